This is an optimization exercise on Yosys and OpenROAD, whose aim is small area, not a production implementation. At most, simulation tests tie the RTL to the original design; equivalence was not proved. Order is by start time. A run may have started before the one above it ended, and the first run may already hold edits. Some runs may be left out. An edit can pass the tests and still lose a function that they never use. Function not checked in runs 3 to 9, 12 to 14 and 17: the RTL went through the layout flow alone. The clock input has no modelled driver; a real chip could not lean on it and would need a root buffer or a full tree.

### flow/config.mk
export PLATFORM = sky130hd
export DESIGN_NAME = HostInterface
export DESIGN_NICKNAME = HostInterface
export VERILOG_FILES = /design/flow/design.v
export SDC_FILE = /design/flow/constraint.sdc
export NUM_CORES = 4
export LEC_CHECK = 0
export CAP_MARGIN = 20
export CORE_MARGIN = 2
export CORE_UTILIZATION = 40
export SLEW_MARGIN = 20
### flow/constraint.sdc
create_clock -name core_clock -period 10.0 [get_ports {ifclk}]
set_input_delay 2.0000 -clock core_clock [delete_from_list [all_inputs] [get_ports {ifclk}]]
set_output_delay 2.0000 -clock core_clock [all_outputs]
set_load 0.01 [all_outputs]
### flow/run.sh
#!/bin/bash
# synth_recipe.tcl (not shown) runs the flow's synth.tcl, then flattens the netlist and writes it again
# the make line also repeats each setting of config.mk as NAME=value (left out here)
make -C /OpenROAD-flow-scripts/flow DESIGN_CONFIG=/design/flow/config.mk WORK_HOME=/design/flow/orfs CLKGATE_MAP_FILE= SYNTH_SCRIPT=/design/flow/synth_recipe.tcl finish
### flow/design.v
module HostInterface
  (
   input wire ifclk,
   input wire resetb,
   input wire fx2_hics_b,
   input [2:0] fx2_flags,
   output reg fx2_sloe_b,
   output reg fx2_slrd_b,
   output reg fx2_slwr_b,
   output reg fx2_slcs_b,
   output reg fx2_pktend_b,
   output reg [1:0] fx2_fifo_addr,
   input [15:0] fx2_fd_in,
   output [15:0] fx2_fd_out,
   output fx2_fd_oe,
   output     [15:0] di_term_addr,
   output reg [31:0] di_reg_addr,
   output reg [31:0] di_len,
   output reg        di_read_mode,
   output reg        di_read_req,
   output reg        di_read,
   input wire        di_read_rdy,
   input      [15:0] di_reg_datao,
   output reg        di_write,
   input wire        di_write_rdy,
   output reg        di_write_mode,
   output reg [15:0] di_reg_datai,
   input [15:0]      di_transfer_status
   );
   wire [31:0] transfer_len;
   reg [2:0] flags;
   wire  empty_b     = flags[0];
   wire  full_b      = flags[1];
   reg  cmd_start;
   reg [15:0] fd_in, fd_out;
   reg [15:0] cmd_buf[0:7];
   assign fx2_fd_out = fd_out;
   assign fx2_fd_oe = fx2_sloe_b;
   always @(posedge ifclk or negedge resetb) begin
      if(!resetb) begin
         flags <= 0;
         fd_in <= 0;
         cmd_start <= 1;
	 fx2_slcs_b <= 0;
      end else begin
         flags <= fx2_flags;
         fd_in <= fx2_fd_in;
         cmd_start <= fx2_hics_b;
      end
   end
   parameter [1:0] WRITE_EP = 0;
   parameter [1:0] READ_EP  = 2;
   parameter 
     IDLE          = 0,
     RCV_CMD       = 1,
     PROCESS_CMD   = 2,
     SEND_ACK      = 3;
   reg [1:0] state;
   reg [31:0] tcount;
   wire [31:0] next_tcount = tcount + 1;
   parameter [15:0] READ_CMD = 16'hC301;
   parameter [15:0] WRITE_CMD= 16'hC302;
   wire [15:0] cmd     = cmd_buf[0];
   assign di_term_addr     = cmd_buf[1];
   reg [15:0] checksum, status;
   reg [1:0]  wait_count;
   wire       read_ok_from_fx2_fifo = !fx2_slrd_b && empty_b;
   always @(posedge ifclk or negedge resetb) begin
      if(!resetb) begin
         state            <= IDLE;
         di_read_mode     <= 0;
         di_write_mode    <= 0;
         di_write         <= 0;
         di_read          <= 0;
         di_read_req      <= 0;
         tcount           <= 0;
         di_reg_datai     <= 0;
	 di_len           <= 0;
	 di_reg_addr      <= 0;
         fx2_sloe_b       <= 0;  
         fx2_slrd_b       <= 1;  
         fx2_slwr_b       <= 1;  
         fx2_pktend_b     <= 1;  
         fx2_fifo_addr    <= 2'b11;
         fd_out           <= 0;
         checksum         <= 0;
         status           <= 0;
	 cmd_buf[0] <= 0;
	 cmd_buf[1] <= 0;
	 cmd_buf[2] <= 0;
	 cmd_buf[3] <= 0;
	 cmd_buf[4] <= 0;
	 cmd_buf[5] <= 0;
	 wait_count <= 0;
      end else begin
         di_read_mode     <= ((state == PROCESS_CMD) || (state == SEND_ACK)) && (cmd == READ_CMD);
         di_write_mode    <= ((state == PROCESS_CMD) || (state == SEND_ACK)) && (cmd == WRITE_CMD);
         status           <= di_transfer_status;
         if(cmd_start) begin
            state         <= RCV_CMD;
            tcount        <= 0;
            fx2_sloe_b    <= 0; 
            fx2_slrd_b    <= !(empty_b && fx2_slrd_b);  
            fx2_slwr_b    <= 1;  
            fx2_pktend_b  <= 1;  
            fx2_fifo_addr <= WRITE_EP;
            tcount        <= 0;
            checksum      <= 0;
            di_read_mode  <= 0;
            di_write_mode <= 0;
            di_write      <= 0;
            di_read       <= 0;
            di_read_req   <= 0;
            di_reg_datai  <= 0;
	    di_len        <= 0;
	    di_reg_addr   <= 0;
            fd_out        <= 0;
            status        <= 0;
	    cmd_buf[0]    <= 0;
	    cmd_buf[1]    <= 0;
	    cmd_buf[2]    <= 0;
	    cmd_buf[3]    <= 0;
	    cmd_buf[4]    <= 0;
	    cmd_buf[5]    <= 0;
         end else begin
            case(state)
              IDLE: begin
                 fx2_sloe_b    <= 0;  
                 fx2_slrd_b    <= 1;  
		 wait_count    <= 0;
                 fx2_slwr_b    <= 1;  
                 fx2_pktend_b  <= 1;  
                 fx2_fifo_addr <= WRITE_EP;
                 tcount        <= 0;
                 checksum      <= 0;
              end
              RCV_CMD: begin
		 wait_count <= 0;
                 if(fx2_slrd_b) begin
                    if(empty_b) begin
                       fx2_slrd_b <= 0;          
                    end
                 end else begin
                    fx2_slrd_b <= 1;  
                 end
                 if(read_ok_from_fx2_fifo) begin
		    if(tcount[2:0] < 6)  
                      cmd_buf[tcount[2:0]] <= fd_in;  
                    tcount <= next_tcount;       
                 end else begin
                    if(tcount[3:0] >= 8) begin
                       state  <= PROCESS_CMD;
                       tcount <= 0;
                       di_reg_addr  <= { cmd_buf[3], cmd_buf[2] };
                       di_len       <= { cmd_buf[5], cmd_buf[4] } >> 1;
                    end
                 end
              end
              SEND_ACK: begin  
                 fx2_fifo_addr <= READ_EP;
                 if(fx2_sloe_b==0) begin
                    fx2_sloe_b      <= 1;  
                 end else if(fx2_slwr_b) begin
                    if (full_b) begin
                        fx2_slwr_b      <= 0;  
                        tcount          <= tcount + 1;
                        case(tcount)
                          0: fd_out          <= 16'hA50F;
                          1: fd_out          <= checksum;
                          2: fd_out          <= status;
                          default:fd_out     <= di_reg_datao;
                        endcase
                    end
                 end else begin
                    fx2_slwr_b      <= 1;
                    if(tcount >= 4) begin
                       state           <= IDLE;
                       fx2_pktend_b <= 0;  
                    end
                 end
              end
              PROCESS_CMD: begin
                 case(cmd)
                    READ_CMD: begin
                       fx2_sloe_b     <= 1;      
                       fx2_fifo_addr  <= READ_EP;
                       fx2_slwr_b     <= !di_read;                       
                       if(di_read) begin
                          fd_out      <= di_reg_datao;
                          checksum    <= checksum + di_reg_datao; 
                       end
                       if(!di_read_mode) begin  
                          di_read_req <= 1;
                       end else if(tcount >= di_len) begin  
                          di_read              <= 0;
                          di_read_req          <= 0;
                          if (!fx2_slwr_b && full_b) begin  
                             if (|tcount[7:0]) begin  
				fx2_pktend_b <= 0;  
			     end else begin
				tcount <= 0;
				state  <= SEND_ACK;  
			     end
                          end else if(!fx2_pktend_b) begin
			     fx2_pktend_b <= 1;
                             tcount <= 0;
			     state  <= SEND_ACK;
			  end
                       end else begin
                          if(full_b && di_read_rdy && !di_read) begin
                             di_read           <= 1;
                             tcount            <= next_tcount;
                             di_reg_addr       <= di_reg_addr + 1;
                             di_read_req       <= (next_tcount < di_len);
                          end else begin
                             di_read_req       <= 0;
                             di_read           <= 0;
                          end
                       end
                    end
                   WRITE_CMD: begin
                      if(!di_write_mode) begin
                         fx2_fifo_addr          <= WRITE_EP;
                         fx2_sloe_b          <= 0;  
                      end else if(tcount >= di_len) begin  
                         fx2_slrd_b         <= 1;
                         di_write           <= 0;
                         if(di_write_rdy) begin 
                            tcount <= 0;
                            state <= SEND_ACK;
                         end
                      end else begin
                         fx2_fifo_addr <= WRITE_EP;
			 if(wait_count >= 2) begin
                            if(empty_b && di_write_rdy) begin
                               fx2_slrd_b <= 0;        
			       wait_count <= 0;
                            end
                         end else begin
                            fx2_slrd_b <= 1;  
			    wait_count <= wait_count + 1;
                         end
			 if(read_ok_from_fx2_fifo) begin 
                            di_write     <= 1;
                            di_reg_datai <= fd_in;    
                            checksum     <= checksum + fd_in;  
                            tcount       <= next_tcount;  
			    if(tcount != 0) begin
			       di_reg_addr <= di_reg_addr + 1;
			    end
			 end else begin
			    di_write     <= 0;
			 end
                      end
                   end
                   default: begin
                      state <= IDLE;
                   end
                 endcase
              end
            endcase
         end
      end
   end
endmodule
==> results of run 1 <==
worst max-delay path, stage by stage (launching register included):
cell,delay (ns)
dfrtp_1,0.38
nor4bb_1,0.48
nand4_1,0.38
nor2_1,0.61
buf_4,0.34
nand2_1,0.08
nand2_1,0.07
ha_1,0.16
inv_1,0.06
fa_1,0.38
nor2b_1,0.15
o21ai_0,0.11
a21boi_0,0.38
o211ai_1,0.16
a21oi_1,0.27
nor2_1,0.12
o311ai_0,0.35
a22o_1,0.17
cell usage in the layout (no fill, tap or decap), drive strengths merged, types with 14 or more instances in the layout:
cell / n
o21ai: 259
a22o: 18
clkdlybuf4s50: 176
clkbuf: 50
nor2b: 30
nor3: 27
buf: 22
dfrtp: 282
nand3: 47
o211ai: 18
nand2b: 61
ha: 87
a22oi: 17
inv: 55
a21o: 14
nand4: 31
nor2: 82
a21oi: 59
xnor2: 25
nand2: 306
xor2: 15
and3: 29
registers in the layout (all words and copies together) (netlist names), 31 cells and up:
register     flops
cmd_buf         95
di_len          31
di_reg_addr     32
tcount          32
layer usage:
| metal | up-vias | share of wire | global-route usage | wire, um |
|---|---|---|---|---|
| li1 | 6408 | - | - | - |
| met1 | 6505 | 0.45 | 0.327 | 21500 |
| met2 | 407 | 0.47 | 0.384 | 22500 |
| met3 | 59 | 0.059 | 0.0364 | 2840 |
| met4 | 2 | 0.017 | 0.0523 | 833 |
| met5 | - | 0.00027 | 0 | 13 |
how the worst max path moves through the flow:
stage | startpoint | to
6_report | cmd_buf[0][6]$_DFFE_PN0P_ | checksum[14]$_DFFE_PN0P_
4_1_cts | cmd_buf[0][6]$_DFFE_PN0P_ | checksum[14]$_DFFE_PN0P_
2_1_floorplan | di_reg_datao[0] | checksum[14]$_DFFE_PN0P_
3_3_place_gp | di_reg_datao[0] | checksum[14]$_DFFE_PN0P_
3_5_place_dp | di_reg_datao[0] | checksum[14]$_DFFE_PN0P_
5_1_grt | cmd_buf[0][6]$_DFFE_PN0P_ | checksum[14]$_DFFE_PN0P_
cell usage after synthesis, types with 25 or more instances:
cell type / instances / area [um2]
dfrtp_1: 282 / 7060
o21ai_0: 257 / 1290
xnor2_1: 25 / 219
nand3_1: 47 / 235
nor2_1: 81 / 304
a21oi_1: 59 / 295
clkbuf_1: 84 / 315
nand4_1: 31 / 194
nand2b_1: 61 / 382
nor3_1: 26 / 130
nand2_1: 306 / 1150
and3_1: 29 / 181
nor2b_1: 30 / 188
ha_1: 87 / 1090
inv_1: 53 / 199
cell families (layout without fill, tap and decap cells):
logic type	after synthesis	after routing	share of synthesized area
compound gates	494	494	0.195
other cells	1	2	0.000241
simple gates	667	667	0.204
buf+inv	154	314	0.0399
fa+ha+maj	88	88	0.0713
xor+xnor	40	40	0.0225
mux	6	6	0.00402
flops	288	288	0.464
final cells by class:
type,instances,area share
tap,518,0.0342
timing repair buffer,198,0.103
clock inverter,13,0.00851
clock buffer,50,0.0528
sequential,288,0.381
multi-input combinational,1297,0.411
inverter,53,0.0105
metrics by stage:
stage          instance area, um2  std cells  hold WS, ns  utilization  setup WS, ns
5_1_grt                     19000       2417        0.501        0.492          4.85
2_1_floorplan               15600       1739        0.441            -          5.97
4_1_cts                     19000       2417        0.476        0.492          5.34
3_3_place_gp                17800       2354        0.457        0.461          4.96
6_report                    19000       2417        0.473        0.492          5.28
3_5_place_dp                17800       2354        0.463        0.461          4.95
==> flow_summary.toml, run 1 <==
[hold_path]
hold_path.class = "flip-flop to flip-flop"
hold_path_depth = 2
min-delay-start = "cmd_buf[2][15]$_DFFE_PN0P_"
hold_end = "cmd_buf[2][15]$_DFFE_PN0P_"

[place]
dp_hpwl_mm = 32.9
place.port_buffers = 177
gp_congestion = 0.904

[worst_setup_path]
worst_r2r_startpoint = "cmd_buf[0][6]$_DFFE_PN0P_"
cp.arrival_ns = 5.19
path_class = "flip-flop to flip-flop"
cp_max_fo = 15
end_kind = "flip-flop"
r2r_cells = 17
r2r_setup_slack_ns = 5.28
cp.required_ns = 10.46
startpoint_type = "flip-flop"
r2r-end = "checksum[14]$_DFFE_PN0P_"

[drt]
vias_per_cell = 5.54
dr.pass1.iters = 5
wire_per_inst_um = 19.7
drtIter0Drc = 1045
totalWireLength_mm = 47.7
num_vias = 13400
detail-route-antenna-nets = 0
drc = 0

[synth]
ys_ff_latch = 288
synth.yosys.seq_area_share = 0.464
yosysWarnings = 2
async_flop_share = 1.00
synth_cell_types = 76
avgSynthCellArea_um2 = 8.95
synth_edf_count = 0
syn_area_mm2 = 0.0156
syn_inst = 1738
ys.flop_type = "dfrtp_1"

[timing]
hold_viol = 0
finalSetupViolCount = 0
rsz0062_at_grt = "no"
slew_headroom = 0.237
tns_ns = 0
min_period_ns = 4.72
tightest_slew_ns = 1.14
maxSlewViolCount = 0
post-route-period-util = 0.472
skew_ns = 0.0218
fmax_mhz = 212

[cells_and_area]
multi_input_area_mm2 = 0.00779
fillers = 3695
area_delta_synth_final_pct = 22.0
nets = 2017
antenna_cells = 0
seq_area_mm2 = 0.00722
layout-drive-gt1-share = 0.0569

[floorplan]
rows = 72
die_x_um = 201
die_h_um = 201
ios = 181
core-area_mm2 = 0.0386
die_area_mm2 = 0.0405
initial_core_util = 0.403

[clocking]
post_cts_buffers = 0
clk_latency_ns = 0.53
cts.reportedPaths.clkPinSlew_ns = 0.06
cts-resized-gates = 0
cts_hold_buf = 0
cts.path.max_buffers = 3
h-tree-depth = 2
root_buffer = "clkbuf_16"
cts_made_buffers = 35
cts_sinks = 288
cts_tree = "built"

[global_routing]
grt_pass1_wl_mm = 74.7
antenna_found_initial = 3
grt_overflow = 0
grt_pass1_vias = 12900
grt_max_degree = 172
grtUsageTotal = 0.234

[job]
max_cap_viol_count = 0

[status]
status = "complete, no violations"
Power of run 1 is not shown: the default activity estimate is doubtful for this run.
==> inputs of run 2 (changes only) <==
==> flow/design.v (replaced) <==
module HostInterface
  (
   input wire ifclk,
   input wire resetb,
   input wire fx2_hics_b,
   input [2:0] fx2_flags,
   output reg fx2_sloe_b,
   output reg fx2_slrd_b,
   output reg fx2_slwr_b,
   output fx2_slcs_b,
   output reg fx2_pktend_b,
   output [1:0] fx2_fifo_addr,
   input [15:0] fx2_fd_in,
   output [15:0] fx2_fd_out,
   output fx2_fd_oe,
   output reg [15:0] di_term_addr,
   output [31:0] di_reg_addr,
   output [31:0] di_len,
   output di_read_mode,
   output reg        di_read_req,
   output reg        di_read,
   input wire        di_read_rdy,
   input      [15:0] di_reg_datao,
   output reg        di_write,
   input wire        di_write_rdy,
   output di_write_mode,
   output [15:0] di_reg_datai,
   input [15:0]      di_transfer_status
   );
   localparam [1:0] RCV_CMD = 2'd0, IDLE = 2'd1, PROCESS_CMD = 2'd2, SEND_ACK = 2'd3;
   reg        empty_b, full_b, cmd_start;
   reg [15:0] fd_in;           
   reg [15:0] fd_out;
   reg [1:0]  state;
   reg        is_rd, is_wr;    
   reg        mode;            
   reg        fa1, fa0;        
   reg [31:0] addr;            
   reg [30:0] len;             
   reg [30:0] rem;             
   reg [3:0]  cnt;             
   reg [15:0] checksum;        
   wire hide = (state == RCV_CMD);
   assign di_reg_addr   = hide ? 32'd0 : addr;
   assign di_len        = hide ? 32'd0 : {1'b0, len};
   assign fx2_slcs_b    = 1'b0;
   assign fx2_fifo_addr = {fa1, fa0};
   assign fx2_fd_out    = fd_out;
   assign fx2_fd_oe     = fx2_sloe_b;
   assign di_reg_datai  = fd_in;
   assign di_read_mode  = mode & is_rd;
   assign di_write_mode = mode & is_wr;
   wire read_ok  = !fx2_slrd_b && empty_b;
   wire rem_zero = (rem == 31'd0);
   wire rem_one  = (rem == 31'd1);
   reg        n_sloe_b, n_slrd_b, n_slwr_b, n_pktend_b, n_fa1;
   reg [1:0]  n_state;
   reg        n_mode, n_read_req, n_read, n_write;
   reg [15:0] n_fd_out, n_checksum, n_term;
   reg [31:0] n_addr;
   reg [30:0] n_len, n_rem;
   reg [3:0]  n_cnt;
   reg        n_is_rd, n_is_wr;
   reg [15:0] sum_in;
   always @* begin
      n_sloe_b   = fx2_sloe_b;
      n_slrd_b   = fx2_slrd_b;
      n_slwr_b   = fx2_slwr_b;
      n_pktend_b = fx2_pktend_b;
      n_fa1      = fa1;
      n_state    = state;
      n_mode     = (state == PROCESS_CMD) || (state == SEND_ACK);
      n_read_req = di_read_req;
      n_read     = di_read;
      n_write    = di_write;
      n_fd_out   = fd_out;
      n_checksum = checksum;
      n_term     = di_term_addr;
      n_addr     = addr;
      n_len      = len;
      n_rem      = rem;
      n_cnt      = cnt;
      n_is_rd    = is_rd;
      n_is_wr    = is_wr;
      sum_in     = is_rd ? di_reg_datao : fd_in;
      if (cmd_start) begin
         n_state    = RCV_CMD;
         n_cnt      = 0;
         n_sloe_b   = 0;
         n_slrd_b   = !(empty_b && fx2_slrd_b);
         n_slwr_b   = 1;
         n_pktend_b = 1;
         n_fa1      = 0;
         n_checksum = 0;
         n_mode     = 0;
         n_write    = 0;
         n_read     = 0;
         n_read_req = 0;
         n_fd_out   = 0;
         n_term     = 0;
      end else begin
         case (state)
           IDLE: begin
              n_sloe_b   = 0;
              n_slrd_b   = 1;
              n_slwr_b   = 1;
              n_pktend_b = 1;
              n_fa1      = 0;
              n_cnt      = 0;
              n_checksum = 0;
           end
           RCV_CMD: begin
              n_slrd_b = !(fx2_slrd_b && empty_b);
              if (read_ok) begin
                 case (cnt[2:0])
                   3'd0: begin
                      n_is_rd = (fd_in == 16'hC301);
                      n_is_wr = (fd_in == 16'hC302);
                   end
                   3'd1: n_term = fd_in;
                   3'd2: n_addr[15:0] = fd_in;
                   3'd3: n_addr[31:16] = fd_in;
                   3'd4: begin
                      n_len[14:0] = fd_in[15:1];
                      n_rem[14:0] = fd_in[15:1];
                   end
                   3'd5: begin
                      n_len[30:15] = fd_in;
                      n_rem[30:15] = fd_in;
                   end
                   default: ;
                 endcase
                 n_cnt = cnt + 1;
              end else if (cnt[3]) begin
                 n_state = PROCESS_CMD;
                 n_cnt   = 0;
              end
           end
           SEND_ACK: begin
              n_fa1 = 1;
              if (cnt[2] | cnt[1])
                n_checksum = di_transfer_status;
              if (!fx2_sloe_b) begin
                 n_sloe_b = 1;
              end else if (fx2_slwr_b) begin
                 if (full_b) begin
                    n_slwr_b = 0;
                    n_cnt    = cnt + 1;
                    case (cnt[1:0])
                      2'd0: n_fd_out = 16'hA50F;
                      2'd3: n_fd_out = di_reg_datao;
                      default: n_fd_out = checksum;
                    endcase
                 end
              end else begin
                 n_slwr_b = 1;
                 if (cnt[2]) begin
                    n_state    = IDLE;
                    n_pktend_b = 0;
                 end
              end
           end
           PROCESS_CMD: begin
              if (is_rd) begin
                 n_sloe_b = 1;
                 n_fa1    = 1;
                 n_slwr_b = !di_read;
                 if (di_read) begin
                    n_fd_out   = di_reg_datao;
                    n_checksum = checksum + sum_in;
                 end
                 if (!mode) begin
                    n_read_req = 1;
                 end else if (rem_zero) begin
                    n_read     = 0;
                    n_read_req = 0;
                    if (!fx2_slwr_b && full_b) begin
                       if (|len[7:0])
                         n_pktend_b = 0;
                       else
                         n_state = SEND_ACK;
                    end else if (!fx2_pktend_b) begin
                       n_pktend_b = 1;
                       n_state    = SEND_ACK;
                    end
                 end else begin
                    if (full_b && di_read_rdy && !di_read) begin
                       n_read     = 1;
                       n_rem      = rem - 1;
                       n_addr     = addr + 1;
                       n_read_req = !rem_one;
                    end else begin
                       n_read_req = 0;
                       n_read     = 0;
                    end
                 end
              end else if (is_wr) begin
                 if (!mode) begin
                    n_fa1    = 0;
                    n_sloe_b = 0;
                 end else if (rem_zero) begin
                    n_slrd_b = 1;
                    n_write  = 0;
                    if (di_write_rdy) begin
                       n_cnt   = 0;
                       n_state = SEND_ACK;
                    end
                 end else begin
                    n_fa1 = 0;
                    if (cnt[1]) begin
                       if (empty_b && di_write_rdy) begin
                          n_slrd_b   = 0;
                          n_cnt[1:0] = 0;
                       end
                    end else begin
                       n_slrd_b   = 1;
                       n_cnt[1:0] = cnt[1:0] + 1;
                    end
                    if (read_ok) begin
                       n_write    = 1;
                       n_checksum = checksum + sum_in;
                       n_rem      = rem - 1;
                       n_cnt[2]   = 1;
                       if (cnt[2])
                         n_addr = addr + 1;
                    end else begin
                       n_write = 0;
                    end
                 end
              end else begin
                 n_state = IDLE;
              end
           end
         endcase
      end
   end
   always @(posedge ifclk or negedge resetb) begin
      if (!resetb) begin
         empty_b      <= 0;
         cmd_start    <= 1;
         state        <= RCV_CMD;
         fx2_sloe_b   <= 0;
         fx2_slrd_b   <= 1;
         fx2_slwr_b   <= 1;
         fx2_pktend_b <= 1;
         fa1          <= 1;
         fa0          <= 1;
         mode         <= 0;
         di_read_req  <= 0;
         di_read      <= 0;
         di_write     <= 0;
         di_term_addr <= 0;
      end else begin
         empty_b      <= fx2_flags[0];
         cmd_start    <= fx2_hics_b;
         state        <= n_state;
         fx2_sloe_b   <= n_sloe_b;
         fx2_slrd_b   <= n_slrd_b;
         fx2_slwr_b   <= n_slwr_b;
         fx2_pktend_b <= n_pktend_b;
         fa1          <= n_fa1;
         fa0          <= 0;
         mode         <= n_mode;
         di_read_req  <= n_read_req;
         di_read      <= n_read;
         di_write     <= n_write;
         di_term_addr <= n_term;
      end
   end
   always @(posedge ifclk) begin
      full_b   <= fx2_flags[1];
      if (!n_slrd_b)
        fd_in  <= fx2_fd_in;
      fd_out   <= n_fd_out;
      checksum <= n_checksum;
      addr     <= n_addr;
      len      <= n_len;
      rem      <= n_rem;
      cnt      <= n_cnt;
      is_rd    <= n_is_rd;
      is_wr    <= n_is_wr;
   end
endmodule
==> run 2 against run 1 <==
Fmax is 1.8% higher. Worst setup slack better by 0.085 ns. Synthesized cell count is 42% lower.
==> flow_summary.toml, run 2 <==
[status]
status = "complete, no violations"

[cells_and_area]
nets = 1240
seq_area_mm2 = 0.00486
reg.largest.list = "addr (32), len (31), rem (31)"
multi_input_area_mm2 = 0.00470
regMostFlops = "addr"
layout_commonest_cell = "clkdlybuf4s50_1"
layout-drive-gt1-share = 0.0818
fillers = 2256
antenna_cells = 0
layout_common_cells = "clkdlybuf4s50_1 (177), a21oi_1 (133), edfxtp_1 (112)"
largest_register_ffs = 32
area_delta_synth_final_pct = 27.7

[clocking]
cts_sinks = 179
cts_hold_buf = 0
post_cts_buffers = 0
cts_tree = "built"
cts_made_buffers = 17
cts.reportedPaths.clkPinSlew_ns = 0.08
cts.path.max_buffers = 2
cts-resized-gates = 0
root_buffer = "clkbuf_16"
clk_latency_ns = 0.44
h-tree-depth = 4

[floorplan]
die_h_um = 161
rows = 57
die_area_mm2 = 0.0258
core-area_mm2 = 0.0242
die_x_um = 161
ios = 181
initial_core_util = 0.405

[timing]
rsz0062_at_grt = "no"
fmax_mhz = 216
maxSlewViolCount = 0
skew_ns = 0.0115
hold_viol = 0
tns_ns = 0
slew_headroom = 0.359
finalSetupViolCount = 0
min_period_ns = 4.64
post-route-period-util = 0.464
tightest_slew_ns = 0.958

[drt]
dr.pass1.iters = 5
totalWireLength_mm = 30.6
num_vias = 8264
wire_per_inst_um = 20.5
drtIter0Drc = 658
vias_per_cell = 5.52
detail-route-antenna-nets = 0
drc = 0

[synth]
ys.flop_type = "edfxtp_1"
yosys.area.top_type_share = 0.342
syn_area_mm2 = 0.00983
yosysTopAreaCell = "edfxtp_1"
synth_cell_types = 70
synth_area_leaders = "edfxtp_1 (34%), dfxtp_1 (7.5%), a21oi_1 (6.8%)"
synth.yosys.seq_area_share = 0.495
avgSynthCellArea_um2 = 9.82
async_flop_share = 0.168
synth_edf_count = 112
synth_commonest_cells = "a21oi_1 (133), edfxtp_1 (112), nand2_1 (100), nor2_1 (76), and2_1 (65)"
synth_most_common_cell = "a21oi_1"
yosysWarnings = 1
syn_inst = 1001
ys_ff_latch = 179

[worst_setup_path]
worst_r2r_startpoint = "is_rd$_DFFE_PP_"
startpoint_type = "primary input"
path_class = "primary input to flip-flop"
cp.required_ns = 10.34
cp_cell_sequence = "clkdlybuf4s50_1 > mux2_2 > ha_1 > fa_1 > a211oi_1 > o211ai_1 > a31oi_1 > o21ai_0 > mux2i_1 > a41o_1"
slowest_delay_ns = 0.47
end_kind = "flip-flop"
cp.arrival_ns = 4.97
cp_max_fo = 3
cpMaxStageDelayCell = "clkdlybuf4s50_1"
critPathLaunch = "di_reg_datao[0]"

[global_routing]
gr-usage-met2 = 0.400
use_met3 = 0.0382
grt_overflow = 0
busiest_layer = "met2"
grt_pass1_vias = 8001
grt_max_degree = 85
grtUsageTotal = 0.238
grtUsageMet1 = 0.307
antenna_found_initial = 0
grt_pass1_wl_mm = 47.1

[place]
dp_hpwl_mm = 21.3
gp_congestion = 0.935
place.port_buffers = 177

[hold_path]
min-delay-start = "checksum[0]$_SDFFE_PP0P_"
hold_path.class = "flip-flop to flip-flop"

[job]
max_cap_viol_count = 0
==> run 2: cell types whose count changed after synthesis, sizes merged, moves of 47 or more <==
cell    previous run  this run
dfrtp            282        24
o21ai            259        29
nand2            306       100
edfxtp             0       112
a21oi             59       133
ha                87        23
and2              10        65
nand2b            61        11
clkbuf            85        38
==> run 2: path summary, 6_finish.rpt <==
| kind | to | slack, ns | depth (start not counted) |
|---|---|---|---|
| max | checksum[10]$_SDFFE_PP0P_ | 5.36 | 10 |
| min | checksum[0]$_SDFFE_PP0P_ | 0.47 | 2 |
| max reg2reg | checksum[10]$_SDFFE_PP0P_ | 6.59 | 10 |
| min reg2reg | checksum[0]$_SDFFE_PP0P_ | 0.47 | 2 |
| max in group asynchronous | fx2_pktend_b$_DFFE_PN1P_ | 7.68 | 2 |
| min in group asynchronous | di_term_addr[6]$_DFFE_PN0P_ | 1.95 | 2 |
==> run 2: layer usage <==
layer	wire, um	share of wire
met4	1040	0.034
met5	0	0
met3	1670	0.054
met2	14900	0.49
met1	13000	0.43
==> run 2: worst max-delay path: cells and delay by family <==
family                   cells  cell delay (ns)
buffers and inverters        1             0.47
adder cells (fa/ha/maj)      2             0.67
multiplexers                 2             0.46
AO/OA/AOI/OAI                5             1.38
==> run 2: layout make-up <==
cell class,count,share of cell area
sequential,179,0.387
timing repair buffer,194,0.151
multi-input combinational,748,0.375
clock buffer,17,0.0339
clock inverter,15,0.0145
inverter,20,0.00598
tap,324,0.0323
==> run 2: metrics by stage <==
step                      utilization  area (um2)  instances  hold slack (ns)  worst slack, ns
after floorplan                     -        9830       1003            0.449             5.40
after global placement          0.493       11900       1465            0.463             5.01
after detailed placement        0.493       11900       1465            0.468             4.97
after CTS                       0.518       12600       1497            0.477             5.41
after global routing            0.518       12600       1497            0.506             5.27
final                           0.518       12600       1497            0.473             5.36
==> run 2: logic make-up (layout without fill, tap and decap cells) <==
logic type / Yosys count / count (layout) / synth area share
xor gates and xnor gates: 66 / 66 / 0.0588
adders and majority gates: 24 / 24 / 0.0313
AOI/OAI and AO/OA: 255 / 255 / 0.159
DFF: 179 / 179 / 0.495
muxes: 25 / 25 / 0.0280
and+or+nand+nor: 375 / 375 / 0.196
other: 1 / 3 / 0.000382
buffers and inverters: 76 / 246 / 0.0312
Power of run 2 is not shown: the default activity estimate is doubtful for this run.
==> inputs of run 3 (changes only) <==
--- a/flow/design.v
+++ b/flow/design.v
@@ -51,6 +51,31 @@
    assign di_read_mode  = mode & is_rd;
    assign di_write_mode = mode & is_wr;
    wire read_ok  = !fx2_slrd_b && empty_b;
+   wire [31:0] addr_inc;
+   wire [32:0] addr_c;
+   wire [30:0] rem_dec;
+   wire [31:0] rem_b;
+   wire [15:0] csum;
+   wire [16:0] csum_c;
+   reg  [15:0] sum_in;
+   assign addr_c[0] = 1'b1;
+   assign rem_b[0]  = 1'b1;
+   assign csum_c[0] = 1'b0;
+   genvar gi;
+   generate
+      for (gi = 0; gi < 32; gi = gi + 1) begin : g_inc
+         assign addr_inc[gi]  = addr[gi] ^ addr_c[gi];
+         assign addr_c[gi+1]  = addr[gi] & addr_c[gi];
+      end
+      for (gi = 0; gi < 31; gi = gi + 1) begin : g_dec
+         assign rem_dec[gi]  = rem[gi] ^ rem_b[gi];
+         assign rem_b[gi+1]  = ~rem[gi] & rem_b[gi];
+      end
+      for (gi = 0; gi < 16; gi = gi + 1) begin : g_add
+         assign csum[gi]     = checksum[gi] ^ sum_in[gi] ^ csum_c[gi];
+         assign csum_c[gi+1] = (checksum[gi] & sum_in[gi]) | (csum_c[gi] & (checksum[gi] ^ sum_in[gi]));
+      end
+   endgenerate
    wire rem_zero = (rem == 31'd0);
    wire rem_one  = (rem == 31'd1);
    reg        n_sloe_b, n_slrd_b, n_slwr_b, n_pktend_b, n_fa1;
@@ -61,7 +86,6 @@
    reg [30:0] n_len, n_rem;
    reg [3:0]  n_cnt;
    reg        n_is_rd, n_is_wr;
-   reg [15:0] sum_in;
    always @* begin
       n_sloe_b   = fx2_sloe_b;
       n_slrd_b   = fx2_slrd_b;
@@ -167,7 +191,7 @@
                  n_slwr_b = !di_read;
                  if (di_read) begin
                     n_fd_out   = di_reg_datao;
-                    n_checksum = checksum + sum_in;
+                    n_checksum = csum;
                  end
                  if (!mode) begin
                     n_read_req = 1;
@@ -186,8 +210,8 @@
                  end else begin
                     if (full_b && di_read_rdy && !di_read) begin
                        n_read     = 1;
-                       n_rem      = rem - 1;
-                       n_addr     = addr + 1;
+                       n_rem      = rem_dec;
+                       n_addr     = addr_inc;
                        n_read_req = !rem_one;
                     end else begin
                        n_read_req = 0;
@@ -218,11 +242,11 @@
                     end
                     if (read_ok) begin
                        n_write    = 1;
-                       n_checksum = checksum + sum_in;
-                       n_rem      = rem - 1;
+                       n_checksum = csum;
+                       n_rem      = rem_dec;
                        n_cnt[2]   = 1;
                        if (cnt[2])
-                         n_addr = addr + 1;
+                         n_addr = addr_inc;
                     end else begin
                        n_write = 0;
                     end
==> flow/flow/run.sh (new file) <==
#!/bin/bash
# Standard synthesis, then the standard layout with small port buffers and
# power (size) recovery on non-critical gates.
set -euo pipefail
bash standard.sh synth > synth.log 2>&1
export BUFFER_PORTS_ARGS="-buffer_cell sky130_fd_sc_hd__buf_1"
export RECOVER_POWER=100
bash standard.sh finish > layout.log 2>&1
==> flow/standard.sh (new file) <==
#!/bin/bash
# synth_recipe.tcl (not shown) runs the flow's synth.tcl, then flattens the netlist and writes it again
# the make line also repeats each setting of config.mk as NAME=value (left out here)
make -C /OpenROAD-flow-scripts/flow DESIGN_CONFIG=/design/flow/config.mk WORK_HOME=/design/flow/orfs CLKGATE_MAP_FILE= SYNTH_SCRIPT=/design/flow/synth_recipe.tcl "${@:-finish}"
--- a/flow/config.mk
+++ b/flow/config.mk
@@ -8,4 +8,5 @@
 export CAP_MARGIN = 20
 export CORE_MARGIN = 2
 export CORE_UTILIZATION = 40
+export CTS_BUF_LIST = sky130_fd_sc_hd__clkbuf_4 sky130_fd_sc_hd__clkbuf_8
 export SLEW_MARGIN = 20
removed: flow/run.sh
==> run 3 against run 2 <==
The layout now fails its checks (capacitance limit, slew limit). Area after synthesis fell by 1.3%. First-iteration DRC count rose by 13%. Non-clock buffer count is the same. Routed wire length fell by 12%. Die area decreased by 1.3%. Count of clock-buffer cells in the layout grew 2. Flip-flop and latch count unchanged. Global-route usage down 2.7 points. Critical path depth grew 10. Sequential share of layout area rose by 5.7 points. Worst setup slack lost 3.6 ns.
==> flow_summary.toml, run 3 <==
[floorplan]
ios = 181
die_x_um = 160
initial_core_util = 0.411
core-area_mm2 = 0.0236
rows = 56
die_area_mm2 = 0.0255
die_h_um = 160

[global_routing]
grtUsageTotal = 0.211
grt_max_degree = 73
antenna_found_initial = 1
grt_pass1_wl_mm = 41.3
grt_overflow = 0
grt_pass1_vias = 7219

[worst_setup_path]
cp.arrival_ns = 8.58
worst_r2r_startpoint = "is_rd$_DFFE_PP_"
cp.required_ns = 10.32
startpoint_type = "flip-flop"
critPathLaunch = "is_rd$_DFFE_PP_"
r2r_setup_slack_ns = 1.74
cp_max_fo = 29
path_class = "flip-flop to flip-flop"
end_kind = "flip-flop"

[drt]
totalWireLength_mm = 27.0
wl_met1_mm = 12.1
top_layer = "met4"
dr.pass1.iters = 6
num_vias = 7438
wl_met3_mm = 2.24
drc = 0
drtIter0Drc = 744
vias_per_cell = 5.25
wl_met2_mm = 12.0
detail-route-antenna-nets = 0
wire_per_inst_um = 19.0

[timing]
finalSetupViolCount = 0
hold_slack_ns = 0.491
tightest_slew_ns = 3.24
hold_viol = 0
skew_ns = 0.0180
tns_ns = 0
min_period_ns = 8.26
fmax_mhz = 121
maxSlewViolCount = 374
rsz0062_at_grt = "no"
post-route-period-util = 0.826
slew_headroom = -1.16

[job]
max_cap_viol_count = 9

[synth]
synth_edf_count = 112
avgSynthCellArea_um2 = 10.5
yosys.area.top_type_share = 0.347
yosysWarnings = 1
ys.flop_type = "edfxtp_1"
ys_ff_latch = 179
synth.yosys.seq_area_share = 0.501
synth_commonest_cells = "nand2_1 (156), edfxtp_1 (112), a21oi_1 (73), nor2b_1 (67), ha_1 (66)"
syn_area_mm2 = 0.00970
yosysTopAreaCell = "edfxtp_1"
syn_inst = 926
synth_area_leaders = "edfxtp_1 (35%), ha_1 (8.5%), dfxtp_1 (7.6%)"
async_flop_share = 0.168
synth_most_common_cell = "nand2_1"
synth_cell_types = 66

[clocking]
clk_latency_ns = 0.48
cts.path.max_buffers = 2
cts_hold_buf = 0
cts.reportedPaths.clkPinSlew_ns = 0.10
cts_tree = "built"
cts_sinks = 179
root_buffer = "clkbuf_8"
cts-resized-gates = 0
cts_made_buffers = 17
post_cts_buffers = 0
h-tree-depth = 4

[cells_and_area]
reg.largest.list = "addr (32), len (31), rem (31)"
multi_input_area_mm2 = 0.00436
layout-drive-gt1-share = 0.0528
nets = 1222
layout_common_cells = "buf_1 (176), nand2_1 (156), edfxtp_1 (112)"
layout_commonest_cell = "buf_1"
regMostFlops = "addr"
antenna_cells = 0
fillers = 2315
area_delta_synth_final_pct = 12.9
seq_area_mm2 = 0.00486
largest_register_ffs = 32

[status]
status = "complete, but fails checks"
so_faults = "capacitance limit, slew limit"

[place]
gp_congestion = 0.898
dp_hpwl_mm = 18.2
place.port_buffers = 177

[hold_path]
hold_path.class = "flip-flop to flip-flop"
min-delay-start = "fa1$_DFFE_PN1P_"
## run 3: changes by cell type after synthesis, moves of 31 or more
cell | previous run | this run
nor2_1 | 76 | 45
nand2_1 | 100 | 156
xnor2_1 | 41 | 5
ha_1 | 23 | 66
and2_1 | 65 | 3
inv_1 | 19 | 57
nor2b_1 | 7 | 67
a21oi_1 | 133 | 73
## run 3: worst paths after layout
check                                                to  depth (start not counted)
hold / removal                          fa1$_DFFE_PN1P_                          2
min in group asynchronous  di_term_addr[10]$_DFFE_PN0P_                          1
max in group asynchronous             empty_b$_DFF_PN0_                          1
setup reg to reg              checksum[14]$_SDFFE_PP0P_                         20
hold reg to reg                         fa1$_DFFE_PN1P_                          2
setup / recovery              checksum[14]$_SDFFE_PP0P_                         20
## run 3: final cells by class
class | instances | share of cell area
clock inverters | 13 | 0.0127
multi-input cells | 637 | 0.398
flip-flops and latches | 179 | 0.444
repair buffers | 194 | 0.0668
well taps | 319 | 0.0364
clock buffers | 19 | 0.0227
inverters | 57 | 0.0195
## run 3: logic make-up after synthesis
family / count (synthesis) / synth area share
AND/OR/NAND/NOR: 347 / 0.186
flip-flops: 179 / 0.501
AO/OA/AOI/OAI: 166 / 0.105
buffers and inverters: 112 / 0.0506
adder cells (fa/ha/maj): 80 / 0.114
multiplexers: 36 / 0.0378
XOR/XNOR: 5 / 0.00452
other: 1 / 0.000387
## run 3: through the flow
stage,setup slack [ns],instances,instance area [um2],utilization
finish,1.74,1418,11000,0.464
global placement,1.48,1386,10700,0.451
detailed placement,1.43,1386,10700,0.451
CTS,1.93,1418,11000,0.468
floorplan,1.87,928,9710,-
global route,1.46,1418,11000,0.464
## run 3: per-layer routing
metal	GRT usage	vias up
met3	0.0644	48
met4	0.0669	0
met2	0.322	309
met1	0.288	3538
met5	0	-
li1	-	3543
## run 3: critical path: stages, from the launching register on
cell      delay, ns
edfxtp_1       0.39
clkbuf_1       1.33
mux2i_1        0.29
fa_1           0.49
fa_1           0.40
fa_1           0.39
fa_1           0.39
fa_1           0.39
fa_1           0.39
fa_1           0.39
fa_1           0.38
fa_1           0.39
fa_1           0.40
fa_1           0.41
fa_1           0.42
fa_1           0.37
inv_1          0.07
fa_1           0.40
mux2_2         0.27
nand2_1        0.07
mux2i_1        0.08
Power of run 3 is not shown: the default activity estimate is doubtful for this run.
==> inputs of run 4 (changes only) <==
--- a/flow/flow/run.sh
+++ b/flow/flow/run.sh
@@ -4,5 +4,4 @@
 set -euo pipefail
 bash standard.sh synth > synth.log 2>&1
 export BUFFER_PORTS_ARGS="-buffer_cell sky130_fd_sc_hd__buf_1"
-export RECOVER_POWER=100
 bash standard.sh finish > layout.log 2>&1
==> run 4 against run 3 <==
Now clean on timing, DRC and antenna. Die area unchanged. First-iteration DRC count decreased by 2.4%. Critical path depth increased by 2. Non-clock buffer count unchanged. Critical endpoint unchanged. Largest cell class unchanged.
==> flow_summary.toml, run 4 <==
[cells_and_area]
nets = 1222
reg.largest.list = "addr (32), len (31), rem (31)"
fillers = 2306
largest_register_ffs = 32
area_delta_synth_final_pct = 13.9
layout_commonest_cell = "buf_1"
layout-drive-gt1-share = 0.0783
layout_common_cells = "buf_1 (176), nand2_1 (156), edfxtp_1 (112)"
antenna_cells = 0
regMostFlops = "addr"

[worst_setup_path]
cp.required_ns = 10.32
path_class = "primary input to flip-flop"
end_kind = "flip-flop"
cp_max_fo = 2
startpoint_type = "primary input"
cp.arrival_ns = 8.40

[timing]
tns_ns = 0
finalSetupViolCount = 0
rsz0062_at_grt = "no"
hold_viol = 0
post-route-period-util = 0.808
slew_headroom = 0.245
skew_ns = 0.0187
tightest_slew_ns = 1.13
maxSlewViolCount = 0
min_period_ns = 8.08
fmax_mhz = 124

[global_routing]
grt_overflow = 0
use_met3 = 0.0644
grt_pass1_wl_mm = 41.3
grt_pass1_vias = 7219
antenna_found_initial = 1
busiest_layer = "met2"
grtUsageTotal = 0.211
grtUsageMet1 = 0.288
grt_max_degree = 73
gr-usage-met2 = 0.322

[floorplan]
core-area_mm2 = 0.0236
die_x_um = 160
rows = 56
initial_core_util = 0.411
die_area_mm2 = 0.0255
die_h_um = 160
ios = 181

[clocking]
cts-resized-gates = 0
cts_sinks = 179
cts_hold_buf = 0
h-tree-depth = 4
cts.path.max_buffers = 2
post_cts_buffers = 0
clk_latency_ns = 0.48
cts.reportedPaths.clkPinSlew_ns = 0.10
cts_tree = "built"
root_buffer = "clkbuf_8"
cts_made_buffers = 17

[synth]
synth_edf_count = 112
synth_area_leaders = "edfxtp_1 (35%), ha_1 (8.5%), dfxtp_1 (7.6%)"
avgSynthCellArea_um2 = 10.5
yosysTopAreaCell = "edfxtp_1"
synth_cell_types = 66
syn_area_mm2 = 0.00970
ys_ff_latch = 179
synth.yosys.seq_area_share = 0.501
syn_inst = 926
synth_commonest_cells = "nand2_1 (156), edfxtp_1 (112), a21oi_1 (73), nor2b_1 (67), ha_1 (66)"
synth_most_common_cell = "nand2_1"
yosysWarnings = 1
async_flop_share = 0.168
yosys.area.top_type_share = 0.347
ys.flop_type = "edfxtp_1"

[drt]
drtIter0Drc = 726
wire_per_inst_um = 19.0
drc = 0
totalWireLength_mm = 27.0
vias_per_cell = 5.26
dr.pass1.iters = 5
num_vias = 7459
detail-route-antenna-nets = 0

[place]
gp_congestion = 0.898
place.port_buffers = 177
dp_hpwl_mm = 18.2

[hold_path]
hold_path.class = "flip-flop to flip-flop"

[job]
max_cap_viol_count = 0

[status]
status = "complete, no violations"
==> run 4: cell types whose count changed in the layout (fill, tap and decap cells not counted), moves of 2 or more <==
cell | previous run | this run
buf_4 | 1 | 17
and2_1 | 1 | 3
a21oi_1 | 73 | 71
a211oi_2 | 0 | 2
dfstp_1 | 4 | 0
and2_0 | 2 | 0
dfstp_2 | 2 | 6
a21oi_2 | 1 | 3
a211oi_1 | 19 | 17
clkbuf_1 | 17 | 0
==> run 4: layout make-up <==
type / instances / area (um2) / area share
clock buffer: 19 / 249 / 0.0225
clock inverter: 13 / 139 / 0.0126
inverter: 57 / 214 / 0.0194
multi-input combinational: 637 / 4390 / 0.397
sequential: 179 / 4860 / 0.440
tap: 319 / 399 / 0.0361
timing repair buffer: 194 / 793 / 0.0718
==> run 4: per-layer routing <==
metal | routed length, um | vias up
met5 | 0 | -
met4 | 562 | 0
met3 | 2320 | 43
met2 | 12100 | 323
met1 | 12000 | 3553
li1 | - | 3540
==> run 4: critical path: stages <==
cell and delay (ns):
buf_1 0.09, mux2_2 0.16, ha_1 0.14, inv_1 0.05
fa_1 0.38, fa_1 0.40, fa_1 0.39, fa_1 0.38
fa_1 0.39, fa_1 0.39, fa_1 0.40, fa_1 0.39
fa_1 0.39, fa_1 0.40, fa_1 0.41, fa_1 0.42
fa_1 0.37, inv_1 0.07, fa_1 0.40, mux2_2 0.26
nand2_1 0.06, mux2i_1 0.08
==> run 4: path summary, 6_finish.rpt <==
path,startpoint,to,slack [ns],cells past startpoint
setup / recovery,di_reg_datao[0],checksum[14]$_SDFFE_PP0P_,1.92,22
hold / removal,fa1$_DFFE_PN1P_,fa1$_DFFE_PN1P_,0.48,2
setup reg to reg,fd_in[0]$_DFFE_PN_,checksum[14]$_SDFFE_PP0P_,2.67,21
hold reg to reg,fa1$_DFFE_PN1P_,fa1$_DFFE_PN1P_,0.48,2
max in group asynchronous,resetb,mode$_DFF_PN0_,7.81,1
min in group asynchronous,resetb,di_term_addr[10]$_DFFE_PN0P_,1.62,1
==> run 4: through the flow <==
| stage | util | instances | hold WS [ns] | setup WS [ns] | cell area [um2] |
|---|---|---|---|---|---|
| 2_1_floorplan | - | 928 | 0.445 | 1.87 | 9710 |
| 3_3_place_gp | 0.451 | 1386 | 0.465 | 1.48 | 10700 |
| 3_5_place_dp | 0.451 | 1386 | 0.468 | 1.43 | 10700 |
| 4_1_cts | 0.468 | 1418 | 0.483 | 1.93 | 11000 |
| 5_1_grt | 0.468 | 1418 | 0.507 | 1.79 | 11000 |
| 6_report | 0.468 | 1418 | 0.480 | 1.92 | 11000 |
==> run 4: cells by family after synthesis <==
logic type | share of synthesized area
simple gates | 0.186
flops | 0.501
compound gates | 0.105
buf+inv | 0.0506
fa+ha+maj | 0.114
mux | 0.0378
xor+xnor | 0.00452
other cells | 0.000387
Power of run 4 is not shown: the default activity estimate is doubtful for this run.
==> inputs of run 5 (changes only) <==
==> flow/run.sh (new file) <==
#!/bin/bash
# synth_recipe.tcl (not shown) runs the flow's synth.tcl, then flattens the netlist and writes it again
# the make line also repeats each setting of config.mk as NAME=value (left out here)
make -C /OpenROAD-flow-scripts/flow DESIGN_CONFIG=/design/flow/config.mk WORK_HOME=/design/flow/orfs CLKGATE_MAP_FILE= SYNTH_SCRIPT=/design/flow/synth_recipe.tcl finish
--- a/flow/config.mk
+++ b/flow/config.mk
@@ -8,5 +8,4 @@
 export CAP_MARGIN = 20
 export CORE_MARGIN = 2
 export CORE_UTILIZATION = 40
-export CTS_BUF_LIST = sky130_fd_sc_hd__clkbuf_4 sky130_fd_sc_hd__clkbuf_8
 export SLEW_MARGIN = 20
removed: flow/flow/run.sh
removed: flow/standard.sh
==> run 5 against run 4 <==
Routed wire length grew 2.1%. Utilization up 5.5 points. Hold slack improved by 0.0023 ns. Die area did not move. Synthesized cell count stayed put.
==> flow_summary.toml, run 5 <==
[synth]
async_flop_share = 0.168
yosys.area.top_type_share = 0.347
synth_area_leaders = "edfxtp_1 (35%), ha_1 (8.5%), dfxtp_1 (7.6%)"
syn_area_mm2 = 0.00970
synth_commonest_cells = "nand2_1 (156), edfxtp_1 (112), a21oi_1 (73), nor2b_1 (67), ha_1 (66)"
avgSynthCellArea_um2 = 10.5
yosysWarnings = 1
ys_ff_latch = 179
synth_cell_types = 66
synth_edf_count = 112
ys.flop_type = "edfxtp_1"
synth_most_common_cell = "nand2_1"
synth.yosys.seq_area_share = 0.501
yosysTopAreaCell = "edfxtp_1"
syn_inst = 926

[clocking]
cts_hold_buf = 0
cts-resized-gates = 0
h-tree-depth = 4
cts.reportedPaths.clkPinSlew_ns = 0.07
cts.path.max_buffers = 2
clk_latency_ns = 0.44
post_cts_buffers = 0
cts_tree = "built"
cts_sinks = 179
cts_made_buffers = 17
root_buffer = "clkbuf_16"

[global_routing]
grt_overflow = 0
grt_pass1_wl_mm = 42.4
grt_max_degree = 87
grt_pass1_vias = 7314
grtUsageTotal = 0.218
antenna_found_initial = 1

[cells_and_area]
multi_input_area_mm2 = 0.00439
largest_register_ffs = 32
fin_area_mm2 = 0.0123
layout-drive-gt1-share = 0.0781
layout_common_cells = "clkdlybuf4s50_1 (177), nand2_1 (156), edfxtp_1 (112)"
nets = 1224
seq_area_mm2 = 0.00486
area_delta_synth_final_pct = 27.3
reg.largest.list = "addr (32), len (31), rem (31)"
final_util = 0.523
layout_commonest_cell = "clkdlybuf4s50_1"
antenna_cells = 0
fillers = 2147
stdcell_count = 1420
regMostFlops = "addr"

[timing]
fmax_mhz = 117
finalSetupViolCount = 0
skew_ns = 0.0155
tightest_slew_ns = 1.08
tns_ns = 0
min_period_ns = 8.53
rsz0062_at_grt = "no"
hold_viol = 0
slew_headroom = 0.279
post-route-period-util = 0.853
maxSlewViolCount = 0

[worst_setup_path]
path_class = "primary input to flip-flop"
setup.worst_path.end = "checksum[14]$_SDFFE_PP0P_"
critPathLaunch = "di_reg_datao[0]"
worst_r2r_startpoint = "is_rd$_DFFE_PP_"
end_kind = "flip-flop"
cp_max_fo = 2
cp.arrival_ns = 8.80
cp.required_ns = 10.28
r2r_cells = 21
r2r_setup_slack_ns = 2.81
startpoint_type = "primary input"
r2r-end = "checksum[14]$_SDFFE_PP0P_"

[drt]
wl_met2_mm = 12.1
wire_per_inst_um = 19.4
detail-route-antenna-nets = 0
dr.pass1.iters = 4
num_vias = 7463
drc = 0
drtIter0Drc = 569
wl_met1_mm = 12.5
wl_met3_mm = 2.21
vias_per_cell = 5.26
top_layer = "met4"
totalWireLength_mm = 27.5

[place]
place_inst = 1388
gp_congestion = 0.864
dp_hpwl_mm = 18.9
placed_area_mm2 = 0.0118
place.port_buffers = 177

[floorplan]
die_area_mm2 = 0.0255
core-area_mm2 = 0.0236
ios = 181
initial_core_util = 0.411
die_x_um = 160
rows = 56
die_h_um = 160

[hold_path]
hold_path.class = "flip-flop to flip-flop"
hold_path_depth = 2

[status]
status = "complete, no violations"

[job]
max_cap_viol_count = 0
==> run 5: through the flow <==
stage	setup WS, ns	hold slack, ns
6_report	1.47	0.482
5_1_grt	1.20	0.509
4_1_cts	1.45	0.490
3_5_place_dp	1.02	0.482
3_3_place_gp	1.09	0.473
2_1_floorplan	1.87	0.445
==> run 5: per-layer routing <==
metal,up-vias,global-route usage
met5,-,0
met3,45,0.0584
met2,303,0.324
met4,0,0.0810
met1,3567,0.305
li1,3548,-
==> run 5: kinds of logic (layout without fill, tap and decap cells) <==
kind of cell    after synthesis  after routing  share of synthesized area
flops                       179            179                      0.501
simple gates                347            347                      0.186
other cells                   1              3                   0.000387
mux                          36             36                     0.0378
fa+ha+maj                    80             80                      0.114
xor+xnor                      5              5                    0.00452
buf+inv                     112            285                     0.0506
compound gates              166            166                      0.105
==> run 5: how the worst min path moves through the flow <==
stage                         start  slack (ns)               to
finish              fa1$_DFFE_PN1P_        0.48  fa1$_DFFE_PN1P_
global route        fa1$_DFFE_PN1P_        0.51  fa1$_DFFE_PN1P_
CTS                 fa1$_DFFE_PN1P_        0.49  fa1$_DFFE_PN1P_
detailed placement  fa1$_DFFE_PN1P_        0.48  fa1$_DFFE_PN1P_
global placement    fa1$_DFFE_PN1P_        0.47  fa1$_DFFE_PN1P_
floorplan           fa1$_DFFE_PN1P_        0.44  fa1$_DFFE_PN1P_
==> run 5: worst max-delay path, cell delays in order <==
cell and delay (ns):
clkdlybuf4s50_1 0.50, mux2_2 0.16, ha_1 0.13, inv_1 0.05, fa_1 0.38, fa_1 0.39, fa_1 0.39, fa_1 0.39
fa_1 0.39, fa_1 0.39, fa_1 0.39, fa_1 0.39, fa_1 0.39, fa_1 0.40, fa_1 0.40, fa_1 0.42
fa_1 0.37, inv_1 0.07, fa_1 0.41, mux2_2 0.28, nand2_1 0.06, mux2i_1 0.07
==> run 5: cell type report <==
| cell class | count | share of cell area |
|---|---|---|
| Clock buffer | 18 | 0.0348 |
| Clock inverter | 14 | 0.0117 |
| Inverter | 57 | 0.0173 |
| Multi-Input combinational cell | 637 | 0.355 |
| Sequential cell | 179 | 0.394 |
| Tap cell | 319 | 0.0323 |
| Timing Repair Buffer | 196 | 0.155 |
Power of run 5 is not shown: the default activity estimate is doubtful for this run.
==> inputs of run 6 (changes only) <==
==> flow/flow/run.sh (new file) <==
#!/bin/bash
# Standard synthesis, then the standard layout with: the smallest buffer on
# each port, synthesis buffers removed and every logic cell downsized at
# floorplan (repair_design restores drive where it is needed).
set -euo pipefail
bash standard.sh synth > synth.log 2>&1
export BUFFER_PORTS_ARGS="-buffer_cell sky130_fd_sc_hd__buf_1"
export REMOVE_ABC_BUFFERS=1
export POST_FLOORPLAN_TCL="$PWD/flow/downsize.tcl"
bash standard.sh finish > layout.log 2>&1
==> flow/flow/downsize.tcl (new file) <==
# Swap every logic cell to the smallest cell of its family (same function and
# pins, lower drive); repair_design later upsizes or buffers where slew or
# capacitance need it.
set db [ord::get_db]
set block [ord::get_db_block]
set smallest [dict create]
foreach lib [$db getLibs] {
  foreach m [$lib getMasters] {
    set n [$m getName]
    if { ![regexp {^(sky130_fd_sc_hd__[a-z0-9]+)_([0-9]+)$} $n -> fam drv] } { continue }
    if { [lsearch -exact $::env(DONT_USE_CELLS) $n] >= 0 } { continue }
    set a [expr {[$m getWidth] * [$m getHeight]}]
    if { ![dict exists $smallest $fam] || $a < [lindex [dict get $smallest $fam] 1] } {
      dict set smallest $fam [list $m $a]
    }
  }
}
set swapped 0
foreach inst [$block getInsts] {
  set m [$inst getMaster]
  set n [$m getName]
  if { ![regexp {^(sky130_fd_sc_hd__[a-z0-9]+)_([0-9]+)$} $n -> fam drv] } { continue }
  if { [regexp {tap|fill|decap|conb|clkbuf|clkinv|dly} $fam] } { continue }
  if { ![dict exists $smallest $fam] } { continue }
  set best [lindex [dict get $smallest $fam] 0]
  if { [$best getName] ne $n } {
    if { [$inst swapMaster $best] } { incr swapped }
  }
}
puts "downsize: swapped $swapped instances"
==> flow/standard.sh (new file) <==
#!/bin/bash
# synth_recipe.tcl (not shown) runs the flow's synth.tcl, then flattens the netlist and writes it again
# the make line also repeats each setting of config.mk as NAME=value (left out here)
make -C /OpenROAD-flow-scripts/flow DESIGN_CONFIG=/design/flow/config.mk WORK_HOME=/design/flow/orfs CLKGATE_MAP_FILE= SYNTH_SCRIPT=/design/flow/synth_recipe.tcl "${@:-finish}"
--- a/flow/config.mk
+++ b/flow/config.mk
@@ -8,4 +8,5 @@
 export CAP_MARGIN = 20
 export CORE_MARGIN = 2
 export CORE_UTILIZATION = 40
+export CTS_BUF_LIST = sky130_fd_sc_hd__clkbuf_4 sky130_fd_sc_hd__clkbuf_8
 export SLEW_MARGIN = 20
removed: flow/run.sh
==> run 6 against run 5 <==
Still clean on timing, DRC and antenna. Routed wire length down 5.9%. Area after synthesis is the same. Register-to-register slack worse by 0.13 ns. Via count fell by 3.6%. Fmax grew 6.4%. Synthesized cell count unchanged. Critical path depth did not move. Cell count shrank 0.35%. Clock skew grew 0.0040 ns. Utilization is 6.3 points lower. Critical path type unchanged.
==> flow_summary.toml, run 6 <==
[status]
status = "complete, no violations"

[timing]
slew_headroom = 0.321
tns_ns = 0
tightest_slew_ns = 1.02
fmax_mhz = 125
hold_viol = 0
maxSlewViolCount = 0
skew_ns = 0.0195
finalSetupViolCount = 0
min_period_ns = 8.02
rsz0062_at_grt = "no"
post-route-period-util = 0.802

[synth]
ys.flop_type = "edfxtp_1"
syn_area_mm2 = 0.00970
synth_commonest_cells = "nand2_1 (156), edfxtp_1 (112), a21oi_1 (73), nor2b_1 (67), ha_1 (66)"
yosys.area.top_type_share = 0.347
syn_inst = 926
avgSynthCellArea_um2 = 10.5
ys_ff_latch = 179
yosysTopAreaCell = "edfxtp_1"
synth_most_common_cell = "nand2_1"
yosysWarnings = 1
async_flop_share = 0.168
synth_cell_types = 66
synth.yosys.seq_area_share = 0.501
synth_edf_count = 112
synth_area_leaders = "edfxtp_1 (35%), ha_1 (8.5%), dfxtp_1 (7.6%)"

[global_routing]
grt_pass1_vias = 6695
grt_max_degree = 83
antenna_found_initial = 0
grtUsageTotal = 0.204
grt_overflow = 0
grt_pass1_wl_mm = 39.7

[place]
place_inst = 1383
dp_hpwl_mm = 17.6
gp_congestion = 0.890
place.port_buffers = 177
placed_area_mm2 = 0.0105

[cells_and_area]
regMostFlops = "addr"
layout_common_cells = "buf_1 (176), nand2_1 (156), edfxtp_1 (112)"
final_util = 0.460
largest_register_ffs = 32
area_delta_synth_final_pct = 12.1
layout-drive-gt1-share = 0.0511
layout_commonest_cell = "buf_1"
stdcell_count = 1415
nets = 1219
reg.largest.list = "addr (32), len (31), rem (31)"
seq_area_mm2 = 0.00486
antenna_cells = 0
fillers = 2310
multi_input_area_mm2 = 0.00427
fin_area_mm2 = 0.0109

[worst_setup_path]
cpMaxStageDelayCell = "fa_1"
cp.arrival_ns = 8.34
slowest_delay_ns = 0.41
cp_cell_sequence = "buf_1 > mux2_1 > ha_1 > inv_1 > fa_1 > fa_1 > fa_1 > fa_1 > fa_1 > fa_1 > fa_1 > fa_1 > fa_1 > fa_1 > fa_1 > fa_1 > fa_1 > inv_1 > fa_1 > mux2_1 > nand2_1 > mux2i_1"
path_class = "primary input to flip-flop"
cp_max_fo = 2
startpoint_type = "primary input"
cp.required_ns = 10.33
path_common_cell = "fa_1"
r2r_cells = 21
end_kind = "flip-flop"

[clocking]
cts_made_buffers = 17
cts_tree = "built"
root_buffer = "clkbuf_8"
cts_sinks = 179
cts.path.max_buffers = 2
cts-resized-gates = 0
cts_hold_buf = 0
clk_latency_ns = 0.46
cts.reportedPaths.clkPinSlew_ns = 0.10
post_cts_buffers = 0
h-tree-depth = 4

[floorplan]
ios = 181
die_h_um = 160
initial_core_util = 0.411
die_area_mm2 = 0.0255
die_x_um = 160
core-area_mm2 = 0.0236
rows = 56

[drt]
dr.pass1.iters = 5
drtIter0Drc = 617
wire_per_inst_um = 18.3
vias_per_cell = 5.08
detail-route-antenna-nets = 0
totalWireLength_mm = 25.9
drc = 0
num_vias = 7192

[hold_path]
hold_path.class = "flip-flop to flip-flop"
hold_path_depth = 2

[job]
max_cap_viol_count = 0
-- run 6: cells by family after synthesis --
logic type,Yosys count,synth area share
mux,36,0.0378
fa+ha+maj,80,0.114
other cells,1,0.000387
xor+xnor,5,0.00452
buf+inv,112,0.0506
compound gates,166,0.105
simple gates,347,0.186
flops,179,0.501
-- run 6: layout make-up --
class                           count  area share
Sequential cell                   179       0.447
Multi-Input combinational cell    637       0.393
Timing Repair Buffer              191      0.0709
Tap cell                          319      0.0367
Clock buffer                       20      0.0236
Inverter                           57      0.0197
Clock inverter                     12     0.00898
-- run 6: worst max-delay path: cells and delay by family --
family | cells | cell delay (ns)
fa+ha+maj | 15 | 5.54
simple gates | 1 | 0.06
mux | 3 | 0.50
buf+inv | 3 | 0.21
-- run 6: final timing paths --
check	startpoint	to	slack (ns)
max reg2reg	is_rd$_DFFE_PP_	checksum[14]$_SDFFE_PP0P_	2.68
min reg2reg	fa1$_DFFE_PN1P_	fa1$_DFFE_PN1P_	0.50
min in group asynchronous	resetb	fx2_sloe_b$_DFFE_PN0P_	1.65
max	di_reg_datao[0]	checksum[14]$_SDFFE_PP0P_	1.98
min	fa1$_DFFE_PN1P_	fa1$_DFFE_PN1P_	0.50
max in group asynchronous	resetb	di_term_addr[0]$_DFFE_PN0P_	7.79
-- run 6: layer usage --
layer	track usage	vias up	routed length (um)
met5	0	-	0
met4	0.0537	0	425
met3	0.0330	25	1460
met2	0.319	234	11900
met1	0.294	3392	12100
li1	-	3541	-
-- run 6: stage by stage --
step                hold WS (ns)  setup slack (ns)
global route               0.514              1.71
finish                     0.497              1.98
detailed placement         0.468              1.46
CTS                        0.490              1.99
global placement           0.470              1.52
floorplan                  0.465              1.83
Power of run 6 is not shown: the default activity estimate is doubtful for this run.
==> inputs of run 7 (changes only) <==
--- a/flow/flow/run.sh
+++ b/flow/flow/run.sh
@@ -7,4 +7,5 @@
 export BUFFER_PORTS_ARGS="-buffer_cell sky130_fd_sc_hd__buf_1"
 export REMOVE_ABC_BUFFERS=1
 export POST_FLOORPLAN_TCL="$PWD/flow/downsize.tcl"
+export CTS_ARGS="-sink_clustering_enable -repair_clock_nets -dont_use_dummy_load -buf_list sky130_fd_sc_hd__clkbuf_8 -sink_clustering_size 30 -sink_clustering_max_diameter 120"
 bash standard.sh finish > layout.log 2>&1
==> run 7 against run 6 <==
Still clean. First-iteration DRC count increased by 9.9%. Cell count shrank 0.99%. Synthesized cell count unchanged. Routed wire length shrank 0.32%. Worst setup slack got worse by 0.010 ns. Hold slack worse by 0.0026 ns. Clock skew rose by 0.015 ns. Via count shrank 0.24%. Design area decreased by 1.1%.
==> flow_summary.toml, run 7 <==
[clocking]
cts.path.max_buffers = 2
cts_made_buffers = 17
clk_latency_ns = 0.46
post_cts_buffers = 0
cts.reportedPaths.clkPinSlew_ns = 0.09
root_buffer = "clkbuf_8"
cts_hold_buf = 0
cts_tree = "built"
cts_sinks = 179
cts-resized-gates = 0
h-tree-depth = 4

[drt]
drtIter0Drc = 678
vias_per_cell = 5.12
drc = 0
totalWireLength_mm = 25.8
wire_per_inst_um = 18.4
dr.pass1.iters = 5
num_vias = 7175
detail-route-antenna-nets = 0

[worst_setup_path]
r2r_setup_slack_ns = 2.69
cp.arrival_ns = 8.34
cp.required_ns = 10.31
path_class = "primary input to flip-flop"
critPathLaunch = "di_reg_datao[0]"
worst_r2r_startpoint = "is_rd$_DFFE_PP_"
cp_max_fo = 2
end_kind = "flip-flop"
startpoint_type = "primary input"

[timing]
post-route-period-util = 0.803
rsz0062_at_grt = "no"
tightest_slew_ns = 1.03
hold_viol = 0
fmax_mhz = 125
tns_ns = 0
slew_headroom = 0.312
skew_ns = 0.0345
min_period_ns = 8.03
maxSlewViolCount = 0
finalSetupViolCount = 0

[floorplan]
initial_core_util = 0.411
core-area_mm2 = 0.0236
die_x_um = 160
die_h_um = 160
ios = 181
die_area_mm2 = 0.0255
rows = 56

[place]
gp_congestion = 0.890
dp_hpwl_mm = 17.6
place.port_buffers = 177

[synth]
synth_commonest_cells = "nand2_1 (156), edfxtp_1 (112), a21oi_1 (73), nor2b_1 (67), ha_1 (66)"
yosysTopAreaCell = "edfxtp_1"
ys_ff_latch = 179
syn_inst = 926
yosysWarnings = 1
synth.yosys.seq_area_share = 0.501
syn_area_mm2 = 0.00970
synth_most_common_cell = "nand2_1"
synth_edf_count = 112
synth_cell_types = 66
yosys.area.top_type_share = 0.347
ys.flop_type = "edfxtp_1"
synth_area_leaders = "edfxtp_1 (35%), ha_1 (8.5%), dfxtp_1 (7.6%)"
avgSynthCellArea_um2 = 10.5
async_flop_share = 0.168

[cells_and_area]
reg.largest.list = "addr (32), len (31), rem (31)"
layout-drive-gt1-share = 0.0379
area_delta_synth_final_pct = 10.9
nets = 1219
largest_register_ffs = 32
layout_common_cells = "buf_1 (176), nand2_1 (156), edfxtp_1 (112)"
layout_commonest_cell = "buf_1"
regMostFlops = "addr"

[global_routing]
grt_overflow = 0
grt_max_degree = 83
grt_pass1_vias = 6683
antenna_found_initial = 0
grt_pass1_wl_mm = 39.6
grtUsageTotal = 0.203

[hold_path]
min-delay-start = "fa1$_DFFE_PN1P_"
hold_path.class = "flip-flop to flip-flop"

[status]
status = "complete, no violations"

[job]
max_cap_viol_count = 0
[run 7: cell counts after synthesis]
Identical to the previous run, type by type.
[run 7: worst max-delay path, cell delays in order]
cell and delay (ns):
buf_1 0.09, mux2_1 0.13, ha_1 0.14, inv_1 0.05, fa_1 0.38, fa_1 0.40
fa_1 0.39, fa_1 0.39, fa_1 0.38, fa_1 0.39, fa_1 0.38, fa_1 0.38
fa_1 0.38, fa_1 0.38, fa_1 0.39, fa_1 0.40, fa_1 0.36, inv_1 0.07
fa_1 0.41, mux2_1 0.29, nand2_1 0.06, mux2i_1 0.07
[run 7: logic make-up after synthesis]
kind of cell | count (synthesis) | share of synthesized area
flip-flops | 179 | 0.501
AND/OR/NAND/NOR | 347 | 0.186
XOR/XNOR | 5 | 0.00452
multiplexers | 36 | 0.0378
other | 1 | 0.000387
adder cells (fa/ha/maj) | 80 | 0.114
buffers and inverters | 112 | 0.0506
AO/OA/AOI/OAI | 166 | 0.105
[run 7: metal layers]
metal	part of all wire	global-route usage
met1	0.48	0.294
met2	0.46	0.315
met3	0.049	0.0353
met4	0.016	0.0537
met5	0	0
[run 7: through the flow]
stage	setup slack [ns]	util	instances	instance area [um2]	hold slack, ns
after floorplan	1.83	-	873	9430	0.465
after global placement	1.52	0.445	1383	10500	0.470
after detailed placement	1.46	0.445	1383	10500	0.468
after CTS	1.98	0.455	1400	10700	0.486
after global routing	1.71	0.455	1400	10700	0.511
final	1.97	0.455	1401	10800	0.494
[run 7: path summary, 6_finish.rpt]
path,end,cells past startpoint
worst max-delay path,checksum[14]$_SDFFE_PP0P_,22
worst min-delay path,fa1$_DFFE_PN1P_,2
worst max register to register,checksum[14]$_SDFFE_PP0P_,21
worst min register to register,fa1$_DFFE_PN1P_,2
max in group asynchronous,di_term_addr[0]$_DFFE_PN0P_,1
min in group asynchronous,di_term_addr[7]$_DFFE_PN0P_,1
[run 7: layout make-up]
class / count / area [um2]
Antenna cell: 1 / 2.50
Clock buffer: 17 / 234
Fill cell: 2307 / 12900
Inverter: 57 / 214
Multi-Input combinational cell: 637 / 4270
Sequential cell: 179 / 4860
Tap cell: 319 / 399
Timing Repair Buffer: 191 / 771
Power of run 7 is not shown: the default activity estimate is doubtful for this run.
==> inputs of run 8 (changes only) <==
--- a/flow/flow/run.sh
+++ b/flow/flow/run.sh
@@ -7,5 +7,5 @@
 export BUFFER_PORTS_ARGS="-buffer_cell sky130_fd_sc_hd__buf_1"
 export REMOVE_ABC_BUFFERS=1
 export POST_FLOORPLAN_TCL="$PWD/flow/downsize.tcl"
-export CTS_ARGS="-sink_clustering_enable -repair_clock_nets -dont_use_dummy_load -buf_list sky130_fd_sc_hd__clkbuf_8 -sink_clustering_size 30 -sink_clustering_max_diameter 120"
+export CTS_ARGS="-sink_clustering_enable -repair_clock_nets -dont_use_dummy_load -buf_list \"sky130_fd_sc_hd__clkbuf_8 sky130_fd_sc_hd__clkbuf_16\" -sink_clustering_size 50 -sink_clustering_max_diameter 200"
 bash standard.sh finish > layout.log 2>&1
==> run 8 against run 7 <==
Still clean on timing, DRC and antenna. Area after synthesis stayed put. Utilization is 0.81 points higher. Count of clock-buffer cells in the layout stayed put. Register-to-register slack hardly changed. Critical path depth stayed put. Flip-flop and latch count stayed put. Design area is 1.8% higher. Clock skew is 0.011 ns lower. Sequential share of layout area is 0.79 points lower. Critical path type unchanged. Critical endpoint unchanged.
==> flow_summary.toml, run 8 <==
[place]
gp_congestion = 0.890
place.port_buffers = 177
place_inst = 1383
dp_hpwl_mm = 17.6

[floorplan]
core-area_mm2 = 0.0236
die_area_mm2 = 0.0255
die_x_um = 160
rows = 56
ios = 181
initial_core_util = 0.411
die_h_um = 160

[job]
max_cap_viol_count = 0

[timing]
rsz0062_at_grt = "no"
min_period_ns = 8.06
tightest_slew_ns = 1.04
skew_ns = 0.0234
slew_headroom = 0.308
tns_ns = 0
finalSetupViolCount = 0
post-route-period-util = 0.806
hold_viol = 0
maxSlewViolCount = 0
fmax_mhz = 124

[clocking]
cts.reportedPaths.clkPinSlew_ns = 0.07
post_cts_buffers = 0
cts_tree = "built"
cts.path.max_buffers = 2
cts_hold_buf = 0
h-tree-depth = 4
cts-resized-gates = 0
root_buffer = "clkbuf_16"
cts_sinks = 179
cts_made_buffers = 17
clk_latency_ns = 0.43

[synth]
ys.flop_type = "edfxtp_1"
synth_cell_types = 66
synth_edf_count = 112
syn_inst = 926
avgSynthCellArea_um2 = 10.5
yosysWarnings = 1
synth_most_common_cell = "nand2_1"
yosys.area.top_type_share = 0.347
synth.yosys.seq_area_share = 0.501
async_flop_share = 0.168
ys_ff_latch = 179
yosysTopAreaCell = "edfxtp_1"
synth_commonest_cells = "nand2_1 (156), edfxtp_1 (112), a21oi_1 (73), nor2b_1 (67), ha_1 (66)"
synth_area_leaders = "edfxtp_1 (35%), ha_1 (8.5%), dfxtp_1 (7.6%)"
syn_area_mm2 = 0.00970

[drt]
vias_per_cell = 5.15
wl_met2_mm = 11.9
drc = 0
top_layer = "met4"
wl_met1_mm = 12.2
drtIter0Drc = 579
num_vias = 7209
detail-route-antenna-nets = 0
totalWireLength_mm = 26.0
wl_met3_mm = 1.45
dr.pass1.iters = 5
wire_per_inst_um = 18.5

[hold_path]
hold_path_depth = 2
hold_path.class = "flip-flop to flip-flop"

[worst_setup_path]
r2r_setup_slack_ns = 2.68
cp.required_ns = 10.28
startpoint_type = "primary input"
r2r_cells = 21
path_class = "primary input to flip-flop"
cp.arrival_ns = 8.35
end_kind = "flip-flop"
cp_max_fo = 2

[cells_and_area]
layout-drive-gt1-share = 0.0379
layout_commonest_cell = "buf_1"
largest_register_ffs = 32
reg.largest.list = "addr (32), len (31), rem (31)"
nets = 1219
area_delta_synth_final_pct = 12.8
regMostFlops = "addr"
layout_common_cells = "buf_1 (176), nand2_1 (156), edfxtp_1 (112)"
stdcell_count = 1401
fillers = 2306

[global_routing]
grt_overflow = 0
antenna_found_initial = 0
grt_pass1_vias = 6747
grtUsageTotal = 0.204
grt_max_degree = 83
grt_pass1_wl_mm = 39.8

[status]
status = "complete, no violations"
## run 8: changes by cell type in the layout (fill, tap and decap cells not counted)
cell       before  now
clkbuf_16       0   17
clkbuf_8       17    0
## run 8: cell type report
cell class | count | area [um2] | area share
diodes | 1 | 2.50 | 0.000229
clock buffers | 17 | 425 | 0.0389
inverters | 57 | 214 | 0.0196
multi-input cells | 637 | 4270 | 0.390
repair buffers | 191 | 771 | 0.0704
flip-flops and latches | 179 | 4860 | 0.444
well taps | 319 | 399 | 0.0365
## run 8: through the flow
stage / utilization / setup WS, ns / hold slack [ns] / area (um2)
2_1_floorplan: - / 1.83 / 0.465 / 9430
3_3_place_gp: 0.445 / 1.52 / 0.470 / 10500
3_5_place_dp: 0.445 / 1.46 / 0.468 / 10500
4_1_cts: 0.463 / 1.92 / 0.483 / 10900
5_1_grt: 0.463 / 1.65 / 0.508 / 10900
6_report: 0.463 / 1.94 / 0.491 / 10900
## run 8: cell families after synthesis
| kind of cell | after synthesis | share of synthesized area |
|---|---|---|
| buf+inv | 112 | 0.0506 |
| simple gates | 347 | 0.186 |
| xor+xnor | 5 | 0.00452 |
| mux | 36 | 0.0378 |
| compound gates | 166 | 0.105 |
| flops | 179 | 0.501 |
| fa+ha+maj | 80 | 0.114 |
| other cells | 1 | 0.000387 |
## run 8: worst paths after layout
kind / endpoint / start
max reg2reg: checksum[14]$_SDFFE_PP0P_ / is_rd$_DFFE_PP_
min: fa1$_DFFE_PN1P_ / fa1$_DFFE_PN1P_
min in group asynchronous: di_term_addr[11]$_DFFE_PN0P_ / resetb
max: checksum[14]$_SDFFE_PP0P_ / di_reg_datao[0]
min reg2reg: fa1$_DFFE_PN1P_ / fa1$_DFFE_PN1P_
max in group asynchronous: di_term_addr[0]$_DFFE_PN0P_ / resetb
## run 8: layer usage
| metal | vias up | GRT usage |
|---|---|---|
| met5 | - | 0 |
| met4 | 0 | 0.0566 |
| met3 | 30 | 0.0340 |
| met2 | 231 | 0.319 |
| met1 | 3424 | 0.293 |
| li1 | 3524 | - |
## run 8: critical path: stages
cell and delay, ns:
buf_1 0.09, mux2_1 0.13, ha_1 0.14, inv_1 0.05, fa_1 0.38, fa_1 0.40
fa_1 0.39, fa_1 0.39, fa_1 0.38, fa_1 0.39, fa_1 0.38, fa_1 0.38
fa_1 0.38, fa_1 0.38, fa_1 0.39, fa_1 0.39, fa_1 0.36, inv_1 0.07
fa_1 0.41, mux2_1 0.29, nand2_1 0.06, mux2i_1 0.07
Power of run 8 is not shown: the default activity estimate is doubtful for this run.
==> inputs of run 9 (changes only) <==
--- a/flow/design.v
+++ b/flow/design.v
@@ -34,7 +34,7 @@
    reg [1:0]  state;
    reg        is_rd, is_wr;    
    reg        mode;            
-   reg        fa1, fa0;        
+   reg        fa1;             
    reg [31:0] addr;            
    reg [30:0] len;             
    reg [30:0] rem;             
@@ -44,7 +44,7 @@
    assign di_reg_addr   = hide ? 32'd0 : addr;
    assign di_len        = hide ? 32'd0 : {1'b0, len};
    assign fx2_slcs_b    = 1'b0;
-   assign fx2_fifo_addr = {fa1, fa0};
+   assign fx2_fifo_addr = {fa1, hide & fa1};
    assign fx2_fd_out    = fd_out;
    assign fx2_fd_oe     = fx2_sloe_b;
    assign di_reg_datai  = fd_in;
@@ -57,7 +57,6 @@
    wire [31:0] rem_b;
    wire [15:0] csum;
    wire [16:0] csum_c;
-   reg  [15:0] sum_in;
    assign addr_c[0] = 1'b1;
    assign rem_b[0]  = 1'b1;
    assign csum_c[0] = 1'b0;
@@ -72,8 +71,8 @@
          assign rem_b[gi+1]  = ~rem[gi] & rem_b[gi];
       end
       for (gi = 0; gi < 16; gi = gi + 1) begin : g_add
-         assign csum[gi]     = checksum[gi] ^ sum_in[gi] ^ csum_c[gi];
-         assign csum_c[gi+1] = (checksum[gi] & sum_in[gi]) | (csum_c[gi] & (checksum[gi] ^ sum_in[gi]));
+         assign csum[gi]     = checksum[gi] ^ fd_out[gi] ^ csum_c[gi];
+         assign csum_c[gi+1] = (checksum[gi] & fd_out[gi]) | (csum_c[gi] & (checksum[gi] ^ fd_out[gi]));
       end
    endgenerate
    wire rem_zero = (rem == 31'd0);
@@ -106,7 +105,6 @@
       n_cnt      = cnt;
       n_is_rd    = is_rd;
       n_is_wr    = is_wr;
-      sum_in     = is_rd ? di_reg_datao : fd_in;
       if (cmd_start) begin
          n_state    = RCV_CMD;
          n_cnt      = 0;
@@ -130,8 +128,6 @@
               n_slwr_b   = 1;
               n_pktend_b = 1;
               n_fa1      = 0;
-              n_cnt      = 0;
-              n_checksum = 0;
            end
            RCV_CMD: begin
               n_slrd_b = !(fx2_slrd_b && empty_b);
@@ -166,6 +162,7 @@
                 n_checksum = di_transfer_status;
               if (!fx2_sloe_b) begin
                  n_sloe_b = 1;
+                 n_fd_out = 0;
               end else if (fx2_slwr_b) begin
                  if (full_b) begin
                     n_slwr_b = 0;
@@ -185,14 +182,14 @@
               end
            end
            PROCESS_CMD: begin
+              if ((is_rd && !fx2_slwr_b) || (is_wr && di_write))
+                n_checksum = csum;
               if (is_rd) begin
                  n_sloe_b = 1;
                  n_fa1    = 1;
                  n_slwr_b = !di_read;
-                 if (di_read) begin
-                    n_fd_out   = di_reg_datao;
-                    n_checksum = csum;
-                 end
+                 if (di_read)
+                   n_fd_out = di_reg_datao;
                  if (!mode) begin
                     n_read_req = 1;
                  end else if (rem_zero) begin
@@ -242,7 +239,7 @@
                     end
                     if (read_ok) begin
                        n_write    = 1;
-                       n_checksum = csum;
+                       n_fd_out   = fd_in;
                        n_rem      = rem_dec;
                        n_cnt[2]   = 1;
                        if (cnt[2])
@@ -268,7 +265,6 @@
          fx2_slwr_b   <= 1;
          fx2_pktend_b <= 1;
          fa1          <= 1;
-         fa0          <= 1;
          mode         <= 0;
          di_read_req  <= 0;
          di_read      <= 0;
@@ -283,7 +279,6 @@
          fx2_slwr_b   <= n_slwr_b;
          fx2_pktend_b <= n_pktend_b;
          fa1          <= n_fa1;
-         fa0          <= 0;
          mode         <= n_mode;
          di_read_req  <= n_read_req;
          di_read      <= n_read;
--- a/flow/flow/run.sh
+++ b/flow/flow/run.sh
@@ -7,5 +7,5 @@
 export BUFFER_PORTS_ARGS="-buffer_cell sky130_fd_sc_hd__buf_1"
 export REMOVE_ABC_BUFFERS=1
 export POST_FLOORPLAN_TCL="$PWD/flow/downsize.tcl"
-export CTS_ARGS="-sink_clustering_enable -repair_clock_nets -dont_use_dummy_load -buf_list \"sky130_fd_sc_hd__clkbuf_8 sky130_fd_sc_hd__clkbuf_16\" -sink_clustering_size 50 -sink_clustering_max_diameter 200"
+export CTS_ARGS="-sink_clustering_enable -repair_clock_nets -dont_use_dummy_load -buf_list sky130_fd_sc_hd__clkbuf_8 -sink_clustering_size 30 -sink_clustering_max_diameter 120"
 bash standard.sh finish > layout.log 2>&1
==> run 9 against run 8 <==
Die area fell by 2.1%. Via count up 1.3%. Critical path depth increased by 10. Sequential share of layout area grew 1.6 points. Still clean on timing, DRC and antenna. Global-route usage increased by 1.5 points. Critical path type is now flip-flop to flip-flop. Register-to-register slack improved by 0.77 ns. Routed wire length grew 2.5%. Flip-flop and latch count shrank 1.
==> flow_summary.toml, run 9 <==
[cells_and_area]
regMostFlops = "addr"
layout-drive-gt1-share = 0.0340
nets = 1197
stdcell_count = 1378
final_util = 0.449
layout_common_cells = "buf_1 (176), nand2_1 (162), edfxtp_1 (112)"
multi_input_area_mm2 = 0.00410
largest_register_ffs = 32
layout_commonest_cell = "buf_1"
fillers = 2302
reg.largest.list = "addr (32), len (31), rem (31)"
seq_area_mm2 = 0.00484
area_delta_synth_final_pct = 10.8
antenna_cells = 0

[synth]
synth_cell_types = 65
syn_area_mm2 = 0.00949
yosysWarnings = 1
avgSynthCellArea_um2 = 10.5
yosys.area.top_type_share = 0.354
syn_inst = 908
yosysTopAreaCell = "edfxtp_1"
synth_area_leaders = "edfxtp_1 (35%), ha_1 (8.7%), dfxtp_1 (7.8%)"
async_flop_share = 0.163
synth_commonest_cells = "nand2_1 (162), edfxtp_1 (112), a21oi_1 (76), and2_1 (68), ha_1 (66)"
ys.flop_type = "edfxtp_1"
synth_edf_count = 112
synth_most_common_cell = "nand2_1"
synth.yosys.seq_area_share = 0.510
ys_ff_latch = 178

[clocking]
cts-resized-gates = 0
cts_made_buffers = 17
cts.path.max_buffers = 2
root_buffer = "clkbuf_8"
cts_hold_buf = 0
h-tree-depth = 4
clk_latency_ns = 0.47
post_cts_buffers = 0
cts.reportedPaths.clkPinSlew_ns = 0.08
cts_sinks = 178
cts_tree = "built"

[worst_setup_path]
crit_cells = 32
r2r_cells = 32
cpMaxStageDelayCell = "edfxtp_1"
end_kind = "flip-flop"
cp.arrival_ns = 6.69
cp_max_fo = 3
worst_r2r_startpoint = "addr[0]$_DFFE_PP_"
cp.required_ns = 10.14
slowest_delay_ns = 0.43
worst-path-buf-inv = 0
crit_family = "adder cells"
startpoint_type = "flip-flop"
path_class = "flip-flop to flip-flop"
critPathLaunch = "addr[0]$_DFFE_PP_"
path_common_cell = "ha_1"

[floorplan]
die_area_mm2 = 0.0250
rows = 56
ios = 181
die_h_um = 158
core-area_mm2 = 0.0234
die_x_um = 158
initial_core_util = 0.405

[timing]
tightest_slew_ns = 1.08
rsz0062_at_grt = "no"
fmax_mhz = 153
maxSlewViolCount = 0
hold_viol = 0
slew_headroom = 0.281
tns_ns = 0
skew_ns = 0.0418
post-route-period-util = 0.655
finalSetupViolCount = 0
min_period_ns = 6.55

[global_routing]
grt_overflow = 0
grt_max_degree = 68
antenna_found_initial = 0
grt_pass1_vias = 7255
grtUsageTotal = 0.219
grt_pass1_wl_mm = 41.4

[hold_path]
hold_path_depth = 2
min-delay-start = "fa1$_DFFE_PN1P_"
hold_path.class = "flip-flop to flip-flop"

[place]
gp_congestion = 0.870
place.port_buffers = 177
dp_hpwl_mm = 18.5
place_inst = 1361

[drt]
wire_per_inst_um = 19.3
drtIter0Drc = 545
dr.pass1.iters = 5
vias_per_cell = 5.30
detail-route-antenna-nets = 0
num_vias = 7303
drc = 0
totalWireLength_mm = 26.6

[job]
max_cap_viol_count = 0

[status]
status = "complete, no violations"
[run 9: changes by cell type after synthesis, sizes merged, moves of 6 or more]
cell | previous run | this run
a221oi | 4 | 13
a222oi | 0 | 8
a22oi | 9 | 0
a311oi | 0 | 12
and2 | 3 | 68
buf | 31 | 24
clkbuf | 24 | 31
mux2i | 31 | 7
nand2 | 156 | 162
nand2b | 21 | 8
nor2 | 46 | 40
nor2b | 67 | 5
o21ai | 25 | 33
[run 9: per-layer routing]
layer / vias up / part of all wire / global-route usage
met4: 0 / 0.015 / 0.0532
met5: - / 0 / 0
met3: 31 / 0.083 / 0.0616
li1: 3500 / - / -
met1: 3487 / 0.44 / 0.297
met2: 285 / 0.47 / 0.347
[run 9: cell families (layout without fill, tap and decap cells)]
logic type,Yosys count,after routing,synth area share
and+or+nand+nor,342,342,0.181
muxes,8,8,0.00857
buffers and inverters,107,257,0.0481
AOI/OAI and AO/OA,189,189,0.133
xor gates and xnor gates,3,3,0.00277
adders and majority gates,80,80,0.117
other,1,2,0.000395
DFF,178,178,0.510
[run 9: worst paths after layout]
kind                                           endpoint  slack [ns]
setup / recovery                     addr[31]$_DFFE_PP_        3.45
hold / removal                          fa1$_DFFE_PN1P_        0.51
setup reg to reg                     addr[31]$_DFFE_PP_        3.45
hold reg to reg                         fa1$_DFFE_PN1P_        0.51
max in group asynchronous   di_term_addr[1]$_DFFE_PN0P_        7.87
min in group asynchronous  di_term_addr[11]$_DFFE_PN0P_        1.61
[run 9: metrics by stage]
step / hold slack (ns) / area (um2) / worst slack, ns
detailed placement: 0.509 / 10300 / 3.39
floorplan: 0.477 / 9230 / 3.90
finish: 0.511 / 10500 / 3.45
CTS: 0.523 / 10500 / 3.35
global placement: 0.506 / 10300 / 3.44
global route: 0.535 / 10500 / 3.04
[run 9: cell type report]
type,instances,area share
multi-input combinational,624,0.390
inverter,52,0.0186
sequential,178,0.460
tap,319,0.0380
timing repair buffer,188,0.0712
clock buffer,17,0.0223
[run 9: worst min-delay path, stage by stage, from the launching register on]
cell and delay (ns):
dfstp_1 0.37, inv_1 0.07, o22ai_1 0.07
Power of run 9 is not shown: the default activity estimate is doubtful for this run.
==> inputs of run 10 (changes only) <==
--- a/flow/design.v
+++ b/flow/design.v
@@ -34,7 +34,7 @@
    reg [1:0]  state;
    reg        is_rd, is_wr;    
    reg        mode;            
-   reg        fa1;             
+   reg        fa1, fa0;        
    reg [31:0] addr;            
    reg [30:0] len;             
    reg [30:0] rem;             
@@ -44,7 +44,7 @@
    assign di_reg_addr   = hide ? 32'd0 : addr;
    assign di_len        = hide ? 32'd0 : {1'b0, len};
    assign fx2_slcs_b    = 1'b0;
-   assign fx2_fifo_addr = {fa1, hide & fa1};
+   assign fx2_fifo_addr = {fa1, fa0};
    assign fx2_fd_out    = fd_out;
    assign fx2_fd_oe     = fx2_sloe_b;
    assign di_reg_datai  = fd_in;
@@ -265,6 +265,7 @@
          fx2_slwr_b   <= 1;
          fx2_pktend_b <= 1;
          fa1          <= 1;
+         fa0          <= 1;
          mode         <= 0;
          di_read_req  <= 0;
          di_read      <= 0;
@@ -279,6 +280,7 @@
          fx2_slwr_b   <= n_slwr_b;
          fx2_pktend_b <= n_pktend_b;
          fa1          <= n_fa1;
+         fa0          <= 0;
          mode         <= n_mode;
          di_read_req  <= n_read_req;
          di_read      <= n_read;
==> run 10 against run 9 <==
First-iteration DRC count grew 4.8%. Synthesized cell count shrank 5.6%. Area after synthesis shrank 2.9%. Count of clock-buffer cells in the layout is the same. Die area shrank 2.9%. Fmax shrank 0.12%. Non-clock buffer count is the same. Global-route usage shrank 1.5 points. Largest cell class unchanged. Register-to-register slack is essentially flat. Highest routed layer unchanged. Clock skew shrank 0.0029 ns.
==> flow_summary.toml, run 10 <==
[status]
status = "complete, no violations"

[worst_setup_path]
cpMaxStageDelayCell = "edfxtp_1"
cp.arrival_ns = 6.71
startpoint_type = "flip-flop"
slowest_delay_ns = 0.44
path_common_cell = "ha_1"
cp_max_fo = 3
cp.required_ns = 10.15
path_class = "flip-flop to flip-flop"
end_kind = "flip-flop"

[timing]
slew_headroom = 0.331
finalSetupViolCount = 0
skew_ns = 0.0390
tightest_slew_ns = 1.00
maxSlewViolCount = 0
tns_ns = 0
post-route-period-util = 0.656
hold_slack_ns = 0.506
fmax_mhz = 152
rsz0062_at_grt = "no"
min_period_ns = 6.56
hold_viol = 0

[cells_and_area]
area_delta_synth_final_pct = 12.1
layout_common_cells = "buf_1 (176), nand2_1 (117), edfxtp_1 (112)"
antenna_cells = 0
nets = 1149
layout_commonest_cell = "buf_1"
reg.largest.list = "addr (32), len (31), rem (31)"
regMostFlops = "addr"
layout-drive-gt1-share = 0.0376
largest_register_ffs = 32
final_util = 0.456

[clocking]
cts.path.max_buffers = 2
root_buffer = "clkbuf_8"
cts-resized-gates = 0
cts_hold_buf = 0
cts_made_buffers = 17
cts.reportedPaths.clkPinSlew_ns = 0.07
clk_latency_ns = 0.47
cts_sinks = 179
cts_tree = "built"
post_cts_buffers = 0
h-tree-depth = 4

[drt]
drc = 0
vias_per_cell = 5.36
wire_per_inst_um = 18.6
detail-route-antenna-nets = 0
num_vias = 6948
totalWireLength_mm = 24.1
drtIter0Drc = 571
dr.pass1.iters = 5

[synth]
async_flop_share = 0.168
synth_area_leaders = "edfxtp_1 (37%), ha_1 (9.0%), dfxtp_1 (8.0%)"
synth_edf_count = 112
ys.flop_type = "edfxtp_1"
syn_area_mm2 = 0.00921
synth.yosys.seq_area_share = 0.528
synth_commonest_cells = "nand2_1 (118), edfxtp_1 (112), nor2_1 (71), and2_1 (66), ha_1 (66)"
syn_inst = 857
yosysTopAreaCell = "edfxtp_1"
avgSynthCellArea_um2 = 10.7
yosys.area.top_type_share = 0.365
ys_ff_latch = 179
synth_most_common_cell = "nand2_1"
yosysWarnings = 1
synth_cell_types = 63

[floorplan]
die_h_um = 156
initial_core_util = 0.407
core-area_mm2 = 0.0226
die_area_mm2 = 0.0243
die_x_um = 156
rows = 55
ios = 181

[place]
gp_congestion = 0.850
place.port_buffers = 177
dp_hpwl_mm = 16.9

[hold_path]
hold_path.class = "flip-flop to flip-flop"

[global_routing]
grt_overflow = 0
grt_pass1_wl_mm = 38.1
antenna_found_initial = 0
grt_pass1_vias = 6813
grtUsageTotal = 0.204
grt_max_degree = 75

[job]
max_cap_viol_count = 0
[run 10: cell count changes in the layout (fill, tap and decap cells not counted), moves of 6 or more]
cell	delta
a21oi_1	-40
a222oi_1	-6
a22o_1	+15
nand2_1	-45
nor2_1	+32
[run 10: cell families after synthesis]
logic type,Yosys count,synth area share
AO/OA/AOI/OAI,168,0.129
XOR/XNOR,3,0.00285
adder cells (fa/ha/maj),80,0.120
buffers and inverters,102,0.0450
flip-flops,179,0.528
multiplexers,7,0.00774
other,1,0.000407
AND/OR/NAND/NOR,317,0.167
[run 10: layer usage]
layer / vias up / global-route usage / wire (um)
met1: 3294 / 0.287 / 11000
met2: 279 / 0.321 / 11000
met4: 0 / 0.0581 / 325
li1: 3348 / - / -
met5: - / 0 / 0
met3: 27 / 0.0417 / 1770
[run 10: layout make-up]
type	count	area, um2
sequential	179	4860
fill	2210	12300
multi-input combinational	578	3940
inverter	49	184
clock buffer	17	234
tap	285	357
timing repair buffer	188	748
[run 10: worst max-delay path: cells and delay by family (launching register included)]
family / cells / cell delay [ns]
xor+xnor: 1 / 0.16
fa+ha+maj: 30 / 5.57
compound gates: 1 / 0.08
flops: 1 / 0.44
[run 10: stage by stage]
| step | setup slack, ns | instances | area [um2] |
|---|---|---|---|
| 4_1_cts | 3.33 | 1296 | 10300 |
| 3_3_place_gp | 3.42 | 1279 | 10100 |
| 6_report | 3.44 | 1296 | 10300 |
| 3_5_place_dp | 3.37 | 1279 | 10100 |
| 5_1_grt | 3.06 | 1296 | 10300 |
| 2_1_floorplan | 3.86 | 806 | 8990 |
[run 10: final timing paths]
path	cells past startpoint	startpoint	slack, ns	endpoint
worst max-delay path	32	addr[0]$_DFFE_PP_	3.44	addr[31]$_DFFE_PP_
worst min-delay path	1	fa1$_DFFE_PN1P_	0.51	fa1$_DFFE_PN1P_
worst max register to register	32	addr[0]$_DFFE_PP_	3.44	addr[31]$_DFFE_PP_
worst min register to register	1	fa1$_DFFE_PN1P_	0.51	fa1$_DFFE_PN1P_
max in group asynchronous	1	resetb	7.86	di_term_addr[13]$_DFFE_PN0P_
min in group asynchronous	1	resetb	1.61	di_term_addr[2]$_DFFE_PN0P_
Power of run 10 is not shown: the default activity estimate is doubtful for this run.
==> inputs of run 11 (changes only) <==
--- a/flow/flow/run.sh
+++ b/flow/flow/run.sh
@@ -7,5 +7,5 @@
 export BUFFER_PORTS_ARGS="-buffer_cell sky130_fd_sc_hd__buf_1"
 export REMOVE_ABC_BUFFERS=1
 export POST_FLOORPLAN_TCL="$PWD/flow/downsize.tcl"
-export CTS_ARGS="-sink_clustering_enable -repair_clock_nets -dont_use_dummy_load -buf_list sky130_fd_sc_hd__clkbuf_8 -sink_clustering_size 30 -sink_clustering_max_diameter 120"
+export CTS_ARGS="-sink_clustering_enable -repair_clock_nets -dont_use_dummy_load -buf_list sky130_fd_sc_hd__clkbuf_8 -sink_buffer_max_cap_derate 1.0"
 bash standard.sh finish > layout.log 2>&1
--- a/flow/config.mk
+++ b/flow/config.mk
@@ -7,6 +7,6 @@
 export LEC_CHECK = 0
 export CAP_MARGIN = 20
 export CORE_MARGIN = 2
-export CORE_UTILIZATION = 40
-export CTS_BUF_LIST = sky130_fd_sc_hd__clkbuf_4 sky130_fd_sc_hd__clkbuf_8
+export CORE_UTILIZATION = 60
+export GPL_TIMING_DRIVEN = 0
 export SLEW_MARGIN = 20
==> run 11 against run 10 <==
Synthesized cell count is the same. First-iteration DRC count grew 9.1%. Via count grew 2.2%. Hold slack gained 0.0096 ns. Utilization grew 23 points. Sequential share of layout area is essentially flat. Critical endpoint unchanged. Worst setup slack gained 0.068 ns. Routed wire length shrank 1.3%. Still clean on timing, DRC and antenna.
==> flow_summary.toml, run 11 <==
[timing]
tns_ns = 0
hold_viol = 0
skew_ns = 0.0228
rsz0062_at_grt = "no"
min_period_ns = 6.49
slew_headroom = 0.362
maxSlewViolCount = 0
post-route-period-util = 0.649
hold_slack_ns = 0.516
finalSetupViolCount = 0
fmax_mhz = 154
tightest_slew_ns = 0.956

[synth]
ys_ff_latch = 179
synth_commonest_cells = "nand2_1 (118), edfxtp_1 (112), nor2_1 (71), and2_1 (66), ha_1 (66)"
yosys.area.top_type_share = 0.365
syn_inst = 857
yosysWarnings = 1
synth_area_leaders = "edfxtp_1 (37%), ha_1 (9.0%), dfxtp_1 (8.0%)"
syn_area_mm2 = 0.00921
synth_edf_count = 112
async_flop_share = 0.168
synth_most_common_cell = "nand2_1"
synth.yosys.seq_area_share = 0.528
synth_cell_types = 63
yosysTopAreaCell = "edfxtp_1"
avgSynthCellArea_um2 = 10.7
ys.flop_type = "edfxtp_1"

[drt]
drtIter0Drc = 623
num_vias = 7098
wire_per_inst_um = 19.8
vias_per_cell = 5.92
dr.pass1.iters = 7
totalWireLength_mm = 23.8
detail-route-antenna-nets = 0
drc = 0

[worst_setup_path]
cpMaxStageDelayCell = "edfxtp_1"
startpoint_type = "flip-flop"
slowest_delay_ns = 0.42
cp_max_fo = 3
cp.required_ns = 10.22
r2r_cells = 32
path_class = "flip-flop to flip-flop"
crit_family = "adder cells"
worst-path-buf-inv = 0
end_kind = "flip-flop"
r2r_setup_slack_ns = 3.51
path_common_cell = "ha_1"
r2r-end = "addr[31]$_DFFE_PP_"
cp.arrival_ns = 6.71
worst_r2r_startpoint = "addr[0]$_DFFE_PP_"

[hold_path]
hold_end = "di_term_addr[7]$_DFFE_PN0P_"
hold_path_depth = 1
hold_path.class = "flip-flop to flip-flop"
min-delay-start = "di_term_addr[7]$_DFFE_PN0P_"

[global_routing]
grt_max_degree = 49
use_met3 = 0.0526
grtUsageMet1 = 0.372
grt_pass1_wl_mm = 36.8
gr-usage-met2 = 0.500
grt_pass1_vias = 7025
antenna_found_initial = 0
busiest_layer = "met2"
grtUsageTotal = 0.296
grt_overflow = 0

[clocking]
clk_latency_ns = 0.46
root_buffer = "clkbuf_8"
h-tree-depth = 4
cts_sinks = 179
cts.reportedPaths.clkPinSlew_ns = 0.09
cts.path.max_buffers = 2
post_cts_buffers = 0
cts_made_buffers = 17
cts-resized-gates = 0
cts_hold_buf = 0
cts_tree = "built"

[floorplan]
ios = 181
core-area_mm2 = 0.0151
die_h_um = 128
die_area_mm2 = 0.0164
die_x_um = 128
rows = 45
initial_core_util = 0.610

[cells_and_area]
nets = 1149
antenna_cells = 0
fillers = 1198
area_delta_synth_final_pct = 12.1
layout_common_cells = "buf_1 (176), nand2_1 (117), edfxtp_1 (112)"
reg.largest.list = "addr (32), len (31), rem (31)"
largest_register_ffs = 32
layout_commonest_cell = "buf_1"
layout-drive-gt1-share = 0.0415
regMostFlops = "addr"

[place]
place.port_buffers = 177
gp_congestion = 0.904
dp_hpwl_mm = 16.7

[job]
max_cap_viol_count = 0

[status]
status = "complete, no violations"
==> run 11: cell counts after synthesis <==
No cell type changed its count.
==> run 11: how the worst max path moves through the flow <==
stage                       from                 end  depth (start not counted)
5_1_grt        addr[0]$_DFFE_PP_  addr[31]$_DFFE_PP_                         32
6_report       addr[0]$_DFFE_PP_  addr[31]$_DFFE_PP_                         32
4_1_cts        addr[0]$_DFFE_PP_  addr[31]$_DFFE_PP_                         32
2_1_floorplan  addr[0]$_DFFE_PP_  addr[31]$_DFFE_PP_                         32
3_3_place_gp   addr[0]$_DFFE_PP_  addr[31]$_DFFE_PP_                         32
3_5_place_dp   addr[0]$_DFFE_PP_  addr[31]$_DFFE_PP_                         32
==> run 11: layer usage <==
layer,part of all wire,routed length [um]
met5,0,0
met4,0.034,805
met2,0.50,11800
met1,0.41,9760
met3,0.058,1370
==> run 11: area by class of cell <==
cell class | count | area, um2 | area share
clock buffers | 17 | 234 | 0.0227
repair buffers | 188 | 851 | 0.0824
inverters | 49 | 184 | 0.0178
well taps | 188 | 235 | 0.0228
flip-flops and latches | 179 | 4860 | 0.471
multi-input cells | 578 | 3960 | 0.383
==> run 11: cells by family after synthesis <==
kind of cell / after synthesis / share of synthesized area
buffers and inverters: 102 / 0.0450
XOR/XNOR: 3 / 0.00285
other: 1 / 0.000407
multiplexers: 7 / 0.00774
flip-flops: 179 / 0.528
AND/OR/NAND/NOR: 317 / 0.167
AO/OA/AOI/OAI: 168 / 0.129
adder cells (fa/ha/maj): 80 / 0.120
==> run 11: per-stage QoR <==
step | instance area, um2 | utilization | setup WS [ns] | cells
floorplan | 8990 | - | 3.86 | 806
global placement | 9840 | 0.652 | 3.28 | 1171
detailed placement | 10100 | 0.668 | 3.39 | 1182
CTS | 10300 | 0.684 | 3.40 | 1199
global route | 10300 | 0.684 | 3.11 | 1199
finish | 10300 | 0.684 | 3.51 | 1199
Power of run 11 is not shown: the default activity estimate is doubtful for this run.
==> inputs of run 12 (changes only) <==
--- a/flow/design.v
+++ b/flow/design.v
@@ -17,7 +17,7 @@
    output [31:0] di_reg_addr,
    output [31:0] di_len,
    output di_read_mode,
-   output reg        di_read_req,
+   output            di_read_req,
    output reg        di_read,
    input wire        di_read_rdy,
    input      [15:0] di_reg_datao,
@@ -34,26 +34,29 @@
    reg [1:0]  state;
    reg        is_rd, is_wr;    
    reg        mode;            
-   reg        fa1, fa0;        
+   reg        rq0;             
+   reg        fa1;             
    reg [31:0] addr;            
    reg [30:0] len;             
-   reg [30:0] rem;             
+   reg [30:0] remn;            
    reg [3:0]  cnt;             
    reg [15:0] checksum;        
    wire hide = (state == RCV_CMD);
    assign di_reg_addr   = hide ? 32'd0 : addr;
    assign di_len        = hide ? 32'd0 : {1'b0, len};
    assign fx2_slcs_b    = 1'b0;
-   assign fx2_fifo_addr = {fa1, fa0};
+   assign fx2_fifo_addr = {fa1, hide & fa1};
    assign fx2_fd_out    = fd_out;
    assign fx2_fd_oe     = fx2_sloe_b;
    assign di_reg_datai  = fd_in;
    assign di_read_mode  = mode & is_rd;
    assign di_write_mode = mode & is_wr;
+   assign di_read_req   = rq0 | (di_read & !rem_zero);
    wire read_ok  = !fx2_slrd_b && empty_b;
+   wire [3:0] cnt_inc = cnt + 4'd1;
    wire [31:0] addr_inc;
    wire [32:0] addr_c;
-   wire [30:0] rem_dec;
+   wire [30:0] rem_dec;        
    wire [31:0] rem_b;
    wire [15:0] csum;
    wire [16:0] csum_c;
@@ -67,19 +70,18 @@
          assign addr_c[gi+1]  = addr[gi] & addr_c[gi];
       end
       for (gi = 0; gi < 31; gi = gi + 1) begin : g_dec
-         assign rem_dec[gi]  = rem[gi] ^ rem_b[gi];
-         assign rem_b[gi+1]  = ~rem[gi] & rem_b[gi];
+         assign rem_dec[gi]  = remn[gi] ^ rem_b[gi];
+         assign rem_b[gi+1]  = remn[gi] & rem_b[gi];
       end
       for (gi = 0; gi < 16; gi = gi + 1) begin : g_add
          assign csum[gi]     = checksum[gi] ^ fd_out[gi] ^ csum_c[gi];
          assign csum_c[gi+1] = (checksum[gi] & fd_out[gi]) | (csum_c[gi] & (checksum[gi] ^ fd_out[gi]));
       end
    endgenerate
-   wire rem_zero = (rem == 31'd0);
-   wire rem_one  = (rem == 31'd1);
+   wire rem_zero = &remn;
    reg        n_sloe_b, n_slrd_b, n_slwr_b, n_pktend_b, n_fa1;
    reg [1:0]  n_state;
-   reg        n_mode, n_read_req, n_read, n_write;
+   reg        n_mode, n_read, n_write;
    reg [15:0] n_fd_out, n_checksum, n_term;
    reg [31:0] n_addr;
    reg [30:0] n_len, n_rem;
@@ -93,7 +95,6 @@
       n_fa1      = fa1;
       n_state    = state;
       n_mode     = (state == PROCESS_CMD) || (state == SEND_ACK);
-      n_read_req = di_read_req;
       n_read     = di_read;
       n_write    = di_write;
       n_fd_out   = fd_out;
@@ -101,7 +102,7 @@
       n_term     = di_term_addr;
       n_addr     = addr;
       n_len      = len;
-      n_rem      = rem;
+      n_rem      = remn;
       n_cnt      = cnt;
       n_is_rd    = is_rd;
       n_is_wr    = is_wr;
@@ -117,7 +118,6 @@
          n_mode     = 0;
          n_write    = 0;
          n_read     = 0;
-         n_read_req = 0;
          n_fd_out   = 0;
          n_term     = 0;
       end else begin
@@ -125,7 +125,6 @@
            IDLE: begin
               n_sloe_b   = 0;
               n_slrd_b   = 1;
-              n_slwr_b   = 1;
               n_pktend_b = 1;
               n_fa1      = 0;
            end
@@ -142,15 +141,15 @@
                    3'd3: n_addr[31:16] = fd_in;
                    3'd4: begin
                       n_len[14:0] = fd_in[15:1];
-                      n_rem[14:0] = fd_in[15:1];
+                      n_rem[14:0] = ~fd_in[15:1];
                    end
                    3'd5: begin
                       n_len[30:15] = fd_in;
-                      n_rem[30:15] = fd_in;
+                      n_rem[30:15] = ~fd_in;
                    end
                    default: ;
                  endcase
-                 n_cnt = cnt + 1;
+                 n_cnt = cnt_inc;
               end else if (cnt[3]) begin
                  n_state = PROCESS_CMD;
                  n_cnt   = 0;
@@ -166,7 +165,7 @@
               end else if (fx2_slwr_b) begin
                  if (full_b) begin
                     n_slwr_b = 0;
-                    n_cnt    = cnt + 1;
+                    n_cnt    = cnt_inc;
                     case (cnt[1:0])
                       2'd0: n_fd_out = 16'hA50F;
                       2'd3: n_fd_out = di_reg_datao;
@@ -191,10 +190,8 @@
                  if (di_read)
                    n_fd_out = di_reg_datao;
                  if (!mode) begin
-                    n_read_req = 1;
                  end else if (rem_zero) begin
                     n_read     = 0;
-                    n_read_req = 0;
                     if (!fx2_slwr_b && full_b) begin
                        if (|len[7:0])
                          n_pktend_b = 0;
@@ -209,16 +206,13 @@
                        n_read     = 1;
                        n_rem      = rem_dec;
                        n_addr     = addr_inc;
-                       n_read_req = !rem_one;
                     end else begin
-                       n_read_req = 0;
                        n_read     = 0;
                     end
                  end
               end else if (is_wr) begin
+                 n_fd_out = fd_in;    
                  if (!mode) begin
-                    n_fa1    = 0;
-                    n_sloe_b = 0;
                  end else if (rem_zero) begin
                     n_slrd_b = 1;
                     n_write  = 0;
@@ -227,7 +221,6 @@
                        n_state = SEND_ACK;
                     end
                  end else begin
-                    n_fa1 = 0;
                     if (cnt[1]) begin
                        if (empty_b && di_write_rdy) begin
                           n_slrd_b   = 0;
@@ -235,11 +228,10 @@
                        end
                     end else begin
                        n_slrd_b   = 1;
-                       n_cnt[1:0] = cnt[1:0] + 1;
+                       n_cnt[1:0] = cnt_inc[1:0];
                     end
                     if (read_ok) begin
                        n_write    = 1;
-                       n_fd_out   = fd_in;
                        n_rem      = rem_dec;
                        n_cnt[2]   = 1;
                        if (cnt[2])
@@ -265,9 +257,8 @@
          fx2_slwr_b   <= 1;
          fx2_pktend_b <= 1;
          fa1          <= 1;
-         fa0          <= 1;
          mode         <= 0;
-         di_read_req  <= 0;
+         rq0          <= 0;
          di_read      <= 0;
          di_write     <= 0;
          di_term_addr <= 0;
@@ -280,9 +271,8 @@
          fx2_slwr_b   <= n_slwr_b;
          fx2_pktend_b <= n_pktend_b;
          fa1          <= n_fa1;
-         fa0          <= 0;
          mode         <= n_mode;
-         di_read_req  <= n_read_req;
+         rq0          <= !cmd_start && state == PROCESS_CMD && is_rd && !mode;
          di_read      <= n_read;
          di_write     <= n_write;
          di_term_addr <= n_term;
@@ -296,7 +286,7 @@
       checksum <= n_checksum;
       addr     <= n_addr;
       len      <= n_len;
-      rem      <= n_rem;
+      remn     <= n_rem;
       cnt      <= n_cnt;
       is_rd    <= n_is_rd;
       is_wr    <= n_is_wr;
--- a/flow/flow/run.sh
+++ b/flow/flow/run.sh
@@ -7,5 +7,5 @@
 export BUFFER_PORTS_ARGS="-buffer_cell sky130_fd_sc_hd__buf_1"
 export REMOVE_ABC_BUFFERS=1
 export POST_FLOORPLAN_TCL="$PWD/flow/downsize.tcl"
-export CTS_ARGS="-sink_clustering_enable -repair_clock_nets -dont_use_dummy_load -buf_list sky130_fd_sc_hd__clkbuf_8 -sink_buffer_max_cap_derate 1.0"
+export CTS_ARGS="-sink_clustering_enable -repair_clock_nets -dont_use_dummy_load -buf_list sky130_fd_sc_hd__clkbuf_8 -sink_clustering_size 30 -sink_clustering_max_diameter 120"
 bash standard.sh finish > layout.log 2>&1
--- a/flow/config.mk
+++ b/flow/config.mk
@@ -7,6 +7,6 @@
 export LEC_CHECK = 0
 export CAP_MARGIN = 20
 export CORE_MARGIN = 2
-export CORE_UTILIZATION = 60
-export GPL_TIMING_DRIVEN = 0
+export CORE_UTILIZATION = 40
+export CTS_BUF_LIST = sky130_fd_sc_hd__clkbuf_4 sky130_fd_sc_hd__clkbuf_8
 export SLEW_MARGIN = 20
==> run 12 against run 11 <==
Still clean. Die area is 47% higher. Hold slack worse by 0.028 ns. Routed wire length is 1.4% higher. Register-to-register slack worse by 0.17 ns. Non-clock buffer count is 4 higher. Clock skew is 0.0011 ns higher. Worst setup slack worse by 0.17 ns. Critical path depth is 11 lower. Area after synthesis is 1.0% lower. Sequential share of layout area is 0.41 points higher. Design area is 1.4% lower. Largest cell class unchanged.
==> flow_summary.toml, run 12 <==
[synth]
synth_cell_types = 67
yosysWarnings = 1
async_flop_share = 0.163
synth_commonest_cells = "nand2_1 (174), edfxtp_1 (112), nor2b_1 (69), ha_1 (65), nor2_1 (45)"
yosysTopAreaCell = "edfxtp_1"
ys.flop_type = "edfxtp_1"
synth.yosys.seq_area_share = 0.531
syn_inst = 827
syn_area_mm2 = 0.00911
avgSynthCellArea_um2 = 11.0
ys_ff_latch = 178
yosys.area.top_type_share = 0.369
synth_most_common_cell = "nand2_1"
synth_edf_count = 112
synth_area_leaders = "edfxtp_1 (37%), ha_1 (8.9%), dfxtp_1 (8.1%)"

[hold_path]
hold_path_depth = 2
min-delay-start = "checksum[15]$_SDFFE_PP0P_"
hold_path.class = "flip-flop to flip-flop"

[clocking]
cts_hold_buf = 0
cts_tree = "built"
h-tree-depth = 4
clk_latency_ns = 0.45
cts-resized-gates = 0
cts.reportedPaths.clkPinSlew_ns = 0.06
post_cts_buffers = 0
cts_sinks = 178
cts_made_buffers = 17
cts.path.max_buffers = 2
root_buffer = "clkbuf_8"

[worst_setup_path]
cp.required_ns = 10.36
worst-path-buf-inv = 2
critPathLaunch = "fd_out[0]$_SDFFE_PP0P_"
cp_cell_sequence = "ha_1 > fa_1 > fa_1 > fa_1 > fa_1 > fa_1 > fa_1 > fa_1 > fa_1 > fa_1 > fa_1 > fa_1 > fa_1 > inv_1 > fa_1 > inv_1 > fa_1 > xnor2_1 > o31ai_1 > nand2_1 > a21oi_1"
r2r_cells = 21
worst_r2r_startpoint = "fd_out[0]$_SDFFE_PP0P_"
crit_cells = 21
crit_family = "adder cells"
path_class = "flip-flop to flip-flop"
cp_max_fo = 3
startpoint_type = "flip-flop"
cp.arrival_ns = 7.02
slowest_delay_ns = 0.41
path_common_cell = "fa_1"
cpMaxStageDelayCell = "fa_1"
end_kind = "flip-flop"

[global_routing]
grt_pass1_vias = 6738
grt_pass1_wl_mm = 38.3
antenna_found_initial = 0
grt_overflow = 0
grt_max_degree = 108
grtUsageTotal = 0.206

[drt]
drc = 0
wire_per_inst_um = 19.0
num_vias = 6788
vias_per_cell = 5.35
totalWireLength_mm = 24.1
detail-route-antenna-nets = 0
drtIter0Drc = 607
dr.pass1.iters = 6

[floorplan]
initial_core_util = 0.405
core-area_mm2 = 0.0225
ios = 181
die_x_um = 155
rows = 55
die_h_um = 155
die_area_mm2 = 0.0240

[cells_and_area]
multi_input_area_mm2 = 0.00392
layout_commonest_cell = "buf_1"
largest_register_ffs = 32
nets = 1120
layout_common_cells = "buf_1 (176), nand2_1 (175), edfxtp_1 (112)"
area_delta_synth_final_pct = 11.7
seq_area_mm2 = 0.00484
fillers = 2184
reg.largest.list = "addr (32), len (31), remn (31)"
regMostFlops = "addr"
antenna_cells = 0
fin_area_mm2 = 0.0102
layout-drive-gt1-share = 0.0417
final_util = 0.452

[timing]
hold_viol = 0
fmax_mhz = 150
post-route-period-util = 0.666
skew_ns = 0.0240
tns_ns = 0
maxSlewViolCount = 0
hold_slack_ns = 0.487
slew_headroom = 0.292
finalSetupViolCount = 0
rsz0062_at_grt = "no"
tightest_slew_ns = 1.06
min_period_ns = 6.66

[status]
status = "complete, no violations"

[place]
gp_congestion = 0.844
place.port_buffers = 177
dp_hpwl_mm = 16.2
placed_area_mm2 = 0.00994

[job]
max_cap_viol_count = 0
[run 12: changes by cell type after synthesis, sizes merged, moves of 19 or more]
cell   before  now
nor2b       8   70
inv        49   14
a21oi      37   18
nand2     118  175
and2       66    5
nor2       71   46
[run 12: cell families after synthesis]
kind of cell	synth area share
AND/OR/NAND/NOR	0.179
flip-flops	0.531
AO/OA/AOI/OAI	0.129
adder cells (fa/ha/maj)	0.120
buffers and inverters	0.0362
XOR/XNOR	0.00288
multiplexers	0.00233
other	0.000411
[run 12: layer usage]
layer	track usage	routed length (um)	part of all wire
met5	0	0	0
met4	0.0639	450	0.019
met3	0.0471	1860	0.077
met2	0.317	10700	0.45
met1	0.290	11000	0.46
[run 12: final timing paths]
| check | end | slack [ns] |
|---|---|---|
| setup / recovery | checksum[15]$_SDFFE_PP0P_ | 3.34 |
| hold / removal | checksum[15]$_SDFFE_PP0P_ | 0.49 |
| setup reg to reg | checksum[15]$_SDFFE_PP0P_ | 3.34 |
| hold reg to reg | checksum[15]$_SDFFE_PP0P_ | 0.49 |
| max in group asynchronous | di_term_addr[14]$_DFFE_PN0P_ | 7.84 |
| min in group asynchronous | empty_b$_DFF_PN0_ | 1.64 |
[run 12: per-stage QoR]
step / setup WS [ns] / cells
finish: 3.34 / 1268
floorplan: 3.65 / 774
CTS: 3.34 / 1268
global route: 3.07 / 1268
global placement: 3.40 / 1251
detailed placement: 3.41 / 1251
[run 12: cell type report]
| class | count | share of cell area |
|---|---|---|
| clock buffers | 17 | 0.0230 |
| inverters | 14 | 0.00516 |
| multi-input cells | 582 | 0.385 |
| flip-flops and latches | 178 | 0.475 |
| well taps | 285 | 0.0350 |
| repair buffers | 192 | 0.0765 |
[run 12: worst min-delay path: cells and delay by family, from the launching register on]
| kind | cells | cell delay, ns |
|---|---|---|
| AOI/OAI and AO/OA | 1 | 0.06 |
| DFF | 1 | 0.33 |
| and+or+nand+nor | 1 | 0.06 |
Power of run 12 is not shown: the default activity estimate is doubtful for this run.
==> inputs of run 13 (changes only) <==
==> flow/config.mk (replaced) <==
export PLATFORM = sky130hd
export DESIGN_NAME = HostInterface
export DESIGN_NICKNAME = HostInterface
export VERILOG_FILES = /design/flow/design.v
export SDC_FILE = /design/flow/constraint.sdc
export NUM_CORES = 4
export LEC_CHECK = 0
export CAP_MARGIN = 0
export CORE_MARGIN = 2
export CORE_UTILIZATION = 40
export SLEW_MARGIN = 0
==> run 13 against run 12 <==
Still clean. Flip-flop and latch count stayed put. Routed wire length unchanged. Sequential share of layout area unchanged. Cell count unchanged. Area after synthesis unchanged. Register-to-register slack is essentially flat. Count of clock-buffer cells in the layout is the same. Non-clock buffer count did not move. Die area unchanged. Global-route usage stayed put. Via count unchanged.
==> flow_summary.toml, run 13 <==
[status]
status = "complete, no violations"

[timing]
post-route-period-util = 0.666
slew_headroom = 0.292
finalSetupViolCount = 0
min_period_ns = 6.66
rsz0062_at_grt = "no"
hold_viol = 0
tightest_slew_ns = 1.06
maxSlewViolCount = 0
skew_ns = 0.0240
fmax_mhz = 150
tns_ns = 0

[floorplan]
initial_core_util = 0.405
die_h_um = 155
rows = 55
die_area_mm2 = 0.0240
core-area_mm2 = 0.0225
ios = 181
die_x_um = 155

[cells_and_area]
area_delta_synth_final_pct = 11.7
seq_area_mm2 = 0.00484
layout_common_cells = "buf_1 (176), nand2_1 (175), edfxtp_1 (112)"
layout-drive-gt1-share = 0.0417
largest_register_ffs = 32
layout_commonest_cell = "buf_1"
stdcell_count = 1268
multi_input_area_mm2 = 0.00392
fillers = 2184
nets = 1120
antenna_cells = 0
reg.largest.list = "addr (32), len (31), remn (31)"
fin_area_mm2 = 0.0102
regMostFlops = "addr"

[synth]
async_flop_share = 0.163
ys.flop_type = "edfxtp_1"
synth.yosys.seq_area_share = 0.531
synth_fa_ha_area_frac = 0.120
synth_most_common_cell = "nand2_1"
synth_top_family_by_area = "simple AND/OR/NAND/NOR gates"
synth_compound_gate_area_share = 0.129
synthXorXnorAreaFrac = 0.00288
syn_area_mm2 = 0.00911
ys_ff_latch = 178
synth_cell_types = 67
synth_edf_count = 112
yosys-mux-area-fraction = 0.00233
yosysTopAreaCell = "edfxtp_1"
avgSynthCellArea_um2 = 11.0
synth_area_leaders = "edfxtp_1 (37%), ha_1 (8.9%), dfxtp_1 (8.1%)"
syn_inst = 827
yosys.area.top_type_share = 0.369
synth_commonest_cells = "nand2_1 (174), edfxtp_1 (112), nor2b_1 (69), ha_1 (65), nor2_1 (45)"
synthSimpleGateAreaFrac = 0.179
yosysWarnings = 1

[worst_setup_path]
r2r-end = "checksum[15]$_SDFFE_PP0P_"
r2r_setup_slack_ns = 3.34
path_class = "flip-flop to flip-flop"
critPathLaunch = "fd_out[0]$_SDFFE_PP0P_"
startpoint_type = "flip-flop"
cp_max_fo = 3
setup.worst_path.end = "checksum[15]$_SDFFE_PP0P_"
r2r_cells = 21
end_kind = "flip-flop"
cp.required_ns = 10.36
cp.arrival_ns = 7.02
worst_r2r_startpoint = "fd_out[0]$_SDFFE_PP0P_"

[hold_path]
hold_path_depth = 2
hold_path.class = "flip-flop to flip-flop"

[drt]
dr.pass1.iters = 6
detail-route-antenna-nets = 0
totalWireLength_mm = 24.1
wl_met1_mm = 11.0
wl_met3_mm = 1.86
num_vias = 6788
vias_per_cell = 5.35
wire_per_inst_um = 19.0
drc = 0
drtIter0Drc = 607
top_layer = "met4"
wl_met2_mm = 10.7

[global_routing]
grtUsageTotal = 0.206
grt_pass1_vias = 6738
antenna_found_initial = 0
grt_max_degree = 108
grt_pass1_wl_mm = 38.3
grt_overflow = 0

[place]
place_inst = 1251
place.port_buffers = 177
placed_area_mm2 = 0.00994
gp_congestion = 0.844
dp_hpwl_mm = 16.2

[clocking]
cts_made_buffers = 17
cts.path.max_buffers = 2
cts_hold_buf = 0
cts-resized-gates = 0
root_buffer = "clkbuf_8"
cts_tree = "built"
cts_sinks = 178
cts.reportedPaths.clkPinSlew_ns = 0.06
clk_latency_ns = 0.45
h-tree-depth = 4
post_cts_buffers = 0

[job]
max_cap_viol_count = 0
## run 13: cell counts after synthesis
No cell type changed its count.
## run 13: cells by family (layout without fill, tap and decap cells)
group,count (synthesis),after routing
simple gates,340,340
mux,2,2
compound gates,156,156
buf+inv,68,223
flops,178,178
fa+ha+maj,79,79
xor+xnor,3,3
other cells,1,2
## run 13: metal layers
| metal | track usage | vias up |
|---|---|---|
| li1 | - | 3277 |
| met4 | 0.0639 | 0 |
| met3 | 0.0471 | 24 |
| met1 | 0.290 | 3189 |
| met5 | 0 | - |
| met2 | 0.317 | 298 |
## run 13: critical path, cell delays in order, from the launching register on
cell and delay (ns):
dfxtp_1 0.33, ha_1 0.22, fa_1 0.40, fa_1 0.40, fa_1 0.39, fa_1 0.40, fa_1 0.40, fa_1 0.40
fa_1 0.41, fa_1 0.40, fa_1 0.41, fa_1 0.40, fa_1 0.41, fa_1 0.38, inv_1 0.09, fa_1 0.16
inv_1 0.05, fa_1 0.38, xnor2_1 0.15, o31ai_1 0.20, nand2_1 0.08, a21oi_1 0.13
## run 13: worst min-delay path by stage
stage	startpoint	endpoint	slack, ns
3_3_place_gp	checksum[15]$_SDFFE_PP0P_	checksum[15]$_SDFFE_PP0P_	0.47
3_5_place_dp	checksum[15]$_SDFFE_PP0P_	checksum[15]$_SDFFE_PP0P_	0.47
5_1_grt	di_term_addr[12]$_DFFE_PN0P_	di_term_addr[12]$_DFFE_PN0P_	0.53
2_1_floorplan	checksum[15]$_SDFFE_PP0P_	checksum[15]$_SDFFE_PP0P_	0.45
4_1_cts	checksum[15]$_SDFFE_PP0P_	checksum[15]$_SDFFE_PP0P_	0.48
6_report	checksum[15]$_SDFFE_PP0P_	checksum[15]$_SDFFE_PP0P_	0.49
## run 13: stage by stage
step	hold slack [ns]	util	setup WS (ns)
floorplan	0.449	-	3.65
global placement	0.473	0.442	3.40
detailed placement	0.472	0.442	3.41
CTS	0.483	0.452	3.34
global route	0.528	0.452	3.07
finish	0.487	0.452	3.34
## run 13: cell type report
class                      instances  share of cell area
multi-input combinational        582               0.385
inverter                          14             0.00516
tap                              285              0.0350
clock buffer                      17              0.0230
sequential                       178               0.475
timing repair buffer             192              0.0765
Power of run 13 is not shown: the default activity estimate is doubtful for this run.
==> inputs of run 14 (changes only) <==
--- a/flow/config.mk
+++ b/flow/config.mk
@@ -7,5 +7,5 @@
 export LEC_CHECK = 0
 export CAP_MARGIN = 0
 export CORE_MARGIN = 2
-export CORE_UTILIZATION = 40
+export CORE_UTILIZATION = 65
 export SLEW_MARGIN = 0
==> run 14 against run 13 <==
First-iteration DRC count is 24% higher. Hold slack improved by 0.0053 ns. Fmax increased by 0.66%. Critical endpoint unchanged. Design area fell by 1.0%. Still clean. Synthesized cell count did not move. Flip-flop and latch count did not move. Sequential share of layout area is 0.50 points higher. Worst setup slack better by 0.044 ns. Cell count fell by 8.0%. Area after synthesis unchanged.
==> flow_summary.toml, run 14 <==
[global_routing]
antenna_found_initial = 0
grt_max_degree = 103
grtUsageTotal = 0.316
grt_pass1_vias = 6817
grt_pass1_wl_mm = 35.3
grt_overflow = 0

[timing]
tightest_slew_ns = 1.30
slew_headroom = 0.132
rsz0062_at_grt = "no"
finalSetupViolCount = 0
min_period_ns = 6.62
post-route-period-util = 0.662
hold_viol = 0
tns_ns = 0
skew_ns = 0.0242
fmax_mhz = 151
maxSlewViolCount = 0

[synth]
ys_ff_latch = 178
async_flop_share = 0.163
synth_most_common_cell = "nand2_1"
syn_area_mm2 = 0.00911
synth.yosys.seq_area_share = 0.531
synth_cell_types = 67
synth_commonest_cells = "nand2_1 (174), edfxtp_1 (112), nor2b_1 (69), ha_1 (65), nor2_1 (45)"
synth_area_leaders = "edfxtp_1 (37%), ha_1 (8.9%), dfxtp_1 (8.1%)"
yosysTopAreaCell = "edfxtp_1"
yosysWarnings = 1
yosys.area.top_type_share = 0.369
avgSynthCellArea_um2 = 11.0
syn_inst = 827
ys.flop_type = "edfxtp_1"
synth_edf_count = 112

[clocking]
cts_tree = "built"
cts.reportedPaths.clkPinSlew_ns = 0.08
cts-resized-gates = 0
cts_hold_buf = 0
clk_latency_ns = 0.46
cts.path.max_buffers = 2
cts_sinks = 178
post_cts_buffers = 0
root_buffer = "clkbuf_8"
cts_made_buffers = 17
h-tree-depth = 4

[floorplan]
die_area_mm2 = 0.0150
die_x_um = 122
core-area_mm2 = 0.0138
rows = 43
initial_core_util = 0.662
die_h_um = 122
ios = 181

[hold_path]
min-delay-start = "checksum[15]$_SDFFE_PP0P_"
hold_path.class = "flip-flop to flip-flop"
hold_end = "checksum[15]$_SDFFE_PP0P_"
hold_path_depth = 2

[worst_setup_path]
cp_cell_sequence = "ha_1 > fa_1 > fa_1 > fa_1 > fa_1 > fa_1 > fa_1 > fa_1 > fa_1 > fa_1 > fa_1 > fa_1 > fa_1 > inv_1 > fa_1 > inv_1 > fa_1 > xnor2_1 > o31ai_1 > nand2_1 > a21oi_1"
worst-path-buf-inv = 2
crit_family = "adder cells"
startpoint_type = "flip-flop"
path_class = "flip-flop to flip-flop"
r2r_cells = 21
cp.required_ns = 10.38
end_kind = "flip-flop"
path_common_cell = "fa_1"
cp_max_fo = 3
cpMaxStageDelayCell = "fa_1"
r2r-end = "checksum[15]$_SDFFE_PP0P_"
cp.arrival_ns = 7.00
slowest_delay_ns = 0.41
worst_r2r_startpoint = "fd_out[0]$_SDFFE_PP0P_"
r2r_setup_slack_ns = 3.38

[cells_and_area]
layout_common_cells = "buf_1 (177), nand2_1 (175), edfxtp_1 (112)"
reg.largest.list = "addr (32), len (31), remn (31)"
area_delta_synth_final_pct = 10.5
layout-drive-gt1-share = 0.0436
layout_commonest_cell = "buf_1"
largest_register_ffs = 32
nets = 1123
regMostFlops = "addr"
fillers = 1064
antenna_cells = 0

[drt]
wire_per_inst_um = 19.5
drc = 0
dr.pass1.iters = 8
drtIter0Drc = 755
detail-route-antenna-nets = 0
vias_per_cell = 6.04
totalWireLength_mm = 22.7
num_vias = 7044

[place]
gp_congestion = 0.891
dp_hpwl_mm = 15.3
place.port_buffers = 177

[job]
max_cap_viol_count = 0

[status]
status = "complete, no violations"
-- run 14: cell counts after synthesis --
No cell type changed its count.
-- run 14: cells by family after synthesis --
family          after synthesis  synth area share
compound gates              156             0.129
xor+xnor                      3           0.00288
fa+ha+maj                    79             0.120
buf+inv                      68            0.0362
flops                       178             0.531
mux                           2           0.00233
other cells                   1          0.000411
simple gates                340             0.179
-- run 14: layout make-up --
type	count	area, um2	area share
clock buffer	17	234	0.0232
timing repair buffer	195	800	0.0794
multi-input combinational	582	3920	0.390
inverter	14	52.6	0.00522
tap	180	225	0.0224
sequential	178	4840	0.480
-- run 14: worst min-delay path, cell delays in order, from the launching register on --
cell and delay (ns):
dfxtp_1 0.33, nand2_1 0.06, a21oi_1 0.06
-- run 14: stage by stage --
stage	std cells	utilization	cell area (um2)	worst slack [ns]	hold slack (ns)
after floorplan	774	-	8840	3.65	0.449
after global placement	1149	0.714	9830	3.47	0.469
after CTS	1166	0.731	10100	3.38	0.496
final	1166	0.731	10100	3.38	0.493
after global routing	1166	0.731	10100	3.06	0.513
after detailed placement	1149	0.714	9830	3.39	0.482
-- run 14: how the worst max path moves through the flow --
stage	from	endpoint	slack [ns]	cells after the start
after detailed placement	addr[0]$_DFFE_PP_	addr[31]$_DFFE_PP_	3.39	32
after global routing	addr[0]$_DFFE_PP_	addr[31]$_DFFE_PP_	3.06	32
after CTS	fd_out[0]$_SDFFE_PP0P_	checksum[15]$_SDFFE_PP0P_	3.38	21
final	fd_out[0]$_SDFFE_PP0P_	checksum[15]$_SDFFE_PP0P_	3.38	21
after floorplan	fd_out[0]$_SDFFE_PP0P_	checksum[15]$_SDFFE_PP0P_	3.65	22
after global placement	fd_out[0]$_SDFFE_PP0P_	checksum[15]$_SDFFE_PP0P_	3.47	21
-- run 14: per-layer routing --
| metal | wire length, um | up-vias | global-route usage |
|---|---|---|---|
| li1 | - | 3278 | - |
| met2 | 10900 | 281 | 0.497 |
| met4 | 620 | 0 | 0.126 |
| met1 | 9220 | 3442 | 0.415 |
| met5 | 0 | - | 0 |
| met3 | 1920 | 43 | 0.0906 |
Power of run 14 is not shown: the default activity estimate is doubtful for this run.
==> inputs of run 15 (changes only) <==
--- a/flow/design.v
+++ b/flow/design.v
@@ -82,7 +82,22 @@
    reg        n_sloe_b, n_slrd_b, n_slwr_b, n_pktend_b, n_fa1;
    reg [1:0]  n_state;
    reg        n_mode, n_read, n_write;
-   reg [15:0] n_fd_out, n_checksum, n_term;
+   reg [15:0] n_term;
+   wire in_proc = !cmd_start && state == PROCESS_CMD;
+   wire in_ack  = !cmd_start && state == SEND_ACK;
+   wire ack_ld  = in_ack && fx2_sloe_b && fx2_slwr_b && full_b;    
+   wire c_add   = in_proc && ((is_rd && !fx2_slwr_b) || (is_wr && di_write));
+   wire c_sts   = in_ack && (cnt[2] || cnt[1]);
+   wire c_hold  = !cmd_start && !c_add && !c_sts;
+   wire [15:0] n_checksum = ({16{c_add}} & csum) | ({16{c_sts}} & di_transfer_status) |
+                            ({16{c_hold}} & checksum);
+   wire f_k     = ack_ld && cnt[1:0] == 2'd0;
+   wire f_c     = ack_ld && (cnt[1:0] == 2'd1 || cnt[1:0] == 2'd2);
+   wire f_d     = (ack_ld && cnt[1:0] == 2'd3) || (in_proc && is_rd && di_read);
+   wire f_f     = in_proc && is_wr;
+   wire f_h     = !cmd_start && !(in_ack && !fx2_sloe_b) && !ack_ld && !(in_proc && (is_wr || di_read));
+   wire [15:0] n_fd_out = ({16{f_k}} & 16'hA50F) | ({16{f_c}} & checksum) | ({16{f_d}} & di_reg_datao) |
+                          ({16{f_f}} & fd_in) | ({16{f_h}} & fd_out);
    reg [31:0] n_addr;
    reg [30:0] n_len, n_rem;
    reg [3:0]  n_cnt;
@@ -97,8 +112,6 @@
       n_mode     = (state == PROCESS_CMD) || (state == SEND_ACK);
       n_read     = di_read;
       n_write    = di_write;
-      n_fd_out   = fd_out;
-      n_checksum = checksum;
       n_term     = di_term_addr;
       n_addr     = addr;
       n_len      = len;
@@ -114,11 +127,9 @@
          n_slwr_b   = 1;
          n_pktend_b = 1;
          n_fa1      = 0;
-         n_checksum = 0;
          n_mode     = 0;
          n_write    = 0;
          n_read     = 0;
-         n_fd_out   = 0;
          n_term     = 0;
       end else begin
          case (state)
@@ -157,20 +168,12 @@
            end
            SEND_ACK: begin
               n_fa1 = 1;
-              if (cnt[2] | cnt[1])
-                n_checksum = di_transfer_status;
               if (!fx2_sloe_b) begin
                  n_sloe_b = 1;
-                 n_fd_out = 0;
               end else if (fx2_slwr_b) begin
                  if (full_b) begin
                     n_slwr_b = 0;
                     n_cnt    = cnt_inc;
-                    case (cnt[1:0])
-                      2'd0: n_fd_out = 16'hA50F;
-                      2'd3: n_fd_out = di_reg_datao;
-                      default: n_fd_out = checksum;
-                    endcase
                  end
               end else begin
                  n_slwr_b = 1;
@@ -181,14 +184,10 @@
               end
            end
            PROCESS_CMD: begin
-              if ((is_rd && !fx2_slwr_b) || (is_wr && di_write))
-                n_checksum = csum;
               if (is_rd) begin
                  n_sloe_b = 1;
                  n_fa1    = 1;
                  n_slwr_b = !di_read;
-                 if (di_read)
-                   n_fd_out = di_reg_datao;
                  if (!mode) begin
                  end else if (rem_zero) begin
                     n_read     = 0;
@@ -211,7 +210,6 @@
                     end
                  end
               end else if (is_wr) begin
-                 n_fd_out = fd_in;    
                  if (!mode) begin
                  end else if (rem_zero) begin
                     n_slrd_b = 1;
--- a/flow/config.mk
+++ b/flow/config.mk
@@ -5,7 +5,8 @@
 export SDC_FILE = /design/flow/constraint.sdc
 export NUM_CORES = 4
 export LEC_CHECK = 0
-export CAP_MARGIN = 0
+export CAP_MARGIN = 20
 export CORE_MARGIN = 2
-export CORE_UTILIZATION = 65
-export SLEW_MARGIN = 0
+export CORE_UTILIZATION = 40
+export CTS_BUF_LIST = sky130_fd_sc_hd__clkbuf_4 sky130_fd_sc_hd__clkbuf_8
+export SLEW_MARGIN = 20
==> run 15 against run 14 <==
Cell count up 6.9%. Worst setup slack lost 0.16 ns. Area after synthesis fell by 1.5%. Count of clock-buffer cells in the layout unchanged. Register-to-register slack worse by 0.16 ns. Hold slack better by 0.015 ns.
==> flow_summary.toml, run 15 <==
[place]
place.port_buffers = 177
place_inst = 1230
place_ws_ns = 3.29
dp_hpwl_mm = 16.4
gp_congestion = 0.877

[synth]
synth.yosys.seq_area_share = 0.539
yosysTopAreaCell = "edfxtp_1"
synth_cell_types = 65
synth_area_leaders = "edfxtp_1 (37%), ha_1 (9.1%), dfxtp_1 (8.2%)"
yosysWarnings = 1
synth_edf_count = 112
avgSynthCellArea_um2 = 11.2
synth_commonest_cells = "nand2_1 (136), edfxtp_1 (112), nor2b_1 (69), ha_1 (65), nor2_1 (49)"
syn_area_mm2 = 0.00898
yosys.area.top_type_share = 0.375
ys.flop_type = "edfxtp_1"
ys_ff_latch = 178
async_flop_share = 0.163
syn_inst = 799
synth_most_common_cell = "nand2_1"

[floorplan]
die_h_um = 154
core-area_mm2 = 0.0220
die_x_um = 154
initial_core_util = 0.409
die_area_mm2 = 0.0237
ios = 181
rows = 54

[cells_and_area]
antenna_cells = 0
layout-drive-gt1-share = 0.0455
nets = 1104
largest_register_ffs = 32
stdcell_count = 1247
fillers = 2118
layout_commonest_cell = "buf_1"
final_util = 0.462
regMostFlops = "addr"
reg.largest.list = "addr (32), len (31), remn (31)"
area_delta_synth_final_pct = 13.0
layout_common_cells = "buf_1 (176), nand2_1 (136), edfxtp_1 (112)"

[timing]
min_period_ns = 6.78
fmax_mhz = 148
tightest_slew_ns = 0.941
skew_ns = 0.0362
finalSetupViolCount = 0
setup_ws_ns = 3.22
slew_headroom = 0.372
rsz0062_at_grt = "no"
post-route-period-util = 0.678
hold_viol = 0
tns_ns = 0
maxSlewViolCount = 0

[worst_setup_path]
end_kind = "flip-flop"
path_class = "flip-flop to flip-flop"
path_common_cell = "fa_1"
cp_cell_sequence = "ha_1 > inv_1 > fa_1 > fa_1 > fa_1 > fa_1 > fa_1 > fa_1 > fa_1 > fa_1 > fa_1 > fa_1 > fa_1 > fa_1 > inv_1 > fa_1 > inv_1 > fa_1 > xnor2_1 > xnor2_1 > nor2_1 > a221o_1"
cpMaxStageDelayCell = "fa_1"
cp.required_ns = 10.34
cp_max_fo = 3
startpoint_type = "flip-flop"
slowest_delay_ns = 0.42
cp.arrival_ns = 7.11

[clocking]
clk_latency_ns = 0.46
cts-resized-gates = 0
cts.reportedPaths.clkPinSlew_ns = 0.10
cts_sinks = 178
root_buffer = "clkbuf_8"
cts_made_buffers = 17
cts_hold_buf = 0
cts.path.max_buffers = 2
cts_tree = "built"
h-tree-depth = 4
post_cts_buffers = 0

[status]
status = "complete, no violations"

[global_routing]
grt_pass1_vias = 6308
grtUsageTotal = 0.200
grt_overflow = 0
grt_pass1_wl_mm = 36.2
grt_max_degree = 92
antenna_found_initial = 0

[drt]
vias_per_cell = 5.31
dr.pass1.iters = 5
wire_per_inst_um = 18.8
num_vias = 6618
detail-route-antenna-nets = 0
drtIter0Drc = 467
drc = 0
totalWireLength_mm = 23.5

[job]
max_cap_viol_count = 0

[hold_path]
hold_path.class = "flip-flop to flip-flop"
run 15: changes by cell type in the layout (fill, tap and decap cells not counted), sizes merged, moves of 5 or more:
cell,change
a211oi,-16
mux2i,+18
a311oi,-12
a221o,+32
a21oi,+5
a222oi,-8
a22o,-15
nand2,-39
inv,+23
run 15: area by class of cell:
cell class,instances,area (um2),share of cell area
flip-flops and latches,178,4840,0.476
multi-input cells,541,3800,0.374
repair buffers,194,793,0.0782
well taps,280,350,0.0345
clock buffers,17,234,0.0231
inverters,37,139,0.0137
run 15: layer usage:
metal  GRT usage  up-vias  share of wire
met3      0.0524       20          0.089
met1       0.277     3122           0.44
met5           0        -              0
li1            -     3180              -
met2       0.312      296           0.45
met4      0.0579        0          0.013
run 15: cells by family (layout without fill, tap and decap cells):
kind of cell | after synthesis | after routing | share of synthesized area
other | 1 | 2 | 0.000418
AO/OA/AOI/OAI | 128 | 128 | 0.107
multiplexers | 20 | 20 | 0.0224
adder cells (fa/ha/maj) | 79 | 79 | 0.122
XOR/XNOR | 4 | 4 | 0.00390
AND/OR/NAND/NOR | 308 | 308 | 0.169
buffers and inverters | 81 | 248 | 0.0366
flip-flops | 178 | 178 | 0.539
run 15: through the flow:
step	instance area (um2)	hold WS (ns)
after CTS	10100	0.512
after global routing	10100	0.536
after floorplan	8790	0.464
final	10100	0.507
after global placement	9920	0.485
after detailed placement	9920	0.486
run 15: path summary, 6_finish.rpt:
kind | to | from | slack, ns | cells past startpoint
worst max register to register | checksum[15]$_DFF_P_ | fd_out[0]$_DFF_P_ | 3.22 | 22
worst max-delay path | checksum[15]$_DFF_P_ | fd_out[0]$_DFF_P_ | 3.22 | 22
worst min register to register | fd_out[11]$_DFF_P_ | fd_out[11]$_DFF_P_ | 0.51 | 2
worst min-delay path | fd_out[11]$_DFF_P_ | fd_out[11]$_DFF_P_ | 0.51 | 2
max in group asynchronous | di_term_addr[1]$_DFFE_PN0P_ | resetb | 7.83 | 1
min in group asynchronous | di_term_addr[12]$_DFFE_PN0P_ | resetb | 1.63 | 1
run 15: worst max-delay path: cells and delay by family, from the launching register on:
kind,cells,cell delay [ns]
AOI/OAI and AO/OA,1,0.27
xor gates and xnor gates,2,0.31
adders and majority gates,15,5.47
buffers and inverters,3,0.17
DFF,1,0.38
and+or+nand+nor,1,0.06
Power of run 15 is not shown: the default activity estimate is doubtful for this run.
==> inputs of run 16 (changes only) <==
--- a/flow/flow/run.sh
+++ b/flow/flow/run.sh
@@ -8,4 +8,5 @@
 export REMOVE_ABC_BUFFERS=1
 export POST_FLOORPLAN_TCL="$PWD/flow/downsize.tcl"
 export CTS_ARGS="-sink_clustering_enable -repair_clock_nets -dont_use_dummy_load -buf_list sky130_fd_sc_hd__clkbuf_8 -sink_clustering_size 30 -sink_clustering_max_diameter 120"
+export POST_CTS_TCL="$PWD/flow/clock_leaves.tcl"
 bash standard.sh finish > layout.log 2>&1
==> flow/flow/clock_leaves.tcl (new file) <==
# After clock tree synthesis: a leaf clock buffer that drives only a few
# flip-flops is swapped for the smaller clkbuf_4 (run as POST_CTS_TCL).
set maxsinks [expr {[info exists ::env(CLK_LEAF_MAX)] ? $::env(CLK_LEAF_MAX) : 9}]
set block [ord::get_db_block]
set small [[ord::get_db] findMaster sky130_fd_sc_hd__clkbuf_4]
foreach inst [$block getInsts] {
  if { ![regexp {^clkbuf_} [$inst getName]] } { continue }
  set out ""
  foreach it [$inst getITerms] {
    if { [[$it getMTerm] getName] eq "X" } { set out [$it getNet] }
  }
  if { $out eq "" || $out eq "NULL" } { continue }
  set n 0; set leaf 1
  foreach it [$out getITerms] {
    if { [$it getInst] eq $inst } { continue }
    if { [[$it getMTerm] getName] ne "CLK" } { set leaf 0 }
    incr n
  }
  if { $leaf && $n <= $maxsinks && [[$inst getMaster] getName] ne "sky130_fd_sc_hd__clkbuf_4" } {
    $inst swapMaster $small
    puts "clock_leaves: [$inst getName] drives $n flip-flops, now clkbuf_4"
  }
}
estimate_parasitics -placement
==> run 16 against run 15 <==
Still clean. Cell count did not move. Fmax hardly changed. Via count grew 0.12%. Count of clock-buffer cells in the layout did not move. Hold slack got worse by 0.00071 ns. Design area decreased by 0.25%. Clock skew fell by 0.0062 ns. Critical path type unchanged.
==> flow_summary.toml, run 16 <==
[status]
status = "complete, no violations"

[timing]
rsz0062_at_grt = "no"
tightest_slew_ns = 0.931
skew_ns = 0.0300
hold_slack_ns = 0.507
post-route-period-util = 0.678
tns_ns = 0
slew_headroom = 0.374
min_period_ns = 6.78
maxSlewViolCount = 0
finalSetupViolCount = 0
hold_viol = 0
setup_ws_ns = 3.22
fmax_mhz = 148

[drt]
vias_per_cell = 5.31
dr.pass1.iters = 5
detail-route-antenna-nets = 0
drtIter0Drc = 453
drc = 0
wire_per_inst_um = 18.8
totalWireLength_mm = 23.4
num_vias = 6626

[floorplan]
ios = 181
die_x_um = 154
die_h_um = 154
die_area_mm2 = 0.0237
rows = 54
initial_core_util = 0.409
core-area_mm2 = 0.0220

[clocking]
clk_latency_ns = 0.45
cts_sinks = 178
cts.reportedPaths.clkPinSlew_ns = 0.10
cts_tree = "built"

[cells_and_area]
layout-drive-gt1-share = 0.0455
fin_area_mm2 = 0.0101
largest_register_ffs = 32
layout_commonest_cell = "buf_1"
antenna_cells = 0
layout_common_cells = "buf_1 (176), nand2_1 (136), edfxtp_1 (112)"
area_delta_synth_final_pct = 12.8
nets = 1104
reg.largest.list = "addr (32), len (31), remn (31)"
regMostFlops = "addr"

[worst_setup_path]
path_common_cell = "fa_1"
end_kind = "flip-flop"
cpMaxStageDelayCell = "fa_1"
cp.required_ns = 10.32
startpoint_type = "flip-flop"
path_class = "flip-flop to flip-flop"
slowest_delay_ns = 0.41
cp.arrival_ns = 7.10
cp_max_fo = 3
cp_cell_sequence = "ha_1 > inv_1 > fa_1 > fa_1 > fa_1 > fa_1 > fa_1 > fa_1 > fa_1 > fa_1 > fa_1 > fa_1 > fa_1 > fa_1 > inv_1 > fa_1 > inv_1 > fa_1 > xnor2_1 > xnor2_1 > nor2_1 > a221o_1"

[place]
dp_hpwl_mm = 16.4
placed_area_mm2 = 0.00992
place_ws_ns = 3.29
gp_congestion = 0.877
place.port_buffers = 177

[synth]
syn_inst = 799
yosysTopAreaCell = "edfxtp_1"
ys.flop_type = "edfxtp_1"
synth.yosys.seq_area_share = 0.539
syn_area_mm2 = 0.00898
yosysWarnings = 1
yosys.area.top_type_share = 0.375
avgSynthCellArea_um2 = 11.2
synth_commonest_cells = "nand2_1 (136), edfxtp_1 (112), nor2b_1 (69), ha_1 (65), nor2_1 (49)"
synth_most_common_cell = "nand2_1"
ys_ff_latch = 178
synth_edf_count = 112
async_flop_share = 0.163
synth_area_leaders = "edfxtp_1 (37%), ha_1 (9.1%), dfxtp_1 (8.2%)"
synth_cell_types = 65

[global_routing]
antenna_found_initial = 0
grt_pass1_wl_mm = 36.3
grt_overflow = 0
grt_pass1_vias = 6305
grtUsageTotal = 0.200
grt_max_degree = 92

[job]
max_cap_viol_count = 0

[hold_path]
hold_path.class = "flip-flop to flip-flop"
==> run 16: cell counts after synthesis <==
No cell type changed its count.
==> run 16: path summary, 6_finish.rpt <==
| kind | end | startpoint | slack (ns) | depth (start not counted) |
|---|---|---|---|---|
| setup / recovery | checksum[15]$_DFF_P_ | fd_out[0]$_DFF_P_ | 3.22 | 22 |
| hold / removal | fd_out[11]$_DFF_P_ | fd_out[11]$_DFF_P_ | 0.51 | 2 |
| setup reg to reg | checksum[15]$_DFF_P_ | fd_out[0]$_DFF_P_ | 3.22 | 22 |
| hold reg to reg | fd_out[11]$_DFF_P_ | fd_out[11]$_DFF_P_ | 0.51 | 2 |
| max in group asynchronous | di_term_addr[7]$_DFFE_PN0P_ | resetb | 7.83 | 1 |
| min in group asynchronous | state[0]$_DFFE_PN0P_ | resetb | 1.62 | 1 |
==> run 16: worst max-delay path: cells and delay by family, from the launching register on <==
kind	cells	cell delay (ns)
and+or+nand+nor	1	0.06
AOI/OAI and AO/OA	1	0.27
buffers and inverters	3	0.17
xor gates and xnor gates	2	0.31
DFF	1	0.38
adders and majority gates	15	5.46
==> run 16: per-layer routing <==
metal,share of wire,GRT usage
met1,0.45,0.277
met2,0.46,0.312
met3,0.083,0.0524
met4,0.013,0.0579
met5,0,0
==> run 16: per-stage QoR <==
step | util | cells
floorplan | - | 756
global placement | 0.452 | 1230
detailed placement | 0.452 | 1230
global route | 0.461 | 1247
finish | 0.461 | 1247
==> run 16: cell families after synthesis <==
| group | count (synthesis) | share of synthesized area |
|---|---|---|
| AOI/OAI and AO/OA | 128 | 0.107 |
| other | 1 | 0.000418 |
| and+or+nand+nor | 308 | 0.169 |
| xor gates and xnor gates | 4 | 0.00390 |
| buffers and inverters | 81 | 0.0366 |
| adders and majority gates | 79 | 0.122 |
| muxes | 20 | 0.0224 |
| DFF | 178 | 0.539 |
==> run 16: final cells by class <==
cell class	instances	area, um2
clock buffer	17	209
tap	280	350
inverter	37	139
timing repair buffer	194	793
multi-input combinational	541	3800
fill	2124	11800
sequential	178	4840
Power of run 16 is not shown: the default activity estimate is doubtful for this run.
==> inputs of run 17 (changes only) <==
--- a/flow/design.v
+++ b/flow/design.v
@@ -37,13 +37,13 @@
    reg        rq0;             
    reg        fa1;             
    reg [31:0] addr;            
-   reg [30:0] len;             
+   reg [30:0] lenn;            
    reg [30:0] remn;            
    reg [3:0]  cnt;             
    reg [15:0] checksum;        
    wire hide = (state == RCV_CMD);
    assign di_reg_addr   = hide ? 32'd0 : addr;
-   assign di_len        = hide ? 32'd0 : {1'b0, len};
+   assign di_len        = {1'b0, ~(lenn | {31{hide}})};
    assign fx2_slcs_b    = 1'b0;
    assign fx2_fifo_addr = {fa1, hide & fa1};
    assign fx2_fd_out    = fd_out;
@@ -114,7 +114,7 @@
       n_write    = di_write;
       n_term     = di_term_addr;
       n_addr     = addr;
-      n_len      = len;
+      n_len      = lenn;
       n_rem      = remn;
       n_cnt      = cnt;
       n_is_rd    = is_rd;
@@ -151,11 +151,11 @@
                    3'd2: n_addr[15:0] = fd_in;
                    3'd3: n_addr[31:16] = fd_in;
                    3'd4: begin
-                      n_len[14:0] = fd_in[15:1];
+                      n_len[14:0] = ~fd_in[15:1];
                       n_rem[14:0] = ~fd_in[15:1];
                    end
                    3'd5: begin
-                      n_len[30:15] = fd_in;
+                      n_len[30:15] = ~fd_in;
                       n_rem[30:15] = ~fd_in;
                    end
                    default: ;
@@ -192,7 +192,7 @@
                  end else if (rem_zero) begin
                     n_read     = 0;
                     if (!fx2_slwr_b && full_b) begin
-                       if (|len[7:0])
+                       if (!(&lenn[7:0]))
                          n_pktend_b = 0;
                        else
                          n_state = SEND_ACK;
@@ -283,7 +283,7 @@
       fd_out   <= n_fd_out;
       checksum <= n_checksum;
       addr     <= n_addr;
-      len      <= n_len;
+      lenn     <= n_len;
       remn     <= n_rem;
       cnt      <= n_cnt;
       is_rd    <= n_is_rd;
--- a/flow/flow/run.sh
+++ b/flow/flow/run.sh
@@ -8,5 +8,4 @@
 export REMOVE_ABC_BUFFERS=1
 export POST_FLOORPLAN_TCL="$PWD/flow/downsize.tcl"
 export CTS_ARGS="-sink_clustering_enable -repair_clock_nets -dont_use_dummy_load -buf_list sky130_fd_sc_hd__clkbuf_8 -sink_clustering_size 30 -sink_clustering_max_diameter 120"
-export POST_CTS_TCL="$PWD/flow/clock_leaves.tcl"
 bash standard.sh finish > layout.log 2>&1
removed: flow/flow/clock_leaves.tcl
==> run 17 against run 16 <==
Clock skew is 0.0024 ns higher. Routed wire length is 2.6% higher. Non-clock buffer count stayed put. First-iteration DRC count is 27% higher. Global-route usage is 0.68 points higher. Critical path depth stayed put. Design area is 0.33% higher. Die area is 0.18% higher. Utilization is 0.15 points higher. Still clean on timing, DRC and antenna. Worst setup slack better by 0.070 ns. Register-to-register slack better by 0.07 ns. Hold slack better by 0.00079 ns.
==> flow_summary.toml, run 17 <==
[synth]
synth_edf_count = 112
avgSynthCellArea_um2 = 11.0
synth_compound_gate_area_share = 0.109
synth_area_leaders = "edfxtp_1 (37%), ha_1 (9.0%), dfxtp_1 (8.2%)"
syn_inst = 820
yosys.area.top_type_share = 0.374
synthSimpleGateAreaFrac = 0.160
synth_fa_ha_area_frac = 0.122
async_flop_share = 0.163
synthXorXnorAreaFrac = 0.00389
synth_most_common_cell = "nand2_1"
yosysWarnings = 1
yosysTopAreaCell = "edfxtp_1"
synth_top_family_by_area = "simple AND/OR/NAND/NOR gates"
synth.yosys.seq_area_share = 0.538
synth_commonest_cells = "nand2_1 (137), edfxtp_1 (112), nor2_1 (78), ha_1 (65), inv_1 (54)"
synth_cell_types = 61
ys.flop_type = "edfxtp_1"
syn_area_mm2 = 0.00899
ys_ff_latch = 178
yosys-mux-area-fraction = 0.0191

[cells_and_area]
area_delta_synth_final_pct = 12.9
seq_area_mm2 = 0.00484
fillers = 2101
nets = 1123
layout-drive-gt1-share = 0.0436
layout_commonest_cell = "buf_1"
multi_input_area_mm2 = 0.00372
regMostFlops = "addr"
largest_register_ffs = 32
reg.largest.list = "addr (32), lenn (31), remn (31)"
antenna_cells = 0
layout_common_cells = "buf_1 (177), nand2_1 (137), edfxtp_1 (112)"

[floorplan]
core-area_mm2 = 0.0220
die_h_um = 154
initial_core_util = 0.410
die_x_um = 154
rows = 54
ios = 181
die_area_mm2 = 0.0237

[worst_setup_path]
r2r_cells = 22
cp.required_ns = 10.35
cpMaxStageDelayCell = "fa_1"
r2r-end = "checksum[15]$_DFF_P_"
path_class = "flip-flop to flip-flop"
cp.arrival_ns = 7.06
cp_cell_sequence = "ha_1 > inv_1 > fa_1 > fa_1 > fa_1 > fa_1 > fa_1 > fa_1 > fa_1 > fa_1 > fa_1 > fa_1 > fa_1 > fa_1 > inv_1 > fa_1 > inv_1 > fa_1 > xnor2_1 > xnor2_1 > nor2_1 > a221o_1"
cp_max_fo = 3
r2r_setup_slack_ns = 3.29
end_kind = "flip-flop"
worst-path-buf-inv = 3
slowest_delay_ns = 0.42
worst_r2r_startpoint = "fd_out[0]$_DFF_P_"
crit_family = "adder cells"
path_common_cell = "fa_1"
startpoint_type = "flip-flop"

[hold_path]
min-delay-start = "fa1$_DFFE_PN1P_"
hold_end = "fa1$_DFFE_PN1P_"
hold_path_depth = 2
hold_path.class = "flip-flop to flip-flop"

[timing]
finalSetupViolCount = 0
post-route-period-util = 0.671
rsz0062_at_grt = "no"
fmax_mhz = 149
hold_viol = 0
maxSlewViolCount = 0
skew_ns = 0.0324
tightest_slew_ns = 1.08
slew_headroom = 0.274
tns_ns = 0
min_period_ns = 6.71

[global_routing]
antenna_found_initial = 0
grtUsageTotal = 0.207
grt_max_degree = 94
grt_pass1_wl_mm = 37.6
grt_pass1_vias = 6677
grt_overflow = 0

[place]
place.port_buffers = 177
dp_hpwl_mm = 16.9
gp_congestion = 0.887

[clocking]
cts.reportedPaths.clkPinSlew_ns = 0.09
h-tree-depth = 4
cts.path.max_buffers = 2
cts-resized-gates = 0
cts_hold_buf = 0
clk_latency_ns = 0.47
cts_tree = "built"
root_buffer = "clkbuf_8"
cts_sinks = 178
post_cts_buffers = 0
cts_made_buffers = 17

[drt]
drtIter0Drc = 575
totalWireLength_mm = 24.0
dr.pass1.iters = 7
drc = 0
vias_per_cell = 5.32
wire_per_inst_um = 19.0
detail-route-antenna-nets = 0
num_vias = 6740

[status]
status = "complete, no violations"

[job]
max_cap_viol_count = 0
==> run 17: cell families after synthesis <==
family	Yosys count
simple gates	308
flops	178
compound gates	130
buf+inv	103
fa+ha+maj	79
mux	17
xor+xnor	4
other cells	1
==> run 17: through the flow <==
stage / area [um2] / std cells / utilization / worst slack, ns / hold WS [ns]
floorplan: 8780 / 775 / - / 3.57 / 0.462
global placement: 9900 / 1248 / 0.451 / 3.32 / 0.484
detailed placement: 9900 / 1248 / 0.451 / 3.30 / 0.498
CTS: 10100 / 1265 / 0.462 / 3.29 / 0.510
global route: 10200 / 1266 / 0.463 / 3.00 / 0.542
finish: 10200 / 1266 / 0.463 / 3.29 / 0.507
==> run 17: how the worst max path moves through the flow <==
| stage | to | start | cells past startpoint | slack [ns] |
|---|---|---|---|---|
| final | checksum[15]$_DFF_P_ | fd_out[0]$_DFF_P_ | 22 | 3.29 |
| after global routing | checksum[15]$_DFF_P_ | fd_out[0]$_DFF_P_ | 22 | 3.00 |
| after CTS | checksum[15]$_DFF_P_ | fd_out[0]$_DFF_P_ | 22 | 3.29 |
| after detailed placement | checksum[15]$_DFF_P_ | fd_out[0]$_DFF_P_ | 22 | 3.30 |
| after global placement | checksum[15]$_DFF_P_ | fd_out[0]$_DFF_P_ | 22 | 3.32 |
| after floorplan | checksum[15]$_DFF_P_ | fd_out[0]$_DFF_P_ | 22 | 3.57 |
==> run 17: final cells by class <==
class	count	share of cell area
inverters	57	0.0211
flip-flops and latches	178	0.476
clock buffers	17	0.0230
repair buffers	194	0.0787
well taps	280	0.0345
multi-input cells	540	0.367
==> run 17: worst reg2reg max path, cell delays in order (launching register included) <==
cell and delay (ns):
dfxtp_1 0.38, ha_1 0.16, inv_1 0.04, fa_1 0.38, fa_1 0.39, fa_1 0.39
fa_1 0.40, fa_1 0.40, fa_1 0.39, fa_1 0.41, fa_1 0.40, fa_1 0.41
fa_1 0.42, fa_1 0.39, fa_1 0.37, inv_1 0.08, fa_1 0.16, inv_1 0.05
fa_1 0.37, xnor2_1 0.17, xnor2_1 0.13, nor2_1 0.05, a221o_1 0.27
==> run 17: metal layers <==
layer	wire, um	vias to the layer above	GRT usage
met4	504	0	0.0672
met2	10800	306	0.322
met3	2180	34	0.0671
met1	10600	3182	0.275
met5	0	-	0
li1	-	3218	-
Power of run 17 is not shown: the default activity estimate is doubtful for this run.
==> inputs of run 18 (changes only) <==
--- a/flow/design.v
+++ b/flow/design.v
@@ -37,13 +37,13 @@
    reg        rq0;             
    reg        fa1;             
    reg [31:0] addr;            
-   reg [30:0] lenn;            
+   reg [30:0] len;             
    reg [30:0] remn;            
    reg [3:0]  cnt;             
    reg [15:0] checksum;        
    wire hide = (state == RCV_CMD);
    assign di_reg_addr   = hide ? 32'd0 : addr;
-   assign di_len        = {1'b0, ~(lenn | {31{hide}})};
+   assign di_len        = hide ? 32'd0 : {1'b0, len};
    assign fx2_slcs_b    = 1'b0;
    assign fx2_fifo_addr = {fa1, hide & fa1};
    assign fx2_fd_out    = fd_out;
@@ -114,7 +114,7 @@
       n_write    = di_write;
       n_term     = di_term_addr;
       n_addr     = addr;
-      n_len      = lenn;
+      n_len      = len;
       n_rem      = remn;
       n_cnt      = cnt;
       n_is_rd    = is_rd;
@@ -151,11 +151,11 @@
                    3'd2: n_addr[15:0] = fd_in;
                    3'd3: n_addr[31:16] = fd_in;
                    3'd4: begin
-                      n_len[14:0] = ~fd_in[15:1];
+                      n_len[14:0] = fd_in[15:1];
                       n_rem[14:0] = ~fd_in[15:1];
                    end
                    3'd5: begin
-                      n_len[30:15] = ~fd_in;
+                      n_len[30:15] = fd_in;
                       n_rem[30:15] = ~fd_in;
                    end
                    default: ;
@@ -192,7 +192,7 @@
                  end else if (rem_zero) begin
                     n_read     = 0;
                     if (!fx2_slwr_b && full_b) begin
-                       if (!(&lenn[7:0]))
+                       if (|len[7:0])
                          n_pktend_b = 0;
                        else
                          n_state = SEND_ACK;
@@ -283,7 +283,7 @@
       fd_out   <= n_fd_out;
       checksum <= n_checksum;
       addr     <= n_addr;
-      lenn     <= n_len;
+      len      <= n_len;
       remn     <= n_rem;
       cnt      <= n_cnt;
       is_rd    <= n_is_rd;
--- a/flow/flow/run.sh
+++ b/flow/flow/run.sh
@@ -8,4 +8,5 @@
 export REMOVE_ABC_BUFFERS=1
 export POST_FLOORPLAN_TCL="$PWD/flow/downsize.tcl"
 export CTS_ARGS="-sink_clustering_enable -repair_clock_nets -dont_use_dummy_load -buf_list sky130_fd_sc_hd__clkbuf_8 -sink_clustering_size 30 -sink_clustering_max_diameter 120"
+export POST_CTS_TCL="$PWD/flow/clock_leaves.tcl"
 bash standard.sh finish > layout.log 2>&1
==> flow/flow/clock_leaves.tcl (new file) <==
# After clock tree synthesis: a leaf clock buffer that drives only a few
# flip-flops is swapped for the smaller clkbuf_4 (run as POST_CTS_TCL).
set maxsinks [expr {[info exists ::env(CLK_LEAF_MAX)] ? $::env(CLK_LEAF_MAX) : 9}]
set block [ord::get_db_block]
set small [[ord::get_db] findMaster sky130_fd_sc_hd__clkbuf_4]
foreach inst [$block getInsts] {
  if { ![regexp {^clkbuf_} [$inst getName]] } { continue }
  set out ""
  foreach it [$inst getITerms] {
    if { [[$it getMTerm] getName] eq "X" } { set out [$it getNet] }
  }
  if { $out eq "" || $out eq "NULL" } { continue }
  set n 0; set leaf 1
  foreach it [$out getITerms] {
    if { [$it getInst] eq $inst } { continue }
    if { [[$it getMTerm] getName] ne "CLK" } { set leaf 0 }
    incr n
  }
  if { $leaf && $n <= $maxsinks && [[$inst getMaster] getName] ne "sky130_fd_sc_hd__clkbuf_4" } {
    $inst swapMaster $small
    puts "clock_leaves: [$inst getName] drives $n flip-flops, now clkbuf_4"
  }
}
estimate_parasitics -placement
--- a/flow/config.mk
+++ b/flow/config.mk
@@ -8,5 +8,5 @@
 export CAP_MARGIN = 20
 export CORE_MARGIN = 2
 export CORE_UTILIZATION = 40
-export CTS_BUF_LIST = sky130_fd_sc_hd__clkbuf_4 sky130_fd_sc_hd__clkbuf_8
+export PLACE_DENSITY = 0.7
 export SLEW_MARGIN = 20
==> run 18 against run 17 <==
Still clean on timing, DRC and antenna. Critical path depth is the same. Synthesized cell count fell by 2.6%. Design area fell by 0.64%. Clock skew up 0.0057 ns. Die area fell by 0.18%. Cell count shrank 1.8%. Critical path type unchanged. Critical endpoint unchanged. Highest routed layer unchanged.
==> flow_summary.toml, run 18 <==
[job]
max_cap_viol_count = 0

[worst_setup_path]
worst_r2r_startpoint = "fd_out[0]$_DFF_P_"
cp_max_fo = 3
path_class = "flip-flop to flip-flop"
cp.required_ns = 10.32
r2r_cells = 22
startpoint_type = "flip-flop"
r2r-end = "checksum[15]$_DFF_P_"
cp.arrival_ns = 7.17
r2r_setup_slack_ns = 3.16
end_kind = "flip-flop"

[floorplan]
ios = 181
die_h_um = 154
core-area_mm2 = 0.0220
die_area_mm2 = 0.0237
die_x_um = 154
rows = 54
initial_core_util = 0.409

[timing]
slew_headroom = 0.320
hold_slack_ns = 0.506
min_period_ns = 6.84
finalSetupViolCount = 0
post-route-period-util = 0.684
hold_viol = 0
rsz0062_at_grt = "no"
skew_ns = 0.0381
maxSlewViolCount = 0
tightest_slew_ns = 1.01
tns_ns = 0
setup_ws_ns = 3.16
fmax_mhz = 146

[synth]
synth_edf_count = 112
ys.flop_type = "edfxtp_1"
yosysTopAreaCell = "edfxtp_1"
async_flop_share = 0.163
synth_area_leaders = "edfxtp_1 (37%), ha_1 (9.1%), dfxtp_1 (8.2%)"
synth.yosys.seq_area_share = 0.539
synth_commonest_cells = "nand2_1 (136), edfxtp_1 (112), nor2b_1 (69), ha_1 (65), nor2_1 (49)"
yosysWarnings = 1
syn_area_mm2 = 0.00898
yosys.area.top_type_share = 0.375
syn_inst = 799
synth_most_common_cell = "nand2_1"
ys_ff_latch = 178
avgSynthCellArea_um2 = 11.2
synth_cell_types = 65

[global_routing]
grt_overflow = 0
grt_max_degree = 66
grtUsageTotal = 0.197
grt_pass1_vias = 6442
grt_pass1_wl_mm = 35.9
antenna_found_initial = 0

[cells_and_area]
multi_input_area_mm2 = 0.00381
area_delta_synth_final_pct = 12.4
stdcell_count = 1243
layout_commonest_cell = "buf_1"
seq_area_mm2 = 0.00484
reg.largest.list = "addr (32), len (31), remn (31)"
largest_register_ffs = 32
regMostFlops = "addr"
layout-drive-gt1-share = 0.0426
antenna_cells = 0
fillers = 2034
layout_common_cells = "buf_1 (176), nand2_1 (136), edfxtp_1 (112)"
nets = 1100

[status]
status = "complete, no violations"

[place]
place_inst = 1226
place.port_buffers = 177
gp_congestion = 0.886
place_ws_ns = 3.23
dp_hpwl_mm = 16.4

[hold_path]
hold_path.class = "flip-flop to flip-flop"
hold_end = "fd_out[6]$_DFF_P_"
min-delay-start = "fd_out[6]$_DFF_P_"
hold_path_depth = 2

[clocking]
clk_latency_ns = 0.45
cts.reportedPaths.clkPinSlew_ns = 0.09
cts_tree = "built"
cts_sinks = 178

[drt]
drc = 0
vias_per_cell = 5.40
num_vias = 6708
drtIter0Drc = 569
detail-route-antenna-nets = 0
wire_per_inst_um = 18.6
totalWireLength_mm = 23.1
dr.pass1.iters = 5
==> run 18: changes by cell type in the layout (fill, tap and decap cells not counted), moves of 5 or more <==
cell,previous run,this run
nor3_1,6,1
clkbuf_8,17,11
inv_1,57,37
nor2b_1,36,69
clkbuf_4,0,6
nor2_1,76,46
==> run 18: worst max-delay path by stage <==
stage	cells past startpoint	slack (ns)	endpoint	startpoint
after floorplan	22	3.57	checksum[15]$_DFF_P_	fd_out[0]$_DFF_P_
final	22	3.16	checksum[15]$_DFF_P_	fd_out[0]$_DFF_P_
after detailed placement	22	3.23	checksum[15]$_DFF_P_	fd_out[0]$_DFF_P_
after global placement	22	3.32	checksum[15]$_DFF_P_	fd_out[0]$_DFF_P_
after global routing	22	2.86	checksum[15]$_DFF_P_	fd_out[0]$_DFF_P_
==> run 18: per-stage QoR <==
step / instance area [um2] / util
after global routing: 10100 / 0.460
after detailed placement: 9890 / 0.450
final: 10100 / 0.460
after floorplan: 8790 / -
after global placement: 9890 / 0.450
==> run 18: layout make-up <==
cell class,instances,area share
timing repair buffer,190,0.0756
clock buffer,17,0.0195
tap,280,0.0347
sequential,178,0.479
inverter,37,0.0138
multi-input combinational,541,0.377
==> run 18: cells by family after synthesis <==
logic type      Yosys count  share of synthesized area
compound gates          128                      0.107
xor+xnor                  4                    0.00390
fa+ha+maj                79                      0.122
buf+inv                  81                     0.0366
flops                   178                      0.539
mux                      20                     0.0224
other cells               1                   0.000418
simple gates            308                      0.169
==> run 18: layer usage <==
layer / vias to the layer above / GRT usage / share of wire
li1: 3175 / - / -
met1: 3162 / 0.264 / 0.44
met2: 326 / 0.310 / 0.44
met3: 45 / 0.0493 / 0.087
met4: 0 / 0.0788 / 0.030
met5: - / 0 / 0
==> run 18: critical path: stages, from the launching register on <==
cell     delay (ns)
dfxtp_1        0.38
ha_1           0.17
inv_1          0.05
fa_1           0.38
fa_1           0.40
fa_1           0.40
fa_1           0.39
fa_1           0.40
fa_1           0.40
fa_1           0.41
fa_1           0.41
fa_1           0.40
fa_1           0.40
fa_1           0.41
fa_1           0.38
inv_1          0.09
fa_1           0.19
inv_1          0.06
fa_1           0.37
xnor2_1        0.19
xnor2_1        0.14
nor2_1         0.05
a221o_1        0.25
Power of run 18 is not shown: the default activity estimate is doubtful for this run.
==> inputs of run 19 (changes only) <==
--- a/flow/config.mk
+++ b/flow/config.mk
@@ -8,5 +8,5 @@
 export CAP_MARGIN = 20
 export CORE_MARGIN = 2
 export CORE_UTILIZATION = 40
-export PLACE_DENSITY = 0.7
+export PLACE_DENSITY = 0.9
 export SLEW_MARGIN = 20
==> run 19 against run 18 <==
Synthesized cell count stayed put. Critical endpoint unchanged. Hold slack improved by 0.015 ns. Design area is 0.31% higher.
==> flow_summary.toml, run 19 <==
[worst_setup_path]
cpMaxStageDelayCell = "fa_1"
worst-path-buf-inv = 3
crit_family = "adder cells"
path_common_cell = "fa_1"
cp.required_ns = 10.33
startpoint_type = "flip-flop"
path_class = "flip-flop to flip-flop"
slowest_delay_ns = 0.42
cp_cell_sequence = "ha_1 > inv_1 > fa_1 > fa_1 > fa_1 > fa_1 > fa_1 > fa_1 > fa_1 > fa_1 > fa_1 > fa_1 > fa_1 > fa_1 > inv_1 > fa_1 > inv_1 > fa_1 > xnor2_1 > xnor2_1 > nor2_1 > a221o_1"
end_kind = "flip-flop"
cp.arrival_ns = 7.15
cp_max_fo = 3

[cells_and_area]
fillers = 2003
layout-drive-gt1-share = 0.0434
largest_register_ffs = 32
nets = 1104
layout_common_cells = "buf_1 (176), nand2_1 (136), edfxtp_1 (112)"
stdcell_count = 1247
reg.largest.list = "addr (32), len (31), remn (31)"
layout_commonest_cell = "buf_1"
antenna_cells = 0
regMostFlops = "addr"
area_delta_synth_final_pct = 12.8

[timing]
finalSetupViolCount = 0
setup_ws_ns = 3.18
tns_ns = 0
maxSlewViolCount = 0
tightest_slew_ns = 1.00
post-route-period-util = 0.682
rsz0062_at_grt = "no"
slew_headroom = 0.334
skew_ns = 0.0391
fmax_mhz = 147
hold_viol = 0
min_period_ns = 6.82

[drt]
wl_met1_mm = 9.82
wl_met2_mm = 11.4
top_layer = "met4"
detail-route-antenna-nets = 0
wire_per_inst_um = 19.6
totalWireLength_mm = 24.4
num_vias = 6893
drtIter0Drc = 683
vias_per_cell = 5.53
dr.pass1.iters = 5
wl_met3_mm = 2.60
drc = 0

[synth]
syn_inst = 799
synth_area_leaders = "edfxtp_1 (37%), ha_1 (9.1%), dfxtp_1 (8.2%)"
ys_ff_latch = 178
synth.yosys.seq_area_share = 0.539
yosysWarnings = 1
avgSynthCellArea_um2 = 11.2
synth_edf_count = 112
yosysTopAreaCell = "edfxtp_1"
async_flop_share = 0.163
synth_cell_types = 65
synth_commonest_cells = "nand2_1 (136), edfxtp_1 (112), nor2b_1 (69), ha_1 (65), nor2_1 (49)"
syn_area_mm2 = 0.00898
yosys.area.top_type_share = 0.375
synth_most_common_cell = "nand2_1"
ys.flop_type = "edfxtp_1"

[floorplan]
die_h_um = 154
rows = 54
core-area_mm2 = 0.0220
ios = 181
initial_core_util = 0.409
die_area_mm2 = 0.0237
die_x_um = 154

[global_routing]
grtUsageTotal = 0.210
grt_pass1_wl_mm = 38.1
grt_overflow = 0
antenna_found_initial = 0
grt_pass1_vias = 6884
grt_max_degree = 71

[clocking]
cts_tree = "built"
cts_sinks = 178
cts.reportedPaths.clkPinSlew_ns = 0.08
clk_latency_ns = 0.47

[job]
max_cap_viol_count = 0

[place]
place_ws_ns = 3.25
place_inst = 1230
gp_congestion = 0.900
dp_hpwl_mm = 17.4
place.port_buffers = 177

[hold_path]
hold_path.class = "flip-flop to flip-flop"

[status]
status = "complete, no violations"
## run 19: worst paths after layout
check	start	endpoint	slack (ns)	depth (start not counted)
min in group asynchronous	resetb	state[1]$_DFFE_PN0P_	1.59	1
min	fd_out[11]$_DFF_P_	fd_out[11]$_DFF_P_	0.52	2
min reg2reg	fd_out[11]$_DFF_P_	fd_out[11]$_DFF_P_	0.52	2
max	checksum[0]$_DFF_P_	checksum[15]$_DFF_P_	3.18	22
max reg2reg	checksum[0]$_DFF_P_	checksum[15]$_DFF_P_	3.18	22
max in group asynchronous	resetb	di_term_addr[2]$_DFFE_PN0P_	7.83	1
## run 19: kinds of logic (layout without fill, tap and decap cells)
group,after synthesis,count (layout),share of synthesized area
mux,20,20,0.0224
xor+xnor,4,4,0.00390
buf+inv,81,248,0.0366
simple gates,308,308,0.169
other cells,1,2,0.000418
fa+ha+maj,79,79,0.122
flops,178,178,0.539
compound gates,128,128,0.107
## run 19: final cells by class
class                      instances  area (um2)  area share
sequential                       178        4840       0.478
multi-input combinational        541        3790       0.374
tap                              280         350      0.0346
inverter                          37         139      0.0137
clock buffer                      17         215      0.0213
timing repair buffer             194         793      0.0783
## run 19: tightest hold or removal path: stages, from the launching register on
cell and delay [ns]:
dfxtp_1 0.36, a222oi_1 0.08, nand2_1 0.06
## run 19: through the flow
| step | util | hold slack (ns) | cell area (um2) |
|---|---|---|---|
| global route | 0.461 | 0.542 | 10100 |
| global placement | 0.451 | 0.481 | 9910 |
| floorplan | - | 0.464 | 8790 |
| finish | 0.461 | 0.520 | 10100 |
| detailed placement | 0.451 | 0.498 | 9910 |
## run 19: per-layer routing
layer  global-route usage  vias to the layer above
li1                     -                     3184
met1                0.270                     3269
met2                0.344                      399
met3               0.0569                       41
met4               0.0730                        0
met5                    0                        -
Power of run 19 is not shown: the default activity estimate is doubtful for this run.
==> inputs of run 20 (changes only) <==
--- a/flow/config.mk
+++ b/flow/config.mk
@@ -8,5 +8,6 @@
 export CAP_MARGIN = 20
 export CORE_MARGIN = 2
 export CORE_UTILIZATION = 40
-export PLACE_DENSITY = 0.9
+export GPL_TIMING_DRIVEN = 0
+export PLACE_DENSITY = 0.8
 export SLEW_MARGIN = 20
==> run 20 against run 19 <==
Still clean. Worst setup slack improved by 0.058 ns. Sequential share of layout area decreased by 0.37 points. Design area increased by 0.78%. Via count decreased by 1.0%. Global-route usage decreased by 1.1 points. First-iteration DRC count decreased by 7.6%. Register-to-register slack improved by 0.06 ns. Flip-flop and latch count unchanged. Fmax increased by 0.86%. Routed wire length decreased by 3.5%. Area after synthesis unchanged. Critical path depth unchanged. Highest routed layer unchanged.
==> flow_summary.toml, run 20 <==
[worst_setup_path]
crit_family = "adder cells"
cp.required_ns = 10.33
worst_r2r_startpoint = "fd_out[0]$_DFF_P_"
cpMaxStageDelayCell = "fa_1"
r2r_cells = 22
r2r-end = "checksum[15]$_DFF_P_"
crit_cells = 22
startpoint_type = "flip-flop"
setup.worst_path.end = "checksum[15]$_DFF_P_"
critPathLaunch = "fd_out[0]$_DFF_P_"
cp_cell_sequence = "ha_1 > inv_1 > fa_1 > fa_1 > fa_1 > fa_1 > fa_1 > fa_1 > fa_1 > fa_1 > fa_1 > fa_1 > fa_1 > fa_1 > inv_1 > fa_1 > inv_1 > fa_1 > xnor2_1 > xnor2_1 > nor2_1 > a221o_1"
path_common_cell = "fa_1"
cp.arrival_ns = 7.09
slowest_delay_ns = 0.42
path_class = "flip-flop to flip-flop"
r2r_setup_slack_ns = 3.23
worst-path-buf-inv = 3
cp_max_fo = 3
end_kind = "flip-flop"

[clocking]
clk_latency_ns = 0.46
cts_sinks = 178
cts_tree = "built"
cts.reportedPaths.clkPinSlew_ns = 0.09

[timing]
setup_ws_ns = 3.23
slew_headroom = 0.315
min_period_ns = 6.77
tns_ns = 0
post-route-period-util = 0.677
hold_viol = 0
fmax_mhz = 148
finalSetupViolCount = 0
tightest_slew_ns = 1.02
rsz0062_at_grt = "no"
skew_ns = 0.0259
maxSlewViolCount = 0

[drt]
drtIter0Drc = 631
num_vias = 6824
dr.pass1.iters = 6
vias_per_cell = 5.49
drc = 0
wire_per_inst_um = 18.9
totalWireLength_mm = 23.6
detail-route-antenna-nets = 0

[floorplan]
initial_core_util = 0.409
die_h_um = 154
rows = 54
die_area_mm2 = 0.0237
ios = 181
die_x_um = 154
core-area_mm2 = 0.0220

[cells_and_area]
stdcell_count = 1244
area_delta_synth_final_pct = 13.6
layout_common_cells = "buf_1 (176), nand2_1 (136), edfxtp_1 (112)"
antenna_cells = 0
multi_input_area_mm2 = 0.00382
reg.largest.list = "addr (32), len (31), remn (31)"
nets = 1101
seq_area_mm2 = 0.00484
fin_area_mm2 = 0.0102
regMostFlops = "addr"
layout-drive-gt1-share = 0.0477
fillers = 2031
largest_register_ffs = 32
layout_commonest_cell = "buf_1"

[global_routing]
busiest_layer = "met2"
antenna_found_initial = 0
gr-usage-met2 = 0.320
grtUsageTotal = 0.199
grt_max_degree = 44
grtUsageMet1 = 0.262
grt_pass1_vias = 6566
grt_pass1_wl_mm = 36.4
grt_overflow = 0
use_met3 = 0.0493

[place]
place_inst = 1227
dp_hpwl_mm = 17.0
place.port_buffers = 177
place_ws_ns = 3.33
placed_area_mm2 = 0.00998
gp_congestion = 0.917

[synth]
async_flop_share = 0.163
synth_cell_types = 65
avgSynthCellArea_um2 = 11.2
yosysTopAreaCell = "edfxtp_1"
synth_commonest_cells = "nand2_1 (136), edfxtp_1 (112), nor2b_1 (69), ha_1 (65), nor2_1 (49)"
synth.yosys.seq_area_share = 0.539
synth_edf_count = 112
synth_area_leaders = "edfxtp_1 (37%), ha_1 (9.1%), dfxtp_1 (8.2%)"
ys_ff_latch = 178
syn_area_mm2 = 0.00898
syn_inst = 799
yosysWarnings = 1
yosys.area.top_type_share = 0.375
ys.flop_type = "edfxtp_1"
synth_most_common_cell = "nand2_1"

[hold_path]
hold_path.class = "flip-flop to flip-flop"

[status]
status = "complete, no violations"

[job]
max_cap_viol_count = 0
[run 20: cell counts after synthesis]
No cell type changed its count.
[run 20: logic make-up (layout without fill, tap and decap cells)]
kind of cell / count (synthesis) / after routing / share of synthesized area
AND/OR/NAND/NOR: 308 / 308 / 0.169
AO/OA/AOI/OAI: 128 / 128 / 0.107
flip-flops: 178 / 178 / 0.539
other: 1 / 2 / 0.000418
XOR/XNOR: 4 / 4 / 0.00390
buffers and inverters: 81 / 245 / 0.0366
adder cells (fa/ha/maj): 79 / 79 / 0.122
multiplexers: 20 / 20 / 0.0224
[run 20: how the worst min path moves through the flow]
stage                                     from                   end  slack (ns)  cells after the start
after floorplan           checksum[14]$_DFF_P_    fd_out[14]$_DFF_P_        0.46                      2
after global placement       fd_out[6]$_DFF_P_     fd_out[6]$_DFF_P_        0.48                      2
after detailed placement     fd_out[7]$_DFF_P_     fd_out[7]$_DFF_P_        0.49                      2
after global routing      checksum[10]$_DFF_P_  checksum[10]$_DFF_P_        0.53                      1
final                        fd_out[7]$_DFF_P_     fd_out[7]$_DFF_P_        0.51                      2
[run 20: worst register-to-register path: stages (launching register included)]
cell     delay (ns)
dfxtp_1        0.38
ha_1           0.16
inv_1          0.05
fa_1           0.39
fa_1           0.41
fa_1           0.39
fa_1           0.39
fa_1           0.39
fa_1           0.40
fa_1           0.42
fa_1           0.40
fa_1           0.39
fa_1           0.39
fa_1           0.40
fa_1           0.38
inv_1          0.09
fa_1           0.18
inv_1          0.05
fa_1           0.37
xnor2_1        0.18
xnor2_1        0.14
nor2_1         0.05
a221o_1        0.25
[run 20: metrics by stage]
step           hold WS (ns)   util
6_report              0.512  0.465
5_1_grt               0.534  0.465
3_5_place_dp          0.486  0.455
3_3_place_gp          0.482  0.443
2_1_floorplan         0.464      -
[run 20: area by class of cell]
type	instances	share of cell area
inverters	37	0.0136
repair buffers	191	0.0819
well taps	280	0.0343
flip-flops and latches	178	0.474
clock buffers	17	0.0217
multi-input cells	541	0.374
[run 20: per-layer routing]
| metal | vias up | routed length [um] | part of all wire |
|---|---|---|---|
| met5 | - | 0 | 0 |
| met4 | 0 | 631 | 0.027 |
| met3 | 40 | 2270 | 0.096 |
| met2 | 388 | 10800 | 0.46 |
| met1 | 3217 | 9840 | 0.42 |
| li1 | 3179 | - | - |
Power of run 20 is not shown: the default activity estimate is doubtful for this run.
==> inputs of run 21 (changes only) <==
--- a/flow/config.mk
+++ b/flow/config.mk
@@ -8,6 +8,5 @@
 export CAP_MARGIN = 20
 export CORE_MARGIN = 2
 export CORE_UTILIZATION = 40
-export GPL_TIMING_DRIVEN = 0
 export PLACE_DENSITY = 0.8
 export SLEW_MARGIN = 20
==> run 21 against run 20 <==
Routed wire length shrank 1.0%. Via count rose by 0.21%. Hold slack got worse by 0.0038 ns. Area after synthesis stayed put. Critical path depth did not move. Design area shrank 1.1%. Worst setup slack worse by 0.074 ns. Clock skew up 0.0070 ns. Synthesized cell count did not move. Utilization fell by 0.50 points. Cell count about the same. Non-clock buffer count fell by 1.
==> flow_summary.toml, run 21 <==
[drt]
wire_per_inst_um = 18.8
drc = 0
detail-route-antenna-nets = 0
totalWireLength_mm = 23.3
num_vias = 6838
drtIter0Drc = 652
vias_per_cell = 5.50
dr.pass1.iters = 8

[timing]
finalSetupViolCount = 0
slew_headroom = 0.298
tightest_slew_ns = 1.04
tns_ns = 0
hold_slack_ns = 0.508
fmax_mhz = 146
min_period_ns = 6.84
post-route-period-util = 0.684
hold_viol = 0
skew_ns = 0.0329
rsz0062_at_grt = "no"
maxSlewViolCount = 0

[worst_setup_path]
cp.arrival_ns = 7.17
cp.required_ns = 10.33
worst-path-buf-inv = 3
path_class = "flip-flop to flip-flop"
path_common_cell = "fa_1"
worst_r2r_startpoint = "fd_out[0]$_DFF_P_"
r2r-end = "checksum[15]$_DFF_P_"
end_kind = "flip-flop"
crit_family = "adder cells"
cpMaxStageDelayCell = "fa_1"
r2r_setup_slack_ns = 3.16
startpoint_type = "flip-flop"
cp_max_fo = 3
r2r_cells = 22
slowest_delay_ns = 0.43
cp_cell_sequence = "ha_1 > inv_1 > fa_1 > fa_1 > fa_1 > fa_1 > fa_1 > fa_1 > fa_1 > fa_1 > fa_1 > fa_1 > fa_1 > fa_1 > inv_1 > fa_1 > inv_1 > fa_1 > xnor2_1 > xnor2_1 > nor2_1 > a221o_1"

[place]
gp_congestion = 0.914
placed_area_mm2 = 0.00989
place.port_buffers = 177
dp_hpwl_mm = 16.3

[floorplan]
die_h_um = 154
initial_core_util = 0.409
die_area_mm2 = 0.0237
core-area_mm2 = 0.0220
ios = 181
die_x_um = 154
rows = 54

[cells_and_area]
antenna_cells = 0
regMostFlops = "addr"
layout_commonest_cell = "buf_1"
fin_area_mm2 = 0.0101
largest_register_ffs = 32
layout_common_cells = "buf_1 (176), nand2_1 (136), edfxtp_1 (112)"
reg.largest.list = "addr (32), len (31), remn (31)"
area_delta_synth_final_pct = 12.4
nets = 1100
layout-drive-gt1-share = 0.0415

[synth]
synth_commonest_cells = "nand2_1 (136), edfxtp_1 (112), nor2b_1 (69), ha_1 (65), nor2_1 (49)"
ys_ff_latch = 178
synth_most_common_cell = "nand2_1"
ys.flop_type = "edfxtp_1"
syn_inst = 799
yosys.area.top_type_share = 0.375
synth_edf_count = 112
async_flop_share = 0.163
synth_area_leaders = "edfxtp_1 (37%), ha_1 (9.1%), dfxtp_1 (8.2%)"
yosysTopAreaCell = "edfxtp_1"
yosysWarnings = 1
avgSynthCellArea_um2 = 11.2
synth.yosys.seq_area_share = 0.539
synth_cell_types = 65
syn_area_mm2 = 0.00898

[global_routing]
antenna_found_initial = 0
grtUsageTotal = 0.198
grt_max_degree = 94
grt_pass1_wl_mm = 35.9
grt_overflow = 0
grt_pass1_vias = 6488

[status]
status = "complete, no violations"

[clocking]
clk_latency_ns = 0.46
cts_sinks = 178
cts.reportedPaths.clkPinSlew_ns = 0.09
cts_tree = "built"

[hold_path]
hold_end = "fd_out[12]$_DFF_P_"
hold_path_depth = 2
hold_path.class = "flip-flop to flip-flop"
min-delay-start = "fd_out[12]$_DFF_P_"

[job]
max_cap_viol_count = 0
==> run 21: cell counts after synthesis <==
Identical to the previous run, type by type.
==> run 21: how the worst max path moves through the flow <==
stage	startpoint	endpoint	slack, ns	cells after the start
5_1_grt	fd_out[0]$_DFF_P_	checksum[15]$_DFF_P_	2.93	22
3_3_place_gp	fd_out[0]$_DFF_P_	checksum[15]$_DFF_P_	3.36	22
3_5_place_dp	checksum[0]$_DFF_P_	checksum[15]$_DFF_P_	3.23	22
6_report	fd_out[0]$_DFF_P_	checksum[15]$_DFF_P_	3.16	22
2_1_floorplan	fd_out[0]$_DFF_P_	checksum[15]$_DFF_P_	3.57	22
==> run 21: final cells by class <==
type | count | area [um2]
Clock buffer | 17 | 209
Fill cell | 1986 | 11900
Inverter | 37 | 139
Multi-Input combinational cell | 541 | 3800
Sequential cell | 178 | 4840
Tap cell | 280 | 350
Timing Repair Buffer | 190 | 763
==> run 21: logic make-up after synthesis <==
logic type,after synthesis,share of synthesized area
other cells,1,0.000418
fa+ha+maj,79,0.122
compound gates,128,0.107
buf+inv,81,0.0366
flops,178,0.539
xor+xnor,4,0.00390
simple gates,308,0.169
mux,20,0.0224
==> run 21: layer usage <==
metal  global-route usage  vias to the layer above  wire length [um]
li1                     -                     3169                 -
met1                0.264                     3211              9650
met2                0.312                      419             10700
met3               0.0544                       39              2450
met4               0.0690                        0               550
met5                    0                        -                 0
==> run 21: tightest hold or removal path: stages (launching register included) <==
cell,delay (ns)
dfxtp_1,0.36
a222oi_1,0.07
nand2_1,0.06
==> run 21: metrics by stage <==
step	instances	util	worst slack, ns
6_report	1243	0.460	3.16
5_1_grt	1243	0.460	2.93
3_5_place_dp	1226	0.450	3.23
3_3_place_gp	1226	0.450	3.36
2_1_floorplan	756	-	3.57
Power of run 21 is not shown: the default activity estimate is doubtful for this run.
==> inputs of run 22 (changes only) <==
--- a/flow/flow/run.sh
+++ b/flow/flow/run.sh
@@ -8,5 +8,5 @@
 export REMOVE_ABC_BUFFERS=1
 export POST_FLOORPLAN_TCL="$PWD/flow/downsize.tcl"
 export CTS_ARGS="-sink_clustering_enable -repair_clock_nets -dont_use_dummy_load -buf_list sky130_fd_sc_hd__clkbuf_8 -sink_clustering_size 30 -sink_clustering_max_diameter 120"
-export POST_CTS_TCL="$PWD/flow/clock_leaves.tcl"
+export POST_CTS_TCL="$PWD/flow/clock_tree.tcl"
 bash standard.sh finish > layout.log 2>&1
==> flow/flow/clock_tree.tcl (new file) <==
# Replace the clock tree that clock_tree_synthesis built (run as POST_CTS_TCL,
# before the CTS step writes its result) with a two-level tree: the
# flip-flops are split by place into groups of at most CLK_GROUP, each group
# is driven by one leaf buffer at its centre (clkbuf_4 for a group of at most
# CLK_SMALL, clkbuf_8 otherwise), and one root buffer fed by the clock port
# drives the leaf buffers.
set group [expr {[info exists ::env(CLK_GROUP)] ? $::env(CLK_GROUP) : 17}]
set small [expr {[info exists ::env(CLK_SMALL)] ? $::env(CLK_SMALL) : 9}]
set rootname [expr {[info exists ::env(CLK_ROOT_BUF)] ? $::env(CLK_ROOT_BUF) : "sky130_fd_sc_hd__clkbuf_16"}]
set block [ord::get_db_block]
set db [ord::get_db]
set root [$block findNet ifclk]

# flip-flop clock pins
set sinks {}
foreach inst [$block getInsts] {
  if { ![regexp {__(df|edf|sdf)} [[$inst getMaster] getName]] } { continue }
  foreach it [$inst getITerms] {
    if { [[$it getMTerm] getName] eq "CLK" } { lappend sinks $it }
  }
}
# remove the buffers and nets that clock_tree_synthesis made
set old_nets {}
foreach inst [$block getInsts] {
  if { [regexp {^(clkbuf_|clkload)} [$inst getName]] } {
    foreach it [$inst getITerms] {
      set net [$it getNet]
      if { $net ne "NULL" && $net ne "" && [$net getName] ne "ifclk" } { lappend old_nets $net }
    }
    odb::dbInst_destroy $inst
  }
}
foreach it $sinks { $it disconnect }
foreach net [lsort -unique $old_nets] {
  if { [llength [$net getITerms]] == 0 && [llength [$net getBTerms]] == 0 } { odb::dbNet_destroy $net }
}

# capacitated k-means on the sink positions
set pts {}
foreach it $sinks {
  set b [[$it getInst] getBBox]
  lappend pts [list [expr {([$b xMin] + [$b xMax]) / 2.0}] [expr {([$b yMin] + [$b yMax]) / 2.0}]]
}
set n [llength $pts]
set k [expr {($n + $group - 1) / $group}]
set sorted [lsort -real -index 0 $pts]
set centers {}
for {set c 0} {$c < $k} {incr c} { lappend centers [lindex $sorted [expr {int(($c + 0.5) * $n / $k)}]] }
for {set iter 0} {$iter < 30} {incr iter} {
  set pairs {}
  for {set i 0} {$i < $n} {incr i} {
    set p [lindex $pts $i]
    for {set c 0} {$c < $k} {incr c} {
      set q [lindex $centers $c]
      lappend pairs [list [expr {abs([lindex $p 0] - [lindex $q 0]) + abs([lindex $p 1] - [lindex $q 1])}] $i $c]
    }
  }
  set assign [lrepeat $n -1]
  set fill [lrepeat $k 0]
  foreach pr [lsort -real -index 0 $pairs] {
    lassign $pr d i c
    if { [lindex $assign $i] >= 0 || [lindex $fill $c] >= $group } { continue }
    lset assign $i $c
    lset fill $c [expr {[lindex $fill $c] + 1}]
  }
  set newc {}
  for {set c 0} {$c < $k} {incr c} {
    set sx 0; set sy 0; set m 0
    foreach p $pts a $assign {
      if { $a == $c } { set sx [expr {$sx + [lindex $p 0]}]; set sy [expr {$sy + [lindex $p 1]}]; incr m }
    }
    lappend newc [expr {$m ? [list [expr {$sx / $m}] [expr {$sy / $m}]] : [lindex $centers $c]}]
  }
  set centers $newc
}

proc add_buf { block master name in out x y } {
  set b [odb::dbInst_create $block $master $name]
  $b setSourceType TIMING
  foreach it [$b getITerms] {
    set t [[$it getMTerm] getName]
    if { $t eq "A" } { $it connect $in }
    if { $t eq "X" } { $it connect $out }
  }
  $b setLocation [expr {int($x)}] [expr {int($y)}]
  $b setPlacementStatus PLACED
  return $b
}
set feed [odb::dbNet_create $block "clknet_root"]
$feed setSigType CLOCK
set sx 0; set sy 0
foreach c $centers { set sx [expr {$sx + [lindex $c 0]}]; set sy [expr {$sy + [lindex $c 1]}] }
add_buf $block [$db findMaster $rootname] "clkbuf_root" $root $feed [expr {$sx / $k}] [expr {$sy / $k}]
for {set c 0} {$c < $k} {incr c} {
  set m [lindex $fill $c]
  if { $m == 0 } { continue }
  set net [odb::dbNet_create $block "clknet_leaf_$c"]
  $net setSigType CLOCK
  set bn [expr {$m <= $small ? "sky130_fd_sc_hd__clkbuf_4" : "sky130_fd_sc_hd__clkbuf_8"}]
  set q [lindex $centers $c]
  add_buf $block [$db findMaster $bn] "clkbuf_leaf_$c" $feed $net [lindex $q 0] [lindex $q 1]
  foreach it $sinks a $assign { if { $a == $c } { $it connect $net } }
  puts "clock_tree: clkbuf_leaf_$c ($bn) drives $m flip-flops"
}
detailed_placement
estimate_parasitics -placement
report_clock_skew
removed: flow/flow/clock_leaves.tcl
==> run 22 against run 21 <==
Synthesized cell count is the same. Critical endpoint unchanged. Clock skew shrank 0.020 ns. Largest cell class unchanged. Critical path depth is the same. Die area is the same. Design area shrank 0.32%. Area after synthesis is the same. Cell count shrank 0.40%. Utilization shrank 0.15 points. Register-to-register slack is essentially flat. Routed wire length grew 0.85%. Hold slack gained 0.0011 ns. Flip-flop and latch count is the same.
==> flow_summary.toml, run 22 <==
[timing]
slew_headroom = 0.314
tightest_slew_ns = 1.03
rsz0062_at_grt = "no"
post-route-period-util = 0.684
setup_ws_ns = 3.16
tns_ns = 0
maxSlewViolCount = 0
fmax_mhz = 146
skew_ns = 0.0129
hold_viol = 0
min_period_ns = 6.84
finalSetupViolCount = 0

[floorplan]
die_h_um = 154
initial_core_util = 0.409
die_area_mm2 = 0.0237
core-area_mm2 = 0.0220
rows = 54
die_x_um = 154
ios = 181

[global_routing]
busiest_layer = "met2"
grt_pass1_wl_mm = 36.0
grtUsageMet1 = 0.260
grt_overflow = 0
grt_max_degree = 94
antenna_found_initial = 0
gr-usage-met2 = 0.314
grtUsageTotal = 0.193
grt_pass1_vias = 6471
use_met3 = 0.0488

[worst_setup_path]
cp.arrival_ns = 7.13
r2r_cells = 22
r2r-end = "checksum[15]$_DFF_P_"
end_kind = "flip-flop"
worst_r2r_startpoint = "fd_out[0]$_DFF_P_"
cp_max_fo = 3
r2r_setup_slack_ns = 3.16
setup.worst_path.end = "checksum[15]$_DFF_P_"
critPathLaunch = "fd_out[0]$_DFF_P_"
cp.required_ns = 10.29
startpoint_type = "flip-flop"
path_class = "flip-flop to flip-flop"

[synth]
avgSynthCellArea_um2 = 11.2
syn_area_mm2 = 0.00898
synth_cell_types = 65
synth_most_common_cell = "nand2_1"
ys_ff_latch = 178
yosysTopAreaCell = "edfxtp_1"
synth_area_leaders = "edfxtp_1 (37%), ha_1 (9.1%), dfxtp_1 (8.2%)"
yosysWarnings = 1
async_flop_share = 0.163
syn_inst = 799
ys.flop_type = "edfxtp_1"
synth.yosys.seq_area_share = 0.539
synth_commonest_cells = "nand2_1 (136), edfxtp_1 (112), nor2b_1 (69), ha_1 (65), nor2_1 (49)"
synth_edf_count = 112
yosys.area.top_type_share = 0.375

[hold_path]
hold_path.class = "flip-flop to flip-flop"

[cells_and_area]
reg.largest.list = "addr (32), len (31), remn (31)"
antenna_cells = 0
largest_register_ffs = 32
layout-drive-gt1-share = 0.0365
layout_common_cells = "buf_1 (176), nand2_1 (136), edfxtp_1 (112)"
fillers = 1980
layout_commonest_cell = "buf_1"
seq_area_mm2 = 0.00484
area_delta_synth_final_pct = 12.1
regMostFlops = "addr"
nets = 1095
multi_input_area_mm2 = 0.00380

[job]
max_cap_viol_count = 0

[drt]
detail-route-antenna-nets = 0
drtIter0Drc = 558
num_vias = 6772
dr.pass1.iters = 5
totalWireLength_mm = 23.5
vias_per_cell = 5.47
wire_per_inst_um = 19.0
drc = 0

[place]
place_ws_ns = 3.23
place.port_buffers = 177
dp_hpwl_mm = 16.3
gp_congestion = 0.914

[clocking]
cts.reportedPaths.clkPinSlew_ns = 0.11
cts_sinks = 178
clk_latency_ns = 0.40

[status]
status = "complete, no violations"
## run 22: cell counts after synthesis
No cell type changed its count.
## run 22: logic make-up (layout without fill, tap and decap cells)
logic type / after synthesis / after routing / share of synthesized area
xor gates and xnor gates: 4 / 4 / 0.00390
other: 1 / 2 / 0.000418
buffers and inverters: 81 / 239 / 0.0366
DFF: 178 / 178 / 0.539
muxes: 20 / 20 / 0.0224
and+or+nand+nor: 308 / 308 / 0.169
AOI/OAI and AO/OA: 128 / 128 / 0.107
adders and majority gates: 79 / 79 / 0.122
## run 22: worst min-delay path by stage
stage	start	to	slack (ns)	depth (start not counted)
2_1_floorplan	checksum[14]$_DFF_P_	fd_out[14]$_DFF_P_	0.46	2
3_3_place_gp	fd_out[12]$_DFF_P_	fd_out[12]$_DFF_P_	0.48	2
3_5_place_dp	fd_out[12]$_DFF_P_	fd_out[12]$_DFF_P_	0.48	2
5_1_grt	fd_out[12]$_DFF_P_	fd_out[12]$_DFF_P_	0.55	2
6_report	fd_out[12]$_DFF_P_	fd_out[12]$_DFF_P_	0.51	2
## run 22: stage by stage
step | hold slack [ns] | area [um2] | instances | utilization
floorplan | 0.464 | 8790 | 756 | -
global placement | 0.483 | 9890 | 1226 | 0.450
detailed placement | 0.485 | 9890 | 1226 | 0.450
global route | 0.546 | 10100 | 1238 | 0.458
finish | 0.509 | 10100 | 1238 | 0.458
## run 22: final cells by class, clock buffers not listed
type                    instances  area share
multi-input cells             541       0.377
well taps                     280      0.0348
flip-flops and latches        178       0.481
repair buffers                190      0.0759
inverters                      37      0.0138
## run 22: per-layer routing
layer / up-vias / wire [um]
li1: 3160 / -
met5: - / 0
met1: 3173 / 9710
met3: 46 / 2540
met4: 0 / 621
met2: 393 / 10600
## run 22: worst max-delay path: stages (launching register included)
cell and delay, ns:
dfxtp_1 0.38, ha_1 0.17, inv_1 0.05, fa_1 0.38
fa_1 0.40, fa_1 0.40, fa_1 0.40, fa_1 0.42
fa_1 0.40, fa_1 0.44, fa_1 0.40, fa_1 0.39
fa_1 0.40, fa_1 0.40, fa_1 0.38, inv_1 0.08
fa_1 0.16, inv_1 0.05, fa_1 0.39, xnor2_1 0.19
xnor2_1 0.14, nor2_1 0.05, a221o_1 0.25
Power of run 22 is not shown: the default activity estimate is doubtful for this run.
==> inputs of run 23 (changes only) <==
--- a/flow/flow/run.sh
+++ b/flow/flow/run.sh
@@ -9,4 +9,5 @@
 export POST_FLOORPLAN_TCL="$PWD/flow/downsize.tcl"
 export CTS_ARGS="-sink_clustering_enable -repair_clock_nets -dont_use_dummy_load -buf_list sky130_fd_sc_hd__clkbuf_8 -sink_clustering_size 30 -sink_clustering_max_diameter 120"
 export POST_CTS_TCL="$PWD/flow/clock_tree.tcl"
+export CLK_GROUP=15
 bash standard.sh finish > layout.log 2>&1
==> run 23 against run 22 <==
Still clean on timing, DRC and antenna. Die area is the same. Sequential share of layout area fell by 0.065 points. Hold slack worse by 0.0019 ns. Fmax is 0.27% higher. Critical path depth unchanged. Design area is 0.14% higher. Synthesized cell count did not move. Utilization grew 0.063 points. Clock skew increased by 0.0013 ns. Critical path type unchanged. Critical endpoint unchanged.
==> flow_summary.toml, run 23 <==
[synth]
synth_area_leaders = "edfxtp_1 (37%), ha_1 (9.1%), dfxtp_1 (8.2%)"
synth_compound_gate_area_share = 0.107
synthXorXnorAreaFrac = 0.00390
synth_most_common_cell = "nand2_1"
yosys.area.top_type_share = 0.375
synth_cell_types = 65
synth.yosys.seq_area_share = 0.539
synth_top_family_by_area = "simple AND/OR/NAND/NOR gates"
syn_inst = 799
synth_edf_count = 112
ys.flop_type = "edfxtp_1"
avgSynthCellArea_um2 = 11.2
synth_commonest_cells = "nand2_1 (136), edfxtp_1 (112), nor2b_1 (69), ha_1 (65), nor2_1 (49)"
async_flop_share = 0.163
yosysWarnings = 1
ys_ff_latch = 178
synthSimpleGateAreaFrac = 0.169
synth_fa_ha_area_frac = 0.122
yosysTopAreaCell = "edfxtp_1"
yosys-mux-area-fraction = 0.0224
syn_area_mm2 = 0.00898

[worst_setup_path]
startpoint_type = "flip-flop"
cp.required_ns = 10.29
cp.arrival_ns = 7.12
end_kind = "flip-flop"
path_class = "flip-flop to flip-flop"
cp_max_fo = 3

[timing]
tightest_slew_ns = 1.02
tns_ns = 0
post-route-period-util = 0.682
slew_headroom = 0.318
fmax_mhz = 147
skew_ns = 0.0142
rsz0062_at_grt = "no"
hold_viol = 0
finalSetupViolCount = 0
min_period_ns = 6.82
maxSlewViolCount = 0

[hold_path]
hold_path.class = "flip-flop to flip-flop"

[floorplan]
rows = 54
die_area_mm2 = 0.0237
die_x_um = 154
core-area_mm2 = 0.0220
ios = 181
initial_core_util = 0.409
die_h_um = 154

[job]
max_cap_viol_count = 0

[global_routing]
grt_pass1_wl_mm = 36.0
antenna_found_initial = 0
grtUsageTotal = 0.193
grt_pass1_vias = 6496
grt_overflow = 0
grt_max_degree = 94

[place]
gp_congestion = 0.914
placed_area_mm2 = 0.00989
place.port_buffers = 177
dp_hpwl_mm = 16.3

[cells_and_area]
fin_area_mm2 = 0.0101
layout-drive-gt1-share = 0.0375
reg.largest.list = "addr (32), len (31), remn (31)"
largest_register_ffs = 32
layout_common_cells = "buf_1 (176), nand2_1 (136), edfxtp_1 (112)"
area_delta_synth_final_pct = 12.2
layout_commonest_cell = "buf_1"
nets = 1096
regMostFlops = "addr"
antenna_cells = 0
final_util = 0.459

[drt]
wire_per_inst_um = 18.9
dr.pass1.iters = 7
detail-route-antenna-nets = 0
totalWireLength_mm = 23.4
drtIter0Drc = 571
vias_per_cell = 5.49
num_vias = 6796
drc = 0

[status]
status = "complete, no violations"

[clocking]
clk_latency_ns = 0.40
cts_sinks = 178
cts.reportedPaths.clkPinSlew_ns = 0.10
-- run 23: changes by cell type in the layout (fill, tap and decap cells not counted), sizes merged --
| cell | previous run | this run |
|---|---|---|
| clkbuf | 13 | 14 |
-- run 23: routing by layer --
layer	up-vias	GRT usage	part of all wire
met2	365	0.315	0.45
met1	3224	0.261	0.42
li1	3160	-	-
met3	47	0.0437	0.092
met4	0	0.0538	0.031
met5	-	0	0
-- run 23: worst paths after layout --
kind                                                     end  depth (start not counted)  slack (ns)                from
worst max-delay path                    checksum[15]$_DFF_P_                         22        3.18   fd_out[0]$_DFF_P_
worst min-delay path                      fd_out[12]$_DFF_P_                          2        0.51  fd_out[12]$_DFF_P_
worst max register to register          checksum[15]$_DFF_P_                         22        3.18   fd_out[0]$_DFF_P_
worst min register to register            fd_out[12]$_DFF_P_                          2        0.51  fd_out[12]$_DFF_P_
max in group asynchronous       di_term_addr[15]$_DFFE_PN0P_                          1        7.81              resetb
min in group asynchronous               state[1]$_DFFE_PN0P_                          1        1.66              resetb
-- run 23: layout make-up, clock buffers not listed --
cell class,instances,area (um2)
flip-flops and latches,178,4840
inverters,37,139
fillers,1982,11900
multi-input cells,541,3800
repair buffers,190,763
well taps,280,350
-- run 23: cell families (layout without fill, tap and decap cells) --
kind of cell	after synthesis	after routing
XOR/XNOR	4	4
multiplexers	20	20
other	1	2
buffers and inverters	81	240
adder cells (fa/ha/maj)	79	79
AND/OR/NAND/NOR	308	308
AO/OA/AOI/OAI	128	128
flip-flops	178	178
-- run 23: per-stage QoR --
stage               hold slack, ns  std cells  setup WS (ns)
global placement             0.483       1226           3.36
floorplan                    0.464        756           3.57
finish                       0.507       1239           3.18
detailed placement           0.485       1226           3.23
global route                 0.544       1239           2.94
-- run 23: critical path: stages, from the launching register on --
cell and delay [ns]:
dfxtp_1 0.38, ha_1 0.17, inv_1 0.05, fa_1 0.38, fa_1 0.41, fa_1 0.40, fa_1 0.40, fa_1 0.42
fa_1 0.40, fa_1 0.43, fa_1 0.39, fa_1 0.39, fa_1 0.40, fa_1 0.41, fa_1 0.38, inv_1 0.08
fa_1 0.16, inv_1 0.05, fa_1 0.39, xnor2_1 0.19, xnor2_1 0.14, nor2_1 0.05, a221o_1 0.25
Power of run 23 is not shown: the default activity estimate is doubtful for this run.
==> inputs of run 24 (changes only) <==
--- a/flow/flow/run.sh
+++ b/flow/flow/run.sh
@@ -9,5 +9,5 @@
 export POST_FLOORPLAN_TCL="$PWD/flow/downsize.tcl"
 export CTS_ARGS="-sink_clustering_enable -repair_clock_nets -dont_use_dummy_load -buf_list sky130_fd_sc_hd__clkbuf_8 -sink_clustering_size 30 -sink_clustering_max_diameter 120"
 export POST_CTS_TCL="$PWD/flow/clock_tree.tcl"
-export CLK_GROUP=15
+export CLK_ROOT_BUF=sky130_fd_sc_hd__clkbuf_8
 bash standard.sh finish > layout.log 2>&1
==> run 24 against run 23 <==
Sequential share of layout area rose by 0.12 points. First-iteration DRC count decreased by 3.7%. Global-route usage barely moved. Die area unchanged.
==> flow_summary.toml, run 24 <==
[synth]
ys.flop_type = "edfxtp_1"
syn_area_mm2 = 0.00898
avgSynthCellArea_um2 = 11.2
synth_cell_types = 65
synth_compound_gate_area_share = 0.107
synth_most_common_cell = "nand2_1"
synth.yosys.seq_area_share = 0.539
yosysTopAreaCell = "edfxtp_1"
synthXorXnorAreaFrac = 0.00390
synth_fa_ha_area_frac = 0.122
yosysWarnings = 1
synth_top_family_by_area = "simple AND/OR/NAND/NOR gates"
synth_commonest_cells = "nand2_1 (136), edfxtp_1 (112), nor2b_1 (69), ha_1 (65), nor2_1 (49)"
yosys.area.top_type_share = 0.375
synthSimpleGateAreaFrac = 0.169
async_flop_share = 0.163
yosys-mux-area-fraction = 0.0224
synth_area_leaders = "edfxtp_1 (37%), ha_1 (9.1%), dfxtp_1 (8.2%)"
syn_inst = 799
synth_edf_count = 112
ys_ff_latch = 178

[floorplan]
die_h_um = 154
die_area_mm2 = 0.0237
die_x_um = 154
ios = 181
rows = 54
core-area_mm2 = 0.0220
initial_core_util = 0.409

[worst_setup_path]
r2r_setup_slack_ns = 3.16
end_kind = "flip-flop"
path_class = "flip-flop to flip-flop"
cp.arrival_ns = 7.21
startpoint_type = "flip-flop"
cp_max_fo = 3
cp.required_ns = 10.37

[cells_and_area]
layout-drive-gt1-share = 0.0365
largest_register_ffs = 32
antenna_cells = 0
regMostFlops = "addr"
fillers = 1983
fin_area_mm2 = 0.0101
area_delta_synth_final_pct = 11.9
nets = 1095
layout_common_cells = "buf_1 (176), nand2_1 (136), edfxtp_1 (112)"
layout_commonest_cell = "buf_1"
reg.largest.list = "addr (32), len (31), remn (31)"

[timing]
skew_ns = 0.0134
tns_ns = 0
hold_slack_ns = 0.508
finalSetupViolCount = 0
slew_headroom = 0.304
min_period_ns = 6.84
tightest_slew_ns = 1.03
rsz0062_at_grt = "no"
fmax_mhz = 146
post-route-period-util = 0.684
hold_viol = 0
maxSlewViolCount = 0

[global_routing]
grtUsageTotal = 0.193
grt_overflow = 0
grt_pass1_wl_mm = 36.0
grt_pass1_vias = 6466
grt_max_degree = 94
antenna_found_initial = 0

[drt]
num_vias = 6734
drtIter0Drc = 550
drc = 0
vias_per_cell = 5.44
dr.pass1.iters = 7
wire_per_inst_um = 19.0
detail-route-antenna-nets = 0
totalWireLength_mm = 23.5

[clocking]
cts_sinks = 178
clk_latency_ns = 0.47
cts.reportedPaths.clkPinSlew_ns = 0.11

[place]
place.port_buffers = 177
placed_area_mm2 = 0.00989
dp_hpwl_mm = 16.3
gp_congestion = 0.914

[job]
max_cap_viol_count = 0

[status]
status = "complete, no violations"

[hold_path]
hold_path.class = "flip-flop to flip-flop"
run 24: cell count changes in the layout (fill, tap and decap cells not counted):
cell       delta
clkbuf_16     -1
run 24: layout make-up, clock buffers not listed:
class                           instances  area [um2]  area share
Inverter                               37         139      0.0138
Multi-Input combinational cell        541        3800       0.378
Tap cell                              280         350      0.0349
Timing Repair Buffer                  190         763      0.0759
Sequential cell                       178        4840       0.481
run 24: critical path: stages, from the launching register on:
cell and delay, ns:
dfxtp_1 0.38, ha_1 0.17, inv_1 0.05, fa_1 0.38
fa_1 0.40, fa_1 0.40, fa_1 0.40, fa_1 0.42
fa_1 0.40, fa_1 0.43, fa_1 0.39, fa_1 0.39
fa_1 0.40, fa_1 0.40, fa_1 0.38, inv_1 0.08
fa_1 0.16, inv_1 0.05, fa_1 0.39, xnor2_1 0.19
xnor2_1 0.14, nor2_1 0.05, a221o_1 0.25
run 24: kinds of logic after synthesis:
kind of cell / Yosys count
DFF: 178
and+or+nand+nor: 308
adders and majority gates: 79
AOI/OAI and AO/OA: 128
buffers and inverters: 81
xor gates and xnor gates: 4
other: 1
muxes: 20
run 24: worst paths after layout:
check                                    from                          end  cells past startpoint
min reg2reg                fd_out[12]$_DFF_P_           fd_out[12]$_DFF_P_                      2
max                         fd_out[0]$_DFF_P_         checksum[15]$_DFF_P_                     22
max reg2reg                 fd_out[0]$_DFF_P_         checksum[15]$_DFF_P_                     22
min in group asynchronous              resetb         state[1]$_DFFE_PN0P_                      1
max in group asynchronous              resetb  di_term_addr[4]$_DFFE_PN0P_                      1
min                        fd_out[12]$_DFF_P_           fd_out[12]$_DFF_P_                      2
run 24: per-layer routing:
layer  vias up  GRT usage  share of wire
met5         -          0              0
met4         0     0.0503          0.026
met3        45     0.0479          0.099
met2       341      0.313           0.46
met1      3192      0.260           0.42
li1       3156          -              -
run 24: metrics by stage:
| step | cells | worst slack, ns | util |
|---|---|---|---|
| 2_1_floorplan | 756 | 3.57 | - |
| 3_3_place_gp | 1226 | 3.36 | 0.450 |
| 3_5_place_dp | 1226 | 3.23 | 0.450 |
| 5_1_grt | 1238 | 2.93 | 0.458 |
| 6_report | 1238 | 3.16 | 0.458 |
Power of run 24 is not shown: the default activity estimate is doubtful for this run.
==> inputs of run 25 (changes only) <==
--- a/flow/flow/run.sh
+++ b/flow/flow/run.sh
@@ -9,5 +9,5 @@
 export POST_FLOORPLAN_TCL="$PWD/flow/downsize.tcl"
 export CTS_ARGS="-sink_clustering_enable -repair_clock_nets -dont_use_dummy_load -buf_list sky130_fd_sc_hd__clkbuf_8 -sink_clustering_size 30 -sink_clustering_max_diameter 120"
 export POST_CTS_TCL="$PWD/flow/clock_tree.tcl"
-export CLK_ROOT_BUF=sky130_fd_sc_hd__clkbuf_8
+export CLK_ROOT_BUF=sky130_fd_sc_hd__clkbuf_4
 bash standard.sh finish > layout.log 2>&1
==> run 25 against run 24 <==
Design area is essentially flat. First-iteration DRC count grew 12%. Area after synthesis is the same. Hold slack gained 0.0027 ns. Sequential share of layout area is essentially flat. Cell count is the same. Largest cell class unchanged. Clock skew grew 0.00061 ns.
==> flow_summary.toml, run 25 <==
[status]
status = "complete, no violations"

[timing]
post-route-period-util = 0.685
finalSetupViolCount = 0
slew_headroom = 0.285
hold_viol = 0
tns_ns = 0
min_period_ns = 6.85
maxSlewViolCount = 0
rsz0062_at_grt = "no"
tightest_slew_ns = 1.06
skew_ns = 0.0140
fmax_mhz = 146

[clocking]
cts.reportedPaths.clkPinSlew_ns = 0.11
clk_latency_ns = 0.61
cts_sinks = 178

[drt]
num_vias = 6827
drtIter0Drc = 615
drc = 0
wire_per_inst_um = 18.9
vias_per_cell = 5.51
dr.pass1.iters = 6
detail-route-antenna-nets = 0
totalWireLength_mm = 23.5

[floorplan]
core-area_mm2 = 0.0220
initial_core_util = 0.409
die_x_um = 154
die_area_mm2 = 0.0237
rows = 54
die_h_um = 154
ios = 181

[synth]
synth.yosys.seq_area_share = 0.539
synth_cell_types = 65
synth_most_common_cell = "nand2_1"
synth_area_leaders = "edfxtp_1 (37%), ha_1 (9.1%), dfxtp_1 (8.2%)"
syn_area_mm2 = 0.00898
ys.flop_type = "edfxtp_1"
synth_commonest_cells = "nand2_1 (136), edfxtp_1 (112), nor2b_1 (69), ha_1 (65), nor2_1 (49)"
syn_inst = 799
synth_edf_count = 112
yosysTopAreaCell = "edfxtp_1"
ys_ff_latch = 178
yosysWarnings = 1
async_flop_share = 0.163
yosys.area.top_type_share = 0.375
avgSynthCellArea_um2 = 11.2

[cells_and_area]
reg.largest.list = "addr (32), len (31), remn (31)"
multi_input_area_mm2 = 0.00380
fillers = 1985
seq_area_mm2 = 0.00484
antenna_cells = 0
regMostFlops = "addr"
layout_common_cells = "buf_1 (176), nand2_1 (136), edfxtp_1 (112)"
layout_commonest_cell = "buf_1"
area_delta_synth_final_pct = 11.9
stdcell_count = 1238
nets = 1095
largest_register_ffs = 32
layout-drive-gt1-share = 0.0365

[global_routing]
grt_pass1_wl_mm = 36.0
grtUsageMet1 = 0.260
antenna_found_initial = 0
grt_pass1_vias = 6464
busiest_layer = "met2"
use_met3 = 0.0476
gr-usage-met2 = 0.313
grt_max_degree = 94
grt_overflow = 0
grtUsageTotal = 0.193

[worst_setup_path]
cp.required_ns = 10.51
cp_max_fo = 3
cp.arrival_ns = 7.35
startpoint_type = "flip-flop"
path_class = "flip-flop to flip-flop"
end_kind = "flip-flop"

[job]
max_cap_viol_count = 0

[hold_path]
hold_path.class = "flip-flop to flip-flop"

[place]
place_inst = 1226
place.port_buffers = 177
dp_hpwl_mm = 16.3
gp_congestion = 0.914
[run 25: cell count changes in the layout (fill, tap and decap cells not counted)]
cell,previous run,this run
clkbuf_8,12,11
clkbuf_4,0,1
[run 25: metrics by stage]
stage	utilization	hold WS [ns]	instance area (um2)	worst slack, ns
floorplan	-	0.464	8790	3.57
global placement	0.450	0.483	9890	3.36
detailed placement	0.450	0.485	9890	3.23
global route	0.457	0.546	10000	2.93
finish	0.457	0.511	10000	3.15
[run 25: layout make-up, clock buffers not listed]
cell class | count | share of cell area
inverter | 37 | 0.0138
sequential | 178 | 0.481
multi-input combinational | 541 | 0.378
timing repair buffer | 190 | 0.0760
tap | 280 | 0.0349
[run 25: worst paths after layout]
check / endpoint / slack, ns / depth (start not counted) / start
max in group asynchronous: di_term_addr[4]$_DFFE_PN0P_ / 8.02 / 1 / resetb
min in group asynchronous: state[1]$_DFFE_PN0P_ / 1.46 / 1 / resetb
setup / recovery: checksum[15]$_DFF_P_ / 3.15 / 22 / fd_out[0]$_DFF_P_
setup reg to reg: checksum[15]$_DFF_P_ / 3.15 / 22 / fd_out[0]$_DFF_P_
hold reg to reg: fd_out[12]$_DFF_P_ / 0.51 / 2 / fd_out[12]$_DFF_P_
hold / removal: fd_out[12]$_DFF_P_ / 0.51 / 2 / fd_out[12]$_DFF_P_
[run 25: kinds of logic (layout without fill, tap and decap cells)]
family,Yosys count,count (layout),share of synthesized area
AND/OR/NAND/NOR,308,308,0.169
flip-flops,178,178,0.539
AO/OA/AOI/OAI,128,128,0.107
buffers and inverters,81,239,0.0366
adder cells (fa/ha/maj),79,79,0.122
multiplexers,20,20,0.0224
XOR/XNOR,4,4,0.00390
other,1,2,0.000418
[run 25: critical path: stages, from the launching register on]
cell and delay [ns]:
dfxtp_1 0.38, ha_1 0.17, inv_1 0.05, fa_1 0.38
fa_1 0.40, fa_1 0.40, fa_1 0.40, fa_1 0.42
fa_1 0.41, fa_1 0.43, fa_1 0.39, fa_1 0.39
fa_1 0.40, fa_1 0.41, fa_1 0.38, inv_1 0.08
fa_1 0.16, inv_1 0.05, fa_1 0.39, xnor2_1 0.19
xnor2_1 0.14, nor2_1 0.05, a221o_1 0.25
[run 25: per-layer routing]
layer	up-vias	part of all wire	wire [um]
met5	-	0	0
met4	0	0.026	599
met3	41	0.11	2510
met2	398	0.45	10700
met1	3232	0.41	9670
li1	3156	-	-
Power of run 25 is not shown: the default activity estimate is doubtful for this run.

separate check: timing with driven ports:
How much do the figures lean on ideal ports? The routed layouts below were timed once more, with nothing changed but the port constraints.
Step 1 sets driving cells, clkbuf_16 on the clock port and buf_2 on the other inputs (assumed; they add their load-dependent delay and slew).
Step 2 moves the port delays by t, midway between the first and last clock arrival at a register: inputs arrive t later, outputs are due t later. That takes back most of the time a late clock gives input paths.
a / b / c = ideal ports / drivers / drivers and shift; a / b = the first two.
| run | t, ns | setup WS [ns] | cell pins on the clock port's net |
|---|---|---|---|
| run 1 | 0.574 | 5.277 / 5.277 / 4.918 | 1 |
| run 2 | 0.482 | 5.362 / 5.387 / 4.905 | 1 |
| run 3 | 0.516 | 1.744 / 1.744 / 1.416 | 1 |
| run 4 | 0.516 | 1.919 / 1.932 / 1.417 | 1 |
| run 5 | 0.475 | 1.473 / 1.494 / 1.019 | 1 |
| run 6 | 0.499 | 1.985 / 1.972 / 1.473 | 1 |
| run 7 | 0.489 | 1.974 / 1.960 / 1.471 | 1 |
| run 8 | 0.468 | 1.936 / 1.925 / 1.457 | 1 |
| run 9 | 0.489 | 3.446 / 3.446 / 3.446 | 1 |
| run 10 | 0.488 | 3.438 / 3.438 / 3.438 | 1 |
| run 11 | 0.485 | 3.507 / 3.507 / 3.507 | 1 |
| run 12 | 0.478 | 3.336 / 3.336 / 3.336 | 1 |
| run 13 | 0.478 | 3.336 / 3.336 / 3.336 | 1 |
| run 14 | 0.487 | 3.380 / 3.380 / 3.380 | 1 |
| run 15 | 0.483 | 3.224 / 3.224 / 3.224 | 1 |
| run 16 | 0.477 | 3.223 / 3.223 / 3.223 | 1 |
| run 17 | 0.491 | 3.292 / 3.292 / 3.292 | 1 |
| run 18 | 0.474 | 3.155 / 3.155 / 3.155 | 1 |
| run 19 | 0.493 | 3.175 / 3.175 / 3.175 | 1 |
| run 20 | 0.485 | 3.233 / 3.233 / 3.233 | 1 |
| run 21 | 0.481 | 3.159 / 3.159 / 3.159 | 1 |
| run 22 | 0.436 | 3.157 / 3.157 / 3.157 | 1 |
| run 23 | 0.434 | 3.175 / 3.175 / 3.175 | 1 |
| run 24 | 0.508 | 3.160 / 3.160 / 3.160 | 1 |
| run 25 | 0.642 | 3.153 / 3.153 / 3.153 | 1 |
The setup slack of run 6, which loses most, moves by -0.013 ns with the drivers and by -0.512 ns with both steps.
